Source: an optimization exercise on an open RTL-to-GDS flow (aim: small area). Production flows keep margins and buffers that such runs may drop. Where RTL was checked, it was by simulation tests only, not by an equivalence proof against the original. Order is by start time. A run may have started before the one above it ended, and the first run may already hold edits. The series may have gaps, and a smaller design here may also do less where the tests do not look. The RTL of runs 3, 4 and 9 to 11 was laid out without a check of its function. No driver is modelled on the clock port, so clocking that relies on it looks cheaper here than on a real chip. No activity file was given, so power comes from the tool's default toggle rates.

==> flow/design.v <==
module axi_gpio
#(
    parameter C_ALL_INPUTS        = 0,             
    parameter C_ALL_OUTPUTS       = 0,             
    parameter C_GPIO_WIDTH        = 32,            
    parameter C_DOUT_DEFAULT      = 32'h00000000,  
    parameter C_TRI_DEFAULT       = 32'hFFFFFFFF,  
    parameter C_IS_DUAL           = 0,             
    parameter C_ALL_INPUTS_2      = 0,             
    parameter C_ALL_OUTPUTS_2     = 0,             
    parameter C_GPIO2_WIDTH       = 32,            
    parameter C_DOUT_DEFAULT_2    = 32'h00000000,  
    parameter C_TRI_DEFAULT_2     = 32'hFFFFFFFF,  
    parameter C_INTERRUPT_PRESENT = 0              
)
(
    input  logic        ACLK,                     
    input  logic        ARESETn,                  
    input  logic  [8:0] s_axi_AWADDR,             
    input  logic        s_axi_AWVALID,            
    output logic        s_axi_AWREADY,            
    input  logic [31:0] s_axi_WDATA,              
    input  logic  [3:0] s_axi_WSTRB,              
    input  logic        s_axi_WVALID,             
    output logic        s_axi_WREADY,             
    output logic  [1:0] s_axi_BRESP,              
    output logic        s_axi_BVALID,             
    input  logic        s_axi_BREADY,             
    input  logic  [8:0] s_axi_ARADDR,             
    input  logic        s_axi_ARVALID,            
    output logic        s_axi_ARREADY,            
    output logic [31:0] s_axi_RDATA,              
    output logic  [1:0] s_axi_RRESP,              
    output logic        s_axi_RVALID,             
    input  logic        s_axi_RREADY,             
    output logic ip2intc_irpt,                    
    input  logic  [C_GPIO_WIDTH-1:0] gpio_io_i,   
    output logic  [C_GPIO_WIDTH-1:0] gpio_io_o,   
    output logic  [C_GPIO_WIDTH-1:0] gpio_io_t,   
    input  logic [C_GPIO2_WIDTH-1:0] gpio2_io_i,  
    output logic [C_GPIO2_WIDTH-1:0] gpio2_io_o,  
    output logic [C_GPIO2_WIDTH-1:0] gpio2_io_t   
);
localparam REG_GPIO_IO       = 9'h000;  
localparam REG_GPIO_IO_T     = 9'h004;  
localparam REG_GPIO2_IO      = 9'h008;  
localparam REG_GPIO2_IO_T    = 9'h00C;  
localparam REG_GLOBAL_INT_EN = 9'h11C;  
localparam REG_IP_INT_EN     = 9'h120;  
localparam REG_IP_INT_STATUS = 9'h128;  
localparam GPIO_IO_HIGH_0  = (C_GPIO_WIDTH >  8) ?  7 : C_GPIO_WIDTH-1;
localparam GPIO_IO_HIGH_1  = (C_GPIO_WIDTH > 16) ? 15 : C_GPIO_WIDTH-1;
localparam GPIO_IO_HIGH_2  = (C_GPIO_WIDTH > 24) ? 23 : C_GPIO_WIDTH-1;
localparam GPIO_IO_HIGH_3  = (C_GPIO_WIDTH > 32) ? 31 : C_GPIO_WIDTH-1;
localparam GPIO2_IO_HIGH_0 = (C_GPIO2_WIDTH >  8) ?  7 : C_GPIO2_WIDTH-1;
localparam GPIO2_IO_HIGH_1 = (C_GPIO2_WIDTH > 16) ? 15 : C_GPIO2_WIDTH-1;
localparam GPIO2_IO_HIGH_2 = (C_GPIO2_WIDTH > 24) ? 23 : C_GPIO2_WIDTH-1;
localparam GPIO2_IO_HIGH_3 = (C_GPIO2_WIDTH > 32) ? 31 : C_GPIO2_WIDTH-1;
logic [8:0] awaddr;
logic [8:0] araddr;
logic [C_GPIO_WIDTH-1:0]  gpio_io_i_reg;
logic [C_GPIO2_WIDTH-1:0] gpio2_io_i_reg;
logic [C_GPIO_WIDTH-1:0]  gpio_io_i_reg2;
logic [C_GPIO2_WIDTH-1:0] gpio2_io_i_reg2;
logic global_int_en;
logic [1:0] ip_int_en;
logic [1:0] ip_int_status;
logic clk;
logic rst;  
logic write_strobe;
logic read_strobe;
logic wr_reg_gpio_io;
logic wr_reg_gpio_io_t;
logic wr_reg_gpio2_io;
logic wr_reg_gpio2_io_t;
logic wr_reg_global_int_en;
logic wr_reg_ip_int_en;
logic wr_reg_ip_int_status;
assign clk = ACLK;
always_ff @(posedge clk) begin
    rst <= ~ARESETn;
end
assign write_strobe = s_axi_AWVALID && s_axi_WVALID && !s_axi_BVALID;
assign awaddr = {s_axi_AWADDR[8:2], 2'b00};
assign wr_reg_gpio_io       = (awaddr == REG_GPIO_IO      );
assign wr_reg_gpio_io_t     = (awaddr == REG_GPIO_IO_T    );
assign wr_reg_gpio2_io      = (awaddr == REG_GPIO2_IO     );
assign wr_reg_gpio2_io_t    = (awaddr == REG_GPIO2_IO_T   );
assign wr_reg_global_int_en = (awaddr == REG_GLOBAL_INT_EN);
assign wr_reg_ip_int_en     = (awaddr == REG_IP_INT_EN    );
assign wr_reg_ip_int_status = (awaddr == REG_IP_INT_STATUS);
assign s_axi_BRESP = 2'b00;  
generate
if (!C_ALL_INPUTS) begin
    if (C_GPIO_WIDTH > 0) begin
        always_ff @(posedge clk) begin
            if (rst)
                gpio_io_o[GPIO_IO_HIGH_0:0] <= C_DOUT_DEFAULT[GPIO_IO_HIGH_0:0];
            else if (write_strobe && wr_reg_gpio_io && s_axi_WSTRB[0])
                gpio_io_o[GPIO_IO_HIGH_0:0] <= s_axi_WDATA[GPIO_IO_HIGH_0:0];
        end
    end
    if (C_GPIO_WIDTH > 8) begin
        always_ff @(posedge clk) begin
            if (rst)
                gpio_io_o[GPIO_IO_HIGH_1:8] <= C_DOUT_DEFAULT[GPIO_IO_HIGH_1:8];
            else if (write_strobe && wr_reg_gpio_io && s_axi_WSTRB[1])
                gpio_io_o[GPIO_IO_HIGH_1:8] <= s_axi_WDATA[GPIO_IO_HIGH_1:8];
        end
    end
    if (C_GPIO_WIDTH > 16) begin
        always_ff @(posedge clk) begin
            if (rst)
                gpio_io_o[GPIO_IO_HIGH_2:16] <= C_DOUT_DEFAULT[GPIO_IO_HIGH_2:16];
            else if (write_strobe && wr_reg_gpio_io && s_axi_WSTRB[2])
                gpio_io_o[GPIO_IO_HIGH_2:16] <= s_axi_WDATA[GPIO_IO_HIGH_2:16];
        end
    end
    if (C_GPIO_WIDTH > 24) begin
        always_ff @(posedge clk) begin
            if (rst)
                gpio_io_o[GPIO_IO_HIGH_3:24] <= C_DOUT_DEFAULT[GPIO_IO_HIGH_3:24];
            else if (write_strobe && wr_reg_gpio_io && s_axi_WSTRB[3])
                gpio_io_o[GPIO_IO_HIGH_3:24] <= s_axi_WDATA[GPIO_IO_HIGH_3:24];
        end
    end
end
else begin
    assign gpio_io_o = C_DOUT_DEFAULT;
end
if (!C_ALL_INPUTS && !C_ALL_OUTPUTS) begin
    if (C_GPIO_WIDTH > 0) begin
        always_ff @(posedge clk) begin
            if (rst)
                gpio_io_t[GPIO_IO_HIGH_0:0] <= C_DOUT_DEFAULT[GPIO_IO_HIGH_0:0];
            else if (write_strobe && wr_reg_gpio_io_t && s_axi_WSTRB[0])
                gpio_io_t[GPIO_IO_HIGH_0:0] <= s_axi_WDATA[GPIO_IO_HIGH_0:0];
        end
    end
    if (C_GPIO_WIDTH > 8) begin
        always_ff @(posedge clk) begin
            if (rst)
                gpio_io_t[GPIO_IO_HIGH_1:8] <= C_DOUT_DEFAULT[GPIO_IO_HIGH_1:8];
            else if (write_strobe && wr_reg_gpio_io_t && s_axi_WSTRB[1])
                gpio_io_t[GPIO_IO_HIGH_1:8] <= s_axi_WDATA[GPIO_IO_HIGH_1:8];
        end
    end
    if (C_GPIO_WIDTH > 16) begin
        always_ff @(posedge clk) begin
            if (rst)
                gpio_io_t[GPIO_IO_HIGH_2:16] <= C_DOUT_DEFAULT[GPIO_IO_HIGH_2:16];
            else if (write_strobe && wr_reg_gpio_io_t && s_axi_WSTRB[2])
                gpio_io_t[GPIO_IO_HIGH_2:16] <= s_axi_WDATA[GPIO_IO_HIGH_2:16];
        end
    end
    if (C_GPIO_WIDTH > 24) begin
        always_ff @(posedge clk) begin
            if (rst)
                gpio_io_t[GPIO_IO_HIGH_3:24] <= C_DOUT_DEFAULT[GPIO_IO_HIGH_3:24];
            else if (write_strobe && wr_reg_gpio_io_t && s_axi_WSTRB[3])
                gpio_io_t[GPIO_IO_HIGH_3:24] <= s_axi_WDATA[GPIO_IO_HIGH_3:24];
        end
    end
end
else begin
    assign gpio_io_t = C_TRI_DEFAULT;
end
if (C_IS_DUAL && !C_ALL_INPUTS_2) begin
    if (C_GPIO2_WIDTH > 0) begin
        always_ff @(posedge clk) begin
            if (rst)
                gpio2_io_o[GPIO2_IO_HIGH_0:0] <= C_DOUT_DEFAULT[GPIO2_IO_HIGH_0:0];
            else if (write_strobe && wr_reg_gpio2_io && s_axi_WSTRB[0])
                gpio2_io_o[GPIO2_IO_HIGH_0:0] <= s_axi_WDATA[GPIO2_IO_HIGH_0:0];
        end
    end
    if (C_GPIO2_WIDTH > 8) begin
        always_ff @(posedge clk) begin
            if (rst)
                gpio2_io_o[GPIO2_IO_HIGH_1:8] <= C_DOUT_DEFAULT[GPIO2_IO_HIGH_1:8];
            else if (write_strobe && wr_reg_gpio2_io && s_axi_WSTRB[1])
                gpio2_io_o[GPIO2_IO_HIGH_1:8] <= s_axi_WDATA[GPIO2_IO_HIGH_1:8];
        end
    end
    if (C_GPIO2_WIDTH > 16) begin
        always_ff @(posedge clk) begin
            if (rst)
                gpio2_io_o[GPIO2_IO_HIGH_2:16] <= C_DOUT_DEFAULT[GPIO2_IO_HIGH_2:16];
            else if (write_strobe && wr_reg_gpio2_io && s_axi_WSTRB[2])
                gpio2_io_o[GPIO2_IO_HIGH_2:16] <= s_axi_WDATA[GPIO2_IO_HIGH_2:16];
        end
    end
    if (C_GPIO2_WIDTH > 24) begin
        always_ff @(posedge clk) begin
            if (rst)
                gpio2_io_o[GPIO2_IO_HIGH_3:24] <= C_DOUT_DEFAULT[GPIO2_IO_HIGH_3:24];
            else if (write_strobe && wr_reg_gpio2_io && s_axi_WSTRB[3])
                gpio2_io_o[GPIO2_IO_HIGH_3:24] <= s_axi_WDATA[GPIO2_IO_HIGH_3:24];
        end
    end
end
else begin
    assign gpio2_io_o = C_DOUT_DEFAULT_2;
end
if (C_IS_DUAL && !C_ALL_INPUTS_2 && !C_ALL_OUTPUTS_2) begin
    if (C_GPIO2_WIDTH > 0) begin
        always_ff @(posedge clk) begin
            if (rst)
                gpio2_io_t[GPIO2_IO_HIGH_0:0] <= C_DOUT_DEFAULT[GPIO2_IO_HIGH_0:0];
            else if (write_strobe && wr_reg_gpio2_io_t && s_axi_WSTRB[0])
                gpio2_io_t[GPIO2_IO_HIGH_0:0] <= s_axi_WDATA[GPIO2_IO_HIGH_0:0];
        end
    end
    if (C_GPIO2_WIDTH > 8) begin
        always_ff @(posedge clk) begin
            if (rst)
                gpio2_io_t[GPIO2_IO_HIGH_1:8] <= C_DOUT_DEFAULT[GPIO2_IO_HIGH_1:8];
            else if (write_strobe && wr_reg_gpio2_io_t && s_axi_WSTRB[1])
                gpio2_io_t[GPIO2_IO_HIGH_1:8] <= s_axi_WDATA[GPIO2_IO_HIGH_1:8];
        end
    end
    if (C_GPIO2_WIDTH > 16) begin
        always_ff @(posedge clk) begin
            if (rst)
                gpio2_io_t[GPIO2_IO_HIGH_2:16] <= C_DOUT_DEFAULT[GPIO2_IO_HIGH_2:16];
            else if (write_strobe && wr_reg_gpio2_io_t && s_axi_WSTRB[2])
                gpio2_io_t[GPIO2_IO_HIGH_2:16] <= s_axi_WDATA[GPIO2_IO_HIGH_2:16];
        end
    end
    if (C_GPIO2_WIDTH > 24) begin
        always_ff @(posedge clk) begin
            if (rst)
                gpio2_io_t[GPIO2_IO_HIGH_3:24] <= C_DOUT_DEFAULT[GPIO2_IO_HIGH_3:24];
            else if (write_strobe && wr_reg_gpio2_io_t && s_axi_WSTRB[3])
                gpio2_io_t[GPIO2_IO_HIGH_3:24] <= s_axi_WDATA[GPIO2_IO_HIGH_3:24];
        end
    end
end
else begin
    assign gpio2_io_t = C_TRI_DEFAULT;
end
if (C_INTERRUPT_PRESENT) begin
    always_ff @(posedge clk) begin
        if (rst) begin
            global_int_en <= 1'b0;
            ip_int_en <= 2'b00;
        end
        else if (write_strobe) begin
            if (wr_reg_global_int_en && s_axi_WSTRB[3]) global_int_en <= s_axi_WDATA[31];
            if (wr_reg_ip_int_en && s_axi_WSTRB[0]) ip_int_en <= s_axi_WDATA[1:0];
        end
    end
end
else begin
    assign global_int_en = 1'b0;
    assign ip_int_en = 2'b00;
end
endgenerate
always_ff @(posedge clk) begin
    if (rst) begin
        s_axi_AWREADY <= 1'b0;
        s_axi_WREADY  <= 1'b0;
        s_axi_BVALID  <= 1'b0;
    end
    else begin
        s_axi_AWREADY <= write_strobe;
        s_axi_WREADY  <= write_strobe;
        if (write_strobe) begin
            s_axi_BVALID  <= 1'b1;
        end
        else if (s_axi_BVALID) begin
            s_axi_BVALID  <= ~s_axi_BREADY;
        end
    end
end
generate
if (!C_ALL_OUTPUTS) begin
    always_ff @(posedge clk) begin
        gpio_io_i_reg  <= gpio_io_i;
    end
end
else begin
    assign gpio_io_i_reg = '0;
end
if (C_IS_DUAL && !C_ALL_OUTPUTS_2) begin
    always_ff @(posedge clk) begin
        gpio2_io_i_reg <= gpio2_io_i;
    end
end
else begin
    assign gpio2_io_i_reg = '0;
end
endgenerate
generate
if (C_INTERRUPT_PRESENT) begin
    always_ff @(posedge clk) begin
        if (rst) begin
            gpio_io_i_reg2  <= '0;
            gpio2_io_i_reg2 <= '0;
            ip_int_status   <= '0;
            ip2intc_irpt    <= 1'b0;
        end
        else begin
            gpio_io_i_reg2  <= gpio_io_i_reg;
            if (gpio_io_i_reg != gpio_io_i_reg2) begin
                ip_int_status[0] <= 1'b1;
            end
            else if (write_strobe && wr_reg_ip_int_status && s_axi_WSTRB[0]) begin
                ip_int_status[0] <= s_axi_WDATA[0] ^ ip_int_status[0];
            end
            gpio2_io_i_reg2 <= gpio2_io_i_reg;
            if (gpio2_io_i_reg != gpio2_io_i_reg2) begin
                ip_int_status[1] <= 1'b1;
            end
            else if (write_strobe && wr_reg_ip_int_status && s_axi_WSTRB[0]) begin
                ip_int_status[1] <= s_axi_WDATA[1] ^ ip_int_status[1];
            end
            ip2intc_irpt <= |ip_int_status[1:0];
        end
    end
end
else begin
    assign ip2intc_irpt = 1'b0;
    assign ip_int_status = 2'b00;
    assign gpio_io_i_reg2 = '0;
    assign gpio2_io_i_reg2 = '0;
end
endgenerate
assign read_strobe = s_axi_ARVALID && !s_axi_RVALID;
assign s_axi_RRESP = 2'b00;  
assign araddr = {s_axi_ARADDR[8:2],2'b00};
always_ff @(posedge clk) begin
    if (rst) begin
        s_axi_ARREADY <= '0;
        s_axi_RDATA   <= '0;
        s_axi_RVALID  <= '0;
    end
    else begin
        s_axi_ARREADY <= read_strobe;
        if (read_strobe) begin
            s_axi_RDATA <= 32'd0;  
            unique case (araddr)
                REG_GPIO_IO       : s_axi_RDATA <= gpio_io_i_reg;           
                REG_GPIO_IO_T     : s_axi_RDATA <= gpio_io_t;               
                REG_GPIO2_IO      : s_axi_RDATA <= gpio2_io_i_reg;          
                REG_GPIO2_IO_T    : s_axi_RDATA <= gpio2_io_t;              
                REG_GLOBAL_INT_EN : s_axi_RDATA <= {global_int_en, 30'd0};  
                REG_IP_INT_EN     : s_axi_RDATA <= {30'd0, ip_int_en};      
                REG_IP_INT_STATUS : s_axi_RDATA <= {30'd0, ip_int_status};  
                default : s_axi_RDATA <= 32'd0;          
            endcase
        end
        if (read_strobe) begin
            s_axi_RVALID <= 1'b1;
        end
        else if (s_axi_RVALID) begin
            s_axi_RVALID <= ~s_axi_RREADY;
        end
    end
end
endmodule
module axi_gpio_expanded
#(
    parameter C_ALL_INPUTS        = 0,             
    parameter C_ALL_OUTPUTS       = 0,             
    parameter C_GPIO_WIDTH        = 32,            
    parameter C_DOUT_DEFAULT      = 32'h00000000,  
    parameter C_TRI_DEFAULT       = 32'hFFFFFFFF,  
    parameter C_IS_DUAL           = 1,             
    parameter C_ALL_INPUTS_2      = 0,             
    parameter C_ALL_OUTPUTS_2     = 0,             
    parameter C_GPIO2_WIDTH       = 32,            
    parameter C_DOUT_DEFAULT_2    = 32'h00000000,  
    parameter C_TRI_DEFAULT_2     = 32'hFFFFFFFF,  
    parameter C_INTERRUPT_PRESENT = 1              
)
(
    input logic ACLK,     
    input logic ARESETn,  
    input  logic              [8:2] AWADDR,    
    input  logic              [2:0] AWPROT,    
    input  logic                    AWVALID,   
    output logic                    AWREADY,   
    input  logic             [31:0] WDATA,   
    input  logic              [3:0] WSTRB,   
    input  logic                    WVALID,  
    output logic                    WREADY,  
    output logic              [1:0] BRESP,   
    output logic                    BVALID,  
    input  logic                    BREADY,  
    input  logic              [8:2] ARADDR,    
    input  logic              [2:0] ARPROT,    
    input  logic                    ARVALID,   
    output logic                    ARREADY,   
    output logic             [31:0] RDATA,   
    output logic              [1:0] RRESP,   
    output logic                    RVALID,  
    input  logic                    RREADY,  
    output logic ip2intc_irpt,                    
    input  logic  [C_GPIO_WIDTH-1:0] gpio_io_i,   
    output logic  [C_GPIO_WIDTH-1:0] gpio_io_o,   
    output logic  [C_GPIO_WIDTH-1:0] gpio_io_t,   
    input  logic [C_GPIO2_WIDTH-1:0] gpio2_io_i,  
    output logic [C_GPIO2_WIDTH-1:0] gpio2_io_o,  
    output logic [C_GPIO2_WIDTH-1:0] gpio2_io_t   
);
   axi_gpio #(.C_ALL_INPUTS(C_ALL_INPUTS),
              .C_ALL_OUTPUTS(C_ALL_OUTPUTS),
              .C_GPIO_WIDTH(C_GPIO_WIDTH),
              .C_DOUT_DEFAULT(C_DOUT_DEFAULT),
              .C_TRI_DEFAULT(C_TRI_DEFAULT),
              .C_IS_DUAL(C_IS_DUAL),
              .C_ALL_INPUTS_2(C_ALL_INPUTS_2),
              .C_ALL_OUTPUTS_2(C_ALL_OUTPUTS_2),
              .C_GPIO2_WIDTH(C_GPIO2_WIDTH),
              .C_DOUT_DEFAULT_2(C_DOUT_DEFAULT_2),
              .C_TRI_DEFAULT_2(C_TRI_DEFAULT_2),
              .C_INTERRUPT_PRESENT(C_INTERRUPT_PRESENT))
     gpio(.ACLK(ACLK), .ARESETn(ARESETn),
          .s_axi_AWADDR({AWADDR, 2'b00}), .s_axi_AWVALID(AWVALID), .s_axi_AWREADY(AWREADY),
          .s_axi_WDATA(WDATA), .s_axi_WSTRB(WSTRB), .s_axi_WVALID(WVALID), .s_axi_WREADY(WREADY),
          .s_axi_BRESP(BRESP), .s_axi_BVALID(BVALID), .s_axi_BREADY(BREADY),
          .s_axi_ARADDR({ARADDR, 2'b00}), .s_axi_ARVALID(ARVALID), .s_axi_ARREADY(ARREADY),
          .s_axi_RDATA(RDATA), .s_axi_RRESP(RRESP), .s_axi_RVALID(RVALID), .s_axi_RREADY(RREADY),
          .ip2intc_irpt(ip2intc_irpt),
          .gpio_io_i(gpio_io_i), .gpio_io_o(gpio_io_o), .gpio_io_t(gpio_io_t),
          .gpio2_io_i(gpio2_io_i), .gpio2_io_o(gpio2_io_o), .gpio2_io_t(gpio2_io_t));
endmodule
==> flow/run.sh <==
#!/bin/bash
# synth_recipe.tcl (not shown) runs the flow's synth.tcl, then flattens the netlist and writes it again
# the make line also repeats each setting of config.mk as NAME=value (left out here)
make -C /OpenROAD-flow-scripts/flow DESIGN_CONFIG=/design/flow/config.mk WORK_HOME=/design/flow/orfs CLKGATE_MAP_FILE= SYNTH_SCRIPT=/design/flow/synth_recipe.tcl finish
==> flow/config.mk <==
export PLATFORM = sky130hd
export DESIGN_NAME = axi_gpio_expanded
export DESIGN_NICKNAME = axi_gpio_expanded
export VERILOG_FILES = /design/flow/design.v
export SDC_FILE = /design/flow/constraint.sdc
export NUM_CORES = 4
export LEC_CHECK = 0
export CAP_MARGIN = 20
export CORE_MARGIN = 2
export CORE_UTILIZATION = 40
export SLEW_MARGIN = 20
==> flow/constraint.sdc <==
create_clock -name core_clock -period 5.0 [get_ports {ACLK}]
set_input_delay 1.0000 -clock core_clock [delete_from_list [all_inputs] [get_ports {ACLK}]]
set_output_delay 1.0000 -clock core_clock [all_outputs]
set_load 0.01 [all_outputs]
==> summary.txt, run 1 <==
The flow ran to the end and the layout has no timing, DRC or antenna violations. The data arrival time of the critical path came out at 3460 ps. In this run the worst hold path is classified as flip-flop to flip-flop.

The number of hold buffers added after CTS is 0. Input and output buffers added on the ports amount to 286. Buffers inserted during clock tree synthesis total 31. The number of slew-limit violations in the final report is 0. The detail route stage leaves a number of antenna-violating nets equal to 0. The horizontal die dimension came out at 167 um. The detailed router's first-iteration violation count came out at 577. The clock slew at the register clock pins of the worst setup and hold paths is 60 ps. The time the final worst path needs with I/O delays and setup is 2970 ps. The number of global-route vias before repair came out at 8116. After clock tree synthesis, the repair step resized 0 gates. The fraction of the mapped netlist area in adder cells is 0%.

The detailed-router iteration count before antenna repair is 5. At the pin with the least slew margin, the transition time is 1110 ps. The endpoint class of the critical path is a flip-flop. The number of rows created at floorplan is 59.

The region available for standard cell placement spans 26100 um^2. On the critical path, the stage with the largest delay is an instance of clkdlybuf4s50_1. The critical path contains buffers and inverters numbering 2 combined. The per-cell via count in the routed design is 4.94.

From bottom edge to top edge, the die measures 167 um. The largest total area in the synthesized netlist belongs to dfxtp_1. The core utilization of the finished layout came out at 56.5%.

The post-synthesis sequential element count came out at 299. The layout cell share with drive strength beyond 1 is 7.73%. The routed wire length is 33.3 mm.

The final-report setup violation count is 0. Of the post-synthesis cell area, the part taken by muxes is 7.05%. Headroom to the max-slew limit came out at 26.3%. The count of warnings emitted by yosys came out at 1. The post-detailed-route DRC marker count is 0. After clock tree synthesis, the setup repair step added 0 buffers. The number of unique standard cell types used by synthesis came out at 37. The cell count after synthesis came out at 1070.

The met2 track demand over resource in global routing is 36.4%. After synthesis the cells add up to 10600 um^2. The count of vias placed by the detailed router is 8380. The full die area is 27800 um^2. For the worst setup path, the data required time is 5480 ps. The worst setup path is launched from an input pin. The mean instance size in the synthesized netlist came out at 9.91 um^2. The final-report hold violation count is 0.

The clock net in this run drives a total of 299 sinks. The fraction of met3 tracks used by global routing came out at 4.80%. The top fanout value on the critical path is 24. The final clock period utilization by the worst path came out at 59.5%. Routability-driven placement finished with a final weighted congestion of 0.819. The first-pass GRT wire length is 50.0 mm. The initial cell density of the core came out at 40.7%.

The power per standard cell area came out at 350 nW/um^2. The count of max-cap constraint violations came out at 0. The worst setup path is of the input pin to flip-flop kind. Entering global routing, the biggest net connects 108 pins.

Of the total synthesized cell area, the portion taken by AND, OR, NAND and NOR gates is 18.9%. Clock tree synthesis selected as its root buffer the cell clkbuf_16. The complex-gate fraction of the synthesized area is 9.12%. The number of H-tree levels came out at 1. The placed wire-length estimate came out at 24.2 mm. On the worst path, the slowest cell contributes a delay of 500 ps. The fmax is 336 MHz.

Sequential elements use 56.4% of the synthesized area. Yosys attributes the largest share of cell area to dfxtp_1 56%, nand2_1 9.6%, mux4_2 6.6%. For the final routed database, the setup TNS stands at 0 ps. Clock latency on the worst-skew pair, taken at its later pin, is 560 ps. The layout net count is 1462. The average routed wire per standard cell came out at 19.6 um. Grouping stages by cell kind, the critical path spends the most delay in simple AND/OR/NAND/NOR gates. For met1 alone, demand over resource in global routing was 32.2%. Setup repair after global routing left no endpoint under its margin. The clock tree buffer depth is 3. The clock tree skew after final layout came out at 21.2 ps.

met2 is the most crowded layer. The main combinational cell family by area after synthesis is simple AND/OR/NAND/NOR gates. TritonCTS built the clock tree. The initial antenna violation count came out at 4.

The combined global-route utilization of all metal layers is 23.1%. The overflow left after global routing is 0. Summing the areas of all xor and xnor instances in the mapped netlist gives 5.45% of the synthesized area.

The signal on the critical path passes through clkdlybuf4s50_1 > or3_1 > nor4_4 > buf_4 > and3_1 > nand2_1 > a21oi_1. From synthesis to final layout, the design area changed by 38.8%. The synthesized design devotes to its leading area cell type 56.4% of total area. The number of top-level pins is 297. The maximum ir drop on the vdd rail is 0.350 mV.

In this run the static leakage power is 5.09 nW.
layout by cell type (no fill, tap or decap), types with 3 or more instances in the layout:
| cell | Yosys | final |
|---|---|---|
| clkbuf_1 | 36 | 9 |
| o21ai_0 | 12 | 12 |
| xnor2_1 | 66 | 66 |
| a21oi_1 | 135 | 134 |
| nand3_1 | 7 | 7 |
| nand3_2 | 10 | 10 |
| nor2b_1 | 66 | 66 |
| dfxtp_1 | 299 | 298 |
| mux2i_1 | 5 | 5 |
| clkbuf_8 | 0 | 8 |
| nand4_1 | 16 | 16 |
| buf_4 | 6 | 4 |
| inv_1 | 10 | 10 |
| bufinv_16 | 0 | 3 |
| nor4_1 | 5 | 5 |
| clkinv_2 | 0 | 5 |
| nor2_1 | 12 | 12 |
| and3_1 | 18 | 17 |
| clkdlybuf4s50_1 | 0 | 284 |
| a22o_1 | 22 | 22 |
| mux4_2 | 31 | 31 |
| diode_2 | 0 | 4 |
| clkbuf_16 | 0 | 31 |
| conb_1 | 1 | 4 |
| nand2_1 | 270 | 270 |
power breakdown:
group | internal (mW) | total [mW] | switching, mW
combinational | 0.176 | 0.302 | 0.126
sequential | 2.44 | 2.50 | 0.0608
clock | 1.41 | 2.35 | 0.936
total | 4.03 | 5.15 | 1.12
Yosys cell counts, drive strengths merged:
cell type  number
nor3b           1
nor4            7
or3             2
or4b            1
nand3          17
mux4           31
a21oi         135
inv            10
o21ai          12
nor2           12
a21bo           1
nand3b          1
buf            26
nor4b           2
nand4b          2
nand2b          2
a211oi          1
xnor2          66
dfxtp         299
a22o           22
or2             1
nor3            2
clkbuf         36
nand2         270
mux2i           5
o32ai           1
and2            1
and3           18
conb            1
nor2b          66
and4            1
nand4          16
a31oi           2
layer usage:
metal	routed length, um	share of wire (%)
met1	15000	45
met3	2160	6.5
met4	846	2.5
met5	0	0
met2	15200	46
logic make-up after synthesis:
group,count (synthesis)
muxes,36
xor gates and xnor gates,66
other,1
buffers and inverters,72
and+or+nand+nor,422
AOI/OAI and AO/OA,174
DFF,299
final timing paths:
kind                            start                   to  slack [ps]  cells after the start
setup reg to reg             gpio.rst  gpio.s_axi_RDATA[3]        2480                      4
setup / recovery            AWADDR[4]  gpio.gpio2_io_t[29]        2030                      7
hold / removal    gpio.gpio2_io_o[19]  gpio.gpio2_io_o[19]         450                      2
hold reg to reg   gpio.gpio2_io_o[19]  gpio.gpio2_io_o[19]         450                      2
stage by stage:
step | hold WS, ps | area, um^2 | cells | power [mW] | setup WS (ps)
after floorplan | 449 | 10600 | 1073 | 2.68 | 2540
after global placement | 436 | 13700 | 1637 | 2.86 | 1530
after detailed placement | 443 | 13700 | 1637 | 2.86 | 1480
after CTS | 451 | 14700 | 1694 | 5.21 | 2060
after global routing | 468 | 14700 | 1697 | 5.33 | 1910
final | 451 | 14700 | 1698 | 5.15 | 2030
final cells by class:
cell class | instances | area (um^2)
multi-input combinational | 702 | 4330
fill | 2366 | 11300
tap | 335 | 419
clock buffer | 48 | 920
sequential | 299 | 5990
timing repair buffer | 291 | 2890
antenna | 4 | 10.0
inverter | 10 | 37.5
clock inverter | 9 | 124
worst reg2reg max path: stages, from the launching register on:
cell and delay, ps:
dfxtp_4 1010, buf_6 730, a21oi_2 40, buf_4 300
a22o_1 320
==> run 2, diff against run 1 <==
==> flow/design.v (replaced) <==
module axi_gpio
(
    input  logic        ACLK,
    input  logic        ARESETn,
    input  logic  [8:2] AWADDR,
    input  logic        AWVALID,
    output logic        AWREADY,
    input  logic [31:0] WDATA,
    input  logic  [3:0] WSTRB,
    input  logic        WVALID,
    output logic        WREADY,
    output logic  [1:0] BRESP,
    output logic        BVALID,
    input  logic        BREADY,
    input  logic  [8:2] ARADDR,
    input  logic        ARVALID,
    output logic        ARREADY,
    output logic [31:0] RDATA,
    output logic  [1:0] RRESP,
    output logic        RVALID,
    input  logic        RREADY,
    output logic        ip2intc_irpt,
    input  logic [31:0] gpio_io_i,
    output logic [31:0] gpio_io_o,
    output logic [31:0] gpio_io_t,
    input  logic [31:0] gpio2_io_i,
    output logic [31:0] gpio2_io_o,
    output logic [31:0] gpio2_io_t
);
localparam [6:0] A_GPIO_IO    = 7'h00;  
localparam [6:0] A_GPIO_IO_T  = 7'h01;  
localparam [6:0] A_GPIO2_IO   = 7'h02;  
localparam [6:0] A_GPIO2_IO_T = 7'h03;  
localparam [6:0] A_GIER       = 7'h47;  
localparam [6:0] A_IER        = 7'h48;  
localparam [6:0] A_ISR        = 7'h4A;  
logic        rst;
logic        wready;
logic        write_strobe;
logic        read_strobe;
logic [31:0] wdat;
logic [31:0] gpio_io_i_reg;
logic [31:0] gpio2_io_i_reg;
logic  [1:0] in_changed;
logic        global_int_en;
logic  [1:0] ip_int_en;
logic  [1:0] ip_int_status;
logic        isr_toggle;
always_ff @(posedge ACLK)
    rst <= ~ARESETn;
assign BRESP = 2'b00;
assign RRESP = 2'b00;
assign write_strobe = AWVALID && WVALID && !BVALID;
assign read_strobe  = ARVALID && !RVALID;
assign wdat = rst ? 32'd0 : WDATA;
genvar b;
generate
for (b = 0; b < 4; b++) begin : g_byte
    always_ff @(posedge ACLK) begin
        if (rst || (write_strobe && AWADDR == A_GPIO_IO && WSTRB[b]))
            gpio_io_o[8*b +: 8] <= wdat[8*b +: 8];
        if (rst || (write_strobe && AWADDR == A_GPIO_IO_T && WSTRB[b]))
            gpio_io_t[8*b +: 8] <= wdat[8*b +: 8];
        if (rst || (write_strobe && AWADDR == A_GPIO2_IO && WSTRB[b]))
            gpio2_io_o[8*b +: 8] <= wdat[8*b +: 8];
        if (rst || (write_strobe && AWADDR == A_GPIO2_IO_T && WSTRB[b]))
            gpio2_io_t[8*b +: 8] <= wdat[8*b +: 8];
    end
end
endgenerate
always_ff @(posedge ACLK) begin
    if (rst || (write_strobe && AWADDR == A_GIER && WSTRB[3]))
        global_int_en <= wdat[31];
    if (rst || (write_strobe && AWADDR == A_IER && WSTRB[0]))
        ip_int_en <= wdat[1:0];
end
always_ff @(posedge ACLK) begin
    wready <= !rst && write_strobe;
    BVALID <= !rst && (write_strobe || (BVALID && !BREADY));
end
assign AWREADY = wready;
assign WREADY  = wready;
always_ff @(posedge ACLK) begin
    gpio_io_i_reg  <= gpio_io_i;
    gpio2_io_i_reg <= gpio2_io_i;
    in_changed[0] <= rst ? |gpio_io_i  : |(gpio_io_i  ^ gpio_io_i_reg);
    in_changed[1] <= rst ? |gpio2_io_i : |(gpio2_io_i ^ gpio2_io_i_reg);
end
assign isr_toggle = write_strobe && AWADDR == A_ISR && WSTRB[0];
always_ff @(posedge ACLK) begin
    ip_int_status <= rst ? 2'b00 :
                     (in_changed | (ip_int_status ^ (WDATA[1:0] & {2{isr_toggle}})));
    ip2intc_irpt  <= !rst && |ip_int_status;
end
always_ff @(posedge ACLK) begin
    ARREADY <= !rst && read_strobe;
    RVALID  <= !rst && (read_strobe || (RVALID && !RREADY));
end
always_ff @(posedge ACLK) begin
    if (!RVALID) begin
        case (ARADDR)
            A_GPIO_IO    : RDATA <= gpio_io_i_reg;
            A_GPIO_IO_T  : RDATA <= gpio_io_t;
            A_GPIO2_IO   : RDATA <= gpio2_io_i_reg;
            A_GPIO2_IO_T : RDATA <= gpio2_io_t;
            A_GIER       : RDATA <= {1'b0, global_int_en, 30'd0};
            A_IER        : RDATA <= {30'd0, ip_int_en};
            A_ISR        : RDATA <= {30'd0, ip_int_status};
            default      : RDATA <= 32'd0;
        endcase
    end
end
endmodule
module axi_gpio_expanded
#(
    parameter C_ALL_INPUTS        = 0,
    parameter C_ALL_OUTPUTS       = 0,
    parameter C_GPIO_WIDTH        = 32,
    parameter C_DOUT_DEFAULT      = 32'h00000000,
    parameter C_TRI_DEFAULT       = 32'hFFFFFFFF,
    parameter C_IS_DUAL           = 1,
    parameter C_ALL_INPUTS_2      = 0,
    parameter C_ALL_OUTPUTS_2     = 0,
    parameter C_GPIO2_WIDTH       = 32,
    parameter C_DOUT_DEFAULT_2    = 32'h00000000,
    parameter C_TRI_DEFAULT_2     = 32'hFFFFFFFF,
    parameter C_INTERRUPT_PRESENT = 1
)
(
    input  logic              ACLK,
    input  logic              ARESETn,
    input  logic        [8:2] AWADDR,
    input  logic        [2:0] AWPROT,
    input  logic              AWVALID,
    output logic              AWREADY,
    input  logic       [31:0] WDATA,
    input  logic        [3:0] WSTRB,
    input  logic              WVALID,
    output logic              WREADY,
    output logic        [1:0] BRESP,
    output logic              BVALID,
    input  logic              BREADY,
    input  logic        [8:2] ARADDR,
    input  logic        [2:0] ARPROT,
    input  logic              ARVALID,
    output logic              ARREADY,
    output logic       [31:0] RDATA,
    output logic        [1:0] RRESP,
    output logic              RVALID,
    input  logic              RREADY,
    output logic ip2intc_irpt,
    input  logic  [C_GPIO_WIDTH-1:0] gpio_io_i,
    output logic  [C_GPIO_WIDTH-1:0] gpio_io_o,
    output logic  [C_GPIO_WIDTH-1:0] gpio_io_t,
    input  logic [C_GPIO2_WIDTH-1:0] gpio2_io_i,
    output logic [C_GPIO2_WIDTH-1:0] gpio2_io_o,
    output logic [C_GPIO2_WIDTH-1:0] gpio2_io_t
);
   axi_gpio gpio(
      .ACLK(ACLK), .ARESETn(ARESETn),
      .AWADDR(AWADDR), .AWVALID(AWVALID), .AWREADY(AWREADY),
      .WDATA(WDATA), .WSTRB(WSTRB), .WVALID(WVALID), .WREADY(WREADY),
      .BRESP(BRESP), .BVALID(BVALID), .BREADY(BREADY),
      .ARADDR(ARADDR), .ARVALID(ARVALID), .ARREADY(ARREADY),
      .RDATA(RDATA), .RRESP(RRESP), .RVALID(RVALID), .RREADY(RREADY),
      .ip2intc_irpt(ip2intc_irpt),
      .gpio_io_i(gpio_io_i), .gpio_io_o(gpio_io_o), .gpio_io_t(gpio_io_t),
      .gpio2_io_i(gpio2_io_i), .gpio2_io_o(gpio2_io_o), .gpio2_io_t(gpio2_io_t));
endmodule
==> summary.txt, run 2 <==
The clock slew at the register clock pins of the worst setup and hold paths is 60 ps (about the same). The mean instance size in the synthesized netlist came to 16.8 um^2 (was 9.91 um^2). The worst hold path startpoint is gpio.BVALID (was gpio.gpio2_io_o[19]). The placed wire-length estimate is 20.0 mm (was 24.2 mm).

The data arrival time of the critical path was 3450 ps (was 3460 ps). The number of global-route vias before repair came out at 6177 (was 8116). The worst reg2reg path depth came out at 5 (was 4). The top fanout value on the critical path was 8 (was 24).

The largest net degree at the start of global routing is 53 (was 108). The number of top-level pins came out at 297 (unchanged). The global placer's final weighted congestion is 0.821 (was 0.819). The leakage power of the design came out at 4.71 nW (was 5.09 nW). The number of unique standard cell types used by synthesis is 35 (was 37).

The setup slack of the worst register-to-register path is 2340 ps (was 2480 ps). The clock tree buffer depth is 3 (unchanged). The count of max-cap constraint violations came out at 0 (unchanged). The share of synthesized area occupied by flip-flops and latches came out at 71.9% (was 56.4%). The final clock period utilization by the worst path is 65.9% (was 59.5%). The cell family with the largest share of critical-path delay is simple AND/OR/NAND/NOR gates (unchanged). Leading cell types in the layout, fill and taps excluded: 284 x clkdlybuf4s50_1, 163 x edfxtp_1, 73 x dfxtp_1 (was 298 x dfxtp_1, 284 x clkdlybuf4s50_1, 270 x nand2_1). RSZ-0062 raised after global routing: false (unchanged). The post-synthesis sequential element count came out at 237 (was 299).

The highest cell delay on the worst timing path came out at 530 ps (was 500 ps). The clock tree skew after final layout came to 10.4 ps (was 21.2 ps). The number of hold buffers added after CTS is 0 (unchanged).

The final-report setup violation count is 0 (unchanged). Most frequent cells after synthesis: 163 x edfxtp_1, 74 x dfxtp_1, 62 x nor2b_1, 62 x xor2_1, 32 x mux4_2 (was 299 x dfxtp_1, 270 x nand2_1, 135 x a21oi_1). The horizontal die dimension came to 153 um (was 167 um). The TritonCTS buffer count is 24 (was 31). The per-cell via count in the routed design is 5.03 (was 4.94). The first-pass GRT wire length is 39.5 mm (was 50.0 mm). The layout net count is 953 (was 1462). Ranking of synthesized cells by area: edfxtp_1 55%, dfxtp_1 17%, mux4_2 8.1% (was dfxtp_1 56%, nand2_1 9.6%, mux4_2 6.6%). The number of cells traversed by the worst hold path is 1 (was 2). The endpoint class of the critical path is a flip-flop (unchanged). The combined global-route utilization of all metal layers came out at 22.4% (was 23.1%). The final-report hold violation count came out at 0 (unchanged). The core utilization of the finished layout came out at 59.0% (was 56.5%). The transition time at the pin with the least slew margin came out at 986 ps (was 1110 ps). The clock latency on the worst-skew pair came out at 510 ps (was 560 ps). Status: timing/DRC/antenna clean (unchanged). The overflow left after global routing is 0 (unchanged). The sum of buffers and inverters on the critical path was 1 (was 2).

The clock root buffer is clkbuf_16 (unchanged). The number of flops mapped to enable cells by yosys is 163 (was 0). The number of rows created at floorplan came out at 54 (was 59).

The port buffer count came out at 286 (unchanged). The full die area came out at 23400 um^2 (was 27800 um^2). The total of fill cells in the finished design is 1751 (was 2366). The initial antenna violation count came out at 2 (was 4). The aggregate negative setup slack came out at 0 ps (unchanged). The count of vias placed by the detailed router is 5668 (was 8380).

The async set or reset register ratio after synthesis was 0% (unchanged). The average routed wire per standard cell was 23.6 um (was 19.6 um). The required arrival time at the worst endpoint came out at 5150 ps (was 5480 ps). The vertical extent of the die came to 153 um (was 167 um). The number of sinks driven by the clock tree came out at 237 (was 299). The fmax is 304 MHz (was 336 MHz). The post-detailed-route DRC marker count is 0 (unchanged). The synthesis-to-finish area growth is 45.1% (was 38.8%).

The power per standard cell area is 366 nW/um^2 (was 350 nW/um^2). The area share of the largest cell type after synthesis is 55.2% (was 56.4%). The TritonCTS clock tree was yes (unchanged). The initial cell density of the core came out at 40.6% (was 40.7%). The number of slew-limit violations in the final report came out at 0 (unchanged). The routed wire length was 26.6 mm (was 33.3 mm). The number of instances in the placed design is 1080 (was 1637).

The reg-to-reg critical path startpoint is gpio.BVALID (was gpio.rst). The post-cts resize count is 0 (unchanged). The commonest non-fill, non-tap cell in the layout is clkdlybuf4s50_1 (was dfxtp_1). The number of standard cells in the final layout excluding fillers was 1126 (was 1698). The slowest library cell on the worst path is clkdlybuf4s50_1 (unchanged). The detailed-router iteration count before antenna repair came out at 4 (was 5).

The startpoint class of the critical path is an input pin (unchanged). The instance count of the mapped netlist is 529 (was 1070). The count of warnings emitted by yosys is 1 (unchanged).

The detailed router's first-iteration violation count is 288 (was 577). The post-CTS setup buffer count is 0 (unchanged). The cell type with the largest total area after synthesis is edfxtp_1 (was dfxtp_1). The primary flip-flop cell chosen by synthesis mapping was edfxtp_1 (was dfxtp_1). The destination of the worst hold path is gpio.wready (was gpio.gpio2_io_o[19]). The number of H-tree levels came out at 1 (unchanged).

The core outline area came out at 21800 um^2 (was 26100 um^2). The time the final worst path needs with I/O delays and setup is 3290 ps (was 2970 ps). The headroom to the max-slew limit is 34.2% (was 26.3%). The path type of the worst min-delay path is flip-flop to flip-flop (unchanged). The destination of the worst register-to-register timing path was gpio.gpio_io_o[20] (was gpio.s_axi_RDATA[3]). The most frequent cell after synthesis is edfxtp_1 (was dfxtp_1). The maximum ir drop on the vdd rail came to 0.222 mV (was 0.350 mV). Cells along the critical path: clkdlybuf4s50_1 > nand3b_4 > or3_1 > or4_4 > nor3_2 > a21o_1 (was clkdlybuf4s50_1 > or3_1 > nor4_4 > buf_4 > and3_1 > nand2_1 > a21oi_1). The synthesized cell area is 8870 um^2 (was 10600 um^2). The post-detailed-route count of antenna-violating nets came out at 0 (unchanged). The startpoint-to-endpoint class of the critical path is input pin to flip-flop (unchanged). The layout cell share with drive strength beyond 1 came out at 10.3% (was 7.73%).
-- run 2: cell count changes after synthesis, sizes merged, moves of 62 or more --
cell / before / now
a21oi: 135 / 3
dfxtp: 299 / 74
edfxtp: 0 / 163
nand2: 270 / 2
xnor2: 66 / 4
xor2: 0 / 62
-- run 2: logic make-up after synthesis --
family / after synthesis / synth area share, %
flops: 237 / 71.9
simple gates: 136 / 9.57
xor+xnor: 66 / 6.52
mux: 34 / 8.35
buf+inv: 28 / 1.44
compound gates: 27 / 2.19
other cells: 1 / 0.0423
-- run 2: worst max-delay path by stage --
stage,slack [ps],to,startpoint,cells after the start
final,1710,gpio.gpio_io_o[20],WVALID,6
after global routing,1600,gpio.gpio_io_o[16],WVALID,6
after CTS,1680,gpio.gpio_io_o[19],WVALID,6
after detailed placement,1160,gpio.gpio_io_o[16],WVALID,6
after global placement,1180,gpio.gpio_io_o[16],WVALID,6
after floorplan,2290,gpio.gpio_io_t[0],WVALID,5
-- run 2: final cells by class --
| type | instances | area (um^2) | area share (%) |
|---|---|---|---|
| flip-flops and latches | 237 | 6380 | 49.5 |
| well taps | 280 | 350 | 2.72 |
| clock inverters | 16 | 190 | 1.48 |
| clock buffers | 28 | 668 | 5.19 |
| multi-input cells | 267 | 2380 | 18.5 |
| diodes | 2 | 5.00 | 0.0389 |
| inverters | 6 | 22.5 | 0.175 |
| repair buffers | 290 | 2880 | 22.4 |
-- run 2: through the flow --
stage               worst slack, ps  cell area, um^2  total power, mW  hold WS [ps]
CTS                            1680            12900             4.74           474
global placement               1180            12000             2.84           445
detailed placement             1160            12000             2.85           454
global route                   1600            12900             4.86           487
finish                         1710            12900             4.71           474
floorplan                      2290             8880             2.50           418
-- run 2: layer usage --
metal  wire length, um  track usage (%)  vias up
li1                  -                -     2602
met1             10900             29.0     2783
met2             12800             38.0      251
met3              2320             6.32       32
met4               506             4.89        0
met5                 0                0        -
-- run 2: power breakdown --
group          internal [mW]  switching (mW)  leakage [nW]
sequential              2.22          0.0619          2.33
clock                   1.17           0.744         0.419
combinational          0.293           0.231          1.97
total                   3.67            1.04          4.71
==> run 3, diff against run 2 <==
--- a/flow/design.v
+++ b/flow/design.v
@@ -40,3 +40,2 @@
 logic        read_strobe;
-logic [31:0] wdat;
 logic [31:0] gpio_io_i_reg;
@@ -54,23 +53,30 @@
 assign read_strobe  = ARVALID && !RVALID;
-assign wdat = rst ? 32'd0 : WDATA;
-genvar b;
-generate
-for (b = 0; b < 4; b++) begin : g_byte
-    always_ff @(posedge ACLK) begin
-        if (rst || (write_strobe && AWADDR == A_GPIO_IO && WSTRB[b]))
-            gpio_io_o[8*b +: 8] <= wdat[8*b +: 8];
-        if (rst || (write_strobe && AWADDR == A_GPIO_IO_T && WSTRB[b]))
-            gpio_io_t[8*b +: 8] <= wdat[8*b +: 8];
-        if (rst || (write_strobe && AWADDR == A_GPIO2_IO && WSTRB[b]))
-            gpio2_io_o[8*b +: 8] <= wdat[8*b +: 8];
-        if (rst || (write_strobe && AWADDR == A_GPIO2_IO_T && WSTRB[b]))
-            gpio2_io_t[8*b +: 8] <= wdat[8*b +: 8];
+logic [3:0] ld_o1, ld_t1, ld_o2, ld_t2;
+logic [3:0] hd_o1, hd_t1, hd_o2, hd_t2;
+logic       ld_gier, hd_gier, ld_ier, hd_ier;
+always_comb begin
+    for (int i = 0; i < 4; i++) begin
+        ld_o1[i] = !rst &&  (write_strobe && AWADDR == A_GPIO_IO    && WSTRB[i]);
+        hd_o1[i] = !rst && !(write_strobe && AWADDR == A_GPIO_IO    && WSTRB[i]);
+        ld_t1[i] = !rst &&  (write_strobe && AWADDR == A_GPIO_IO_T  && WSTRB[i]);
+        hd_t1[i] = !rst && !(write_strobe && AWADDR == A_GPIO_IO_T  && WSTRB[i]);
+        ld_o2[i] = !rst &&  (write_strobe && AWADDR == A_GPIO2_IO   && WSTRB[i]);
+        hd_o2[i] = !rst && !(write_strobe && AWADDR == A_GPIO2_IO   && WSTRB[i]);
+        ld_t2[i] = !rst &&  (write_strobe && AWADDR == A_GPIO2_IO_T && WSTRB[i]);
+        hd_t2[i] = !rst && !(write_strobe && AWADDR == A_GPIO2_IO_T && WSTRB[i]);
     end
+    ld_gier = !rst &&  (write_strobe && AWADDR == A_GIER && WSTRB[3]);
+    hd_gier = !rst && !(write_strobe && AWADDR == A_GIER && WSTRB[3]);
+    ld_ier  = !rst &&  (write_strobe && AWADDR == A_IER  && WSTRB[0]);
+    hd_ier  = !rst && !(write_strobe && AWADDR == A_IER  && WSTRB[0]);
 end
-endgenerate
 always_ff @(posedge ACLK) begin
-    if (rst || (write_strobe && AWADDR == A_GIER && WSTRB[3]))
-        global_int_en <= wdat[31];
-    if (rst || (write_strobe && AWADDR == A_IER && WSTRB[0]))
-        ip_int_en <= wdat[1:0];
+    for (int i = 0; i < 32; i++) begin
+        gpio_io_o[i]  <= (ld_o1[i/8] & WDATA[i]) | (hd_o1[i/8] & gpio_io_o[i]);
+        gpio_io_t[i]  <= (ld_t1[i/8] & WDATA[i]) | (hd_t1[i/8] & gpio_io_t[i]);
+        gpio2_io_o[i] <= (ld_o2[i/8] & WDATA[i]) | (hd_o2[i/8] & gpio2_io_o[i]);
+        gpio2_io_t[i] <= (ld_t2[i/8] & WDATA[i]) | (hd_t2[i/8] & gpio2_io_t[i]);
+    end
+    global_int_en <= (ld_gier & WDATA[31]) | (hd_gier & global_int_en);
+    ip_int_en     <= ({2{ld_ier}} & WDATA[1:0]) | ({2{hd_ier}} & ip_int_en);
 end
@@ -85,4 +91,4 @@
     gpio2_io_i_reg <= gpio2_io_i;
-    in_changed[0] <= rst ? |gpio_io_i  : |(gpio_io_i  ^ gpio_io_i_reg);
-    in_changed[1] <= rst ? |gpio2_io_i : |(gpio2_io_i ^ gpio2_io_i_reg);
+    in_changed[0] <= rst ? (|gpio_io_i)  : (|(gpio_io_i  ^ gpio_io_i_reg));
+    in_changed[1] <= rst ? (|gpio2_io_i) : (|(gpio2_io_i ^ gpio2_io_i_reg));
 end
@@ -98,15 +104,21 @@
 end
+logic s_io1, s_t1, s_io2, s_t2, s_gier, s_ier, s_isr;
+always_comb begin
+    s_io1  = !RVALID && ARADDR == A_GPIO_IO;
+    s_t1   = !RVALID && ARADDR == A_GPIO_IO_T;
+    s_io2  = !RVALID && ARADDR == A_GPIO2_IO;
+    s_t2   = !RVALID && ARADDR == A_GPIO2_IO_T;
+    s_gier = !RVALID && ARADDR == A_GIER;
+    s_ier  = !RVALID && ARADDR == A_IER;
+    s_isr  = !RVALID && ARADDR == A_ISR;
+end
 always_ff @(posedge ACLK) begin
-    if (!RVALID) begin
-        case (ARADDR)
-            A_GPIO_IO    : RDATA <= gpio_io_i_reg;
-            A_GPIO_IO_T  : RDATA <= gpio_io_t;
-            A_GPIO2_IO   : RDATA <= gpio2_io_i_reg;
-            A_GPIO2_IO_T : RDATA <= gpio2_io_t;
-            A_GIER       : RDATA <= {1'b0, global_int_en, 30'd0};
-            A_IER        : RDATA <= {30'd0, ip_int_en};
-            A_ISR        : RDATA <= {30'd0, ip_int_status};
-            default      : RDATA <= 32'd0;
-        endcase
-    end
+    RDATA <= ({32{RVALID}} & RDATA)
+           | ({32{s_io1}} & gpio_io_i_reg)
+           | ({32{s_t1}}  & gpio_io_t)
+           | ({32{s_io2}} & gpio2_io_i_reg)
+           | ({32{s_t2}}  & gpio2_io_t)
+           | ({32{s_gier}} & {1'b0, global_int_en, 30'd0})
+           | ({32{s_ier}}  & {30'd0, ip_int_en})
+           | ({32{s_isr}}  & {30'd0, ip_int_status});
 end
--- a/flow/config.mk
+++ b/flow/config.mk
@@ -7,2 +7,3 @@
 export LEC_CHECK = 0
+export ABC_AREA = 1
 export CAP_MARGIN = 20
==> summary.txt, run 3 <==
The final total power is 4.13 mW (was 4.71 mW). The combined global-route utilization of all metal layers is 26.0% (was 22.4%). The path type of the worst min-delay path is flip-flop to flip-flop (unchanged). The number of sinks driven by the clock tree came out at 237 (unchanged).

The synthesized cell area came out at 9480 um^2 (was 8870 um^2). Most frequent cells after synthesis: 479 x nand2_1, 237 x dfxtp_1, 169 x nand3_1 (was 163 x edfxtp_1, 74 x dfxtp_1, 62 x nor2b_1, 62 x xor2_1, 32 x mux4_2). The TritonCTS clock tree is yes (unchanged).

The maximum ir drop on the vdd rail was 0.205 mV (was 0.222 mV). The post-CTS setup buffer count came out at 0 (unchanged). The multi-input gate area in the final layout was 3990 um^2 (was 2380 um^2). The layout cell share with drive strength beyond 1 came out at 4.05% (was 10.3%). The combined flip-flop and latch cell area is 4740 um^2 (was 6380 um^2).

RSZ-0062 raised after global routing: false (unchanged). The number of global-route vias before repair was 8888 (was 6177). Cells along the critical path: clkdlybuf4s50_1 (was clkdlybuf4s50_1 > nand3b_4 > or3_1 > or4_4 > nor3_2 > a21o_1).

The number of hold buffers added after CTS came out at 0 (unchanged). The detailed-router iteration count before antenna repair is 5 (was 4). The port buffer count is 286 (unchanged).

The aggregate negative setup slack is 0 ps (unchanged). The primary flip-flop cell chosen by synthesis mapping is dfxtp_1 (was edfxtp_1). The initial antenna violation count came to 0 (was 2). The count of vias placed by the detailed router is 9412 (was 5668).

The overflow left after global routing is 0 (unchanged). The number of standard cells in the final layout excluding fillers came out at 1949 (was 1126). The number of slew-limit violations in the final report came out at 0 (unchanged). The largest net degree at the start of global routing is 87 (was 53).

The time the final worst path needs with I/O delays and setup is 3030 ps (was 3290 ps). The endpoint class of the critical path is an output port (was flip-flop). The most frequent cell after synthesis is nand2_1 (was edfxtp_1). The cell-internal power came out at 3.18 mW (was 3.67 mW). The count of warnings emitted by yosys came out at 1 (unchanged). The first-pass GRT wire length is 49.8 mm (was 39.5 mm). The TritonCTS buffer count was 26 (was 24).

The clock tree skew after final layout came out at 8.80 ps (was 10.4 ps). The share of total power consumed by net switching came out at 23.0% (was 22.0%). The post-detailed-route DRC marker count came out at 0 (unchanged).

The post-cts resize count came out at 0 (unchanged). The number of flops mapped to enable cells by yosys is 0 (was 163). The final clock period utilization by the worst path is 60.7% (was 65.9%). The worst-case hold slack came out at 468 ps (was 474 ps). The fmax came to 330 MHz (was 304 MHz). Status: timing/DRC/antenna clean (unchanged).

The number of H-tree levels was 1 (unchanged). The total of fill cells in the finished design was 2325 (was 1751). The minimum setup slack after placement is 1560 ps (was 1160 ps).

The async set or reset register ratio after synthesis is 0% (unchanged). The startpoint-to-endpoint class of the critical path is flip-flop to output port (was input pin to flip-flop). The full die area came out at 25000 um^2 (was 23400 um^2). The initial cell density of the core came out at 40.5% (was 40.6%).

The setup slack of the worst register-to-register path is 2370 ps (was 2340 ps). The core outline area came out at 23400 um^2 (was 21800 um^2). The leakage power of the design is 5.95 nW (was 4.71 nW). The number of top-level pins came to 297 (unchanged). The fraction of power consumed by sequential logic came out at 47.2% (was 48.3%).

The instance count of the mapped netlist is 1328 (was 529). The vertical extent of the die came out at 158 um (was 153 um). The number of unique standard cell types used by synthesis came out at 28 (was 35). The detailed router's first-iteration violation count was 594 (was 288).

The horizontal die dimension is 158 um (was 153 um). The final-report setup violation count came out at 0 (unchanged). The part of the power in combinational logic came to 7.2% (was 11.1%). The final antenna diode count came out at 0 (was 2). The post-route worst setup slack came to 1970 ps (was 1710 ps). The clock root buffer is clkbuf_16 (unchanged). The power dissipated by switching net loads is 0.951 mW (was 1.04 mW).

The share of synthesized area occupied by flip-flops and latches is 50.0% (was 71.9%). The startpoint class of the critical path is a flip-flop (was input pin). The highest cell delay on the worst timing path is 830 ps (was 530 ps).

The number of instances in the placed design was 1902 (was 1080). The final-report hold violation count came to 0 (unchanged). The mean instance size in the synthesized netlist was 7.14 um^2 (was 16.8 um^2).

The cell area reported after detailed placement came out at 12600 um^2 (was 12000 um^2). The layout net count came out at 1738 (was 953). The transition time at the pin with the least slew margin was 934 ps (was 986 ps). The data arrival time of the critical path came out at 2030 ps (was 3450 ps). The clock tree buffer depth is 3 (unchanged). The post-detailed-route count of antenna-violating nets is 0 (unchanged). The commonest non-fill, non-tap cell in the layout is nand2_1 (was clkdlybuf4s50_1).

The synthesis-to-finish area growth is 42.1% (was 45.1%). The required arrival time at the worst endpoint is 4000 ps (was 5150 ps). The count of max-cap constraint violations is 0 (unchanged). The sum of buffers and inverters on the critical path came out at 1 (unchanged). The headroom to the max-slew limit came out at 37.7% (was 34.2%). The power per standard cell area came out at 307 nW/um^2 (was 366 nW/um^2). The final standard cell area without fillers is 13500 um^2 (was 12900 um^2). The routed wire length came to 33.2 mm (was 26.6 mm).

The average routed wire per standard cell was 17.1 um (was 23.6 um). The per-cell via count in the routed design is 4.83 (was 5.03). The area share of the largest cell type after synthesis is 50.0% (was 55.2%).

The core utilization of the finished layout is 57.6% (was 59.0%). The placed wire-length estimate was 25.4 mm (was 20.0 mm). The slowest library cell on the worst path is dfxtp_1 (was clkdlybuf4s50_1). The cell type with the largest total area after synthesis was dfxtp_1 (was edfxtp_1). The clock network fraction of design power was 45.5% (was 40.5%). The cell family with the largest share of critical-path delay is flip-flops (was simple AND/OR/NAND/NOR gates). The clock latency on the worst-skew pair is 530 ps (was 510 ps).

The clock slew at the register clock pins of the worst setup and hold paths was 60 ps (about the same). Leading cell types in the layout, fill and taps excluded: 479 x nand2_1, 286 x clkdlybuf4s50_1, 237 x dfxtp_1 (was 284 x clkdlybuf4s50_1, 163 x edfxtp_1, 73 x dfxtp_1). The global placer's final weighted congestion came out at 0.866 (was 0.821). The top fanout value on the critical path came to 19 (was 8). The number of rows created at floorplan is 56 (was 54). The post-synthesis sequential element count was 237 (unchanged). Ranking of synthesized cells by area: dfxtp_1 50%, nand2_1 19%, nand3_1 8.9% (was edfxtp_1 55%, dfxtp_1 17%, mux4_2 8.1%).
[run 3: logic make-up after synthesis]
kind of cell           synth area share, %
other                               0.0395
AO/OA/AOI/OAI                         4.64
buffers and inverters                 8.15
flip-flops                            50.0
AND/OR/NAND/NOR                       35.1
XOR/XNOR                              2.03
[run 3: metal layers]
metal  track usage [%]  share of wire, %  wire, um  vias up
met5                 0                 0         0        -
met4              7.25               2.4       799        0
met3              6.35               7.9      2630       47
met2              43.7                47     15500      346
met1              33.3                43     14300     4268
li1                  -                 -         -     4751
[run 3: layout make-up]
type	count	area share [%]
clock buffer	42	6.10
clock inverter	5	0.186
inverter	153	4.28
multi-input combinational	900	29.6
sequential	237	35.2
tap	319	2.96
timing repair buffer	293	21.6
[run 3: worst paths after layout]
check	from	to	cells after the start
hold reg to reg	gpio.gpio2_io_o[8]	gpio.gpio2_io_o[8]	2
hold / removal	gpio.gpio2_io_o[8]	gpio.gpio2_io_o[8]	2
setup reg to reg	gpio.RVALID	gpio.RDATA[14]	5
setup / recovery	gpio.RVALID	RVALID	1
[run 3: power by group through the flow]
stage | registers [mW] | clock network, mW | logic [mW]
floorplan | 1.98 | 0 | 0.126
global placement | 1.99 | 0 | 0.295
detailed placement | 1.99 | 0 | 0.296
CTS | 1.95 | 1.92 | 0.298
global route | 1.96 | 1.99 | 0.324
finish | 1.95 | 1.88 | 0.298
==> run 4, diff against run 3 <==
--- a/flow/config.mk
+++ b/flow/config.mk
@@ -11,2 +11,4 @@
 export CORE_UTILIZATION = 40
+export CTS_BUF_LIST = sky130_fd_sc_hd__clkbuf_4
+export CTS_CLUSTER_SIZE = 30
 export SLEW_MARGIN = 20
==> summary.txt, run 4 <==
The fraction of power consumed by sequential logic is 48.4% (was 47.2%). The power per standard cell area is 299 nW/um^2 (was 307 nW/um^2). The number of global-route vias before repair came out at 9247 (was 8888). The post-synthesis sequential element count is 237 (unchanged). The top fanout value on the critical path came out at 19 (unchanged). The clock slew at the register clock pins of the worst setup and hold paths came out at 60 ps (about the same). The slowest library cell on the worst path is dfxtp_1 (unchanged). The number of flops mapped to enable cells by yosys is 0 (unchanged). The primary flip-flop cell chosen by synthesis mapping is dfxtp_1 (unchanged). The part of the power in combinational logic came to 7.4% (was 7.2%).

The initial antenna violation count was 1 (was 0). The number of unique standard cell types used by synthesis came out at 28 (unchanged). The instance count of the mapped netlist is 1328 (unchanged). The setup slack of the worst register-to-register path is 2380 ps (was 2370 ps).

The cell family with the largest share of critical-path delay is flip-flops (unchanged). The most frequent cell after synthesis was nand2_1 (unchanged). The count of warnings emitted by yosys is 1 (unchanged). The startpoint class of the critical path is a flip-flop (unchanged). The clock tree skew after final layout is 26.3 ps (was 8.80 ps). The TritonCTS clock tree is yes (unchanged). The number of rows created at floorplan was 56 (unchanged).

The detailed router's first-iteration violation count is 641 (was 594). The horizontal die dimension came out at 158 um (unchanged). Leading cell types in the layout, fill and taps excluded: 479 x nand2_1, 286 x clkdlybuf4s50_1, 237 x dfxtp_1 (unchanged). The routed wire length is 33.6 mm (was 33.2 mm). The TritonCTS buffer count is 66 (was 26). The cell count along the critical path is 1 (unchanged). The path type of the worst min-delay path is flip-flop to flip-flop (unchanged). The largest net degree at the start of global routing came out at 87 (unchanged). The worst-case hold slack came out at 469 ps (was 468 ps). The final-report setup violation count is 0 (unchanged). The sum of buffers and inverters on the critical path came out at 1 (unchanged).

The synthesis-to-finish area growth is 42.2% (was 42.1%). The number of sinks driven by the clock tree is 237 (unchanged). The worst reg2reg path depth came out at 5 (unchanged).

The post-cts resize count was 0 (unchanged). The maximum ir drop on the vdd rail came out at 0.144 mV (was 0.205 mV). The power dissipated by switching net loads is 0.981 mW (was 0.951 mW). The fmax came to 316 MHz (was 330 MHz).

The routing usage on met1 was 32.7% (was 33.3%). The cell type with the largest total area after synthesis is dfxtp_1 (unchanged). The layout net count is 1778 (was 1738). The clock tree buffer depth was 3 (unchanged). The endpoint class of the critical path is an output port (unchanged). The fraction of met3 tracks used by global routing is 8.27% (was 6.35%). The post-CTS setup buffer count is 0 (unchanged). The first-pass GRT wire length came out at 50.6 mm (was 49.8 mm). The synthesized cell area is 9480 um^2 (unchanged). The overflow left after global routing is 0 (unchanged). The port buffer count is 286 (unchanged). The clock root buffer is clkbuf_4 (was clkbuf_16).

Most frequent cells after synthesis: 479 x nand2_1, 237 x dfxtp_1, 169 x nand3_1 (unchanged). The number of slew-limit violations in the final report came out at 0 (unchanged). The detailed-router iteration count before antenna repair came out at 5 (unchanged).

The clock latency on the worst-skew pair is 660 ps (was 530 ps). Ranking of synthesized cells by area: dfxtp_1 50%, nand2_1 19%, nand3_1 8.9% (unchanged). The layout cell share with drive strength beyond 1 came out at 8.00% (was 4.05%). The placed wire-length estimate is 25.4 mm (unchanged). The final clock period utilization by the worst path came out at 63.3% (was 60.7%). The number of H-tree levels came to 3 (was 1).

The transition time at the pin with the least slew margin is 932 ps (was 934 ps). The clock network fraction of design power is 44.3% (was 45.5%). The share of total power consumed by net switching is 24.3% (was 23.0%). The full die area is 25000 um^2 (unchanged). The final-report hold violation count came out at 0 (unchanged). The commonest non-fill, non-tap cell in the layout is nand2_1 (unchanged). The post-route worst setup slack is 1830 ps (was 1970 ps). The headroom to the max-slew limit was 37.9% (was 37.7%).

The cell-internal power is 3.05 mW (was 3.18 mW). The global placer's final weighted congestion came to 0.866 (unchanged). RSZ-0062 raised after global routing: false (unchanged). The aggregate negative setup slack is 0 ps (unchanged).

The busiest metal layer after global routing was met2 (unchanged). The data arrival time of the critical path was 2170 ps (was 2030 ps). The number of top-level pins is 297 (unchanged). The met2 track demand over resource in global routing is 44.3% (was 43.7%).

The total of fill cells in the finished design is 2357 (was 2325). The per-cell via count in the routed design is 4.80 (was 4.83). The average routed wire per standard cell is 16.6 um (was 17.1 um). The area share of the largest cell type after synthesis is 50.0% (unchanged). The post-detailed-route count of antenna-violating nets came out at 0 (unchanged).

The leakage power of the design came out at 6.04 nW (was 5.95 nW). The mean instance size in the synthesized netlist is 7.14 um^2 (unchanged). The share of synthesized area occupied by flip-flops and latches is 50.0% (unchanged). The combined global-route utilization of all metal layers is 26.6% (was 26.0%).

The number of hold buffers added after CTS came out at 0 (unchanged). The post-detailed-route DRC marker count was 0 (unchanged). Cells along the critical path: clkdlybuf4s50_1 (unchanged). The highest cell delay on the worst timing path is 850 ps (was 830 ps). The count of vias placed by the detailed router came to 9695 (was 9412). The async set or reset register ratio after synthesis is 0% (unchanged). The minimum setup slack after placement came to 1560 ps (unchanged). The core outline area is 23400 um^2 (unchanged). The time the final worst path needs with I/O delays and setup was 3170 ps (was 3030 ps). The count of max-cap constraint violations came out at 0 (unchanged).

The initial cell density of the core is 40.5% (unchanged). The startpoint-to-endpoint class of the critical path was flip-flop to output port (unchanged). Status: timing/DRC/antenna clean (unchanged). The number of cells traversed by the worst hold path came out at 2 (unchanged). The required arrival time at the worst endpoint is 4000 ps (about the same).

The vertical extent of the die is 158 um (unchanged).
run 4: cell counts after synthesis:
Identical to the previous run, type by type.
run 4: power by group through the flow:
| stage | logic (mW) | clock network [mW] | registers, mW |
|---|---|---|---|
| 4_1_cts | 0.298 | 1.83 | 1.95 |
| 5_1_grt | 0.325 | 1.95 | 1.95 |
| 6_report | 0.298 | 1.79 | 1.95 |
| 3_3_place_gp | 0.295 | 0 | 1.99 |
| 2_1_floorplan | 0.126 | 0 | 1.98 |
| 3_5_place_dp | 0.296 | 0 | 1.99 |
run 4: kinds of logic after synthesis:
kind of cell    count (synthesis)  share of synthesized area (%)
buf+inv                       194                           8.15
xor+xnor                       22                           2.03
simple gates                  788                           35.1
compound gates                 86                           4.64
other cells                     1                         0.0395
flops                         237                           50.0
run 4: path summary, 6_finish.rpt:
path | endpoint | start
max reg2reg | gpio.RDATA[11] | gpio.RVALID
min | gpio.gpio2_io_o[8] | gpio.gpio2_io_o[8]
max | RVALID | gpio.RVALID
min reg2reg | gpio.gpio2_io_o[8] | gpio.gpio2_io_o[8]
run 4: worst register-to-register path, delay by kind of cell (launching register included):
kind          cells  cell delay [ps]
simple gates      4             1010
buf+inv           1              650
flops             1              850
run 4: per-layer routing:
| layer | part of all wire (%) | vias to the layer above |
|---|---|---|
| li1 | - | 4868 |
| met1 | 42 | 4401 |
| met2 | 47 | 379 |
| met3 | 8.5 | 47 |
| met4 | 2.2 | 0 |
| met5 | 0 | - |
run 4: area by class of cell:
| class | count | area (um^2) | share of cell area (%) |
|---|---|---|---|
| clock inverter | 5 | 18.8 | 0.139 |
| antenna | 1 | 2.50 | 0.0186 |
| clock buffer | 111 | 833 | 6.18 |
| timing repair buffer | 293 | 2920 | 21.6 |
| inverter | 153 | 577 | 4.28 |
| multi-input combinational | 900 | 3990 | 29.6 |
| tap | 319 | 399 | 2.96 |
| sequential | 237 | 4740 | 35.2 |
run 4: through the flow:
stage | instances | cell area (um^2) | total power, mW | util (%)
2_1_floorplan | 1331 | 9490 | 2.11 | -
3_3_place_gp | 1902 | 12600 | 2.29 | 53.9
3_5_place_dp | 1902 | 12600 | 2.29 | 54.0
4_1_cts | 2018 | 13500 | 4.08 | 57.6
5_1_grt | 2019 | 13500 | 4.22 | 57.6
6_report | 2019 | 13500 | 4.03 | 57.6
==> run 5, diff against run 4 <==
--- a/flow/design.v
+++ b/flow/design.v
@@ -72,9 +72,19 @@
 end
-always_ff @(posedge ACLK) begin
-    for (int i = 0; i < 32; i++) begin
-        gpio_io_o[i]  <= (ld_o1[i/8] & WDATA[i]) | (hd_o1[i/8] & gpio_io_o[i]);
-        gpio_io_t[i]  <= (ld_t1[i/8] & WDATA[i]) | (hd_t1[i/8] & gpio_io_t[i]);
-        gpio2_io_o[i] <= (ld_o2[i/8] & WDATA[i]) | (hd_o2[i/8] & gpio2_io_o[i]);
-        gpio2_io_t[i] <= (ld_t2[i/8] & WDATA[i]) | (hd_t2[i/8] & gpio2_io_t[i]);
+genvar i;
+generate
+for (i = 0; i < 32; i++) begin : g_bit
+    logic d_o1, d_t1, d_o2, d_t2;
+    gpio_ao22 u_o1(.a1(ld_o1[i/8]), .a2(WDATA[i]), .b1(hd_o1[i/8]), .b2(gpio_io_o[i]),  .y(d_o1));
+    gpio_ao22 u_t1(.a1(ld_t1[i/8]), .a2(WDATA[i]), .b1(hd_t1[i/8]), .b2(gpio_io_t[i]),  .y(d_t1));
+    gpio_ao22 u_o2(.a1(ld_o2[i/8]), .a2(WDATA[i]), .b1(hd_o2[i/8]), .b2(gpio2_io_o[i]), .y(d_o2));
+    gpio_ao22 u_t2(.a1(ld_t2[i/8]), .a2(WDATA[i]), .b1(hd_t2[i/8]), .b2(gpio2_io_t[i]), .y(d_t2));
+    always_ff @(posedge ACLK) begin
+        gpio_io_o[i]  <= d_o1;
+        gpio_io_t[i]  <= d_t1;
+        gpio2_io_o[i] <= d_o2;
+        gpio2_io_t[i] <= d_t2;
     end
+end
+endgenerate
+always_ff @(posedge ACLK) begin
     global_int_en <= (ld_gier & WDATA[31]) | (hd_gier & global_int_en);
@@ -114,8 +124,15 @@
 end
-always_ff @(posedge ACLK) begin
-    RDATA <= ({32{RVALID}} & RDATA)
-           | ({32{s_io1}} & gpio_io_i_reg)
-           | ({32{s_t1}}  & gpio_io_t)
-           | ({32{s_io2}} & gpio2_io_i_reg)
-           | ({32{s_t2}}  & gpio2_io_t)
+logic [31:0] rd_mux;
+generate
+for (i = 0; i < 32; i++) begin : g_rd
+    gpio_rd_bit u_rd(.hold(RVALID), .q(RDATA[i]),
+                     .s0(s_io1), .d0(gpio_io_i_reg[i]),
+                     .s1(s_t1),  .d1(gpio_io_t[i]),
+                     .s2(s_io2), .d2(gpio2_io_i_reg[i]),
+                     .s3(s_t2),  .d3(gpio2_io_t[i]),
+                     .y(rd_mux[i]));
+end
+endgenerate
+always_ff @(posedge ACLK) begin
+    RDATA <= rd_mux
            | ({32{s_gier}} & {1'b0, global_int_en, 30'd0})
@@ -124,2 +141,9 @@
 end
+endmodule
+module gpio_ao22 (input logic a1, a2, b1, b2, output logic y);
+    assign y = (a1 & a2) | (b1 & b2);
+endmodule
+module gpio_rd_bit (input logic hold, q, s0, d0, s1, d1, s2, d2, s3, d3,
+                    output logic y);
+    assign y = (hold & q) | (s0 & d0) | (s1 & d1) | (s2 & d2) | (s3 & d3);
 endmodule
--- a/flow/config.mk
+++ b/flow/config.mk
@@ -7,3 +7,2 @@
 export LEC_CHECK = 0
-export ABC_AREA = 1
 export CAP_MARGIN = 20
@@ -11,4 +10,3 @@
 export CORE_UTILIZATION = 40
-export CTS_BUF_LIST = sky130_fd_sc_hd__clkbuf_4
-export CTS_CLUSTER_SIZE = 30
 export SLEW_MARGIN = 20
+export SYNTH_HIERARCHICAL = 1
==> summary.txt, run 5 <==
The number of slew-limit violations in the final report is 0 (unchanged). The path type of the worst min-delay path is flip-flop to flip-flop (unchanged). The initial antenna violation count came out at 0 (was 1).

The final antenna diode count is 0 (was 1). The horizontal die dimension is 146 um (was 158 um). The slowest library cell on the worst path is nor3b_4 (was dfxtp_1). The number of H-tree levels came out at 1 (was 3). The number of instances in the placed design is 1238 (was 1902). The count of warnings emitted by yosys is 7 (was 1). The full die area came to 21300 um^2 (was 25000 um^2). The area share of the largest cell type after synthesis came out at 58.9% (was 50.0%). The clock root buffer is clkbuf_16 (was clkbuf_4). The number of flops mapped to enable cells by yosys was 0 (unchanged).

The count of vias placed by the detailed router came out at 7381 (was 9695). The highest cell delay on the worst timing path is 640 ps (was 850 ps). The synthesized cell area is 8050 um^2 (was 9480 um^2).

The number of hold buffers added after CTS is 0 (unchanged). The clock slew at the register clock pins of the worst setup and hold paths came out at 60 ps (about the same). The main combinational cell family by area after synthesis is compound AO/OA/AOI/OAI gates (was simple AND/OR/NAND/NOR gates). The fraction of the mapped netlist area in adder cells is 0% (unchanged). The synthesis-to-finish area growth is 51.5% (was 42.2%). The number of global-route vias before repair is 7303 (was 9247). The detailed-router iteration count before antenna repair came to 8 (was 5). The sum of buffers and inverters on the critical path came out at 2 (was 1). The mean instance size in the synthesized netlist is 11.8 um^2 (was 7.14 um^2). The number of standard cells in the final layout excluding fillers came to 1284 (was 2019). The initial cell density of the core is 41.1% (was 40.5%).

The number of rows created at floorplan is 51 (was 56). The commonest non-fill, non-tap cell in the layout is clkdlybuf4s50_1 (was nand2_1). The cell type with the largest total area after synthesis is dfxtp_1 (unchanged). The fraction of synthesized area in multiplexers came out at 0.621% (was 0%). The port buffer count came out at 286 (unchanged). The vertical extent of the die is 146 um (was 158 um). The final clock period utilization by the worst path came out at 63.6% (was 63.3%).

The combined global-route utilization of all metal layers came out at 27.2% (was 26.6%). The fraction of synthesized cell area in xor and xnor cells is 6.74% (was 2.03%). The number of unique standard cell types used by synthesis came out at 42 (was 28).

The clock latency on the worst-skew pair is 530 ps (was 660 ps). The share of synthesized cell area in and, or, nand and nor gates came out at 9.55% (was 35.1%). The required arrival time at the worst endpoint is 5450 ps (was 4000 ps). The post-CTS setup buffer count came out at 0 (unchanged). The post-cts resize count came out at 0 (unchanged). The cell family with the largest share of critical-path delay is simple AND/OR/NAND/NOR gates (was flip-flops). The most frequent cell after synthesis is dfxtp_1 (was nand2_1). The detailed router's first-iteration violation count came to 670 (was 641). The power per standard cell area is 350 nW/um^2 (was 299 nW/um^2).

The clock tree buffer depth is 3 (unchanged). Most frequent cells after synthesis: 237 x dfxtp_1, 128 x a22o_1, 37 x nand2_1 (was 479 x nand2_1, 237 x dfxtp_1, 169 x nand3_1). Status: timing/DRC/antenna clean (unchanged). The startpoint-to-endpoint class of the critical path is input pin to flip-flop (was flip-flop to output port). The leakage power of the design is 4.63 nW (was 6.04 nW). RSZ-0062 raised after global routing: false (unchanged). The endpoint class of the critical path is a flip-flop (was output port). The TritonCTS clock tree is yes (unchanged). The overflow left after global routing is 0 (unchanged). The per-cell via count in the routed design came out at 5.75 (was 4.80). The average routed wire per standard cell was 23.3 um (was 16.6 um). The TritonCTS buffer count came out at 25 (was 66). The largest net degree at the start of global routing is 37 (was 87). The aggregate negative setup slack was 0 ps (unchanged). The final-report hold violation count came out at 0 (unchanged). The maximum ir drop on the vdd rail is 0.259 mV (was 0.144 mV). The complex-gate fraction of the synthesized area came out at 23.0% (was 4.64%). The post-detailed-route DRC marker count was 0 (unchanged). The number of top-level pins came to 297 (unchanged). The primary flip-flop cell chosen by synthesis mapping is dfxtp_1 (unchanged). Ranking of synthesized cells by area: dfxtp_1 59%, a22o_1 14%, a222oi_1 4.1% (was dfxtp_1 50%, nand2_1 19%, nand3_1 8.9%). The layout cell share with drive strength beyond 1 came out at 5.99% (was 8.00%). The clock tree skew after final layout is 7.01 ps (was 26.3 ps). The startpoint class of the critical path is an input pin (was flip-flop). The post-synthesis sequential element count is 237 (unchanged).

The async set or reset register ratio after synthesis came out at 0% (unchanged). The transition time at the pin with the least slew margin is 995 ps (was 932 ps). The routed wire length is 30.0 mm (was 33.6 mm). The final-report setup violation count came out at 0 (unchanged). The number of sinks driven by the clock tree is 237 (unchanged). The data arrival time of the critical path is 3620 ps (was 2170 ps).

The count of max-cap constraint violations was 0 (unchanged). The global placer's final weighted congestion is 0.906 (was 0.866). The first-pass GRT wire length is 44.9 mm (was 50.6 mm).

Leading cell types in the layout, fill and taps excluded: 286 x clkdlybuf4s50_1, 237 x dfxtp_1, 128 x a22o_1 (was 479 x nand2_1, 286 x clkdlybuf4s50_1, 237 x dfxtp_1). The fmax is 315 MHz (was 316 MHz). The total of fill cells in the finished design was 1611 (was 2357). The placed wire-length estimate is 22.5 mm (was 25.4 mm).

The headroom to the max-slew limit came out at 33.7% (was 37.9%). The post-detailed-route count of antenna-violating nets came out at 0 (unchanged). The share of synthesized area occupied by flip-flops and latches came to 58.9% (was 50.0%).

The top fanout value on the critical path came to 14 (was 19). The time the final worst path needs with I/O delays and setup is 3180 ps (was 3170 ps). The layout net count is 1127 (was 1778). The instance count of the mapped netlist is 685 (was 1328).

The core outline area came to 19600 um^2 (was 23400 um^2). Cells along the critical path: clkdlybuf4s50_1 > or3_1 > or4_4 > nor3b_4 > buf_4 > a22oi_1 > nand2_1 > o21bai_1 (was clkdlybuf4s50_1).
==> run 5: cell type report <==
| class | instances | area (um^2) | share of cell area [%] |
|---|---|---|---|
| sequential | 237 | 4740 | 38.9 |
| clock inverter | 16 | 245 | 2.01 |
| tap | 265 | 332 | 2.72 |
| multi-input combinational | 432 | 3250 | 26.6 |
| inverter | 9 | 33.8 | 0.277 |
| clock buffer | 30 | 664 | 5.45 |
| timing repair buffer | 295 | 2930 | 24.0 |
==> run 5: worst paths after layout <==
path | from | to | slack [ps] | cells after the start
worst max-delay path | ARADDR[7] | gpio.RDATA[1] | 1820 | 8
worst min-delay path | gpio.gpio_io_o[27] | gpio.gpio_io_o[27] | 470 | 1
worst max register to register | gpio.RVALID | gpio.RDATA[1] | 2440 | 7
worst min register to register | gpio.gpio_io_o[27] | gpio.gpio_io_o[27] | 470 | 1
==> run 5: routing by layer <==
layer / wire [um] / global-route usage (%) / vias to the layer above
met2: 13600 / 43.2 / 399
li1: - / - / 3325
met4: 845 / 8.63 / 0
met3: 2980 / 6.61 / 43
met5: 0 / 0 / -
met1: 12500 / 36.6 / 3614
==> run 5: through the flow <==
| stage | worst slack (ps) | hold slack (ps) | total power, mW | cell area (um^2) | utilization (%) |
|---|---|---|---|---|---|
| finish | 1820 | 468 | 4.27 | 12200 | 62.3 |
| detailed placement | 1320 | 452 | 2.27 | 11300 | 57.6 |
| global route | 1720 | 483 | 4.40 | 12200 | 62.3 |
| global placement | 1340 | 451 | 2.26 | 11300 | 57.6 |
| CTS | 1850 | 473 | 4.29 | 12200 | 62.3 |
| floorplan | 1030 | 411 | 2.07 | 8070 | - |
==> run 5: kinds of logic (layout without fill, tap and decap cells) <==
family,Yosys count,in the layout
buf+inv,19,350
compound gates,221,221
mux,5,5
simple gates,140,140
xor+xnor,62,62
flops,237,237
other cells,1,4
==> run 5: modules after synthesis (local to each module, per instance), a selection <==
| module | flops+latches | times used | cells |
|---|---|---|---|
| gpio_rd_bit | 0 | 32 | 3 |
| gpio_ao22 | 0 | 128 | 1 |
| axi_gpio | 237 | 1 | 461 |
==> run 5: power breakdown <==
part / internal, mW / total, mW / switching (mW)
combinational: 0.138 / 0.281 / 0.144
sequential: 1.92 / 1.95 / 0.0276
clock: 1.26 / 2.04 / 0.776
==> run 6, diff against run 5 <==
--- a/flow/config.mk
+++ b/flow/config.mk
@@ -10,2 +10,5 @@
 export CORE_UTILIZATION = 40
+export CTS_BUF_LIST = sky130_fd_sc_hd__clkbuf_16
+export CTS_CLUSTER_DIAMETER = 200
+export CTS_CLUSTER_SIZE = 30
 export SLEW_MARGIN = 20
==> summary.txt, run 6 <==
Status: timing/DRC/antenna clean (unchanged). The number of flops mapped to enable cells by yosys came out at 0 (unchanged). The worst hold path startpoint is gpio.in_changed[1] (was gpio.gpio_io_o[27]). The fmax was 310 MHz (was 315 MHz). The detailed-router iteration count before antenna repair came out at 7 (was 8). The power per standard cell area came out at 278 nW/um^2 (was 350 nW/um^2). The time the final worst path needs with I/O delays and setup came out at 3230 ps (was 3180 ps). Leading cell types in the layout, fill and taps excluded: 286 x clkdlybuf4s50_1, 237 x dfxtp_1, 128 x a22o_1 (unchanged). The TritonCTS buffer count is 11 (was 25).

The post-detailed-route DRC marker count is 0 (unchanged). The layout cell share with drive strength beyond 1 came out at 3.05% (was 5.99%). The instance count of the mapped netlist is 685 (unchanged). The number of H-tree levels is 1 (unchanged).

The fraction of synthesized cell area in xor and xnor cells is 6.74% (unchanged). The startpoint-to-endpoint class of the critical path is input pin to flip-flop (unchanged). The per-cell via count in the routed design is 5.76 (was 5.75). The combined global-route utilization of all metal layers came out at 26.8% (was 27.2%). The complex-gate fraction of the synthesized area came to 23.0% (unchanged).

The most frequent cell after synthesis is dfxtp_1 (unchanged). RSZ-0062 raised after global routing: false (unchanged). The clock slew at the register clock pins of the worst setup and hold paths is 120 ps (was 60 ps). The required arrival time at the worst endpoint came out at 5420 ps (was 5450 ps). The minimum setup slack after placement is 1320 ps (unchanged). The synthesized cell area is 8050 um^2 (unchanged). The final-report setup violation count came out at 0 (unchanged). The clock root buffer is clkbuf_16 (unchanged).

The global placer's final weighted congestion came to 0.906 (unchanged). The leakage power of the design is 4.32 nW (was 4.63 nW). The horizontal die dimension came out at 146 um (unchanged).

The cell type with the largest total area after synthesis is dfxtp_1 (unchanged). The number of rows created at floorplan is 51 (unchanged). The count of warnings emitted by yosys came out at 7 (unchanged).

Most frequent cells after synthesis: 237 x dfxtp_1, 128 x a22o_1, 37 x nand2_1 (unchanged). The overflow left after global routing came out at 0 (unchanged). The full die area is 21300 um^2 (unchanged). The path type of the worst min-delay path was flip-flop to flip-flop (unchanged). The number of top-level pins is 297 (unchanged). The layout net count is 1113 (was 1127).

The maximum ir drop on the vdd rail is 0.213 mV (was 0.259 mV). Ranking of synthesized cells by area: dfxtp_1 59%, a22o_1 14%, a222oi_1 4.1% (unchanged). The final clock period utilization by the worst path was 64.6% (was 63.6%). The number of global-route vias before repair is 7072 (was 7303). The post-CTS setup buffer count came out at 0 (unchanged). The number of sinks driven by the clock tree came to 237 (unchanged).

The transition time at the pin with the least slew margin came out at 1030 ps (was 995 ps). The count of vias placed by the detailed router came to 7203 (was 7381). The initial cell density of the core came out at 41.1% (unchanged). The largest net degree at the start of global routing was 37 (unchanged). The headroom to the max-slew limit is 31.4% (was 33.7%). The area share of the largest cell type after synthesis is 58.9% (unchanged). The data arrival time of the critical path is 3640 ps (was 3620 ps). The share of synthesized cell area in and, or, nand and nor gates came to 9.55% (unchanged). The clock latency on the worst-skew pair came out at 480 ps (was 530 ps). The endpoint class of the critical path is a flip-flop (unchanged).

The port buffer count came to 286 (unchanged). The worst reg2reg path depth is 7 (unchanged). The post-detailed-route count of antenna-violating nets is 0 (unchanged). The commonest non-fill, non-tap cell in the layout is clkdlybuf4s50_1 (unchanged). The clock tree buffer depth was 3 (unchanged). The routed wire length came out at 29.6 mm (was 30.0 mm). The core outline area came out at 19600 um^2 (unchanged).

The share of synthesized area occupied by flip-flops and latches came out at 58.9% (unchanged). The top fanout value on the critical path is 14 (unchanged). The main combinational cell family by area after synthesis is compound AO/OA/AOI/OAI gates (unchanged). The primary flip-flop cell chosen by synthesis mapping is dfxtp_1 (unchanged). The number of hold buffers added after CTS is 0 (unchanged). The fraction of synthesized area in multiplexers came to 0.621% (unchanged). The aggregate negative setup slack came out at 0 ps (unchanged).

The TritonCTS clock tree is yes (unchanged). The first-pass GRT wire length is 44.2 mm (was 44.9 mm). The final-report hold violation count came out at 0 (unchanged). The post-route worst setup slack is 1770 ps (was 1820 ps). The detailed router's first-iteration violation count was 674 (was 670). The startpoint class of the critical path is an input pin (unchanged). The mean instance size in the synthesized netlist was 11.8 um^2 (unchanged).

The number of cells traversed by the worst hold path came out at 2 (was 1). The setup slack of the worst register-to-register path came out at 2400 ps (was 2440 ps). The worst-case hold slack came out at 475 ps (was 468 ps). The destination of the worst register-to-register timing path was gpio.RDATA[1] (unchanged). The synthesis-to-finish area growth is 43.7% (was 51.5%). The number of slew-limit violations in the final report came out at 0 (unchanged).

The count of max-cap constraint violations came out at 0 (unchanged). The number of unique standard cell types used by synthesis came to 42 (unchanged). The destination of the worst hold path was gpio.ip_int_status[1] (was gpio.gpio_io_o[27]). The clock tree skew after final layout is 15.8 ps (was 7.01 ps). The post-cts resize count came out at 0 (unchanged). The initial antenna violation count came out at 0 (unchanged). The vertical extent of the die is 146 um (unchanged). The reg-to-reg critical path startpoint is gpio.RVALID (unchanged). The fraction of the mapped netlist area in adder cells is 0% (unchanged). The post-synthesis sequential element count came out at 237 (unchanged).

The async set or reset register ratio after synthesis is 0% (unchanged). The average routed wire per standard cell came out at 23.6 um (was 23.3 um). The placed wire-length estimate came out at 22.5 mm (unchanged).
run 6: cell count changes in the layout (fill, tap and decap cells not counted), sizes merged:
| cell | before | now |
|---|---|---|
| bufinv | 6 | 0 |
| diode | 0 | 1 |
| clkinv | 8 | 1 |
| inv | 11 | 9 |
| clkbuf | 30 | 11 |
run 6: worst max path at each step:
stage / start / slack (ps) / cells after the start / end
5_1_grt: ARADDR[6] / 1700 / 8 / gpio.RDATA[1]
2_1_floorplan: ARADDR[7] / 1030 / 7 / gpio.RDATA[30]
4_1_cts: ARADDR[7] / 1820 / 8 / gpio.RDATA[1]
6_report: ARADDR[7] / 1770 / 8 / gpio.RDATA[1]
3_5_place_dp: ARADDR[7] / 1320 / 8 / gpio.RDATA[1]
3_3_place_gp: ARADDR[7] / 1340 / 9 / gpio.RDATA[30]
run 6: cells by family after synthesis:
logic type	Yosys count
flops	237
compound gates	221
simple gates	140
xor+xnor	62
buf+inv	19
mux	5
other cells	1
run 6: worst max-delay path, stage by stage:
cell,delay [ps]
clkdlybuf4s50_1,390
or3_1,440
or4_4,510
nor3b_4,640
buf_4,340
a22oi_1,110
nand2_1,90
o21bai_1,110
run 6: modules after synthesis (local to each module, per instance), a selection:
| module | times used | area [um^2] |
|---|---|---|
| gpio_ao22 | 128 | 8.76 |
| gpio_rd_bit | 32 | 21.3 |
| axi_gpio | 1 | 6250 |
run 6: power by group:
part | internal (mW) | switching [mW]
Sequential | 1.92 | 0.0274
Clock | 0.403 | 0.586
Combinational | 0.138 | 0.144
Total | 2.46 | 0.758
run 6: area by class of cell:
cell class	count	area, um^2
Timing Repair Buffer	295	2930
Fill cell	1664	8020
Clock buffer	11	275
Antenna cell	1	2.50
Multi-Input combinational cell	432	3250
Tap cell	265	332
Clock inverter	1	5.00
Inverter	9	33.8
Sequential cell	237	4740
run 6: metal layers:
layer | global-route usage [%] | wire (um) | up-vias
met5 | 0 | 0 | -
met4 | 7.11 | 814 | 0
met3 | 5.30 | 2580 | 36
met2 | 42.9 | 13400 | 371
met1 | 37.0 | 12800 | 3520
li1 | - | - | 3276
run 6: stage by stage:
stage | util, % | instance area (um^2) | power (mW) | instances
2_1_floorplan | - | 8070 | 2.07 | 688
3_3_place_gp | 57.6 | 11300 | 2.26 | 1238
3_5_place_dp | 57.6 | 11300 | 2.27 | 1238
4_1_cts | 59.1 | 11600 | 3.23 | 1250
5_1_grt | 59.1 | 11600 | 3.32 | 1250
6_report | 59.1 | 11600 | 3.22 | 1251
==> run 7, diff against run 6 <==
--- a/flow/config.mk
+++ b/flow/config.mk
@@ -10,5 +10,5 @@
 export CORE_UTILIZATION = 40
-export CTS_BUF_LIST = sky130_fd_sc_hd__clkbuf_16
-export CTS_CLUSTER_DIAMETER = 200
-export CTS_CLUSTER_SIZE = 30
+export CTS_BUF_LIST = sky130_fd_sc_hd__clkbuf_8
+export CTS_CLUSTER_DIAMETER = 100
+export CTS_CLUSTER_SIZE = 16
 export SLEW_MARGIN = 20
==> summary.txt, run 7 <==
The fmax is 316 MHz (was 310 MHz). The first-pass GRT wire length came to 44.4 mm (was 44.2 mm). The initial antenna violation count came to 0 (unchanged).

RSZ-0062 raised after global routing: false (unchanged). The count of max-cap constraint violations came out at 0 (unchanged). The fraction of synthesized cell area in xor and xnor cells came out at 6.74% (unchanged). The number of top-level pins was 297 (unchanged). The endpoint class of the critical path is a flip-flop (unchanged). The final-report setup violation count came out at 0 (unchanged). The average routed wire per standard cell was 23.6 um (about the same). The startpoint class of the critical path is an input pin (unchanged). The final clock period utilization by the worst path is 63.3% (was 64.6%). The final-report hold violation count is 0 (unchanged). The worst-case hold slack came out at 472 ps (was 475 ps). The number of slew-limit violations in the final report came to 0 (unchanged). The routed wire length came to 29.7 mm (was 29.6 mm). The power per standard cell area is 274 nW/um^2 (was 278 nW/um^2). The combined global-route utilization of all metal layers was 26.9% (was 26.8%). The number of flops mapped to enable cells by yosys is 0 (unchanged). The clock tree buffer depth is 3 (unchanged).

The layout net count was 1120 (was 1113). The post-synthesis sequential element count was 237 (unchanged). The layout cell share with drive strength beyond 1 came out at 3.83% (was 3.05%). The async set or reset register ratio after synthesis came out at 0% (unchanged). The fraction of synthesized area in multiplexers came out at 0.621% (unchanged). The global placer's final weighted congestion was 0.906 (unchanged). The setup slack of the worst register-to-register path is 2420 ps (was 2400 ps). The share of synthesized area occupied by flip-flops and latches is 58.9% (unchanged). The clock root buffer is clkbuf_8 (was clkbuf_16). The met2 track demand over resource in global routing is 43.0% (was 42.9%). The vertical extent of the die came out at 146 um (unchanged). The number of global-route vias before repair is 7135 (was 7072).

The share of synthesized cell area in and, or, nand and nor gates was 9.55% (unchanged). The synthesis-to-finish area growth came out at 43.5% (was 43.7%). The fraction of the mapped netlist area in adder cells is 0% (unchanged). The aggregate negative setup slack was 0 ps (unchanged). The main combinational cell family by area after synthesis was compound AO/OA/AOI/OAI gates (unchanged). The number of sinks driven by the clock tree came to 237 (unchanged). The primary flip-flop cell chosen by synthesis mapping is dfxtp_1 (unchanged).

The post-detailed-route DRC marker count is 0 (unchanged). The destination of the worst hold path is gpio.ip_int_status[1] (unchanged). The number of H-tree levels is 1 (unchanged). The core outline area is 19600 um^2 (unchanged). The initial cell density of the core is 41.1% (unchanged). The count of warnings emitted by yosys is 7 (unchanged). Leading cell types in the layout, fill and taps excluded: 286 x clkdlybuf4s50_1, 237 x dfxtp_1, 128 x a22o_1 (unchanged). Status: timing/DRC/antenna clean (unchanged). The post-cts resize count came out at 0 (unchanged). The commonest non-fill, non-tap cell in the layout is clkdlybuf4s50_1 (unchanged). The instance count of the mapped netlist is 685 (unchanged).

The count of vias placed by the detailed router is 7244 (was 7203). The worst reg2reg path depth came out at 7 (unchanged). The worst hold path startpoint is gpio.in_changed[1] (unchanged).

The reg-to-reg critical path startpoint was gpio.RVALID (unchanged). The number of hold buffers added after CTS is 0 (unchanged). The destination of the worst register-to-register timing path is gpio.RDATA[1] (unchanged).

The startpoint-to-endpoint class of the critical path is input pin to flip-flop (unchanged). The clock tree skew after final layout came to 17.0 ps (was 15.8 ps). Most frequent cells after synthesis: 237 x dfxtp_1, 128 x a22o_1, 37 x nand2_1 (unchanged).

The leakage power of the design came to 4.32 nW (about the same). The TritonCTS buffer count is 18 (was 11). The clock slew at the register clock pins of the worst setup and hold paths was 110 ps (was 120 ps). The most frequent cell after synthesis is dfxtp_1 (unchanged). The detailed-router iteration count before antenna repair came out at 6 (was 7). The fraction of met3 tracks used by global routing is 5.71% (was 5.30%). The TritonCTS clock tree is yes (unchanged). The maximum ir drop on the vdd rail came out at 0.176 mV (was 0.213 mV). The time the final worst path needs with I/O delays and setup is 3170 ps (was 3230 ps). The top fanout value on the critical path came out at 14 (unchanged).

The final total power was 3.17 mW (was 3.22 mW). The routing usage on met1 is 36.9% (was 37.0%). The data arrival time of the critical path is 3620 ps (was 3640 ps). The clock latency on the worst-skew pair came out at 530 ps (was 480 ps).

The transition time at the pin with the least slew margin is 969 ps (was 1030 ps). The busiest metal layer after global routing is met2 (unchanged). The final antenna diode count was 0 (was 1). The headroom to the max-slew limit came out at 35.4% (was 31.4%). The cell type with the largest total area after synthesis was dfxtp_1 (unchanged). The path type of the worst min-delay path is flip-flop to flip-flop (unchanged). The post-CTS setup buffer count is 0 (unchanged).

The complex-gate fraction of the synthesized area is 23.0% (unchanged). Ranking of synthesized cells by area: dfxtp_1 59%, a22o_1 14%, a222oi_1 4.1% (unchanged). The overflow left after global routing came out at 0 (unchanged). The largest net degree at the start of global routing is 37 (unchanged). The horizontal die dimension is 146 um (unchanged). The required arrival time at the worst endpoint was 5460 ps (was 5420 ps).

The number of cells traversed by the worst hold path came out at 2 (unchanged). The placed wire-length estimate came out at 22.5 mm (unchanged). The port buffer count is 286 (unchanged). The post-detailed-route count of antenna-violating nets came out at 0 (unchanged). The synthesized cell area came out at 8050 um^2 (unchanged). The mean instance size in the synthesized netlist came out at 11.8 um^2 (unchanged). The detailed router's first-iteration violation count is 647 (was 674). The number of rows created at floorplan came out at 51 (unchanged).

The full die area is 21300 um^2 (unchanged). The area share of the largest cell type after synthesis came out at 58.9% (unchanged). The number of unique standard cell types used by synthesis is 42 (unchanged). The per-cell via count in the routed design is 5.76 (about the same).
[run 7: cell counts after synthesis]
No cell type changed its count.
[run 7: metal layers]
metal	vias to the layer above	share of wire, %	wire, um
met5	-	0	0
met4	0	2.5	756
met3	43	9.1	2700
met2	376	46	13500
met1	3545	43	12700
li1	3280	-	-
[run 7: area by class of cell]
| type | instances | area [um^2] |
|---|---|---|
| clock buffer | 19 | 262 |
| inverter | 9 | 33.8 |
| timing repair buffer | 295 | 2930 |
| fill | 1676 | 8030 |
| sequential | 237 | 4740 |
| multi-input combinational | 432 | 3250 |
| tap | 265 | 332 |
| clock inverter | 1 | 5.00 |
[run 7: worst max-delay path by stage]
| stage | startpoint | end | slack, ps | cells after the start |
|---|---|---|---|---|
| 2_1_floorplan | ARADDR[7] | gpio.RDATA[30] | 1030 | 7 |
| 3_3_place_gp | ARADDR[7] | gpio.RDATA[30] | 1340 | 9 |
| 3_5_place_dp | ARADDR[7] | gpio.RDATA[1] | 1320 | 8 |
| 4_1_cts | ARADDR[7] | gpio.RDATA[1] | 1870 | 8 |
| 5_1_grt | ARADDR[6] | gpio.RDATA[1] | 1750 | 8 |
| 6_report | ARADDR[7] | gpio.RDATA[1] | 1830 | 8 |
[run 7: where the power goes]
part           total, mW  switching, mW  internal [mW]
registers           1.95         0.0273           1.92
clock network      0.937          0.593          0.344
logic              0.282          0.144          0.138
[run 7: cells by family after synthesis]
logic type	Yosys count
AOI/OAI and AO/OA	221
buffers and inverters	19
xor gates and xnor gates	62
and+or+nand+nor	140
other	1
muxes	5
DFF	237
[run 7: metrics by stage]
step / util (%) / worst slack, ps / instance area (um^2) / instances
after global placement: 57.6 / 1340 / 11300 / 1238
final: 59.0 / 1830 / 11600 / 1258
after floorplan: - / 1030 / 8070 / 688
after detailed placement: 57.6 / 1320 / 11300 / 1238
after CTS: 59.0 / 1870 / 11600 / 1258
after global routing: 59.0 / 1750 / 11600 / 1258
[run 7: worst max-delay path, stage by stage]
cell and delay, ps:
clkdlybuf4s50_1 390, or3_1 440, or4_4 500, nor3b_4 630, buf_4 340, a22oi_1 110, nand2_1 100, o21bai_1 110
[run 7: per-module statistics from Yosys (local to each module, per instance), excerpt]
module,cell area [um^2],flip-flops and latches
axi_gpio,6250,237
gpio_ao22,8.76,0
gpio_rd_bit,21.3,0
==> run 8, diff against run 7 <==
==> flow/flow/run.sh (new file) <==
#!/bin/bash
# Own layout flow: the standard ORFS flow (standard.sh, unchanged synthesis),
# with two layout options changed:
#  - port buffers use the smallest buffer cell (buf_1) instead of the tool's pick;
#  - clock tree synthesis without dummy load cells.
# Each tool's full output stays in orfs/logs/; make's own output goes to flow_make.log.
set -euo pipefail
cd "$(dirname "$0")/.."
BPA="-buffer_cell sky130_fd_sc_hd__buf_1"
CTSA="-sink_clustering_enable -repair_clock_nets -dont_use_dummy_load"
if [[ -f flow/cts_args.txt ]]; then CTSA="$(cat flow/cts_args.txt)"; fi
export BUFFER_PORTS_ARGS="$BPA"
export CTS_ARGS="$CTSA"
bash standard.sh "BUFFER_PORTS_ARGS=$BPA" "CTS_ARGS=$CTSA" finish > flow_make.log 2>&1
==> flow/flow/cts_args.txt (new file) <==
-sink_clustering_enable -repair_clock_nets -dont_use_dummy_load -sink_clustering_size 30 -sink_clustering_max_diameter 200 -buf_list sky130_fd_sc_hd__clkbuf_16
==> flow/standard.sh (new file) <==
#!/bin/bash
# synth_recipe.tcl (not shown) runs the flow's synth.tcl, then flattens the netlist and writes it again
# the make line also repeats each setting of config.mk as NAME=value (left out here)
make -C /OpenROAD-flow-scripts/flow DESIGN_CONFIG=/design/flow/config.mk WORK_HOME=/design/flow/orfs CLKGATE_MAP_FILE= SYNTH_SCRIPT=/design/flow/synth_recipe.tcl "${@:-finish}"
--- a/flow/config.mk
+++ b/flow/config.mk
@@ -10,5 +10,2 @@
 export CORE_UTILIZATION = 40
-export CTS_BUF_LIST = sky130_fd_sc_hd__clkbuf_8
-export CTS_CLUSTER_DIAMETER = 100
-export CTS_CLUSTER_SIZE = 16
 export SLEW_MARGIN = 20
removed: flow/run.sh
==> summary.txt, run 8 <==
The aggregate negative setup slack came out at 0 ps (unchanged). The post-route worst setup slack is 2130 ps (was 1830 ps). The power per standard cell area is 321 nW/um^2 (was 274 nW/um^2). The number of hold buffers added after CTS is 0 (unchanged). The commonest non-fill, non-tap cell in the layout was buf_1 (was clkdlybuf4s50_1).

The placed wire-length estimate came out at 21.4 mm (was 22.5 mm). The final-report hold violation count came to 0 (unchanged). The number of slew-limit violations in the final report was 0 (unchanged).

The cell type with the largest total area after synthesis is dfxtp_1 (unchanged). The number of flops mapped to enable cells by yosys was 0 (unchanged). The number of instances in the placed design is 1239 (was 1238). The top fanout value on the critical path came out at 13 (was 14). The number of standard cells in the final layout excluding fillers is 1252 (was 1258). The clock slew at the register clock pins of the worst setup and hold paths came out at 110 ps (about the same). The leakage power of the design is 3.62 nW (was 4.32 nW).

The initial cell density of the core is 41.1% (unchanged). The transition time at the pin with the least slew margin came out at 997 ps (was 969 ps). The setup slack of the worst register-to-register path came out at 2450 ps (was 2420 ps). The final total power is 3.14 mW (was 3.17 mW). The first-pass GRT wire length is 42.2 mm (was 44.4 mm). The mean instance size in the synthesized netlist came out at 11.8 um^2 (unchanged). The final clock period utilization by the worst path is 57.3% (was 63.3%). The core outline area came to 19600 um^2 (unchanged). The sum of buffers and inverters on the critical path was 3 (was 2). The primary flip-flop cell chosen by synthesis mapping is dfxtp_1 (unchanged).

The clock root buffer was clkbuf_16 (was clkbuf_8). The destination of the worst hold path is gpio.ip_int_status[0] (was gpio.ip_int_status[1]). The combined global-route utilization of all metal layers came out at 25.7% (was 26.9%). The headroom to the max-slew limit is 33.5% (was 35.4%). The destination of the worst register-to-register timing path was gpio.RDATA[30] (was gpio.RDATA[1]). The path type of the worst min-delay path is flip-flop to flip-flop (unchanged). The worst hold path startpoint was gpio.in_changed[0] (was gpio.in_changed[1]). The number of unique standard cell types used by synthesis came out at 42 (unchanged).

The detailed router's first-iteration violation count is 561 (was 647). The synthesis-to-finish area growth is 21.5% (was 43.5%). The minimum setup slack after placement was 1620 ps (was 1320 ps). The combined flip-flop and latch cell area is 4740 um^2 (unchanged). The routed wire length came out at 28.2 mm (was 29.7 mm). The port buffer count came out at 286 (unchanged). The post-CTS setup buffer count came to 0 (unchanged). The per-cell via count in the routed design is 5.62 (was 5.76).

The number of H-tree levels is 1 (unchanged). The horizontal die dimension came out at 146 um (unchanged). The number of rows created at floorplan came to 51 (unchanged).

Ranking of synthesized cells by area: dfxtp_1 59%, a22o_1 14%, a222oi_1 4.1% (unchanged). The number of top-level pins is 297 (unchanged). The average routed wire per standard cell is 22.6 um (was 23.6 um). Leading cell types in the layout, fill and taps excluded: 286 x buf_1, 237 x dfxtp_1, 128 x a22o_1 (was 286 x clkdlybuf4s50_1, 237 x dfxtp_1, 128 x a22o_1). Cells along the critical path: buf_1 > or3_1 > or4_4 > nor3b_4 > buf_4 > a222oi_1 > nand2_1 > inv_1 > o31ai_1 (was clkdlybuf4s50_1 > or3_1 > or4_4 > nor3b_4 > buf_4 > a22oi_1 > nand2_1 > o21bai_1). The data arrival time of the critical path is 3270 ps (was 3620 ps).

The count of vias placed by the detailed router is 7034 (was 7244). The number of sinks driven by the clock tree came out at 237 (unchanged). The endpoint class of the critical path was a flip-flop (unchanged).

The startpoint-to-endpoint class of the critical path is input pin to flip-flop (unchanged). The post-detailed-route DRC marker count is 0 (unchanged). RSZ-0062 raised after global routing: false (unchanged). The number of global-route vias before repair came to 6814 (was 7135). The share of synthesized area occupied by flip-flops and latches came to 58.9% (unchanged).

The TritonCTS clock tree is yes (unchanged). The startpoint class of the critical path is an input pin (unchanged). The multi-input gate area in the final layout came out at 3250 um^2 (unchanged).

The post-synthesis sequential element count came out at 237 (unchanged). The layout cell share with drive strength beyond 1 is 3.05% (was 3.83%). Status: timing/DRC/antenna clean (unchanged). The clock tree skew after final layout came out at 15.9 ps (was 17.0 ps). The required arrival time at the worst endpoint is 5400 ps (was 5460 ps). The overflow left after global routing was 0 (unchanged).

The async set or reset register ratio after synthesis came out at 0% (unchanged). The synthesized cell area came out at 8050 um^2 (unchanged). The layout net count came out at 1114 (was 1120). The global placer's final weighted congestion came out at 0.897 (was 0.906). The TritonCTS buffer count came out at 11 (was 18). The post-detailed-route count of antenna-violating nets is 0 (unchanged). The vertical extent of the die came out at 146 um (unchanged). The total of fill cells in the finished design came out at 1926 (was 1676).

The area share of the largest cell type after synthesis was 58.9% (unchanged). The post-cts resize count is 0 (unchanged). The slowest library cell on the worst path is nor3b_4 (unchanged). The full die area came to 21300 um^2 (unchanged). The count of warnings emitted by yosys came to 7 (unchanged). The most frequent cell after synthesis is dfxtp_1 (unchanged). The count of max-cap constraint violations is 0 (unchanged). The fmax is 349 MHz (was 316 MHz). The largest net degree at the start of global routing is 37 (unchanged).

The final-report setup violation count is 0 (unchanged). The clock tree buffer depth is 3 (unchanged). The instance count of the mapped netlist is 685 (unchanged). The number of cells traversed by the worst hold path is 2 (unchanged). The reg-to-reg critical path startpoint is gpio.RVALID (unchanged). The highest cell delay on the worst timing path is 620 ps (was 630 ps). The cell family with the largest share of critical-path delay is simple AND/OR/NAND/NOR gates (unchanged).

The clock latency on the worst-skew pair came out at 480 ps (was 530 ps). The worst reg2reg path depth is 8 (was 7). The maximum ir drop on the vdd rail was 0.184 mV (was 0.176 mV). The initial antenna violation count is 1 (was 0). The time the final worst path needs with I/O delays and setup came out at 2870 ps (was 3170 ps).

Most frequent cells after synthesis: 237 x dfxtp_1, 128 x a22o_1, 37 x nand2_1 (unchanged). The detailed-router iteration count before antenna repair came to 5 (was 6).
run 8: cell counts after synthesis:
Identical to the previous run, type by type.
run 8: metal layers:
layer  track usage, %  part of all wire (%)  vias to the layer above  wire length, um
met2             40.0                    44                      306            12400
li1                 -                     -                     3285                -
met5                0                     0                        -                0
met4             7.16                   2.8                        0              803
met3             4.92                   7.1                       35             1990
met1             36.5                    46                     3408            13100
run 8: area by class of cell:
class,count,area share [%]
Antenna cell,2,0.0511
Clock buffer,11,2.81
Inverter,9,0.345
Multi-Input combinational cell,432,33.2
Sequential cell,237,48.5
Tap cell,265,3.39
Timing Repair Buffer,296,11.7
run 8: kinds of logic (layout without fill, tap and decap cells):
logic type / after synthesis / in the layout / share of synthesized area, %
buffers and inverters: 19 / 316 / 1.12
other: 1 / 6 / 0.0466
multiplexers: 5 / 5 / 0.621
AND/OR/NAND/NOR: 140 / 140 / 9.55
flip-flops: 237 / 237 / 58.9
XOR/XNOR: 62 / 62 / 6.74
AO/OA/AOI/OAI: 221 / 221 / 23.0
run 8: Yosys stat by module, one instance, submodules excluded, excerpt:
module	flops+latches	cells inside
gpio_ao22	0	1
gpio_rd_bit	0	3
axi_gpio	237	461
run 8: report_power, final:
group          switching (mW)  internal (mW)
logic                   0.143         0.0686
clock network           0.583          0.401
registers              0.0266           1.92
run 8: per-stage QoR:
stage	util (%)	cell area, um^2	hold WS, ps
2_1_floorplan	-	8070	411
3_3_place_gp	48.5	9510	451
3_5_place_dp	48.5	9510	451
4_1_cts	49.9	9780	472
5_1_grt	50.0	9790	496
6_report	50.0	9790	466
run 8: worst max path at each step:
stage / slack (ps) / end / start / depth (start not counted)
detailed placement: 1620 / gpio.RDATA[0] / ARADDR[7] / 8
CTS: 2120 / gpio.RDATA[0] / ARADDR[7] / 8
finish: 2130 / gpio.RDATA[30] / ARADDR[7] / 9
floorplan: 1030 / gpio.RDATA[30] / ARADDR[7] / 7
global route: 2020 / gpio.RDATA[30] / ARADDR[7] / 9
global placement: 1650 / gpio.RDATA[30] / ARADDR[7] / 9
run 8: worst register-to-register path: stages, from the launching register on:
cell	delay, ps
dfxtp_1	330
or3_1	370
or4_4	500
nor3b_4	620
buf_4	310
a222oi_1	100
nand2_1	130
inv_1	50
o31ai_1	50
==> run 9, diff against run 8 <==
--- a/flow/design.v
+++ b/flow/design.v
@@ -114,8 +114,4 @@
 end
-logic s_io1, s_t1, s_io2, s_t2, s_gier, s_ier, s_isr;
+logic s_gier, s_ier, s_isr;
 always_comb begin
-    s_io1  = !RVALID && ARADDR == A_GPIO_IO;
-    s_t1   = !RVALID && ARADDR == A_GPIO_IO_T;
-    s_io2  = !RVALID && ARADDR == A_GPIO2_IO;
-    s_t2   = !RVALID && ARADDR == A_GPIO2_IO_T;
     s_gier = !RVALID && ARADDR == A_GIER;
@@ -124,2 +120,7 @@
 end
+logic [1:0] h_io1, h_t1, h_io2, h_t2;
+gpio_rsel u_rsel_lo(.rvalid(RVALID), .addr(ARADDR),
+                    .s0(h_io1[0]), .s1(h_t1[0]), .s2(h_io2[0]), .s3(h_t2[0]));
+gpio_rsel u_rsel_hi(.rvalid(RVALID), .addr(ARADDR),
+                    .s0(h_io1[1]), .s1(h_t1[1]), .s2(h_io2[1]), .s3(h_t2[1]));
 logic [31:0] rd_mux;
@@ -128,6 +129,6 @@
     gpio_rd_bit u_rd(.hold(RVALID), .q(RDATA[i]),
-                     .s0(s_io1), .d0(gpio_io_i_reg[i]),
-                     .s1(s_t1),  .d1(gpio_io_t[i]),
-                     .s2(s_io2), .d2(gpio2_io_i_reg[i]),
-                     .s3(s_t2),  .d3(gpio2_io_t[i]),
+                     .s0(h_io1[i/16]), .d0(gpio_io_i_reg[i]),
+                     .s1(h_t1[i/16]),  .d1(gpio_io_t[i]),
+                     .s2(h_io2[i/16]), .d2(gpio2_io_i_reg[i]),
+                     .s3(h_t2[i/16]),  .d3(gpio2_io_t[i]),
                      .y(rd_mux[i]));
@@ -148,2 +149,11 @@
     assign y = (hold & q) | (s0 & d0) | (s1 & d1) | (s2 & d2) | (s3 & d3);
+endmodule
+module gpio_rsel (input logic rvalid, input logic [8:2] addr,
+                  output logic s0, s1, s2, s3);
+    logic base;
+    assign base = !rvalid && addr[8:4] == 5'd0;
+    assign s0 = base && addr[3:2] == 2'd0;
+    assign s1 = base && addr[3:2] == 2'd1;
+    assign s2 = base && addr[3:2] == 2'd2;
+    assign s3 = base && addr[3:2] == 2'd3;
 endmodule
--- a/flow/config.mk
+++ b/flow/config.mk
@@ -9,3 +9,3 @@
 export CORE_MARGIN = 2
-export CORE_UTILIZATION = 40
+export CORE_UTILIZATION = 55
 export SLEW_MARGIN = 20
==> summary.txt, run 9 <==
The per-cell via count in the routed design came out at 6.08 (was 5.62). The number of flops mapped to enable cells by yosys was 0 (unchanged). The most frequent cell after synthesis is dfxtp_1 (unchanged).

The core outline area is 14500 um^2 (was 19600 um^2). The sum of buffers and inverters on the critical path is 1 (was 3). The number of H-tree levels is 1 (unchanged). The instance count of the mapped netlist came out at 689 (was 685).

The number of hold buffers added after CTS came out at 0 (unchanged). The number of slew-limit violations in the final report is 0 (unchanged). The final clock period utilization by the worst path is 53.1% (was 57.3%). The synthesized cell area came to 8100 um^2 (was 8050 um^2). The final-report setup violation count came out at 0 (unchanged).

The commonest non-fill, non-tap cell in the layout is buf_1 (unchanged). The count of vias placed by the detailed router is 7135 (was 7034). The clock tree buffer depth came out at 3 (unchanged). The detailed router's first-iteration violation count came out at 583 (was 561). The share of synthesized area occupied by flip-flops and latches was 58.6% (was 58.9%). The data arrival time of the critical path came out at 3020 ps (was 3270 ps). The post-synthesis sequential element count is 237 (unchanged).

The TritonCTS buffer count came to 11 (unchanged). The endpoint class of the critical path is a flip-flop (unchanged). The post-detailed-route count of antenna-violating nets was 0 (unchanged).

The post-CTS setup buffer count was 0 (unchanged). The average routed wire per standard cell is 21.3 um (was 22.6 um). Status: timing/DRC/antenna clean (unchanged). The primary flip-flop cell chosen by synthesis mapping is dfxtp_1 (unchanged). The final-report hold violation count is 0 (unchanged). The clock latency on the worst-skew pair came to 470 ps (was 480 ps). The global placer's final weighted congestion is 0.928 (was 0.897). The slowest library cell on the worst path is nor2_1 (was nor3b_4).

The headroom to the max-slew limit is 26.8% (was 33.5%). The mean instance size in the synthesized netlist came to 11.8 um^2 (about the same). The clock slew at the register clock pins of the worst setup and hold paths came to 110 ps (about the same). The TritonCTS clock tree is yes (unchanged).

The time the final worst path needs with I/O delays and setup came out at 2660 ps (was 2870 ps). The overflow left after global routing came out at 0 (unchanged). The fmax was 377 MHz (was 349 MHz). The initial cell density of the core was 56.0% (was 41.1%). The area share of the largest cell type after synthesis came out at 58.6% (was 58.9%). The full die area is 15700 um^2 (was 21300 um^2). The clock root buffer is clkbuf_16 (unchanged). The routed wire length came out at 24.9 mm (was 28.2 mm). The number of global-route vias before repair is 6907 (was 6814). The number of top-level pins came to 297 (unchanged). The async set or reset register ratio after synthesis is 0% (unchanged). Ranking of synthesized cells by area: dfxtp_1 59%, a22o_1 14%, xor2_1 6.3% (was dfxtp_1 59%, a22o_1 14%, a222oi_1 4.1%). The multi-input gate area in the final layout is 3330 um^2 (was 3250 um^2). The startpoint class of the critical path is an input pin (unchanged).

The layout net count is 1118 (was 1114). The first-pass GRT wire length came out at 38.0 mm (was 42.2 mm). The count of max-cap constraint violations is 0 (unchanged). The post-detailed-route DRC marker count is 0 (unchanged). The horizontal die dimension is 125 um (was 146 um). The synthesis-to-finish area growth is 20.2% (was 21.5%). Cells along the critical path: buf_1 > or3_1 > nor3_2 > nand2_1 > nor2_1 > a21oi_1 > a22o_1 (was buf_1 > or3_1 > or4_4 > nor3b_4 > buf_4 > a222oi_1 > nand2_1 > inv_1 > o31ai_1). The path type of the worst min-delay path is flip-flop to flip-flop (unchanged).

The initial antenna violation count came out at 0 (was 1). The layout cell share with drive strength beyond 1 came out at 3.64% (was 3.05%). The post-cts resize count was 0 (unchanged).

Leading cell types in the layout, fill and taps excluded: 286 x buf_1, 237 x dfxtp_1, 128 x a22o_1 (unchanged). The core utilization of the finished layout came out at 67.3% (was 50.0%). The required arrival time at the worst endpoint is 5360 ps (was 5400 ps). The count of warnings emitted by yosys came out at 7 (unchanged).

The number of rows created at floorplan came out at 44 (was 51). The cell family with the largest share of critical-path delay is simple AND/OR/NAND/NOR gates (unchanged). The largest net degree at the start of global routing is 40 (was 37). The clock tree skew after final layout is 14.7 ps (was 15.9 ps). The startpoint-to-endpoint class of the critical path is input pin to flip-flop (unchanged). The port buffer count is 286 (unchanged). The power per standard cell area is 319 nW/um^2 (was 321 nW/um^2). The combined flip-flop and latch cell area is 4740 um^2 (unchanged).

The top fanout value on the critical path came out at 8 (was 13). The cell type with the largest total area after synthesis is dfxtp_1 (unchanged). The number of sinks driven by the clock tree is 237 (unchanged).

The number of unique standard cell types used by synthesis is 41 (was 42). The leakage power of the design is 3.66 nW (was 3.62 nW). The transition time at the pin with the least slew margin came out at 1090 ps (was 997 ps). The maximum ir drop on the vdd rail is 0.232 mV (was 0.184 mV). The aggregate negative setup slack came out at 0 ps (unchanged).

The combined global-route utilization of all metal layers came to 30.1% (was 25.7%). The total of fill cells in the finished design is 1212 (was 1926). The placed wire-length estimate is 19.3 mm (was 21.4 mm). RSZ-0062 raised after global routing: false (unchanged). The final antenna diode count came out at 0 (was 2). Most frequent cells after synthesis: 237 x dfxtp_1, 128 x a22o_1, 58 x xor2_1 (was 237 x dfxtp_1, 128 x a22o_1, 37 x nand2_1). The highest cell delay on the worst timing path was 500 ps (was 620 ps). The detailed-router iteration count before antenna repair is 7 (was 5).

The vertical extent of the die came to 125 um (was 146 um).
[run 9: worst min-delay path, stage by stage, from the launching register on]
cell	delay, ps
dfxtp_1	320
inv_1	50
a21oi_1	50
[run 9: power breakdown]
group / switching [mW] / internal [mW] / leakage [nW]
clock network: 0.558 / 0.400 / 0.136
registers: 0.0281 / 1.92 / 1.94
logic: 0.137 / 0.0654 / 1.59
[run 9: kinds of logic after synthesis]
group	after synthesis	synth area share, %
flip-flops	237	58.6
buffers and inverters	14	0.880
multiplexers	5	0.618
XOR/XNOR	66	7.13
other	1	0.0463
AND/OR/NAND/NOR	149	10.3
AO/OA/AOI/OAI	217	22.4
[run 9: cell type report]
type	count	area share, %
inverter	5	0.193
timing repair buffer	295	11.7
clock buffer	11	2.83
multi-input combinational	441	34.2
sequential	237	48.7
tap	184	2.36
[run 9: metal layers]
metal | global-route usage (%) | vias up | share of wire, % | wire length, um
met3 | 4.92 | 52 | 7.9 | 1960
met2 | 51.4 | 367 | 48 | 11900
met1 | 38.9 | 3424 | 41 | 10200
met4 | 9.93 | 0 | 3.4 | 838
met5 | 0 | - | 0 | 0
li1 | - | 3292 | - | -
[run 9: metrics by stage]
| stage | setup WS [ps] | power, mW | cells | hold slack [ps] | area [um^2] |
|---|---|---|---|---|---|
| 5_1_grt | 2280 | 3.19 | 1173 | 493 | 9740 |
| 2_1_floorplan | 1730 | 2.07 | 692 | 411 | 8110 |
| 4_1_cts | 2440 | 3.11 | 1173 | 457 | 9740 |
| 3_5_place_dp | 1950 | 2.19 | 1162 | 442 | 9460 |
| 3_3_place_gp | 1960 | 2.18 | 1162 | 438 | 9460 |
| 6_report | 2340 | 3.11 | 1173 | 460 | 9740 |
[run 9: Yosys stat by module, one instance, submodules excluded, excerpt]
module | cell area (um^2) | flops+latches | cells | times used
axi_gpio | 6190 | 237 | 449 | 1
gpio_rsel | 57.6 | 0 | 8 | 2
gpio_rd_bit | 21.3 | 0 | 3 | 32
gpio_ao22 | 8.76 | 0 | 1 | 128
[run 9: worst paths after layout]
check	endpoint	startpoint	cells after the start	slack [ps]
setup / recovery	gpio.gpio2_io_t[5]	AWADDR[7]	7	2340
setup reg to reg	gpio.RDATA[30]	gpio.RVALID	6	2590
hold reg to reg	gpio.ip_int_status[0]	gpio.in_changed[0]	2	460
hold / removal	gpio.ip_int_status[0]	gpio.in_changed[0]	2	460
==> run 10, diff against run 9 <==
--- a/flow/config.mk
+++ b/flow/config.mk
@@ -9,3 +9,3 @@
 export CORE_MARGIN = 2
-export CORE_UTILIZATION = 55
+export CORE_UTILIZATION = 40
 export SLEW_MARGIN = 20
==> summary.txt, run 10 <==
The overflow left after global routing is 0 (unchanged). The final total power is 3.13 mW (was 3.11 mW). The synthesized cell area is 8100 um^2 (unchanged). The area share of the largest cell type after synthesis came out at 58.6% (unchanged). The mean instance size in the synthesized netlist is 11.8 um^2 (unchanged). The first-pass GRT wire length came to 40.7 mm (was 38.0 mm). The primary flip-flop cell chosen by synthesis mapping is dfxtp_1 (unchanged). The initial antenna violation count is 1 (was 0). The final-report hold violation count came out at 0 (unchanged).

Leading cell types in the layout, fill and taps excluded: 286 x buf_1, 237 x dfxtp_1, 128 x a22o_1 (unchanged). The maximum ir drop on the vdd rail came out at 0.198 mV (was 0.232 mV). The final clock period utilization by the worst path came out at 57.1% (was 53.1%). The number of top-level pins was 297 (unchanged). The post-synthesis sequential element count came out at 237 (unchanged). Status: timing/DRC/antenna clean (unchanged). The global placer's final weighted congestion came out at 0.862 (was 0.928). The largest net degree at the start of global routing is 40 (unchanged). The number of H-tree levels is 1 (unchanged). The count of warnings emitted by yosys came out at 7 (unchanged).

The vertical extent of the die came to 146 um (was 125 um). The startpoint-to-endpoint class of the critical path is input pin to flip-flop (unchanged). The post-CTS setup buffer count came out at 0 (unchanged).

The clock root buffer is clkbuf_16 (unchanged). The port buffer count is 286 (unchanged). The leakage power of the design is 3.67 nW (was 3.66 nW). The commonest non-fill, non-tap cell in the layout is buf_1 (unchanged). The instance count of the mapped netlist is 689 (unchanged). The number of sinks driven by the clock tree came out at 237 (unchanged).

The synthesis-to-finish area growth was 21.6% (was 20.2%). The layout net count is 1118 (unchanged). The TritonCTS clock tree is yes (unchanged). The horizontal die dimension is 146 um (was 125 um). The final-report setup violation count came to 0 (unchanged). The data arrival time of the critical path was 3210 ps (was 3020 ps). The most frequent cell after synthesis is dfxtp_1 (unchanged). The clock latency on the worst-skew pair is 470 ps (about the same). The average routed wire per standard cell is 21.6 um (was 21.3 um). The routed wire length came to 27.3 mm (was 24.9 mm). The worst-case hold slack is 460 ps (about the same).

The aggregate negative setup slack is 0 ps (unchanged). The count of max-cap constraint violations is 0 (unchanged). RSZ-0062 raised after global routing: false (unchanged). The number of unique standard cell types used by synthesis came out at 41 (unchanged). The top fanout value on the critical path was 8 (unchanged). The fmax came to 350 MHz (was 377 MHz).

The power per standard cell area is 317 nW/um^2 (was 319 nW/um^2). The headroom to the max-slew limit was 45.0% (was 26.8%). The path type of the worst min-delay path is flip-flop to flip-flop (unchanged). The clock slew at the register clock pins of the worst setup and hold paths came out at 110 ps (about the same). The number of global-route vias before repair is 6691 (was 6907). The placed wire-length estimate is 21.2 mm (was 19.3 mm). The TritonCTS buffer count came to 11 (unchanged).

The number of flops mapped to enable cells by yosys came out at 0 (unchanged). The clock tree buffer depth is 3 (unchanged). The initial cell density of the core is 40.4% (was 56.0%). The minimum setup slack after placement is 1760 ps (was 1950 ps). The count of vias placed by the detailed router is 6884 (was 7135). The startpoint class of the critical path is an input pin (unchanged). Ranking of synthesized cells by area: dfxtp_1 59%, a22o_1 14%, xor2_1 6.3% (unchanged). The endpoint class of the critical path is a flip-flop (unchanged). The number of slew-limit violations in the final report came out at 0 (unchanged).

The number of rows created at floorplan was 52 (was 44). The post-detailed-route count of antenna-violating nets is 0 (unchanged). The core utilization of the finished layout is 49.2% (was 67.3%). The post-cts resize count came out at 0 (unchanged). The full die area came out at 21400 um^2 (was 15700 um^2). Most frequent cells after synthesis: 237 x dfxtp_1, 128 x a22o_1, 58 x xor2_1 (unchanged). The core outline area came out at 20000 um^2 (was 14500 um^2).

The cell type with the largest total area after synthesis is dfxtp_1 (unchanged). The post-detailed-route DRC marker count came to 0 (unchanged). The number of hold buffers added after CTS came out at 0 (unchanged). The clock tree skew after final layout came out at 14.7 ps (about the same). The layout cell share with drive strength beyond 1 was 3.64% (unchanged). The post-route worst setup slack is 2150 ps (was 2340 ps). The detailed-router iteration count before antenna repair came out at 7 (unchanged).

The per-cell via count in the routed design came out at 5.46 (was 6.08). The required arrival time at the worst endpoint is 5360 ps (about the same). The time the final worst path needs with I/O delays and setup is 2850 ps (was 2660 ps). The async set or reset register ratio after synthesis is 0% (unchanged). The share of synthesized area occupied by flip-flops and latches is 58.6% (unchanged). The combined global-route utilization of all metal layers came out at 24.7% (was 30.1%). The detailed router's first-iteration violation count is 544 (was 583). The transition time at the pin with the least slew margin is 821 ps (was 1090 ps).
==> run 10: cell families (layout without fill, tap and decap cells) <==
family / Yosys count / count (layout) / share of synthesized area [%]
xor gates and xnor gates: 66 / 66 / 7.13
and+or+nand+nor: 149 / 149 / 10.3
DFF: 237 / 237 / 58.6
muxes: 5 / 5 / 0.618
buffers and inverters: 14 / 311 / 0.880
other: 1 / 6 / 0.0463
AOI/OAI and AO/OA: 217 / 217 / 22.4
==> run 10: final cells by class <==
class                           instances  area [um^2]
Fill cell                            2012        10200
Clock buffer                           11          275
Inverter                                5         18.8
Antenna cell                            2         5.00
Tap cell                              270          338
Timing Repair Buffer                  295         1140
Multi-Input combinational cell        441         3330
Sequential cell                       237         4740
==> run 10: layer usage <==
| layer | track usage, % | routed length, um | share of wire [%] | vias to the layer above |
|---|---|---|---|---|
| met5 | 0 | 0 | 0 | - |
| met3 | 4.91 | 2250 | 8.3 | 37 |
| met2 | 41.4 | 12800 | 47 | 284 |
| met1 | 32.4 | 11500 | 42 | 3266 |
| li1 | - | - | - | 3297 |
| met4 | 7.14 | 798 | 2.9 | 0 |
==> run 10: stage by stage <==
step                      instance area, um^2  instances
after CTS                                9850       1259
after floorplan                          8110        692
after global routing                     9850       1260
after global placement                   9570       1248
final                                    9860       1261
after detailed placement                 9570       1248
==> run 10: critical path, cell delays in order <==
cell	delay, ps
buf_1	110
or3_1	420
nor3_2	190
nand2_1	110
nor3_2	640
a21oi_1	430
a22o_1	300
==> run 10: modules after synthesis, one instance, submodules excluded, excerpt <==
module	flops+latches	times used	area (um^2)	cells inside
axi_gpio	237	1	6190	449
gpio_rsel	0	2	57.6	8
gpio_rd_bit	0	32	21.3	3
gpio_ao22	0	128	8.76	1
==> run 10: final timing paths <==
path,start,end,slack [ps],depth (start not counted)
min,gpio.in_changed[1],gpio.ip_int_status[1],460,2
min reg2reg,gpio.in_changed[1],gpio.ip_int_status[1],460,2
max,AWADDR[7],gpio.gpio2_io_o[6],2150,7
max reg2reg,gpio.BVALID,gpio.gpio2_io_t[8],2800,5
==> run 10: power breakdown <==
group | switching [mW] | leakage [nW] | internal [mW]
clock network | 0.572 | 0.136 | 0.400
logic | 0.138 | 1.60 | 0.0654
registers | 0.0275 | 1.94 | 1.92
total | 0.738 | 3.67 | 2.39
==> run 11, diff against run 10 <==
--- a/flow/config.mk
+++ b/flow/config.mk
@@ -10,2 +10,3 @@
 export CORE_UTILIZATION = 40
+export GPL_TIMING_DRIVEN = 0
 export SLEW_MARGIN = 20
==> summary.txt, run 11 <==
The core utilization of the finished layout came to 49.7% (was 49.2%). The synthesis-to-finish area growth came out at 22.8% (was 21.6%). The detailed-router iteration count before antenna repair came out at 6 (was 7). The initial antenna violation count is 0 (was 1).

The TritonCTS clock tree is yes (unchanged). The port buffer count was 285 (was 286). The worst-case hold slack came to 455 ps (was 460 ps). The post-CTS setup buffer count came out at 0 (unchanged). The most frequent cell after synthesis was dfxtp_1 (unchanged).

The part of the power in combinational logic is 6.7% (was 6.5%). The topmost layer with routed signal wires is met4 (unchanged). The endpoint class of the critical path is a flip-flop (unchanged). The final-report hold violation count is 0 (unchanged).

The vertical extent of the die is 146 um (unchanged). The cell type with the largest total area after synthesis is dfxtp_1 (unchanged). The post-detailed-route count of antenna-violating nets came to 0 (unchanged). The combined global-route utilization of all metal layers is 24.7% (about the same). The placed wire-length estimate is 22.0 mm (was 21.2 mm). The number of H-tree levels came to 1 (unchanged). The first-pass GRT wire length is 40.9 mm (was 40.7 mm).

The async set or reset register ratio after synthesis came to 0% (unchanged). The number of global-route vias before repair came out at 6728 (was 6691). The clock slew at the register clock pins of the worst setup and hold paths came out at 110 ps (about the same). The power per standard cell area is 316 nW/um^2 (was 317 nW/um^2).

The required arrival time at the worst endpoint is 5360 ps (about the same). The top fanout value on the critical path came out at 8 (unchanged). The detailed router's first-iteration violation count came to 538 (was 544). The clock root buffer is clkbuf_16 (unchanged). The time the final worst path needs with I/O delays and setup was 2770 ps (was 2850 ps).

The startpoint-to-endpoint class of the critical path is input pin to flip-flop (unchanged). The cell area reported after detailed placement is 9670 um^2 (was 9570 um^2). The count of vias placed by the detailed router was 6985 (was 6884). The clock tree skew after final layout came out at 21.7 ps (was 14.7 ps).

The mean instance size in the synthesized netlist came out at 11.8 um^2 (unchanged). The number of rows created at floorplan came out at 52 (unchanged). The cell-internal power came out at 2.39 mW (about the same). The layout cell share with drive strength beyond 1 came out at 4.70% (was 3.64%).

The instance count of the mapped netlist came out at 689 (unchanged). The average routed wire per standard cell came out at 21.9 um (was 21.6 um). The clock tree buffer depth is 3 (unchanged). The routed wire length was 27.9 mm (was 27.3 mm). The clock latency on the worst-skew pair is 480 ps (was 470 ps). The per-cell via count in the routed design came out at 5.48 (was 5.46). The maximum ir drop on the vdd rail is 0.189 mV (was 0.198 mV). The area share of the largest cell type after synthesis is 58.6% (unchanged). The total met2 wirelength after detailed routing is 13.2 mm (was 12.8 mm). The post-synthesis sequential element count came out at 237 (unchanged).

The final clock period utilization by the worst path came to 55.3% (was 57.1%). Most frequent cells after synthesis: 237 x dfxtp_1, 128 x a22o_1, 58 x xor2_1 (unchanged). The startpoint class of the critical path was an input pin (unchanged). The synthesized cell area came out at 8100 um^2 (unchanged). The overflow left after global routing is 0 (unchanged).

The final standard cell area without fillers is 9950 um^2 (was 9860 um^2). The post-detailed-route DRC marker count came out at 0 (unchanged). The detailed-routed wire length on met3 came to 2.07 mm (was 2.25 mm). The minimum setup slack after placement came out at 1820 ps (was 1760 ps). The path type of the worst min-delay path is flip-flop to flip-flop (unchanged). The number of unique standard cell types used by synthesis came out at 41 (unchanged). The primary flip-flop cell chosen by synthesis mapping is dfxtp_1 (unchanged). The aggregate negative setup slack is 0 ps (unchanged). The share of total power consumed by net switching is 23.9% (was 23.6%). The transition time at the pin with the least slew margin came to 853 ps (was 821 ps). The number of flops mapped to enable cells by yosys came to 0 (unchanged).

RSZ-0062 raised after global routing: false (unchanged). The data arrival time of the critical path came to 3130 ps (was 3210 ps). The post-cts resize count is 0 (unchanged). The core outline area came out at 20000 um^2 (unchanged).

The fraction of power consumed by sequential logic is 62.1% (was 62.4%). The number of top-level pins was 297 (unchanged). The number of hold buffers added after CTS came out at 0 (unchanged). Ranking of synthesized cells by area: dfxtp_1 59%, a22o_1 14%, xor2_1 6.3% (unchanged). The initial cell density of the core is 40.4% (unchanged). The count of max-cap constraint violations came out at 0 (unchanged). The final-report setup violation count came to 0 (unchanged). The horizontal die dimension came out at 146 um (unchanged). The share of synthesized area occupied by flip-flops and latches came out at 58.6% (unchanged). The wire length the detailed router placed on met1 is 11.9 mm (was 11.5 mm). The power dissipated by switching net loads is 0.751 mW (was 0.738 mW). The count of warnings emitted by yosys is 7 (unchanged). The headroom to the max-slew limit came to 43.2% (was 45.0%). The number of sinks driven by the clock tree is 237 (unchanged). The full die area was 21400 um^2 (unchanged). The post-route worst setup slack was 2230 ps (was 2150 ps).

The TritonCTS buffer count is 11 (unchanged). The largest net degree at the start of global routing is 35 (was 40). The clock network fraction of design power is 31.3% (was 31.1%). The number of slew-limit violations in the final report was 0 (unchanged). Status: timing/DRC/antenna clean (unchanged). The global placer's final weighted congestion came out at 0.882 (was 0.862).

Leading cell types in the layout, fill and taps excluded: 286 x buf_1, 236 x dfxtp_1, 128 x a22o_1 (was 286 x buf_1, 237 x dfxtp_1, 128 x a22o_1). The leakage power of the design came to 3.73 nW (was 3.67 nW). The layout net count came out at 1130 (was 1118). The fmax was 362 MHz (was 350 MHz). The commonest non-fill, non-tap cell in the layout is buf_1 (unchanged).
[run 11: cell counts after synthesis]
No cell type changed its count.
[run 11: layout make-up]
cell class | instances | area, um^2
multi-input cells | 441 | 3350
clock buffers | 11 | 275
well taps | 270 | 338
inverters | 5 | 18.8
repair buffers | 298 | 1160
flip-flops and latches | 237 | 4750
fillers | 2019 | 10100
diodes | 3 | 7.51
plain buffers | 9 | 52.6
[run 11: worst max-delay path: stages]
cell	delay [ps]
buf_1	110
or3_1	420
nor3_2	190
nand2_1	110
nor3_2	540
a21oi_1	430
a22o_1	310
[run 11: metal layers]
layer  vias up  global-route usage, %
met5         -                      0
li1       3315                      -
met2       290                   42.0
met4         0                   7.38
met3        34                   4.78
met1      3346                   32.1
[run 11: final timing paths]
check | slack, ps | startpoint | to | depth (start not counted)
worst max-delay path | 2230 | AWADDR[7] | gpio.gpio2_io_o[5] | 7
worst min-delay path | 450 | gpio.in_changed[1] | gpio.ip_int_status[1] | 2
worst max register to register | 2540 | gpio.rst | gpio.gpio2_io_o[5] | 4
worst min register to register | 450 | gpio.in_changed[1] | gpio.ip_int_status[1] | 2
[run 11: per-stage QoR]
| stage | cells | power, mW |
|---|---|---|
| floorplan | 692 | 2.07 |
| global placement | 1247 | 2.19 |
| detailed placement | 1260 | 2.20 |
| CTS | 1271 | 3.16 |
| global route | 1271 | 3.25 |
| finish | 1274 | 3.14 |
[run 11: cells by family after synthesis]
logic type | Yosys count | share of synthesized area [%]
other | 1 | 0.0463
flip-flops | 237 | 58.6
multiplexers | 5 | 0.618
XOR/XNOR | 66 | 7.13
AND/OR/NAND/NOR | 149 | 10.3
AO/OA/AOI/OAI | 217 | 22.4
buffers and inverters | 14 | 0.880
[run 11: per-module statistics from Yosys, one instance, submodules excluded, excerpt]
module | cells | flops+latches | area [um^2] | copies in the design
gpio_ao22 | 1 | 0 | 8.76 | 128
axi_gpio | 449 | 237 | 6190 | 1
gpio_rsel | 8 | 0 | 57.6 | 2
gpio_rd_bit | 3 | 0 | 21.3 | 32
[run 11: power by group through the flow]
stage	Sequential, mW	Clock (mW)	Combinational (mW)
final	1.95	0.983	0.209
after global routing	1.96	1.07	0.227
after CTS	1.95	1.00	0.210
after detailed placement	1.99	0	0.208
after global placement	2.00	0	0.194
after floorplan	1.99	0	0.0806
==> run 12, diff against run 11 <==
--- a/flow/design.v
+++ b/flow/design.v
@@ -114,4 +114,8 @@
 end
-logic s_gier, s_ier, s_isr;
+logic s_io1, s_t1, s_io2, s_t2, s_gier, s_ier, s_isr;
 always_comb begin
+    s_io1  = !RVALID && ARADDR == A_GPIO_IO;
+    s_t1   = !RVALID && ARADDR == A_GPIO_IO_T;
+    s_io2  = !RVALID && ARADDR == A_GPIO2_IO;
+    s_t2   = !RVALID && ARADDR == A_GPIO2_IO_T;
     s_gier = !RVALID && ARADDR == A_GIER;
@@ -120,7 +124,2 @@
 end
-logic [1:0] h_io1, h_t1, h_io2, h_t2;
-gpio_rsel u_rsel_lo(.rvalid(RVALID), .addr(ARADDR),
-                    .s0(h_io1[0]), .s1(h_t1[0]), .s2(h_io2[0]), .s3(h_t2[0]));
-gpio_rsel u_rsel_hi(.rvalid(RVALID), .addr(ARADDR),
-                    .s0(h_io1[1]), .s1(h_t1[1]), .s2(h_io2[1]), .s3(h_t2[1]));
 logic [31:0] rd_mux;
@@ -129,6 +128,6 @@
     gpio_rd_bit u_rd(.hold(RVALID), .q(RDATA[i]),
-                     .s0(h_io1[i/16]), .d0(gpio_io_i_reg[i]),
-                     .s1(h_t1[i/16]),  .d1(gpio_io_t[i]),
-                     .s2(h_io2[i/16]), .d2(gpio2_io_i_reg[i]),
-                     .s3(h_t2[i/16]),  .d3(gpio2_io_t[i]),
+                     .s0(s_io1), .d0(gpio_io_i_reg[i]),
+                     .s1(s_t1),  .d1(gpio_io_t[i]),
+                     .s2(s_io2), .d2(gpio2_io_i_reg[i]),
+                     .s3(s_t2),  .d3(gpio2_io_t[i]),
                      .y(rd_mux[i]));
@@ -149,11 +148,2 @@
     assign y = (hold & q) | (s0 & d0) | (s1 & d1) | (s2 & d2) | (s3 & d3);
-endmodule
-module gpio_rsel (input logic rvalid, input logic [8:2] addr,
-                  output logic s0, s1, s2, s3);
-    logic base;
-    assign base = !rvalid && addr[8:4] == 5'd0;
-    assign s0 = base && addr[3:2] == 2'd0;
-    assign s1 = base && addr[3:2] == 2'd1;
-    assign s2 = base && addr[3:2] == 2'd2;
-    assign s3 = base && addr[3:2] == 2'd3;
 endmodule
==> summary.txt, run 12 <==
Status: timing/DRC/antenna clean (unchanged). The core outline area came to 19600 um^2 (was 20000 um^2). The path type of the worst min-delay path is flip-flop to flip-flop (unchanged). The TritonCTS buffer count is 11 (unchanged). The startpoint class of the critical path is an input pin (unchanged). The first-pass GRT wire length is 42.4 mm (was 40.9 mm). The routed wire length is 28.4 mm (was 27.9 mm).

The horizontal die dimension is 146 um (about the same). The layout cell share with drive strength beyond 1 was 3.53% (was 4.70%). The minimum setup slack after placement came out at 1580 ps (was 1820 ps). The fmax came out at 344 MHz (was 362 MHz). The initial antenna violation count came out at 0 (unchanged).

Most frequent cells after synthesis: 237 x dfxtp_1, 128 x a22o_1, 37 x nand2_1 (was 237 x dfxtp_1, 128 x a22o_1, 58 x xor2_1). The multi-input gate area in the final layout came to 3260 um^2 (was 3350 um^2). RSZ-0062 raised after global routing: false (unchanged). The post-synthesis sequential element count came out at 237 (unchanged). The global placer's final weighted congestion is 0.869 (was 0.882).

The final-report setup violation count came out at 0 (unchanged). The share of synthesized cell area in and, or, nand and nor gates is 9.55% (was 10.3%). The combined flip-flop and latch cell area was 4750 um^2 (unchanged). The number of top-level pins came out at 297 (unchanged). The count of warnings emitted by yosys came to 7 (unchanged). The count of max-cap constraint violations is 0 (unchanged). The combined global-route utilization of all metal layers is 25.8% (was 24.7%). The maximum ir drop on the vdd rail is 0.170 mV (was 0.189 mV). The total of fill cells in the finished design came to 1915 (was 2019). The aggregate negative setup slack is 0 ps (unchanged). Leading cell types in the layout, fill and taps excluded: 285 x buf_1, 236 x dfxtp_1, 128 x a22o_1 (was 286 x buf_1, 236 x dfxtp_1, 128 x a22o_1).

The port buffer count is 284 (was 285). The post-detailed-route count of antenna-violating nets came out at 0 (unchanged). The time the final worst path needs with I/O delays and setup was 2900 ps (was 2770 ps).

The transition time at the pin with the least slew margin is 999 ps (was 853 ps). The number of slew-limit violations in the final report was 0 (unchanged). The leakage power of the design is 3.67 nW (was 3.73 nW). The most frequent cell after synthesis is dfxtp_1 (unchanged). The fraction of synthesized cell area in xor and xnor cells is 6.74% (was 7.13%). The headroom to the max-slew limit is 33.4% (was 43.2%). The data arrival time of the critical path came out at 3250 ps (was 3130 ps). The number of sinks driven by the clock tree came out at 237 (unchanged). The number of flops mapped to enable cells by yosys came out at 0 (unchanged). The post-detailed-route DRC marker count is 0 (unchanged). The slowest library cell on the worst path is nor3b_4 (was nor3_2). The TritonCTS clock tree is yes (unchanged). The full die area is 21300 um^2 (was 21400 um^2).

The synthesis-to-finish area growth is 22.9% (was 22.8%). The clock latency on the worst-skew pair is 470 ps (was 480 ps). The startpoint-to-endpoint class of the critical path is input pin to flip-flop (unchanged). The clock tree skew after final layout is 17.0 ps (was 21.7 ps). The top fanout value on the critical path is 13 (was 8). The number of unique standard cell types used by synthesis was 42 (was 41).

The average routed wire per standard cell was 22.6 um (was 21.9 um). The number of global-route vias before repair came out at 6778 (was 6728). The async set or reset register ratio after synthesis came to 0% (unchanged). The post-CTS setup buffer count came to 0 (unchanged).

The vertical extent of the die is 146 um (about the same). The per-cell via count in the routed design is 5.57 (was 5.48). The fraction of synthesized area in multiplexers came out at 0.621% (was 0.618%). The final clock period utilization by the worst path was 58.1% (was 55.3%). The final-report hold violation count came out at 0 (unchanged).

The count of vias placed by the detailed router is 6997 (was 6985). The highest cell delay on the worst timing path came out at 620 ps (was 540 ps). The detailed-router iteration count before antenna repair came out at 5 (was 6). The post-cts resize count came out at 0 (unchanged). The instance count of the mapped netlist came out at 685 (was 689). The mean instance size in the synthesized netlist is 11.8 um^2 (about the same).

The endpoint class of the critical path is a flip-flop (unchanged). The number of hold buffers added after CTS came out at 0 (unchanged). The layout net count is 1121 (was 1130). The detailed router's first-iteration violation count is 552 (was 538). Ranking of synthesized cells by area: dfxtp_1 59%, a22o_1 14%, a222oi_1 4.1% (was dfxtp_1 59%, a22o_1 14%, xor2_1 6.3%).

The share of synthesized area occupied by flip-flops and latches is 58.9% (was 58.6%). Cells along the critical path: buf_1 > or3_1 > or4_4 > nor3b_4 > buf_6 > a222oi_1 > nand2_1 > inv_1 > o31ai_1 (was buf_1 > or3_1 > nor3_2 > nand2_1 > nor3_2 > a21oi_1 > a22o_1). The worst-case hold slack came to 456 ps (was 455 ps). The number of H-tree levels came out at 1 (unchanged). The power per standard cell area came out at 318 nW/um^2 (was 316 nW/um^2).

The complex-gate fraction of the synthesized area came out at 23.0% (was 22.4%). The clock root buffer was clkbuf_16 (unchanged). The overflow left after global routing came out at 0 (unchanged). The largest net degree at the start of global routing was 31 (was 35).

The main combinational cell family by area after synthesis is compound AO/OA/AOI/OAI gates (unchanged). The initial cell density of the core is 41.1% (was 40.4%). The clock tree buffer depth is 3 (unchanged). The final antenna diode count came out at 0 (was 3). The clock slew at the register clock pins of the worst setup and hold paths is 120 ps (was 110 ps). The commonest non-fill, non-tap cell in the layout was buf_1 (unchanged). The post-route worst setup slack is 2100 ps (was 2230 ps). The synthesized cell area is 8050 um^2 (was 8100 um^2).

The area share of the largest cell type after synthesis came to 58.9% (was 58.6%). The cell family with the largest share of critical-path delay is simple AND/OR/NAND/NOR gates (unchanged). The required arrival time at the worst endpoint came to 5350 ps (was 5360 ps). The setup slack of the worst register-to-register path was 2200 ps (was 2540 ps). The number of rows created at floorplan came out at 51 (was 52).

The placed wire-length estimate came to 22.0 mm (about the same). The cell type with the largest total area after synthesis is dfxtp_1 (unchanged). The sum of buffers and inverters on the critical path is 3 (was 1). The primary flip-flop cell chosen by synthesis mapping is dfxtp_1 (unchanged).

The fraction of the mapped netlist area in adder cells came out at 0% (unchanged).
==> run 12: through the flow <==
| step | instance area [um^2] | util, % | instances | power [mW] |
|---|---|---|---|---|
| detailed placement | 9620 | 49.1 | 1246 | 2.21 |
| finish | 9900 | 50.5 | 1257 | 3.15 |
| global placement | 9460 | 48.3 | 1237 | 2.20 |
| CTS | 9900 | 50.5 | 1257 | 3.17 |
| global route | 9900 | 50.5 | 1257 | 3.25 |
| floorplan | 8070 | - | 688 | 2.07 |
==> run 12: Yosys stat by module, one instance, submodules excluded, a selection <==
module	flip-flops and latches	times used	area (um^2)	cells
gpio_ao22	0	128	8.76	1
axi_gpio	237	1	6250	461
gpio_rd_bit	0	32	21.3	3
==> run 12: worst paths after layout <==
| path | cells after the start | endpoint | start |
|---|---|---|---|
| min | 2 | gpio.ip_int_status[0] | gpio.in_changed[0] |
| min reg2reg | 2 | gpio.ip_int_status[0] | gpio.in_changed[0] |
| max reg2reg | 8 | gpio.RDATA[30] | gpio.RVALID |
| max | 9 | gpio.RDATA[30] | ARADDR[7] |
==> run 12: power by group <==
part           internal, mW  total, mW  leakage, nW  switching [mW]
sequential             1.92       1.95         1.94          0.0321
combinational        0.0738      0.214         1.59           0.141
clock                 0.401      0.978        0.136           0.577
total                  2.40       3.15         3.67           0.750
==> run 12: worst register-to-register path: stages, from the launching register on <==
cell      delay [ps]
dfxtp_2          480
or3_1            430
or4_4            510
nor3b_4          620
buf_6            250
a222oi_1         110
nand2_1          120
inv_1             50
o31ai_1          100
==> run 12: logic make-up (layout without fill, tap and decap cells) <==
| group | Yosys count | after routing |
|---|---|---|
| compound gates | 221 | 221 |
| flops | 237 | 237 |
| other cells | 1 | 4 |
| xor+xnor | 62 | 62 |
| simple gates | 140 | 140 |
| mux | 5 | 5 |
| buf+inv | 19 | 323 |
==> run 12: per-layer routing <==
| metal | routed length [um] | up-vias | share of wire, % | track usage [%] |
|---|---|---|---|---|
| met5 | 0 | - | 0 | 0 |
| met4 | 799 | 0 | 2.8 | 7.25 |
| met3 | 2340 | 35 | 8.2 | 6.21 |
| met2 | 12400 | 325 | 44 | 40.0 |
| met1 | 12800 | 3350 | 45 | 35.9 |
| li1 | - | 3287 | - | - |
==> run 12: cell type report <==
type	instances	share of cell area, %
plain buffers	10	0.569
inverters	9	0.341
repair buffers	293	12.1
flip-flops and latches	237	47.9
well taps	265	3.35
clock buffers	11	2.78
multi-input cells	432	32.9
==> run 13, diff against run 12 <==
--- a/flow/design.v
+++ b/flow/design.v
@@ -53,2 +53,11 @@
 assign read_strobe  = ARVALID && !RVALID;
+logic ws_ok;
+logic aw_low;
+logic [3:0] w_sel;
+assign ws_ok  = write_strobe && !rst;
+assign aw_low = AWADDR[8:4] == 5'd0;
+assign w_sel[0] = ws_ok && aw_low && AWADDR[3:2] == 2'd0;
+assign w_sel[1] = ws_ok && aw_low && AWADDR[3:2] == 2'd1;
+assign w_sel[2] = ws_ok && aw_low && AWADDR[3:2] == 2'd2;
+assign w_sel[3] = ws_ok && aw_low && AWADDR[3:2] == 2'd3;
 logic [3:0] ld_o1, ld_t1, ld_o2, ld_t2;
@@ -56,17 +65,16 @@
 logic       ld_gier, hd_gier, ld_ier, hd_ier;
+genvar k;
+generate
+for (k = 0; k < 4; k++) begin : g_ldhd
+    gpio_ldhd u_o1(.sel(w_sel[0]), .strb(WSTRB[k]), .rst(rst), .ld(ld_o1[k]), .hd(hd_o1[k]));
+    gpio_ldhd u_t1(.sel(w_sel[1]), .strb(WSTRB[k]), .rst(rst), .ld(ld_t1[k]), .hd(hd_t1[k]));
+    gpio_ldhd u_o2(.sel(w_sel[2]), .strb(WSTRB[k]), .rst(rst), .ld(ld_o2[k]), .hd(hd_o2[k]));
+    gpio_ldhd u_t2(.sel(w_sel[3]), .strb(WSTRB[k]), .rst(rst), .ld(ld_t2[k]), .hd(hd_t2[k]));
+end
+endgenerate
 always_comb begin
-    for (int i = 0; i < 4; i++) begin
-        ld_o1[i] = !rst &&  (write_strobe && AWADDR == A_GPIO_IO    && WSTRB[i]);
-        hd_o1[i] = !rst && !(write_strobe && AWADDR == A_GPIO_IO    && WSTRB[i]);
-        ld_t1[i] = !rst &&  (write_strobe && AWADDR == A_GPIO_IO_T  && WSTRB[i]);
-        hd_t1[i] = !rst && !(write_strobe && AWADDR == A_GPIO_IO_T  && WSTRB[i]);
-        ld_o2[i] = !rst &&  (write_strobe && AWADDR == A_GPIO2_IO   && WSTRB[i]);
-        hd_o2[i] = !rst && !(write_strobe && AWADDR == A_GPIO2_IO   && WSTRB[i]);
-        ld_t2[i] = !rst &&  (write_strobe && AWADDR == A_GPIO2_IO_T && WSTRB[i]);
-        hd_t2[i] = !rst && !(write_strobe && AWADDR == A_GPIO2_IO_T && WSTRB[i]);
-    end
-    ld_gier = !rst &&  (write_strobe && AWADDR == A_GIER && WSTRB[3]);
-    hd_gier = !rst && !(write_strobe && AWADDR == A_GIER && WSTRB[3]);
-    ld_ier  = !rst &&  (write_strobe && AWADDR == A_IER  && WSTRB[0]);
-    hd_ier  = !rst && !(write_strobe && AWADDR == A_IER  && WSTRB[0]);
+    ld_gier = ws_ok && AWADDR == A_GIER && WSTRB[3];
+    hd_gier = !(ld_gier || rst);
+    ld_ier  = ws_ok && AWADDR == A_IER  && WSTRB[0];
+    hd_ier  = !(ld_ier || rst);
 end
@@ -101,5 +109,7 @@
     gpio2_io_i_reg <= gpio2_io_i;
-    in_changed[0] <= rst ? (|gpio_io_i)  : (|(gpio_io_i  ^ gpio_io_i_reg));
-    in_changed[1] <= rst ? (|gpio2_io_i) : (|(gpio2_io_i ^ gpio2_io_i_reg));
-end
+    in_changed    <= in_changed_d;
+end
+logic [1:0] in_changed_d;
+assign in_changed_d[0] = rst ? (|gpio_io_i)  : (|(gpio_io_i  ^ gpio_io_i_reg));
+assign in_changed_d[1] = rst ? (|gpio2_io_i) : (|(gpio2_io_i ^ gpio2_io_i_reg));
 assign isr_toggle = write_strobe && AWADDR == A_ISR && WSTRB[0];
@@ -148,2 +158,9 @@
     assign y = (hold & q) | (s0 & d0) | (s1 & d1) | (s2 & d2) | (s3 & d3);
+endmodule
+module gpio_chg (input logic rst, input logic [31:0] i, r, output logic y);
+    assign y = rst ? (|i) : (|(i ^ r));
+endmodule
+module gpio_ldhd (input logic sel, strb, rst, output logic ld, hd);
+    assign ld = sel & strb;
+    assign hd = ~(ld | rst);
 endmodule
--- a/flow/config.mk
+++ b/flow/config.mk
@@ -7,7 +7,6 @@
 export LEC_CHECK = 0
-export CAP_MARGIN = 20
+export CAP_MARGIN = 5
 export CORE_MARGIN = 2
 export CORE_UTILIZATION = 40
-export GPL_TIMING_DRIVEN = 0
-export SLEW_MARGIN = 20
+export SLEW_MARGIN = 5
 export SYNTH_HIERARCHICAL = 1
==> summary.txt, run 13 <==
The endpoint class of the critical path is a flip-flop (unchanged). The global placer's final weighted congestion is 0.826 (was 0.869). The cell type with the largest total area after synthesis is dfxtp_1 (unchanged). The clock network fraction of design power is 31.2% (was 31.1%). The final-report setup violation count came out at 0 (unchanged). The part of the power in combinational logic is 6.3% (was 6.8%). The clock root buffer is clkbuf_16 (unchanged).

The initial cell density of the core came out at 40.9% (was 41.1%). The setup slack of the worst register-to-register path is 1890 ps (was 2200 ps). The headroom to the max-slew limit is 40.2% (was 33.4%). The core outline area is 19500 um^2 (was 19600 um^2).

The clock tree buffer depth came out at 3 (unchanged). The post-CTS setup buffer count is 0 (unchanged). The overflow left after global routing came out at 0 (unchanged). The worst reg2reg path depth is 7 (was 8). The number of H-tree levels is 1 (unchanged).

The share of synthesized area occupied by flip-flops and latches came to 59.3% (was 58.9%). The power dissipated by switching net loads came to 0.734 mW (was 0.750 mW). The share of total power consumed by net switching came out at 23.5% (was 23.8%). The final standard cell area without fillers is 9730 um^2 (was 9900 um^2). The number of unique standard cell types used by synthesis is 36 (was 42).

The post-synthesis sequential element count came out at 237 (unchanged). Leading cell types in the layout, fill and taps excluded: 286 x buf_1, 237 x dfxtp_1, 128 x a22o_1 (was 285 x buf_1, 236 x dfxtp_1, 128 x a22o_1). The path type of the worst min-delay path is flip-flop to flip-flop (unchanged). The final clock period utilization by the worst path was 65.0% (was 58.1%).

The port buffer count was 286 (was 284). The routed wire length is 26.5 mm (was 28.4 mm). The post-detailed-route DRC marker count is 0 (unchanged). The worst hold path startpoint is gpio.gpio_io_o[9] (was gpio.in_changed[0]). The leakage power of the design is 3.66 nW (was 3.67 nW).

The destination of the worst hold path is gpio.gpio_io_o[9] (was gpio.ip_int_status[0]). The count of vias placed by the detailed router came out at 6813 (was 6997). The fmax is 308 MHz (was 344 MHz). The cell-internal power came to 2.39 mW (was 2.40 mW). The cell area reported after detailed placement came out at 9450 um^2 (was 9620 um^2). The number of top-level pins came out at 297 (unchanged).

The area share of the largest cell type after synthesis is 59.3% (was 58.9%). The post-detailed-route count of antenna-violating nets came out at 0 (unchanged). The largest net degree at the start of global routing is 37 (was 31).

The detailed-router iteration count before antenna repair is 6 (was 5). The startpoint-to-endpoint class of the critical path is input pin to flip-flop (unchanged). The reg-to-reg critical path startpoint is gpio.rst (was gpio.RVALID). The horizontal die dimension came out at 145 um (was 146 um). The time the final worst path needs with I/O delays and setup came out at 3250 ps (was 2900 ps). The per-cell via count in the routed design came out at 5.49 (was 5.57). The number of sinks driven by the clock tree is 237 (unchanged).

RSZ-0062 raised after global routing: false (unchanged). The synthesis-to-finish area growth is 21.7% (was 22.9%). The transition time at the pin with the least slew margin came to 896 ps (was 999 ps). The commonest non-fill, non-tap cell in the layout is buf_1 (unchanged). The mean instance size in the synthesized netlist is 11.9 um^2 (was 11.8 um^2). The fraction of power consumed by sequential logic came out at 62.5% (was 62.1%).

The number of hold buffers added after CTS is 0 (unchanged). The startpoint class of the critical path is an input pin (unchanged). The count of warnings emitted by yosys is 7 (unchanged).

The combined global-route utilization of all metal layers came to 23.6% (was 25.8%). The post-cts resize count was 0 (unchanged). The power per standard cell area is 321 nW/um^2 (was 318 nW/um^2). The number of global-route vias before repair came out at 6364 (was 6778).

The async set or reset register ratio after synthesis is 0% (unchanged). The primary flip-flop cell chosen by synthesis mapping is dfxtp_1 (unchanged). The full die area came out at 21100 um^2 (was 21300 um^2). The core utilization of the finished layout is 49.8% (was 50.5%). The average routed wire per standard cell came out at 21.3 um (was 22.6 um).

The first-pass GRT wire length came out at 39.1 mm (was 42.4 mm). The clock latency on the worst-skew pair came out at 470 ps (about the same). The clock tree skew after final layout is 19.3 ps (was 17.0 ps). The count of max-cap constraint violations is 0 (unchanged). The TritonCTS clock tree was yes (unchanged). The layout cell share with drive strength beyond 1 came out at 3.08% (was 3.53%). The most frequent cell after synthesis is dfxtp_1 (unchanged). The aggregate negative setup slack came out at 0 ps (unchanged). The number of rows created at floorplan is 51 (unchanged). The destination of the worst register-to-register timing path is gpio.gpio_io_t[21] (was gpio.RDATA[30]).

The TritonCTS buffer count came out at 11 (unchanged). The top fanout value on the critical path was 8 (was 13). The placed wire-length estimate is 20.3 mm (was 22.0 mm). The number of flops mapped to enable cells by yosys is 0 (unchanged). The detailed router's first-iteration violation count came out at 512 (was 552). The synthesized cell area came out at 8000 um^2 (was 8050 um^2). The final-report hold violation count came to 0 (unchanged). The clock slew at the register clock pins of the worst setup and hold paths came out at 110 ps (was 120 ps). The maximum ir drop on the vdd rail came out at 0.260 mV (was 0.170 mV). The required arrival time at the worst endpoint was 5370 ps (was 5350 ps).

The layout net count is 1104 (was 1121). The vertical extent of the die was 145 um (was 146 um). The data arrival time of the critical path is 3620 ps (was 3250 ps). The number of slew-limit violations in the final report was 0 (unchanged). The initial antenna violation count is 0 (unchanged). Ranking of synthesized cells by area: dfxtp_1 59%, a22o_1 14%, xor2_1 6.1% (was dfxtp_1 59%, a22o_1 14%, a222oi_1 4.1%). Most frequent cells after synthesis: 237 x dfxtp_1, 128 x a22o_1, 56 x xor2_1 (was 237 x dfxtp_1, 128 x a22o_1, 37 x nand2_1). The instance count of the mapped netlist came out at 674 (was 685). The total of fill cells in the finished design came out at 1979 (was 1915). Status: timing/DRC/antenna clean (unchanged).

The number of cells traversed by the worst hold path came to 1 (was 2).
run 13: cell type report:
class | count | area, um^2 | share of cell area (%)
Timing Repair Buffer | 294 | 1130 | 11.7
Antenna cell | 1 | 2.50 | 0.0257
Inverter | 2 | 7.51 | 0.0772
Multi-Input combinational cell | 431 | 3230 | 33.2
Clock buffer | 11 | 275 | 2.83
Sequential cell | 237 | 4740 | 48.8
Tap cell | 265 | 332 | 3.41
run 13: power groups by stage:
stage	Clock (mW)	Sequential [mW]	Combinational (mW)
finish	0.975	1.95	0.196
global placement	0	1.99	0.192
global route	1.06	1.95	0.213
detailed placement	0	1.99	0.193
floorplan	0	1.99	0.0737
CTS	0.997	1.95	0.195
run 13: worst max path at each step:
| stage | startpoint | end | depth (start not counted) |
|---|---|---|---|
| 6_report | AWVALID | gpio.gpio_io_t[21] | 8 |
| 3_3_place_gp | AWVALID | gpio.gpio2_io_t[7] | 8 |
| 3_5_place_dp | AWVALID | gpio.gpio_io_t[21] | 8 |
| 4_1_cts | AWVALID | gpio.gpio2_io_t[11] | 8 |
| 2_1_floorplan | ARADDR[7] | gpio.RDATA[0] | 6 |
| 5_1_grt | AWVALID | gpio.gpio_io_t[10] | 8 |
run 13: critical path, stage by stage:
cell	delay (ps)
buf_1	130
nand3b_4	90
or2_4	240
or3_1	330
or3_4	370
nor3b_2	720
a21oi_1	410
a22o_1	300
run 13: metal layers:
layer  GRT usage [%]  routed length (um)  up-vias
met5               0                   0        -
met4            3.24                 244        0
met3            4.33                2060       15
met2            37.4               11800      290
met1            34.6               12400     3287
li1                -                   -     3221
run 13: stage by stage:
stage	hold slack (ps)	worst slack (ps)	std cells	total power [mW]
after floorplan	413	1200	677	2.06
after global placement	450	1290	1229	2.19
after detailed placement	453	1240	1229	2.19
after CTS	482	1740	1240	3.14
after global routing	496	1570	1240	3.22
final	477	1750	1241	3.12
run 13: Yosys stat by module (local to each module, per instance), excerpt:
module	cells	flops+latches	cell area (um^2)	times used
axi_gpio	418	237	6010	1
gpio_ao22	1	0	8.76	128
gpio_rd_bit	3	0	21.3	32
gpio_ldhd	2	0	11.3	16
run 13: cells by family (layout without fill, tap and decap cells):
kind of cell	Yosys count	in the layout	synth area share, %
AND/OR/NAND/NOR	140	140	9.55
multiplexers	3	3	0.391
XOR/XNOR	64	64	7.01
AO/OA/AOI/OAI	220	220	23.0
flip-flops	237	237	59.3
buffers and inverters	9	307	0.657
other	1	5	0.0469
==> run 14, diff against run 13 <==
--- a/flow/config.mk
+++ b/flow/config.mk
@@ -7,6 +7,6 @@
 export LEC_CHECK = 0
-export CAP_MARGIN = 5
+export CAP_MARGIN = 20
 export CORE_MARGIN = 2
 export CORE_UTILIZATION = 40
-export SLEW_MARGIN = 5
+export SLEW_MARGIN = 20
 export SYNTH_HIERARCHICAL = 1
==> summary.txt, run 14 <==
Status: timing/DRC/antenna clean (unchanged). The TritonCTS clock tree was yes (unchanged). The power per standard cell area was 321 nW/um^2 (unchanged). The number of flops mapped to enable cells by yosys came out at 0 (unchanged). The clock tree buffer depth came out at 3 (unchanged). The vertical extent of the die came out at 145 um (unchanged).

Leading cell types in the layout, fill and taps excluded: 286 x buf_1, 237 x dfxtp_1, 128 x a22o_1 (unchanged). The cell type with the largest total area after synthesis is dfxtp_1 (unchanged). The number of instances in the placed design came out at 1229 (unchanged). The post-CTS setup buffer count is 0 (unchanged). The overflow left after global routing came out at 0 (unchanged).

The detailed router's first-iteration violation count came to 512 (unchanged). The reg-to-reg critical path startpoint is gpio.rst (unchanged). The number of sinks driven by the clock tree is 237 (unchanged).

The count of vias placed by the detailed router came to 6813 (unchanged). The full die area came out at 21100 um^2 (unchanged). The fmax came out at 308 MHz (unchanged). The count of max-cap constraint violations came out at 0 (unchanged). The required arrival time at the worst endpoint came out at 5370 ps (about the same). The minimum setup slack after placement came to 1240 ps (unchanged). The mean instance size in the synthesized netlist came to 11.9 um^2 (unchanged). Ranking of synthesized cells by area: dfxtp_1 59%, a22o_1 14%, xor2_1 6.1% (unchanged). The final total power is 3.12 mW (unchanged). The worst-case hold slack came out at 477 ps (unchanged). The commonest non-fill, non-tap cell in the layout is buf_1 (unchanged). The post-detailed-route count of antenna-violating nets came out at 0 (unchanged).

The primary flip-flop cell chosen by synthesis mapping is dfxtp_1 (unchanged). The count of warnings emitted by yosys was 7 (unchanged). The layout net count came out at 1104 (unchanged). The number of rows created at floorplan is 51 (unchanged).

The destination of the worst hold path is gpio.gpio_io_o[9] (unchanged). The async set or reset register ratio after synthesis was 0% (unchanged). The clock latency on the worst-skew pair came out at 470 ps (about the same).

The layout cell share with drive strength beyond 1 was 3.08% (unchanged). The number of slew-limit violations in the final report came to 0 (unchanged). The detailed-router iteration count before antenna repair is 6 (unchanged). The TritonCTS buffer count was 11 (unchanged). The synthesized cell area is 8000 um^2 (unchanged).

The transition time at the pin with the least slew margin came out at 896 ps (unchanged). The horizontal die dimension came to 145 um (unchanged). The area share of the largest cell type after synthesis is 59.3% (unchanged). The startpoint class of the critical path is an input pin (unchanged). The data arrival time of the critical path came out at 3620 ps (about the same). The instance count of the mapped netlist came out at 674 (unchanged).

The per-cell via count in the routed design came to 5.49 (unchanged). The number of top-level pins is 297 (unchanged). The aggregate negative setup slack was 0 ps (unchanged).

The leakage power of the design is 3.66 nW (unchanged). The headroom to the max-slew limit is 40.2% (unchanged). The post-synthesis sequential element count is 237 (unchanged). The combined global-route utilization of all metal layers is 23.6% (unchanged).

The clock slew at the register clock pins of the worst setup and hold paths is 110 ps (about the same). The number of H-tree levels came out at 1 (unchanged). RSZ-0062 raised after global routing: false (unchanged). The routed wire length came out at 26.5 mm (unchanged).

The final-report hold violation count is 0 (unchanged). The clock root buffer is clkbuf_16 (unchanged). The post-route worst setup slack came out at 1750 ps (unchanged). The core outline area is 19500 um^2 (unchanged). The placed wire-length estimate came out at 20.3 mm (unchanged). The average routed wire per standard cell came to 21.3 um (unchanged).

The port buffer count is 286 (unchanged). The share of synthesized area occupied by flip-flops and latches is 59.3% (unchanged). The maximum ir drop on the vdd rail came to 0.260 mV (unchanged). The total of fill cells in the finished design is 1979 (unchanged). Most frequent cells after synthesis: 237 x dfxtp_1, 128 x a22o_1, 56 x xor2_1 (unchanged). The post-cts resize count came out at 0 (unchanged). The synthesis-to-finish area growth came out at 21.7% (unchanged). The endpoint class of the critical path is a flip-flop (unchanged).

The number of standard cells in the final layout excluding fillers came out at 1241 (unchanged). The clock tree skew after final layout was 19.3 ps (unchanged). The worst reg2reg path depth came to 7 (unchanged).

The most frequent cell after synthesis was dfxtp_1 (unchanged). The global placer's final weighted congestion came to 0.826 (unchanged). The startpoint-to-endpoint class of the critical path is input pin to flip-flop (unchanged). The final clock period utilization by the worst path came to 65.0% (unchanged). The initial antenna violation count was 0 (unchanged). The time the final worst path needs with I/O delays and setup is 3250 ps (unchanged). The largest net degree at the start of global routing came to 37 (unchanged). The number of cells traversed by the worst hold path is 1 (unchanged). The final-report setup violation count came out at 0 (unchanged). The number of unique standard cell types used by synthesis is 36 (unchanged).

The first-pass GRT wire length is 39.1 mm (unchanged). The destination of the worst register-to-register timing path is gpio.gpio_io_t[21] (unchanged). The number of hold buffers added after CTS is 0 (unchanged). The number of global-route vias before repair is 6364 (unchanged).

The worst hold path startpoint is gpio.gpio_io_o[9] (unchanged). The initial cell density of the core was 40.9% (unchanged). The path type of the worst min-delay path is flip-flop to flip-flop (unchanged).

The post-detailed-route DRC marker count came to 0 (unchanged). The setup slack of the worst register-to-register path came out at 1890 ps (about the same). The top fanout value on the critical path is 8 (unchanged).
## run 14: cell counts after synthesis
Identical to the previous run, type by type.
## run 14: final cells by class
type / instances / area, um^2 / area share, %
diodes: 1 / 2.50 / 0.0257
multi-input cells: 431 / 3230 / 33.2
flip-flops and latches: 237 / 4740 / 48.8
repair buffers: 294 / 1130 / 11.7
inverters: 2 / 7.51 / 0.0772
well taps: 265 / 332 / 3.41
clock buffers: 11 / 275 / 2.83
## run 14: worst max path at each step
stage / to / depth (start not counted) / startpoint / slack, ps
after floorplan: gpio.RDATA[0] / 6 / ARADDR[7] / 1200
after global placement: gpio.gpio2_io_t[7] / 8 / AWVALID / 1290
after detailed placement: gpio.gpio_io_t[21] / 8 / AWVALID / 1240
after CTS: gpio.gpio2_io_t[11] / 8 / AWVALID / 1740
after global routing: gpio.gpio_io_t[10] / 8 / AWVALID / 1570
final: gpio.gpio_io_t[21] / 8 / AWVALID / 1750
## run 14: worst max-delay path, stage by stage
cell and delay (ps):
buf_1 130, nand3b_4 90, or2_4 240, or3_1 330, or3_4 370, nor3b_2 720, a21oi_1 410, a22o_1 300
## run 14: modules after synthesis, one instance, submodules excluded, a selection
module / copies in the design / flip-flops and latches / area (um^2) / cells inside
axi_gpio: 1 / 237 / 6010 / 418
gpio_ao22: 128 / 0 / 8.76 / 1
gpio_rd_bit: 32 / 0 / 21.3 / 3
gpio_ldhd: 16 / 0 / 11.3 / 2
## run 14: power by group
part | total, mW | internal [mW] | switching, mW
Combinational | 0.196 | 0.0634 | 0.133
Clock | 0.975 | 0.401 | 0.574
Sequential | 1.95 | 1.92 | 0.0279
Total | 3.12 | 2.39 | 0.734
## run 14: per-stage QoR
| step | util (%) | instance area, um^2 |
|---|---|---|
| after detailed placement | 48.4 | 9450 |
| final | 49.8 | 9730 |
| after floorplan | - | 8010 |
| after CTS | 49.8 | 9720 |
| after global placement | 48.4 | 9450 |
| after global routing | 49.8 | 9720 |
## run 14: kinds of logic after synthesis
kind of cell,Yosys count,share of synthesized area (%)
compound gates,220,23.0
xor+xnor,64,7.01
buf+inv,9,0.657
flops,237,59.3
mux,3,0.391
other cells,1,0.0469
simple gates,140,9.55
## run 14: metal layers
metal | vias to the layer above | track usage (%) | routed length (um)
li1 | 3221 | - | -
met1 | 3287 | 34.6 | 12400
met2 | 290 | 37.4 | 11800
met3 | 15 | 4.33 | 2060
met4 | 0 | 3.24 | 244
met5 | - | 0 | 0
==> run 15, diff against run 14 <==
==> flow/flow/cts_args.txt (replaced) <==
-sink_clustering_enable -repair_clock_nets -dont_use_dummy_load -sink_clustering_size 30 -sink_clustering_max_diameter 200 -buf_list sky130_fd_sc_hd__clkbuf_16 -root_buf sky130_fd_sc_hd__clkbuf_8 -tree_buf sky130_fd_sc_hd__clkbuf_8
==> summary.txt, run 15 <==
The number of top-level pins is 297 (unchanged). The overflow left after global routing is 0 (unchanged). The commonest non-fill, non-tap cell in the layout is buf_1 (unchanged).

The number of rows created at floorplan came out at 51 (unchanged). The data arrival time of the critical path came out at 3630 ps (was 3620 ps). The final total power came to 3.06 mW (was 3.12 mW). The headroom to the max-slew limit is 39.4% (was 40.2%). The vertical extent of the die came out at 145 um (unchanged). The startpoint class of the critical path is an input pin (unchanged). The leakage power of the design was 3.65 nW (was 3.66 nW). The post-cts resize count is 0 (unchanged). The number of cells traversed by the worst hold path came to 2 (was 1). The async set or reset register ratio after synthesis was 0% (unchanged).

Status: timing/DRC/antenna clean (unchanged). The count of max-cap constraint violations is 0 (unchanged). The initial cell density of the core came to 40.9% (unchanged).

The number of hold buffers added after CTS came out at 0 (unchanged). The cell type with the largest total area after synthesis is dfxtp_1 (unchanged). The layout cell share with drive strength beyond 1 is 3.08% (unchanged). The startpoint-to-endpoint class of the critical path is input pin to flip-flop (unchanged).

The number of sinks driven by the clock tree came out at 237 (unchanged). The share of synthesized area occupied by flip-flops and latches is 59.3% (unchanged). The synthesis-to-finish area growth came out at 21.2% (was 21.7%). The fmax came out at 311 MHz (was 308 MHz).

The clock root buffer was clkbuf_8 (was clkbuf_16). The number of global-route vias before repair was 6363 (was 6364). The area share of the largest cell type after synthesis came out at 59.3% (unchanged).

The time the final worst path needs with I/O delays and setup is 3220 ps (was 3250 ps). The destination of the worst hold path is gpio.BVALID (was gpio.gpio_io_o[9]). Ranking of synthesized cells by area: dfxtp_1 59%, a22o_1 14%, xor2_1 6.1% (unchanged).

The path type of the worst min-delay path is flip-flop to flip-flop (unchanged). The post-CTS setup buffer count is 0 (unchanged). The core outline area is 19500 um^2 (unchanged). The horizontal die dimension is 145 um (unchanged). The per-cell via count in the routed design came out at 5.50 (was 5.49). The slowest library cell on the worst path was nor3b_2 (unchanged). The TritonCTS buffer count came out at 11 (unchanged).

The detailed-router iteration count before antenna repair is 7 (was 6). The destination of the worst register-to-register timing path is gpio.gpio_io_t[26] (was gpio.gpio_io_t[21]). The full die area is 21100 um^2 (unchanged).

The required arrival time at the worst endpoint is 5410 ps (was 5370 ps). The worst-case hold slack is 475 ps (was 477 ps). The post-detailed-route count of antenna-violating nets came out at 0 (unchanged). The number of standard cells in the final layout excluding fillers came out at 1241 (unchanged). The final-report setup violation count came to 0 (unchanged). RSZ-0062 raised after global routing: false (unchanged). The power per standard cell area came out at 316 nW/um^2 (was 321 nW/um^2). The primary flip-flop cell chosen by synthesis mapping was dfxtp_1 (unchanged). The largest net degree at the start of global routing is 37 (unchanged). The layout net count came out at 1104 (unchanged). The routed wire length is 26.5 mm (about the same). Most frequent cells after synthesis: 237 x dfxtp_1, 128 x a22o_1, 56 x xor2_1 (unchanged). Leading cell types in the layout, fill and taps excluded: 286 x buf_1, 237 x dfxtp_1, 128 x a22o_1 (unchanged). The number of unique standard cell types used by synthesis is 36 (unchanged). The highest cell delay on the worst timing path was 740 ps (was 720 ps). The setup slack of the worst register-to-register path is 1880 ps (was 1890 ps).

The mean instance size in the synthesized netlist is 11.9 um^2 (unchanged). Cells along the critical path: buf_1 > nand3b_4 > or2_4 > or3_1 > or3_4 > nor3b_2 > a21oi_1 > a22o_1 (unchanged). The clock tree buffer depth is 3 (unchanged). The number of flops mapped to enable cells by yosys is 0 (unchanged). The post-detailed-route DRC marker count is 0 (unchanged). The first-pass GRT wire length is 39.1 mm (about the same).

The count of warnings emitted by yosys came out at 7 (unchanged). The clock slew at the register clock pins of the worst setup and hold paths came out at 120 ps (was 110 ps). The detailed router's first-iteration violation count came to 552 (was 512). The aggregate negative setup slack came out at 0 ps (unchanged). The most frequent cell after synthesis is dfxtp_1 (unchanged). The worst reg2reg path depth is 7 (unchanged). The number of instances in the placed design is 1229 (unchanged). The TritonCTS clock tree was yes (unchanged). The transition time at the pin with the least slew margin is 904 ps (was 896 ps).

The post-synthesis sequential element count is 237 (unchanged). The maximum ir drop on the vdd rail came out at 0.258 mV (was 0.260 mV). The worst hold path startpoint is gpio.BVALID (was gpio.gpio_io_o[9]). The count of vias placed by the detailed router is 6830 (was 6813).

The initial antenna violation count is 0 (unchanged). The global placer's final weighted congestion came to 0.826 (unchanged). The combined global-route utilization of all metal layers came to 23.7% (was 23.6%). The number of H-tree levels came out at 1 (unchanged).

The endpoint class of the critical path is a flip-flop (unchanged). The instance count of the mapped netlist came out at 674 (unchanged). The average routed wire per standard cell is 21.4 um (was 21.3 um). The clock latency on the worst-skew pair is 520 ps (was 470 ps). The reg-to-reg critical path startpoint was gpio.rst (unchanged). The placed wire-length estimate came out at 20.3 mm (unchanged). The final-report hold violation count came out at 0 (unchanged). The final clock period utilization by the worst path is 64.4% (was 65.0%). The top fanout value on the critical path was 8 (unchanged). The synthesized cell area came out at 8000 um^2 (unchanged).

The port buffer count is 286 (unchanged). The number of slew-limit violations in the final report is 0 (unchanged). The clock tree skew after final layout is 24.6 ps (was 19.3 ps).
run 15: cell counts after synthesis:
No cell type changed its count.
run 15: final cells by class:
class                           count  area [um^2]
Antenna cell                        1         2.50
Tap cell                          265          332
Timing Repair Buffer              294         1130
Clock buffer                       11          241
Inverter                            2         7.51
Fill cell                        1984         9830
Multi-Input combinational cell    431         3230
Sequential cell                   237         4740
run 15: worst max path at each step:
stage / startpoint / endpoint / depth (start not counted)
5_1_grt: AWVALID / gpio.gpio_io_t[10] / 8
3_5_place_dp: AWVALID / gpio.gpio_io_t[21] / 8
3_3_place_gp: AWVALID / gpio.gpio2_io_t[7] / 8
2_1_floorplan: ARADDR[7] / gpio.RDATA[0] / 6
4_1_cts: AWVALID / gpio.gpio2_io_t[23] / 8
6_report: AWVALID / gpio.gpio_io_t[26] / 8
run 15: critical path, delay by kind of cell:
family	cells	cell delay (ps)
and+or+nand+nor	5	1770
AOI/OAI and AO/OA	2	710
buffers and inverters	1	130
run 15: power breakdown:
part,total (mW),switching [mW],internal (mW)
Clock,0.918,0.571,0.347
Combinational,0.196,0.132,0.0634
Sequential,1.95,0.0279,1.92
run 15: metrics by stage:
step                      utilization [%]  area, um^2  worst slack, ps
after floorplan                         -        8010             1200
after global placement               48.4        9450             1290
after detailed placement             48.4        9450             1240
after CTS                            49.6        9690             1780
after global routing                 49.6        9690             1620
final                                49.6        9690             1780
run 15: metal layers:
metal | share of wire [%] | wire length, um | up-vias | GRT usage [%]
met3 | 7.1 | 1880 | 16 | 4.33
met4 | 1.2 | 320 | 0 | 3.77
met1 | 47 | 12500 | 3320 | 34.6
met5 | 0 | 0 | - | 0
met2 | 45 | 11800 | 271 | 37.4
li1 | - | - | 3223 | -
run 15: kinds of logic after synthesis:
| logic type | Yosys count | share of synthesized area [%] |
|---|---|---|
| flops | 237 | 59.3 |
| compound gates | 220 | 23.0 |
| buf+inv | 9 | 0.657 |
| other cells | 1 | 0.0469 |
| xor+xnor | 64 | 7.01 |
| simple gates | 140 | 9.55 |
| mux | 3 | 0.391 |
run 15: Yosys stat by module, one instance, submodules excluded, excerpt:
module	copies in the design	flops+latches	cells
gpio_ldhd	16	0	2
axi_gpio	1	237	418
gpio_rd_bit	32	0	3
gpio_ao22	128	0	1
==> run 16, diff against run 15 <==
==> flow/flow/cts_args.txt (replaced) <==
-sink_clustering_enable -repair_clock_nets -dont_use_dummy_load -sink_clustering_size 30 -sink_clustering_max_diameter 200 -buf_list sky130_fd_sc_hd__clkbuf_16 -root_buf sky130_fd_sc_hd__clkbuf_4 -tree_buf sky130_fd_sc_hd__clkbuf_4
==> summary.txt, run 16 <==
The endpoint class of the critical path is a flip-flop (unchanged). The synthesized cell area came out at 8000 um^2 (unchanged). The final-report setup violation count is 0 (unchanged). The detailed-router iteration count before antenna repair came out at 8 (was 7). The global placer's final weighted congestion is 0.826 (unchanged).

The post-detailed-route DRC marker count is 0 (unchanged). The instance count of the mapped netlist came to 674 (unchanged). The clock tree skew after final layout came out at 25.9 ps (was 24.6 ps).

The leakage power of the design was 3.64 nW (was 3.65 nW). The post-cts resize count was 0 (unchanged). The number of slew-limit violations in the final report came to 0 (unchanged). The multi-input gate area in the final layout is 3230 um^2 (unchanged). The initial antenna violation count came out at 0 (unchanged). The placed wire-length estimate was 20.3 mm (unchanged). The largest net degree at the start of global routing came to 37 (unchanged).

The async set or reset register ratio after synthesis is 0% (unchanged). The number of H-tree levels came to 1 (unchanged). RSZ-0062 raised after global routing: false (unchanged). The cell area reported after detailed placement is 9450 um^2 (unchanged). The path type of the worst min-delay path is flip-flop to flip-flop (unchanged).

The final-report hold violation count came to 0 (unchanged). The data arrival time of the critical path is 3630 ps (about the same). The combined global-route utilization of all metal layers is 23.6% (was 23.7%). The TritonCTS clock tree is yes (unchanged). The first-pass GRT wire length came to 39.1 mm (about the same). The commonest non-fill, non-tap cell in the layout is buf_1 (unchanged). The area share of the largest cell type after synthesis came to 59.3% (unchanged).

The transition time at the pin with the least slew margin was 918 ps (was 904 ps). The most frequent cell after synthesis is dfxtp_1 (unchanged). The share of synthesized area occupied by flip-flops and latches came out at 59.3% (unchanged). The startpoint class of the critical path was an input pin (unchanged). Most frequent cells after synthesis: 237 x dfxtp_1, 128 x a22o_1, 56 x xor2_1 (unchanged).

The total of fill cells in the finished design is 1986 (was 1984). The combined flip-flop and latch cell area is 4740 um^2 (unchanged). The startpoint-to-endpoint class of the critical path is input pin to flip-flop (unchanged). The core outline area came out at 19500 um^2 (unchanged). The detailed router's first-iteration violation count came out at 502 (was 552). The number of global-route vias before repair is 6363 (unchanged). The aggregate negative setup slack came out at 0 ps (unchanged). The count of vias placed by the detailed router is 6869 (was 6830). The number of unique standard cell types used by synthesis is 36 (unchanged). The initial cell density of the core came to 40.9% (unchanged). The post-detailed-route count of antenna-violating nets came to 0 (unchanged). The TritonCTS buffer count came out at 11 (unchanged).

The number of sinks driven by the clock tree came out at 237 (unchanged). The primary flip-flop cell chosen by synthesis mapping was dfxtp_1 (unchanged). The mean instance size in the synthesized netlist came out at 11.9 um^2 (unchanged). The number of flops mapped to enable cells by yosys came out at 0 (unchanged). Status: timing/DRC/antenna clean (unchanged). The number of top-level pins was 297 (unchanged). The clock slew at the register clock pins of the worst setup and hold paths came to 120 ps (about the same). The final total power was 3.03 mW (was 3.06 mW). The power per standard cell area is 313 nW/um^2 (was 316 nW/um^2). The layout net count is 1104 (unchanged).

Leading cell types in the layout, fill and taps excluded: 286 x buf_1, 237 x dfxtp_1, 128 x a22o_1 (unchanged). The final standard cell area without fillers came out at 9670 um^2 (was 9690 um^2). Ranking of synthesized cells by area: dfxtp_1 59%, a22o_1 14%, xor2_1 6.1% (unchanged). The count of max-cap constraint violations is 0 (unchanged).

The routed wire length came out at 26.5 mm (about the same). The vertical extent of the die came to 145 um (unchanged). The clock latency on the worst-skew pair is 600 ps (was 520 ps). The count of warnings emitted by yosys is 7 (unchanged).

The overflow left after global routing is 0 (unchanged). The fmax is 318 MHz (was 311 MHz). The number of rows created at floorplan came out at 51 (unchanged). The number of hold buffers added after CTS came out at 0 (unchanged). The post-synthesis sequential element count is 237 (unchanged). The clock tree buffer depth came to 3 (unchanged). The cell type with the largest total area after synthesis was dfxtp_1 (unchanged). The maximum ir drop on the vdd rail was 0.258 mV (about the same).

The clock root buffer was clkbuf_4 (was clkbuf_8). The final clock period utilization by the worst path came to 62.8% (was 64.4%). The required arrival time at the worst endpoint is 5490 ps (was 5410 ps). The full die area came to 21100 um^2 (unchanged).

The port buffer count came out at 286 (unchanged). The average routed wire per standard cell is 21.4 um (about the same). The horizontal die dimension came out at 145 um (unchanged). The per-cell via count in the routed design came to 5.54 (was 5.50). The post-CTS setup buffer count was 0 (unchanged). The headroom to the max-slew limit is 38.5% (was 39.4%). The layout cell share with drive strength beyond 1 is 3.08% (unchanged).

The top fanout value on the critical path is 8 (unchanged). The time the final worst path needs with I/O delays and setup was 3140 ps (was 3220 ps). The synthesis-to-finish area growth is 21.0% (was 21.2%).
==> run 16: cell types whose count changed in the layout (fill, tap and decap cells not counted) <==
cell | previous run | this run
clkbuf_4 | 0 | 3
clkbuf_8 | 3 | 0
==> run 16: worst max-delay path: stages <==
cell and delay, ps:
buf_1 130, nand3b_4 90, or2_4 240, or3_1 330, or3_4 370, nor3b_2 740
a21oi_1 410, a22o_1 290
==> run 16: where the power goes <==
part	leakage [nW]	switching, mW	internal [mW]
Clock	0.112	0.568	0.318
Sequential	1.94	0.0280	1.92
Combinational	1.59	0.132	0.0634
==> run 16: layout make-up <==
class                           count  share of cell area (%)
Antenna cell                        1                  0.0259
Inverter                            2                  0.0776
Tap cell                          265                    3.43
Multi-Input combinational cell    431                    33.4
Timing Repair Buffer              294                    11.7
Clock buffer                       11                    2.30
Sequential cell                   237                    49.0
==> run 16: path summary, 6_finish.rpt <==
kind,from,end,slack (ps),depth (start not counted)
max,AWVALID,gpio.gpio_io_t[10],1860,8
min,gpio.BVALID,gpio.BVALID,470,2
max reg2reg,gpio.rst,gpio.gpio_io_t[10],1880,7
min reg2reg,gpio.BVALID,gpio.BVALID,470,2
==> run 16: modules after synthesis, one instance, submodules excluded, excerpt <==
module	times used	cells	flops+latches	cell area [um^2]
axi_gpio	1	418	237	6010
gpio_rd_bit	32	3	0	21.3
gpio_ldhd	16	2	0	11.3
gpio_ao22	128	1	0	8.76
==> run 16: per-stage QoR <==
stage	std cells	utilization, %	hold WS [ps]	worst slack, ps
after floorplan	677	-	413	1200
after global routing	1240	49.5	496	1690
after detailed placement	1229	48.4	453	1240
after CTS	1240	49.5	483	1860
final	1241	49.5	475	1860
after global placement	1229	48.4	450	1290
==> run 16: cells by family after synthesis <==
family,Yosys count,synth area share [%]
other,1,0.0469
buffers and inverters,9,0.657
xor gates and xnor gates,64,7.01
DFF,237,59.3
muxes,3,0.391
and+or+nand+nor,140,9.55
AOI/OAI and AO/OA,220,23.0
==> run 16: metal layers <==
metal / routed length [um] / up-vias / GRT usage, %
li1: - / 3224 / -
met1: 12400 / 3332 / 34.6
met2: 11800 / 299 / 37.4
met3: 2060 / 14 / 4.33
met4: 261 / 0 / 3.48
met5: 0 / - / 0
==> run 17, diff against run 16 <==
--- a/flow/config.mk
+++ b/flow/config.mk
@@ -9,3 +9,3 @@
 export CORE_MARGIN = 2
-export CORE_UTILIZATION = 40
+export CORE_UTILIZATION = 55
 export SLEW_MARGIN = 20
==> summary.txt, run 17 <==
Status: timing/DRC/antenna clean (unchanged). The area share of the largest cell type after synthesis is 59.3% (unchanged). The top fanout value on the critical path is 8 (unchanged).

The TritonCTS clock tree is yes (unchanged). The async set or reset register ratio after synthesis is 0% (unchanged). The number of rows created at floorplan is 44 (was 51).

The layout net count is 1104 (unchanged). The number of H-tree levels came out at 1 (unchanged). The count of vias placed by the detailed router was 7057 (was 6869). The post-detailed-route count of antenna-violating nets came out at 0 (unchanged). The post-synthesis sequential element count is 237 (unchanged).

The leakage power of the design is 3.65 nW (was 3.64 nW). The combined global-route utilization of all metal layers is 30.1% (was 23.6%). RSZ-0062 raised after global routing: false (unchanged). The clock tree buffer depth came out at 3 (unchanged). The transition time at the pin with the least slew margin was 973 ps (was 918 ps).

The startpoint-to-endpoint class of the critical path is input pin to flip-flop (unchanged). The synthesized cell area is 8000 um^2 (unchanged). The placed wire-length estimate was 18.9 mm (was 20.3 mm). The commonest non-fill, non-tap cell in the layout is buf_1 (unchanged). The detailed router's first-iteration violation count came out at 738 (was 502). The per-cell via count in the routed design was 6.09 (was 5.54). Ranking of synthesized cells by area: dfxtp_1 59%, a22o_1 14%, xor2_1 6.1% (unchanged). The mean instance size in the synthesized netlist came out at 11.9 um^2 (unchanged). The power per standard cell area is 314 nW/um^2 (was 313 nW/um^2). The final-report hold violation count came out at 0 (unchanged). The final antenna diode count is 0 (was 1). The number of slew-limit violations in the final report came to 0 (unchanged). The core outline area is 14400 um^2 (was 19500 um^2). The full die area came out at 15500 um^2 (was 21100 um^2). The worst-case hold slack came to 480 ps (was 475 ps).

The share of synthesized area occupied by flip-flops and latches came out at 59.3% (unchanged). The initial cell density of the core came to 55.6% (was 40.9%). The global placer's final weighted congestion came out at 0.891 (was 0.826). The final clock period utilization by the worst path is 63.4% (was 62.8%). The number of unique standard cell types used by synthesis came out at 36 (unchanged).

The headroom to the max-slew limit came to 34.9% (was 38.5%). The clock root buffer is clkbuf_4 (unchanged). The worst reg2reg path depth came out at 7 (unchanged).

The routed wire length came out at 24.7 mm (was 26.5 mm). The data arrival time of the critical path is 3650 ps (was 3630 ps). Leading cell types in the layout, fill and taps excluded: 286 x buf_1, 237 x dfxtp_1, 128 x a22o_1 (unchanged). The most frequent cell after synthesis is dfxtp_1 (unchanged). The average routed wire per standard cell is 21.3 um (was 21.4 um).

The first-pass GRT wire length came out at 37.6 mm (was 39.1 mm). The initial antenna violation count came to 0 (unchanged). The aggregate negative setup slack was 0 ps (unchanged). The cell type with the largest total area after synthesis was dfxtp_1 (unchanged). The clock slew at the register clock pins of the worst setup and hold paths came to 110 ps (was 120 ps). The primary flip-flop cell chosen by synthesis mapping is dfxtp_1 (unchanged). The destination of the worst register-to-register timing path is gpio.gpio2_io_o[22] (was gpio.gpio_io_t[10]).

The TritonCTS buffer count came out at 11 (unchanged). The path type of the worst min-delay path is flip-flop to flip-flop (unchanged). The setup slack of the worst register-to-register path came out at 1970 ps (was 1880 ps). The total of fill cells in the finished design is 1203 (was 1986). The number of global-route vias before repair is 6741 (was 6363). The post-CTS setup buffer count came out at 0 (unchanged). The post-detailed-route DRC marker count came to 0 (unchanged). The largest net degree at the start of global routing came out at 38 (was 37). The detailed-router iteration count before antenna repair came out at 7 (was 8).

The overflow left after global routing is 0 (unchanged). The final-report setup violation count came to 0 (unchanged). The layout cell share with drive strength beyond 1 came out at 2.97% (was 3.08%). The fmax is 315 MHz (was 318 MHz). The port buffer count is 286 (unchanged). The clock latency on the worst-skew pair came to 580 ps (was 600 ps).

The number of cells traversed by the worst hold path is 1 (was 2). Most frequent cells after synthesis: 237 x dfxtp_1, 128 x a22o_1, 56 x xor2_1 (unchanged). The number of hold buffers added after CTS came out at 0 (unchanged). The count of warnings emitted by yosys came out at 7 (unchanged).

The worst hold path startpoint is gpio.gpio_io_o[27] (was gpio.BVALID). The vertical extent of the die was 125 um (was 145 um). The number of top-level pins came out at 297 (unchanged). The time the final worst path needs with I/O delays and setup is 3170 ps (was 3140 ps).

The clock tree skew after final layout is 23.3 ps (was 25.9 ps). The synthesis-to-finish area growth came out at 19.8% (was 21.0%). The final total power came to 3.01 mW (was 3.03 mW). The number of sinks driven by the clock tree came out at 237 (unchanged). The post-cts resize count is 0 (unchanged).

The count of max-cap constraint violations came out at 0 (unchanged). The destination of the worst hold path was gpio.gpio_io_o[27] (was gpio.BVALID). The endpoint class of the critical path is a flip-flop (unchanged). The maximum ir drop on the vdd rail came out at 0.248 mV (was 0.258 mV).

The required arrival time at the worst endpoint is 5480 ps (was 5490 ps). The startpoint class of the critical path is an input pin (unchanged). The reg-to-reg critical path startpoint is gpio.BVALID (was gpio.rst). The horizontal die dimension is 125 um (was 145 um).

The number of flops mapped to enable cells by yosys came to 0 (unchanged). The instance count of the mapped netlist is 674 (unchanged).
-- run 17: changes by cell type in the layout (fill, tap and decap cells not counted) --
cell     before  now
nor3_4        0    1
nor3b_2       3    2
nor3_2        2    0
nor3b_4       0    1
nor3_1        9   10
diode_2       1    0
-- run 17: area by class of cell --
class,instances,area (um^2),area share [%]
inverters,2,7.51,0.0784
multi-input cells,431,3240,33.8
flip-flops and latches,237,4740,49.5
repair buffers,294,1130,11.8
clock buffers,11,223,2.33
well taps,184,230,2.40
-- run 17: metal layers --
layer	GRT usage, %	share of wire, %	vias up
met5	0	0	-
met4	7.80	2.6	0
met3	5.46	8.9	41
met2	48.4	45	370
met1	42.2	43	3411
li1	-	-	3235
-- run 17: kinds of logic (layout without fill, tap and decap cells) --
logic type      Yosys count  count (layout)  synth area share, %
simple gates            140             140                 9.55
mux                       3               3                0.391
other cells               1               4               0.0469
buf+inv                   9             307                0.657
xor+xnor                 64              64                 7.01
compound gates          220             220                 23.0
flops                   237             237                 59.3
-- run 17: Yosys stat by module, one instance, submodules excluded, a selection --
module,copies in the design,cell area (um^2),cells
axi_gpio,1,6010,418
gpio_ao22,128,8.76,1
gpio_ldhd,16,11.3,2
gpio_rd_bit,32,21.3,3
-- run 17: metrics by stage --
| stage | cells | util [%] | setup slack (ps) | cell area, um^2 |
|---|---|---|---|---|
| after floorplan | 677 | - | 1200 | 8010 |
| after global placement | 1147 | 65.0 | 1370 | 9340 |
| after detailed placement | 1148 | 65.0 | 1270 | 9340 |
| after CTS | 1159 | 66.6 | 1880 | 9570 |
| after global routing | 1159 | 66.7 | 1760 | 9580 |
| final | 1159 | 66.7 | 1830 | 9580 |
-- run 17: how the worst max path moves through the flow --
stage / start / slack (ps) / to / cells after the start
global route: WVALID / 1760 / gpio.gpio_io_t[28] / 8
floorplan: ARADDR[7] / 1200 / gpio.RDATA[0] / 6
finish: AWVALID / 1830 / gpio.gpio2_io_o[22] / 8
global placement: AWVALID / 1370 / gpio.gpio2_io_o[22] / 8
detailed placement: AWVALID / 1270 / gpio.gpio2_io_o[16] / 8
CTS: AWVALID / 1880 / gpio.gpio2_io_o[22] / 8
-- run 17: power by group --
group | total (mW) | internal (mW) | switching [mW]
Combinational | 0.194 | 0.0636 | 0.131
Clock | 0.869 | 0.317 | 0.551
Sequential | 1.95 | 1.92 | 0.0268
-- run 17: critical path, cell delays in order --
cell and delay [ps]:
buf_1 130, nand3b_4 90, or2_4 250, or3_1 330
or3_4 360, nor2_1 760, a21oi_1 420, a22o_1 310
==> run 18, diff against run 17 <==
--- a/flow/config.mk
+++ b/flow/config.mk
@@ -9,3 +9,4 @@
 export CORE_MARGIN = 2
-export CORE_UTILIZATION = 55
+export CORE_UTILIZATION = 40
+export PLACE_DENSITY = 0.85
 export SLEW_MARGIN = 20
==> summary.txt, run 18 <==
Status: timing/DRC/antenna clean (unchanged). The share of total power consumed by net switching is 23.9% (was 23.5%). The count of warnings emitted by yosys came out at 7 (unchanged).

The commonest non-fill, non-tap cell in the layout is buf_1 (unchanged). The post-cts resize count is 0 (unchanged). The post-detailed-route count of antenna-violating nets came out at 0 (unchanged). The cell-internal power is 2.30 mW (about the same). RSZ-0062 raised after global routing: false (unchanged). The initial antenna violation count came out at 1 (was 0). The fraction of power consumed by sequential logic is 64.5% (was 64.7%). The post-route worst setup slack is 1830 ps (about the same). The final-report setup violation count came to 0 (unchanged). The global placer's final weighted congestion came out at 0.886 (was 0.891). The minimum setup slack after placement is 1250 ps (was 1270 ps). Ranking of synthesized cells by area: dfxtp_1 59%, a22o_1 14%, xor2_1 6.1% (unchanged). The number of sinks driven by the clock tree is 237 (unchanged). The final clock period utilization by the worst path was 63.4% (about the same). The first-pass GRT wire length came to 40.8 mm (was 37.6 mm). The startpoint class of the critical path is an input pin (unchanged).

The clock root buffer is clkbuf_4 (unchanged). The endpoint class of the critical path was a flip-flop (unchanged). The mean instance size in the synthesized netlist is 11.9 um^2 (unchanged). The synthesized cell area is 8000 um^2 (unchanged). The post-synthesis sequential element count is 237 (unchanged). The TritonCTS buffer count is 11 (unchanged). The fmax came out at 315 MHz (about the same). The layout cell share with drive strength beyond 1 is 3.47% (was 2.97%). The per-cell via count in the routed design is 5.65 (was 6.09).

The TritonCTS clock tree was yes (unchanged). The clock tree skew after final layout is 44.8 ps (was 23.3 ps). The cell type with the largest total area after synthesis is dfxtp_1 (unchanged). The top fanout value on the critical path is 8 (unchanged). The vertical extent of the die was 145 um (was 125 um).

The full die area is 21100 um^2 (was 15500 um^2). The clock slew at the register clock pins of the worst setup and hold paths was 120 ps (was 110 ps). The count of vias placed by the detailed router came out at 7032 (was 7057). The clock latency on the worst-skew pair is 620 ps (was 580 ps). Most frequent cells after synthesis: 237 x dfxtp_1, 128 x a22o_1, 56 x xor2_1 (unchanged). The overflow left after global routing is 0 (unchanged). The number of cells traversed by the worst hold path is 2 (was 1). The core outline area is 19500 um^2 (was 14400 um^2). The area share of the largest cell type after synthesis came out at 59.3% (unchanged). The part of the power in combinational logic is 6.5% (was 6.4%). The power per standard cell area is 312 nW/um^2 (was 314 nW/um^2).

The setup slack of the worst register-to-register path came to 1930 ps (was 1970 ps). The async set or reset register ratio after synthesis is 0% (unchanged). The placed wire-length estimate came out at 21.4 mm (was 18.9 mm). The path type of the worst min-delay path is flip-flop to flip-flop (unchanged). The number of global-route vias before repair is 6909 (was 6741). The detailed router's first-iteration violation count is 577 (was 738). The count of max-cap constraint violations was 0 (unchanged). The destination of the worst register-to-register timing path is gpio.gpio_io_t[13] (was gpio.gpio2_io_o[22]). The reg-to-reg critical path startpoint was gpio.BVALID (unchanged).

The number of rows created at floorplan is 51 (was 44). The horizontal die dimension was 145 um (was 125 um). The number of flops mapped to enable cells by yosys is 0 (unchanged). The worst reg2reg path depth is 7 (unchanged). The post-CTS setup buffer count is 0 (unchanged). The worst hold path startpoint is gpio.in_changed[1] (was gpio.gpio_io_o[27]). The most frequent cell after synthesis is dfxtp_1 (unchanged). The maximum ir drop on the vdd rail is 0.233 mV (was 0.248 mV). The number of unique standard cell types used by synthesis is 36 (unchanged). The clock network fraction of design power came out at 29.0% (was 28.8%).

The initial cell density of the core was 40.9% (was 55.6%). The leakage power of the design came out at 3.66 nW (was 3.65 nW). The data arrival time of the critical path is 3650 ps (about the same).

The final total power came to 3.03 mW (was 3.01 mW). The largest net degree at the start of global routing is 37 (was 38). The number of top-level pins came to 297 (unchanged).

The number of H-tree levels is 1 (unchanged). The destination of the worst hold path is gpio.ip_int_status[1] (was gpio.gpio_io_o[27]). The headroom to the max-slew limit came to 41.1% (was 34.9%). Leading cell types in the layout, fill and taps excluded: 286 x buf_1, 237 x dfxtp_1, 128 x a22o_1 (unchanged). The power dissipated by switching net loads is 0.724 mW (was 0.709 mW). The layout net count came out at 1108 (was 1104). The startpoint-to-endpoint class of the critical path is input pin to flip-flop (unchanged). The primary flip-flop cell chosen by synthesis mapping is dfxtp_1 (unchanged).

The aggregate negative setup slack was 0 ps (unchanged). The average routed wire per standard cell is 22.0 um (was 21.3 um). The share of synthesized area occupied by flip-flops and latches is 59.3% (unchanged). The post-detailed-route DRC marker count came out at 0 (unchanged). The time the final worst path needs with I/O delays and setup is 3170 ps (about the same).

The port buffer count is 286 (unchanged). The combined global-route utilization of all metal layers is 24.6% (was 30.1%). The detailed-router iteration count before antenna repair came to 5 (was 7). The routed wire length came to 27.4 mm (was 24.7 mm). The number of slew-limit violations in the final report was 0 (unchanged).

The synthesis-to-finish area growth is 21.4% (was 19.8%). The final-report hold violation count came out at 0 (unchanged). The required arrival time at the worst endpoint came out at 5480 ps (about the same).

The transition time at the pin with the least slew margin is 880 ps (was 973 ps). The instance count of the mapped netlist came out at 674 (unchanged). The clock tree buffer depth was 3 (unchanged). The number of hold buffers added after CTS was 0 (unchanged).
## run 18: cell counts after synthesis
No cell type changed its count.
## run 18: cell families (layout without fill, tap and decap cells)
family	count (synthesis)	count (layout)	share of synthesized area (%)
xor gates and xnor gates	64	64	7.01
other	1	5	0.0469
muxes	3	3	0.391
DFF	237	237	59.3
AOI/OAI and AO/OA	220	220	23.0
and+or+nand+nor	140	140	9.55
buffers and inverters	9	311	0.657
## run 18: layout make-up
class | count | area (um^2)
Multi-Input combinational cell | 431 | 3230
Fill cell | 1808 | 9820
Inverter | 2 | 7.51
Clock buffer | 11 | 223
Tap cell | 265 | 332
Timing Repair Buffer | 298 | 1160
Antenna cell | 1 | 2.50
Sequential cell | 237 | 4740
## run 18: how the worst max path moves through the flow
| stage | start | cells past startpoint | to | slack [ps] |
|---|---|---|---|---|
| 5_1_grt | AWVALID | 8 | gpio.gpio_io_t[13] | 1800 |
| 6_report | AWVALID | 8 | gpio.gpio_io_t[13] | 1830 |
| 2_1_floorplan | ARADDR[7] | 6 | gpio.RDATA[0] | 1200 |
| 4_1_cts | AWVALID | 8 | gpio.gpio_io_t[13] | 1870 |
| 3_3_place_gp | AWVALID | 8 | gpio.gpio_io_t[11] | 1310 |
| 3_5_place_dp | AWVALID | 8 | gpio.gpio_io_t[15] | 1250 |
## run 18: power groups by stage
| stage | registers (mW) | logic, mW | clock network (mW) |
|---|---|---|---|
| after floorplan | 1.99 | 0.0737 | 0 |
| after global placement | 1.99 | 0.190 | 0 |
| after detailed placement | 1.99 | 0.193 | 0 |
| after CTS | 1.95 | 0.194 | 0.894 |
| after global routing | 1.96 | 0.211 | 0.970 |
| final | 1.95 | 0.195 | 0.879 |
## run 18: Yosys stat by module, one instance, submodules excluded, a selection
| module | area [um^2] | copies in the design | flip-flops and latches |
|---|---|---|---|
| gpio_ao22 | 8.76 | 128 | 0 |
| gpio_rd_bit | 21.3 | 32 | 0 |
| axi_gpio | 6010 | 1 | 237 |
| gpio_ldhd | 11.3 | 16 | 0 |
## run 18: per-layer routing
metal  wire length, um  up-vias  global-route usage (%)
met5                 0        -                       0
met3              2090       41                    4.23
li1                  -     3245                       -
met1             11500     3387                    32.3
met4               647        0                    6.23
met2             13200      359                    42.3
## run 18: through the flow
stage / utilization (%) / std cells / cell area, um^2 / hold slack [ps]
3_3_place_gp: 48.5 / 1233 / 9480 / 450
3_5_place_dp: 48.5 / 1233 / 9480 / 452
5_1_grt: 49.7 / 1245 / 9700 / 496
6_report: 49.7 / 1245 / 9700 / 476
2_1_floorplan: - / 677 / 8010 / 413
4_1_cts: 49.7 / 1244 / 9700 / 481
## run 18: worst max-delay path, stage by stage
cell,delay (ps)
buf_1,130
nand3b_4,90
or2_4,240
or3_1,330
or3_4,370
nor3b_2,730
a21oi_1,440
a22o_1,310
==> run 19, diff against run 18 <==
--- a/flow/design.v
+++ b/flow/design.v
@@ -65,2 +65,5 @@
 logic       ld_gier, hd_gier, ld_ier, hd_ier;
+logic [3:0] w_sel_n, wstrb_n;
+assign w_sel_n = ~w_sel;
+assign wstrb_n = ~WSTRB;
 genvar k;
@@ -68,6 +71,6 @@
 for (k = 0; k < 4; k++) begin : g_ldhd
-    gpio_ldhd u_o1(.sel(w_sel[0]), .strb(WSTRB[k]), .rst(rst), .ld(ld_o1[k]), .hd(hd_o1[k]));
-    gpio_ldhd u_t1(.sel(w_sel[1]), .strb(WSTRB[k]), .rst(rst), .ld(ld_t1[k]), .hd(hd_t1[k]));
-    gpio_ldhd u_o2(.sel(w_sel[2]), .strb(WSTRB[k]), .rst(rst), .ld(ld_o2[k]), .hd(hd_o2[k]));
-    gpio_ldhd u_t2(.sel(w_sel[3]), .strb(WSTRB[k]), .rst(rst), .ld(ld_t2[k]), .hd(hd_t2[k]));
+    gpio_ldhd u_o1(.sel_n(w_sel_n[0]), .strb_n(wstrb_n[k]), .rst(rst), .ld(ld_o1[k]), .hd(hd_o1[k]));
+    gpio_ldhd u_t1(.sel_n(w_sel_n[1]), .strb_n(wstrb_n[k]), .rst(rst), .ld(ld_t1[k]), .hd(hd_t1[k]));
+    gpio_ldhd u_o2(.sel_n(w_sel_n[2]), .strb_n(wstrb_n[k]), .rst(rst), .ld(ld_o2[k]), .hd(hd_o2[k]));
+    gpio_ldhd u_t2(.sel_n(w_sel_n[3]), .strb_n(wstrb_n[k]), .rst(rst), .ld(ld_t2[k]), .hd(hd_t2[k]));
 end
@@ -159,8 +162,8 @@
 endmodule
-module gpio_chg (input logic rst, input logic [31:0] i, r, output logic y);
-    assign y = rst ? (|i) : (|(i ^ r));
-endmodule
-module gpio_ldhd (input logic sel, strb, rst, output logic ld, hd);
-    assign ld = sel & strb;
-    assign hd = ~(ld | rst);
+module gpio_ldhd (input logic sel_n, strb_n, rst, output logic ld, hd);
+    gpio_nor2 u_ld(.a(sel_n), .b(strb_n), .y(ld));
+    gpio_nor2 u_hd(.a(ld),    .b(rst),    .y(hd));
+endmodule
+module gpio_nor2 (input logic a, b, output logic y);
+    assign y = ~(a | b);
 endmodule
--- a/flow/config.mk
+++ b/flow/config.mk
@@ -10,3 +10,2 @@
 export CORE_UTILIZATION = 40
-export PLACE_DENSITY = 0.85
 export SLEW_MARGIN = 20
==> summary.txt, run 19 <==
The primary flip-flop cell chosen by synthesis mapping is dfxtp_1 (unchanged). The synthesis-to-finish area growth is 21.4% (about the same). The post-route worst setup slack came out at 1780 ps (was 1830 ps). The detailed-router iteration count before antenna repair came out at 5 (unchanged).

The port buffer count came out at 286 (unchanged). The synthesized cell area is 7950 um^2 (was 8000 um^2). The full die area came to 21000 um^2 (was 21100 um^2). The time the final worst path needs with I/O delays and setup is 3220 ps (was 3170 ps).

The count of max-cap constraint violations came out at 0 (unchanged). The overflow left after global routing was 0 (unchanged). The top fanout value on the critical path came out at 9 (was 8). The TritonCTS buffer count came out at 11 (unchanged). The maximum ir drop on the vdd rail came out at 0.180 mV (was 0.233 mV). The number of sinks driven by the clock tree came out at 237 (unchanged). The detailed router's first-iteration violation count is 483 (was 577).

The post-cts resize count came to 0 (unchanged). The layout cell share with drive strength beyond 1 came out at 3.26% (was 3.47%). The number of hold buffers added after CTS came to 0 (unchanged).

The minimum setup slack after placement is 1220 ps (was 1250 ps). Status: timing/DRC/antenna clean (unchanged). The share of synthesized area occupied by flip-flops and latches came out at 59.7% (was 59.3%). The endpoint class of the critical path was a flip-flop (unchanged). The final clock period utilization by the worst path came out at 64.5% (was 63.4%). The leakage power of the design came to 3.66 nW (about the same). The final-report setup violation count is 0 (unchanged). The first-pass GRT wire length is 39.6 mm (was 40.8 mm). The post-synthesis sequential element count came out at 237 (unchanged).

The number of global-route vias before repair is 6609 (was 6909). The post-detailed-route count of antenna-violating nets is 0 (unchanged). The clock tree skew after final layout was 18.3 ps (was 44.8 ps).

The initial antenna violation count is 3 (was 1). The async set or reset register ratio after synthesis is 0% (unchanged). The mean instance size in the synthesized netlist came out at 11.7 um^2 (was 11.9 um^2). The routed wire length came out at 26.2 mm (was 27.4 mm). The global placer's final weighted congestion was 0.832 (was 0.886). The number of slew-limit violations in the final report came out at 0 (unchanged). The number of H-tree levels is 1 (unchanged). The vertical extent of the die came out at 145 um (about the same). The post-CTS setup buffer count came to 0 (unchanged). The power per standard cell area was 314 nW/um^2 (was 312 nW/um^2). The cell type with the largest total area after synthesis is dfxtp_1 (unchanged). Leading cell types in the layout, fill and taps excluded: 286 x buf_1, 237 x dfxtp_1, 128 x a22o_1 (unchanged). The horizontal die dimension came out at 145 um (about the same).

The commonest non-fill, non-tap cell in the layout is buf_1 (unchanged). The core utilization of the finished layout came out at 49.6% (was 49.7%). The final standard cell area without fillers came out at 9650 um^2 (was 9700 um^2). The core outline area came out at 19500 um^2 (about the same). The number of rows created at floorplan was 51 (unchanged). The number of unique standard cell types used by synthesis is 38 (was 36). The path type of the worst min-delay path is flip-flop to flip-flop (unchanged). The clock latency on the worst-skew pair came to 590 ps (was 620 ps). The post-detailed-route DRC marker count came out at 0 (unchanged). The layout net count is 1111 (was 1108).

The data arrival time of the critical path came out at 3710 ps (was 3650 ps). The headroom to the max-slew limit came out at 47.9% (was 41.1%). The average routed wire per standard cell is 21.0 um (was 22.0 um). The fmax is 310 MHz (was 315 MHz). The placed wire-length estimate is 20.2 mm (was 21.4 mm). The area share of the largest cell type after synthesis came to 59.7% (was 59.3%).

The startpoint-to-endpoint class of the critical path is input pin to flip-flop (unchanged). The required arrival time at the worst endpoint came to 5480 ps (about the same). The most frequent cell after synthesis is dfxtp_1 (unchanged). The count of warnings emitted by yosys is 7 (unchanged).

The combined global-route utilization of all metal layers came out at 23.8% (was 24.6%). The largest net degree at the start of global routing came to 37 (unchanged). The clock tree buffer depth is 3 (unchanged).

Ranking of synthesized cells by area: dfxtp_1 60%, a22o_1 14%, xor2_1 6.2% (was dfxtp_1 59%, a22o_1 14%, xor2_1 6.1%). The instance count of the mapped netlist is 678 (was 674). The number of top-level pins came out at 297 (unchanged).

The number of flops mapped to enable cells by yosys is 0 (unchanged). The transition time at the pin with the least slew margin is 781 ps (was 880 ps). The TritonCTS clock tree is yes (unchanged). The count of vias placed by the detailed router came out at 6748 (was 7032).

The cell area reported after detailed placement is 9430 um^2 (was 9480 um^2). Most frequent cells after synthesis: 237 x dfxtp_1, 128 x a22o_1, 56 x xor2_1 (unchanged). The startpoint class of the critical path is an input pin (unchanged). The final-report hold violation count came to 0 (unchanged). RSZ-0062 raised after global routing: false (unchanged). The worst-case hold slack came to 466 ps (was 476 ps). The per-cell via count in the routed design came out at 5.40 (was 5.65). The aggregate negative setup slack came to 0 ps (unchanged).

The initial cell density of the core was 40.9% (about the same). The clock slew at the register clock pins of the worst setup and hold paths came out at 120 ps (about the same). The clock root buffer is clkbuf_4 (unchanged).
-- run 19: cell types whose count changed after synthesis, sizes merged, moves of 2 or more --
cell / previous run / this run
a21oi: 20 / 4
and2: 16 / 0
inv: 2 / 7
nor2: 15 / 45
nor3: 11 / 9
nor3b: 5 / 3
or4: 0 / 3
-- run 19: modules after synthesis (local to each module, per instance), a selection --
module	cell area, um^2	cells	copies in the design
axi_gpio	6030	422	1
gpio_ao22	8.76	1	128
gpio_nor2	3.75	1	32
gpio_rd_bit	21.3	3	32
-- run 19: path summary, 6_finish.rpt --
check | cells past startpoint | slack, ps | to | startpoint
worst max-delay path | 9 | 1780 | gpio.gpio2_io_t[11] | AWVALID
worst min-delay path | 2 | 470 | gpio.BVALID | gpio.BVALID
worst max register to register | 8 | 1910 | gpio.gpio2_io_t[11] | gpio.BVALID
worst min register to register | 2 | 470 | gpio.BVALID | gpio.BVALID
-- run 19: routing by layer --
metal  wire [um]  global-route usage [%]  up-vias
met5           0                       0        -
met4         421                    4.46        0
met3        1690                    4.25       20
met2       12200                    39.9      261
met1       11900                    32.6     3239
li1            -                       -     3228
-- run 19: stage by stage --
step | cells | total power [mW]
after floorplan | 681 | 2.07
after detailed placement | 1236 | 2.19
after global placement | 1236 | 2.18
after global routing | 1249 | 3.14
final | 1249 | 3.03
after CTS | 1247 | 3.06
-- run 19: final cells by class --
cell class | instances | area [um^2]
multi-input cells | 430 | 3170
repair buffers | 297 | 1160
flip-flops and latches | 237 | 4740
inverters | 7 | 26.3
well taps | 265 | 332
fillers | 1875 | 9810
diodes | 2 | 5.00
clock buffers | 11 | 223
-- run 19: critical path, stage by stage --
cell,delay [ps]
buf_1,120
nand3b_4,90
or2_4,240
or3_4,340
nor3_1,250
nand3_1,400
nor2_1,670
nor2_1,310
a22o_1,280
-- run 19: power breakdown --
group	internal, mW	switching [mW]	leakage [nW]
logic	0.0634	0.130	1.61
clock network	0.317	0.569	0.112
registers	1.92	0.0278	1.94
total	2.30	0.727	3.66
-- run 19: cells by family (layout without fill, tap and decap cells) --
| kind of cell | after synthesis | in the layout | synth area share [%] |
|---|---|---|---|
| simple gates | 155 | 155 | 9.88 |
| xor+xnor | 64 | 64 | 7.05 |
| other cells | 1 | 6 | 0.0471 |
| flops | 237 | 237 | 59.7 |
| compound gates | 204 | 204 | 22.1 |
| mux | 3 | 3 | 0.393 |
| buf+inv | 14 | 315 | 0.897 |
==> run 20, diff against run 19 <==
==> flow/flow/run.sh (replaced) <==
#!/bin/bash
# Own layout flow: the standard ORFS flow (standard.sh, unchanged synthesis),
# with these layout options changed:
#  - port buffers use the smallest buffer cell (buf_1) instead of the tool's pick;
#  - clock tree synthesis arguments from flow/cts_args.txt (no dummy load cells);
#  - extra ORFS make variables, one per line, from flow/extra_vars.txt (if present).
# Each tool's full output stays in orfs/logs/; make's own output goes to flow_make.log.
set -euo pipefail
cd "$(dirname "$0")/.."
BPA="-buffer_cell sky130_fd_sc_hd__buf_1"
CTSA="-sink_clustering_enable -repair_clock_nets -dont_use_dummy_load"
if [[ -f flow/cts_args.txt ]]; then CTSA="$(cat flow/cts_args.txt)"; fi
EXTRA=()
if [[ -f flow/extra_vars.txt ]]; then
  while IFS= read -r line; do
    [[ -n "$line" ]] && EXTRA+=("$line") && export "$line"
  done < flow/extra_vars.txt
fi
export BUFFER_PORTS_ARGS="$BPA"
export CTS_ARGS="$CTSA"
bash standard.sh "BUFFER_PORTS_ARGS=$BPA" "CTS_ARGS=$CTSA" ${EXTRA[@]+"${EXTRA[@]}"} finish > flow_make.log 2>&1
==> flow/flow/extra_vars.txt (new file) <==
RECOVER_POWER=100
==> summary.txt, run 20 <==
Status: failed layout checks (was timing/DRC/antenna clean). The layout checks failed on max-capacitance violations, max-slew violations. The number of standard cells in the final layout excluding fillers came out at 1249 (unchanged). The aggregate negative setup slack was 0 ps (unchanged). The number of unique standard cell types used by synthesis came to 38 (unchanged).

The post-detailed-route count of antenna-violating nets was 0 (unchanged). The total of fill cells in the finished design came out at 1886 (was 1875). The minimum setup slack after placement is 1220 ps (unchanged). The primary flip-flop cell chosen by synthesis mapping is dfxtp_1 (unchanged). The clock tree buffer depth is 3 (unchanged).

The endpoint class of the critical path is a flip-flop (unchanged). The clock root buffer is clkbuf_4 (unchanged). The share of synthesized area occupied by flip-flops and latches is 59.7% (unchanged). The clock tree skew after final layout is 17.6 ps (was 18.3 ps). The initial antenna violation count is 3 (unchanged).

The cell area reported after detailed placement came out at 9430 um^2 (unchanged). The instance count of the mapped netlist came out at 678 (unchanged). The final clock period utilization by the worst path came out at 75.0% (was 64.5%). RSZ-0062 raised after global routing: false (unchanged). The post-detailed-route DRC marker count came to 0 (unchanged). The worst reg2reg path depth was 8 (unchanged).

The TritonCTS clock tree is yes (unchanged). The time the final worst path needs with I/O delays and setup is 3750 ps (was 3220 ps). The number of H-tree levels came out at 1 (unchanged). The final-report hold violation count came out at 0 (unchanged). The layout cell share with drive strength beyond 1 came out at 2.24% (was 3.26%). The per-cell via count in the routed design came out at 5.43 (was 5.40). The detailed router's first-iteration violation count is 460 (was 483). The post-CTS setup buffer count is 0 (unchanged). The horizontal die dimension is 145 um (unchanged). The combined flip-flop and latch cell area is 4740 um^2 (unchanged).

The combined global-route utilization of all metal layers is 23.8% (unchanged). The number of instances in the placed design came out at 1236 (unchanged). The area share of the largest cell type after synthesis came out at 59.7% (unchanged). The startpoint class of the critical path is an input pin (unchanged).

The average routed wire per standard cell is 21.0 um (about the same). The global placer's final weighted congestion is 0.832 (unchanged). The core outline area came out at 19500 um^2 (unchanged).

The commonest non-fill, non-tap cell in the layout is buf_1 (unchanged). The count of vias placed by the detailed router came to 6784 (was 6748). The leakage power of the design came out at 3.62 nW (was 3.66 nW).

The number of top-level pins came out at 297 (unchanged). The clock slew at the register clock pins of the worst setup and hold paths is 120 ps (about the same). The port buffer count came out at 286 (unchanged). The number of flops mapped to enable cells by yosys came out at 0 (unchanged). The number of hold buffers added after CTS was 0 (unchanged). The number of global-route vias before repair is 6609 (unchanged).

The layout net count was 1111 (unchanged). The detailed-router iteration count before antenna repair came out at 6 (was 5). The most frequent cell after synthesis is dfxtp_1 (unchanged). The clock latency on the worst-skew pair is 590 ps (about the same). The data arrival time of the critical path came out at 4260 ps (was 3710 ps). The number of sinks driven by the clock tree came out at 237 (unchanged). The transition time at the pin with the least slew margin is 1900 ps (was 781 ps).

The synthesis-to-finish area growth came to 20.8% (was 21.4%). The async set or reset register ratio after synthesis is 0% (unchanged). The count of max-cap constraint violations came out at 2 (was 0). The final-report setup violation count is 0 (unchanged). The post-route worst setup slack came out at 1250 ps (was 1780 ps). The first-pass GRT wire length was 39.6 mm (unchanged).

The largest net degree at the start of global routing is 37 (unchanged). The required arrival time at the worst endpoint came to 5510 ps (was 5480 ps). Most frequent cells after synthesis: 237 x dfxtp_1, 128 x a22o_1, 56 x xor2_1 (unchanged). The cell type with the largest total area after synthesis is dfxtp_1 (unchanged).

The path type of the worst min-delay path is flip-flop to flip-flop (unchanged). The number of slew-limit violations in the final report was 67 (was 0). The full die area came to 21000 um^2 (unchanged). The setup slack of the worst register-to-register path came to 1450 ps (was 1910 ps). Leading cell types in the layout, fill and taps excluded: 286 x buf_1, 237 x dfxtp_1, 128 x a22o_1 (unchanged). Ranking of synthesized cells by area: dfxtp_1 60%, a22o_1 14%, xor2_1 6.2% (unchanged).

The number of rows created at floorplan was 51 (unchanged). The mean instance size in the synthesized netlist is 11.7 um^2 (unchanged). The synthesized cell area came out at 7950 um^2 (unchanged). The routed wire length came out at 26.2 mm (about the same). The number of cells traversed by the worst hold path is 2 (unchanged). The vertical extent of the die came out at 145 um (unchanged). The top fanout value on the critical path was 20 (was 9). The multi-input gate area in the final layout is 3140 um^2 (was 3170 um^2). The placed wire-length estimate is 20.2 mm (unchanged). The post-synthesis sequential element count is 237 (unchanged). The worst-case hold slack came out at 460 ps (was 466 ps). The fmax came out at 267 MHz (was 310 MHz). The power per standard cell area came to 316 nW/um^2 (was 314 nW/um^2). The count of warnings emitted by yosys was 7 (unchanged). The startpoint-to-endpoint class of the critical path is input pin to flip-flop (unchanged). The initial cell density of the core is 40.9% (unchanged). The core utilization of the finished layout came out at 49.4% (was 49.6%). The headroom to the max-slew limit came to -26.5% (was 47.9%). The maximum ir drop on the vdd rail is 0.179 mV (was 0.180 mV).

The TritonCTS buffer count is 11 (unchanged). The final total power was 3.03 mW (about the same). The final standard cell area without fillers was 9610 um^2 (was 9650 um^2). The overflow left after global routing is 0 (unchanged). The post-cts resize count is 0 (unchanged).
==> run 20: cell counts after synthesis <==
No cell type changed its count.
==> run 20: kinds of logic after synthesis <==
| logic type | Yosys count | synth area share, % |
|---|---|---|
| AOI/OAI and AO/OA | 204 | 22.1 |
| xor gates and xnor gates | 64 | 7.05 |
| buffers and inverters | 14 | 0.897 |
| DFF | 237 | 59.7 |
| muxes | 3 | 0.393 |
| other | 1 | 0.0471 |
| and+or+nand+nor | 155 | 9.88 |
==> run 20: layout make-up <==
type                            count  share of cell area (%)
Multi-Input combinational cell    430                    32.7
Clock buffer                       11                    2.32
Tap cell                          265                    3.45
Antenna cell                        2                  0.0521
Inverter                            7                   0.273
Sequential cell                   237                    49.4
Timing Repair Buffer              297                    11.8
==> run 20: per-module statistics from Yosys, one instance, submodules excluded, excerpt <==
module       flops+latches  cells  times used
axi_gpio               237    422           1
gpio_nor2                0      1          32
gpio_rd_bit              0      3          32
gpio_ao22                0      1         128
==> run 20: critical path: stages <==
cell	delay [ps]
buf_1	70
or3_1	410
or4_1	540
nor2_1	960
clkbuf_1	890
a222oi_1	150
nand2_1	130
inv_1	50
o31ai_1	50
==> run 20: final timing paths <==
path,start,endpoint
worst min register to register,gpio.BVALID,gpio.BVALID
worst max register to register,gpio.RVALID,gpio.RDATA[30]
worst max-delay path,ARADDR[7],gpio.RDATA[30]
worst min-delay path,gpio.BVALID,gpio.BVALID
==> run 20: power breakdown <==
part           leakage (nW)  switching [mW]  internal [mW]
combinational          1.57           0.130         0.0621
clock                 0.112           0.574          0.317
sequential             1.94          0.0278           1.92
total                  3.62           0.732           2.30
==> run 20: layer usage <==
metal	GRT usage, %	part of all wire (%)
met1	32.6	45
met2	39.9	47
met3	4.25	7.3
met4	4.46	1.6
met5	0	0
==> run 21, diff against run 20 <==
--- a/flow/flow/run.sh
+++ b/flow/flow/run.sh
@@ -20,2 +20,3 @@
 export CTS_ARGS="$CTSA"
+if [[ -f flow/post_cts.tcl ]]; then EXTRA+=("POST_CTS_TCL=$PWD/flow/post_cts.tcl"); export POST_CTS_TCL="$PWD/flow/post_cts.tcl"; fi
 bash standard.sh "BUFFER_PORTS_ARGS=$BPA" "CTS_ARGS=$CTSA" ${EXTRA[@]+"${EXTRA[@]}"} finish > flow_make.log 2>&1
==> flow/flow/extra_vars.txt (replaced) <==
==> flow/flow/post_cts.tcl (new file) <==
# After clock tree synthesis: downsize cells that have timing slack to spare,
# then repair any slew/capacitance limits that broke, and legalize again.
estimate_parasitics -placement
repair_timing -recover_power 100 -setup_margin 0.5
repair_design -slew_margin 20 -cap_margin 20
detailed_placement
check_placement -verbose
==> summary.txt, run 21 <==
Status: timing/DRC/antenna clean (was failed layout checks). The synthesized cell area is 7950 um^2 (unchanged). The fraction of power consumed by sequential logic is 64.3% (about the same). The clock slew at the register clock pins of the worst setup and hold paths came out at 110 ps (was 120 ps). In this design, the critical path's most frequently occurring cell is nor2_1.

The cell-internal power is 2.30 mW (about the same). The number of flops mapped to enable cells by yosys came out at 0 (unchanged). The detailed-router iteration count before antenna repair was 5 (was 6). The part of the power in combinational logic is 6.4% (was 6.3%). The first-pass GRT wire length came out at 39.7 mm (was 39.6 mm). The startpoint-to-endpoint class of the critical path is input pin to flip-flop (unchanged).

The number of instances in the placed design came out at 1236 (unchanged). The number of slew-limit violations in the final report is 0 (was 67). The maximum ir drop on the vdd rail is 0.180 mV (was 0.179 mV).

The number of top-level pins came out at 297 (unchanged). The commonest non-fill, non-tap cell in the layout is buf_1 (unchanged). The detailed router's first-iteration violation count is 451 (was 460). The cell type with the largest total area after synthesis is dfxtp_1 (unchanged). The average routed wire per standard cell came to 21.0 um (about the same). The clock tree skew after final layout came out at 19.6 ps (was 17.6 ps). The instance count of the mapped netlist came out at 678 (unchanged).

The post-detailed-route DRC marker count came to 0 (unchanged). The per-cell via count in the routed design came out at 5.45 (was 5.43). The async set or reset register ratio after synthesis is 0% (unchanged).

The count of warnings emitted by yosys came to 7 (unchanged). The clock latency on the worst-skew pair is 590 ps (about the same). The final clock period utilization by the worst path is 65.2% (was 75.0%). The post-route worst setup slack came out at 1740 ps (was 1250 ps). The highest cell delay on the worst timing path is 720 ps (was 960 ps).

Ranking of synthesized cells by area: dfxtp_1 60%, a22o_1 14%, xor2_1 6.2% (unchanged). The global placer's final weighted congestion is 0.832 (unchanged). The final-report setup violation count came out at 0 (unchanged).

The combined global-route utilization of all metal layers is 23.9% (was 23.8%). The endpoint class of the critical path is a flip-flop (unchanged). The minimum setup slack after placement is 1220 ps (unchanged).

The most frequent cell after synthesis is dfxtp_1 (unchanged). The core utilization of the finished layout is 49.6% (was 49.4%). The area share of the largest cell type after synthesis is 59.7% (unchanged).

The post-synthesis sequential element count came to 237 (unchanged). The required arrival time at the worst endpoint is 5470 ps (was 5510 ps). The share of synthesized area occupied by flip-flops and latches came to 59.7% (unchanged). The headroom to the max-slew limit came out at 25.5% (was -26.5%). The layout cell share with drive strength beyond 1 came out at 2.64% (was 2.24%). The number of unique standard cell types used by synthesis came out at 38 (unchanged). The top fanout value on the critical path is 9 (was 20). The vertical extent of the die came out at 145 um (unchanged). The full die area came out at 21000 um^2 (unchanged). The layout net count came out at 1113 (was 1111). The post-detailed-route count of antenna-violating nets is 0 (unchanged).

The fmax is 307 MHz (was 267 MHz). The routed wire length was 26.3 mm (was 26.2 mm). RSZ-0062 raised after global routing: false (unchanged).

The largest net degree at the start of global routing is 33 (was 37). The final total power is 3.03 mW (about the same). The count of vias placed by the detailed router came out at 6815 (was 6784). The placed wire-length estimate came out at 20.2 mm (unchanged).

The number of sinks driven by the clock tree is 237 (unchanged). The final standard cell area without fillers is 9650 um^2 (was 9610 um^2). The horizontal die dimension came out at 145 um (unchanged). The number of standard cells in the final layout excluding fillers came out at 1251 (was 1249).

The transition time at the pin with the least slew margin came out at 1120 ps (was 1900 ps). The cell area reported after detailed placement came to 9430 um^2 (unchanged). The slowest library cell on the worst path was or4_1 (was nor2_1). The startpoint class of the critical path is an input pin (unchanged). Most frequent cells after synthesis: 237 x dfxtp_1, 128 x a22o_1, 56 x xor2_1 (unchanged).

Leading cell types in the layout, fill and taps excluded: 286 x buf_1, 237 x dfxtp_1, 128 x a22o_1 (unchanged). The initial cell density of the core came to 40.9% (unchanged). The TritonCTS clock tree is yes (unchanged). The primary flip-flop cell chosen by synthesis mapping is dfxtp_1 (unchanged).

The path type of the worst min-delay path was flip-flop to flip-flop (unchanged). The synthesis-to-finish area growth is 21.3% (was 20.8%). The number of global-route vias before repair came out at 6609 (unchanged). The overflow left after global routing came out at 0 (unchanged).

The aggregate negative setup slack is 0 ps (unchanged). The leakage power of the design was 3.64 nW (was 3.62 nW). The final-report hold violation count is 0 (unchanged). The worst-case hold slack is 460 ps (about the same). The time the final worst path needs with I/O delays and setup came out at 3260 ps (was 3750 ps). The number of rows created at floorplan came out at 51 (unchanged). The data arrival time of the critical path came out at 3730 ps (was 4260 ps).

Cells along the critical path: buf_1 > nand3b_2 > or2_0 > or3_1 > or4_1 > nor2_1 > nor2_1 > a22o_1 (was buf_1 > or3_1 > or4_1 > nor2_1 > clkbuf_1 > a222oi_1 > nand2_1 > inv_1 > o31ai_1). The count of max-cap constraint violations came to 0 (was 2). The port buffer count is 286 (unchanged). The share of total power consumed by net switching is 24.0% (was 24.1%).

The power per standard cell area is 314 nW/um^2 (was 316 nW/um^2). The initial antenna violation count is 3 (unchanged). The clock network fraction of design power came out at 29.3% (was 29.4%). The mean instance size in the synthesized netlist came out at 11.7 um^2 (unchanged). The power dissipated by switching net loads came out at 0.728 mW (was 0.732 mW). The core outline area came out at 19500 um^2 (unchanged).
-- run 21: area by class of cell --
class	count	area, um^2
Antenna cell	2	5.00
Clock buffer	11	223
Fill cell	1880	9820
Inverter	7	26.3
Multi-Input combinational cell	430	3140
Sequential cell	237	4740
Tap cell	265	332
Timing Repair Buffer	299	1170
-- run 21: critical path: cells and delay by family --
kind | cells | cell delay (ps)
buffers and inverters | 1 | 90
AO/OA/AOI/OAI | 1 | 290
AND/OR/NAND/NOR | 6 | 2350
-- run 21: cell families after synthesis --
logic type,Yosys count,share of synthesized area (%)
buffers and inverters,14,0.897
AND/OR/NAND/NOR,155,9.88
AO/OA/AOI/OAI,204,22.1
XOR/XNOR,64,7.05
multiplexers,3,0.393
other,1,0.0471
flip-flops,237,59.7
-- run 21: power groups by stage --
stage               logic [mW]  clock network, mW  registers (mW)
floorplan               0.0749                  0            1.99
global placement         0.192                  0            1.99
detailed placement       0.192                  0            1.99
global route             0.214              0.973            1.95
finish                   0.195              0.887            1.95
-- run 21: per-module statistics from Yosys (local to each module, per instance), a selection --
module	cells	cell area, um^2
gpio_nor2	1	3.75
axi_gpio	422	6030
gpio_rd_bit	3	21.3
gpio_ao22	1	8.76
-- run 21: layer usage --
layer | share of wire, % | GRT usage [%] | vias to the layer above
met2 | 47 | 39.7 | 274
met3 | 6.7 | 4.12 | 20
met5 | 0 | 0 | -
met4 | 1.5 | 4.55 | 0
li1 | - | - | 3240
met1 | 45 | 33.0 | 3281
-- run 21: worst paths after layout --
| path | start | end | slack [ps] | cells past startpoint |
|---|---|---|---|---|
| min reg2reg | gpio.BVALID | gpio.BVALID | 460 | 2 |
| min | gpio.BVALID | gpio.BVALID | 460 | 2 |
| max | AWVALID | gpio.gpio2_io_o[26] | 1740 | 8 |
| max reg2reg | gpio.BVALID | gpio.gpio2_io_o[26] | 1800 | 7 |

-- what the ideal ports hide --
How much do the figures lean on ideal ports? The routed layouts below were timed once more, with nothing changed but the port constraints.
Step 1 (the two cells are an assumption about what drives the block):
set clk [get_ports {ACLK}]
set_driving_cell -lib_cell sky130_fd_sc_hd__clkbuf_16 $clk
set_driving_cell -lib_cell sky130_fd_sc_hd__buf_2 [delete_from_list [all_inputs] $clk]
Step 2 also shifts input and output timing later by t, the mid clock arrival at the registers, as if the neighbouring blocks saw the same clock.
Slacks: ideal ports / drivers / drivers and shift; pairs: ideal ports / drivers.
| run | shift t [ns] | setup WS [ns] | cell pins on the clock port's net |
|---|---|---|---|
| run 1 | 0.601 | 2.025 / 2.030 / 1.429 | 1 |
| run 2 | 0.548 | 1.706 / 1.727 / 1.180 | 1 |
| run 3 | 0.571 | 1.967 / 1.920 / 1.576 | 1 |
| run 4 | 0.688 | 1.834 / 1.792 / 1.567 | 1 |
| run 5 | 0.567 | 1.821 / 1.840 / 1.273 | 1 |
| run 6 | 0.518 | 1.772 / 1.790 / 1.272 | 1 |
| run 7 | 0.562 | 1.834 / 1.851 / 1.288 | 1 |
| run 8 | 0.515 | 2.133 / 2.159 / 1.644 | 1 |
| run 9 | 0.501 | 2.345 / 2.362 / 1.861 | 1 |
| run 10 | 0.508 | 2.145 / 2.171 / 1.663 | 1 |
| run 11 | 0.512 | 2.234 / 2.256 / 1.744 | 1 |
| run 12 | 0.514 | 2.097 / 2.124 / 1.611 | 1 |
| run 13 | 0.502 | 1.749 / 1.764 / 1.262 | 1 |
| run 14 | 0.502 | 1.749 / 1.764 / 1.262 | 1 |
| run 15 | 0.544 | 1.780 / 1.793 / 1.250 | 1 |
| run 16 | 0.623 | 1.859 / 1.869 / 1.245 | 1 |
| run 17 | 0.610 | 1.829 / 1.842 / 1.232 | 1 |
| run 18 | 0.633 | 1.828 / 1.840 / 1.208 | 1 |
| run 19 | 0.623 | 1.776 / 1.796 / 1.173 | 1 |
| run 20 | 0.624 | 1.251 / 1.273 / 0.649 | 1 |
| run 21 | 0.622 | 1.742 / 1.761 / 1.139 | 1 |
For run 18, which loses most, drivers alone change the setup slack by +0.012 ns; drivers and shift together by -0.620 ns.
